This design comes from an exercise in tuning for small area on the open sky130 flow, not from production work.
At most, simulation tests tie the RTL to the original design; equivalence was not proved.
The runs stand in the order in which they began. Some may have run side by side, so a run need not build on the results above it, and the first need not be the original design.
Not every run is shown, and edits may drop behaviour that the tests do not exercise.
The RTL of runs 2, 3, 5, 6 and 10 was laid out without a check of its function.
The flow treats the clock pin as an ideal source, which a real chip does not have.

<file path="flow/run.sh">
#!/bin/bash
# synth_recipe.tcl (not shown) runs the flow's synth.tcl, then flattens the netlist and writes it again
# the make line also repeats each setting of config.mk as NAME=value (left out here)
make -C /OpenROAD-flow-scripts/flow DESIGN_CONFIG=/design/flow/config.mk WORK_HOME=/design/flow/orfs CLKGATE_MAP_FILE= SYNTH_SCRIPT=/design/flow/synth_recipe.tcl finish
</file>
<file path="flow/config.mk">
export PLATFORM = sky130hd
export DESIGN_NAME = arm
export DESIGN_NICKNAME = arm
export VERILOG_FILES = /design/flow/design.v
export SDC_FILE = /design/flow/constraint.sdc
export NUM_CORES = 8
export LEC_CHECK = 0
export CAP_MARGIN = 20
export CORE_MARGIN = 2
export CORE_UTILIZATION = 40
export SETUP_SLACK_MARGIN = 0.5
export SLEW_MARGIN = 20
</file>
<file path="flow/constraint.sdc">
create_clock -name core_clock -period 20.0 [get_ports {clk}]
set_input_delay 4.0000 -clock core_clock [delete_from_list [all_inputs] [get_ports {clk}]]
set_output_delay 4.0000 -clock core_clock [all_outputs]
set_load 0.01 [all_outputs]
</file>
<file path="flow/design.v">
module ALU
    #(parameter DATA_WIDTH = 32)
    (
        i_Operand1,
        i_Operand2,
        i_ALU_OpCode,
        o_CPSR,
        o_ALU_Result
    );
    input  logic [DATA_WIDTH - 1:0] i_Operand1;
    input  logic [DATA_WIDTH - 1:0] i_Operand2;
    input  logic [2:0] i_ALU_OpCode;
    output logic [3:0] o_CPSR;
    output logic [DATA_WIDTH - 1:0] o_ALU_Result;
    logic Negative;
    logic Zero;
    logic Carry;
    logic Overflow;
    logic throwaway;
    logic [DATA_WIDTH - 1:0] ALU_Result;
    logic SUB_Enable;
    assign SUB_Enable = i_ALU_OpCode[0] & ^i_ALU_OpCode;
    assign o_ALU_Result = ALU_Result;
    assign Negative = ALU_Result[DATA_WIDTH - 1:0];
    assign Zero = &~ALU_Result;
    assign Overflow = &~i_ALU_OpCode[2:1] & (i_Operand1[DATA_WIDTH - 1:0] ^ ALU_Result[DATA_WIDTH - 1:0]) & ( (i_Operand1[DATA_WIDTH - 1:0] & i_Operand2[DATA_WIDTH - 1:0] & &~i_ALU_OpCode) | ((i_Operand1[DATA_WIDTH - 1:0] ^ i_Operand2[DATA_WIDTH - 1:0]) & SUB_Enable) );
    assign o_CPSR = { Negative, Zero, Carry, Overflow };
    logic [DATA_WIDTH + 1:0] Op1_ADD_SUB;
    logic [DATA_WIDTH + 1:0] Op2_ADD_SUB;
    assign Op1_ADD_SUB = { 1'b0, i_Operand1, SUB_Enable };
    assign Op2_ADD_SUB = { 1'b0, SUB_Enable ? ~i_Operand2 : i_Operand2, SUB_Enable };
    always_comb begin
        throwaway <= 1'b0;
        casex (i_ALU_OpCode)
            3'b00x:  
                { Carry, ALU_Result, throwaway } <= Op1_ADD_SUB + Op2_ADD_SUB;
            3'b010:  
                begin
                    Carry <= 1'b0;
                    ALU_Result <= i_Operand1 & i_Operand2;
                end
            3'b011:  
                begin
                    Carry <= 1'b0;
                    ALU_Result <= i_Operand1 | i_Operand2;
                end
            3'b100:  
                begin
                    Carry <= 1'b0;
                    ALU_Result <= i_Operand1 ^ i_Operand2;
                end
            3'b101:  
                begin
                    Carry <= 1'b0;
                    ALU_Result <= ~i_Operand1;
                end
            3'b110:  
                begin
                    Carry <= 1'b0;
                    ALU_Result <= i_Operand1;
                end
            3'b111:  
                begin
                    Carry <= 1'b0;
                    ALU_Result <= i_Operand2;
                end
            default
                begin
                    Carry <= 1'b0;
                    ALU_Result <= 32'bx;
                end
        endcase
    end
endmodule
module ALU_Decoder
    (
        clk,
        reset,
        i_OpCode,
        i_Set_Condition,
        i_CPSR,
        i_IfCondition,
        i_IfDP,
        o_ALU_OpCode,
        o_CPSR
    );
    input  logic clk;
    input  logic reset;
    input  logic [3:0] i_OpCode;
    input  logic i_Set_Condition;
    input logic [3:0] i_CPSR;
    input  logic i_IfCondition;
    input  logic i_IfDP;
    output logic [2:0] o_ALU_OpCode;
    output logic [3:0] o_CPSR;
    always_comb begin
        if (~i_IfDP)
            o_ALU_OpCode <= 3'b000;
        else
            case (i_OpCode)
            4'b0100:
                o_ALU_OpCode <= 3'b000;
            4'b0010:
                o_ALU_OpCode <= 3'b001;
            4'b0000:
                o_ALU_OpCode <= 3'b010;
            4'b1100:
                o_ALU_OpCode <= 3'b011;
            4'b0001:
                o_ALU_OpCode <= 3'b100;
            4'b1111:
                o_ALU_OpCode <= 3'b101;
            4'b1101:
                o_ALU_OpCode <= 3'b111;
            default:
                o_ALU_OpCode <= 3'b0;
            endcase
    end
    always_ff @(posedge clk) begin
        if (reset)
            o_CPSR <= 4'b0;
        else if (i_Set_Condition & i_IfCondition)
            o_CPSR <= i_CPSR;
    end
endmodule
module Check_Condition
    (
        i_Cond,
        i_CPSR,
        o_IfCondition
    );
    input  logic [3:0] i_Cond;
    input  logic [3:0] i_CPSR;
    output logic o_IfCondition;
    logic N, Z, C, V;
    assign { N, Z, C, V } = i_CPSR;
    always_comb begin
        case (i_Cond)
            4'b0000:
                o_IfCondition <= Z;
            4'b0001:
                o_IfCondition <= ~Z;
            4'b0010:
                o_IfCondition <= C;
            4'b0011:
                o_IfCondition <= ~C;
            4'b0100:
                o_IfCondition <= N;
            4'b0101:
                o_IfCondition <= ~N;
            4'b0110:
                o_IfCondition <= V;
            4'b0111:
                o_IfCondition <= ~V;
            4'b1000:
                o_IfCondition <= C & ~Z;
            4'b1001:
                o_IfCondition <= ~C | Z;
            4'b1010:
                o_IfCondition <= N & V;
            4'b1011:
                o_IfCondition <= N ^ V;
            4'b1100:
                o_IfCondition <= ~Z & (N & V);
            4'b1101:
                o_IfCondition <= Z | (N ^ V);
            4'b1110:
                o_IfCondition <= 1'b1;
            default:
                o_IfCondition <= 1'b0;
        endcase
    end
endmodule
module Main_Decoder
    (
        i_Op,
        i_Immediate_Enable,
        i_Set_Condition,
        o_Port3_Write_Enable,
        o_Memory_Write_Enable,
        o_Memory_to_Port3_Write_Enable,
        o_Operand2_Src,
        o_Immediate_Src,
        o_Port1_Read_Address_Src,
        o_Port2_Read_Address_Src,
        o_IfBranch,
        o_IfDP
    );
    input  logic [1:0] i_Op;
    input  logic i_Immediate_Enable;
    input  logic i_Set_Condition;
    output logic o_Port3_Write_Enable;
    output logic o_Memory_Write_Enable;
    output logic o_Memory_to_Port3_Write_Enable;
    output logic o_Operand2_Src;
    output logic [1:0] o_Immediate_Src;
    output logic o_Port1_Read_Address_Src;
    output logic o_Port2_Read_Address_Src;
    output logic o_IfBranch;
    output logic o_IfDP;
    assign o_Port3_Write_Enable = &~i_Op | (~i_Op[1] & i_Op[0] & i_Set_Condition);
    assign o_Memory_Write_Enable = ~i_Op[1] & i_Op[0] & ~i_Set_Condition;  
    assign o_Memory_to_Port3_Write_Enable = ~i_Op[1] & i_Op[0] & i_Set_Condition;  
    assign o_Operand2_Src = |{ i_Op, i_Immediate_Enable, i_Set_Condition };  
    assign o_Immediate_Src = i_Op;
    assign o_Port1_Read_Address_Src = i_Op[1];
    assign o_Port2_Read_Address_Src = i_Op[0];
    assign o_IfBranch = i_Op[1] & ~i_Op[0];
    assign o_IfDP = &~i_Op;
endmodule
module Control_Unit
    #(parameter DATA_WIDTH = 32)
    (
        clk,
        reset,
        i_Cond,
        i_Op,
        i_Funct,
        i_Rd,
        i_CPSR,
        o_PC_Src,
        o_Port3_Write_Enable,
        o_Memory_Write_Enable,
        o_Memory_to_Port3_Write_Enable,
        o_Port1_Read_Address_Src,
        o_Port2_Read_Address_Src,
        o_Immediate_Src,
        o_Operand2_Src,
        o_ALU_OpCode
    );
    input  logic clk;
    input  logic reset;
    input  logic [3:0] i_Cond;
    input  logic [1:0] i_Op;
    input  logic [5:0] i_Funct;
    input  logic [3:0] i_Rd;
    input  logic [3:0] i_CPSR;
    output logic o_PC_Src;
    output logic o_Port3_Write_Enable;
    output logic o_Memory_Write_Enable;
    output logic o_Memory_to_Port3_Write_Enable;
    output logic o_Port1_Read_Address_Src;
    output logic o_Port2_Read_Address_Src;
    output logic [1:0] o_Immediate_Src;
    output logic o_Operand2_Src;
    output logic [2:0] o_ALU_OpCode;
    logic Immediate_Enable;
    logic [3:0] OpCode;
    logic Set_Condition;
    assign Immediate_Enable = i_Funct[5];
    assign OpCode = i_Funct[4:1];
    assign Set_Condition = i_Funct[0];
    logic IfBranch;
    logic Port3_Write_Enable;
    logic Memory_to_Port3_Write_Enable;
    logic IfDP;
    Main_Decoder md(
        .i_Op(i_Op),
        .i_Immediate_Enable(Immediate_Enable),
        .i_Set_Condition(Set_Condition),
        .o_Port3_Write_Enable(Port3_Write_Enable),
        .o_Memory_Write_Enable(o_Memory_Write_Enable),
        .o_Memory_to_Port3_Write_Enable(Memory_to_Port3_Write_Enable),
        .o_Operand2_Src(o_Operand2_Src),
        .o_Immediate_Src(o_Immediate_Src),
        .o_Port1_Read_Address_Src(o_Port1_Read_Address_Src),
        .o_Port2_Read_Address_Src(o_Port2_Read_Address_Src),
        .o_IfBranch(IfBranch),
        .o_IfDP(IfDP)
    );
    logic IfCondition;
    logic [3:0] CPSR;
    Check_Condition check(
        .i_Cond(i_Cond),
        .i_CPSR(CPSR),
        .o_IfCondition(IfCondition)
    );
    ALU_Decoder alu_decoder(
        .clk(clk),
        .reset(reset),
        .i_OpCode(OpCode),
        .i_Set_Condition(Set_Condition),
        .i_CPSR(i_CPSR),
        .i_IfCondition(IfCondition),
        .i_IfDP(IfDP),
        .o_ALU_OpCode(o_ALU_OpCode),
        .o_CPSR(CPSR)
    );
    assign o_PC_Src = IfCondition & (((i_Rd == 15) & Port3_Write_Enable) | IfBranch);
    assign o_Port3_Write_Enable = IfCondition & Port3_Write_Enable;
    assign o_Memory_to_Port3_Write_Enable = IfCondition & Memory_to_Port3_Write_Enable;
endmodule
module Immediate_Select
    (
        i_Immediate_24,
        i_Immediate_Src,
        o_Immediate_32
    );
    input  logic [23:0] i_Immediate_24;
    input  logic [1:0] i_Immediate_Src;
    output logic [31:0] o_Immediate_32;
    always_comb begin
        case (i_Immediate_Src)
            2'b00:
                o_Immediate_32 <= { 24'b0, i_Immediate_24[7:0] };
            2'b01:
                o_Immediate_32 <= { 20'b0, i_Immediate_24[11:0] };
            2'b10:
                o_Immediate_32 <= { 6'b0, i_Immediate_24[23:0], 2'b0 };
            default:
                o_Immediate_32 <= 32'b0;
        endcase
    end
endmodule
module Register_File
    #(parameter DATA_WIDTH = 32)
    (  
        clk,
        reset,
        i_Port1_Read_Address,
        i_Port2_Read_Address,
        i_Port3_Write_Enable,
        i_Port3_Write_Address,
        i_Port3_Write_Data,
        i_PC,
        o_Port1_Read_Data,
        o_Port2_Read_Data,
        o_Register_Bus
    );
    input  logic clk;
    input  logic reset;
    input  logic [3:0] i_Port1_Read_Address;
    input  logic [3:0] i_Port2_Read_Address;
    input  logic i_Port3_Write_Enable;
    input  logic [3:0]i_Port3_Write_Address;
    input  logic [DATA_WIDTH - 1:0] i_Port3_Write_Data;
    input  logic [DATA_WIDTH - 1:0] i_PC;
    output logic [DATA_WIDTH - 1:0] o_Port1_Read_Data;
    output logic [DATA_WIDTH - 1:0] o_Port2_Read_Data;
    output logic [(DATA_WIDTH * 16) - 1:0] o_Register_Bus;
    logic [DATA_WIDTH - 1:0] memory [0:14];
    integer j;
    always_comb begin
        for (j = 0; j < 15; j = j + 1) o_Register_Bus[32*j +: 32] <= memory[j]; 
        o_Register_Bus[32*15 + 31 : 32*15] <= i_PC;
    end
    assign o_Port1_Read_Data = i_Port1_Read_Address == 15 ? i_PC : memory[i_Port1_Read_Address];
    assign o_Port2_Read_Data = i_Port2_Read_Address == 15 ? i_PC : memory[i_Port2_Read_Address];
    integer i;
    always_ff @(posedge clk, posedge reset) begin
        if (reset) begin
            for (i = 0; i < 15; i = i + 1)
                memory[i] <= 32'b0;
        end
        else if (i_Port3_Write_Enable && i_Port3_Write_Address != 4'd15) begin
            memory[i_Port3_Write_Address] <= i_Port3_Write_Data;
        end
    end
endmodule
module DECODE
    #(parameter DATA_WIDTH = 32)
    (
        clk,
        reset,
        i_Instruction,
        i_Port3_Write_Data,
        i_PC,
        i_CPSR,
        o_PC_Src,
        o_Operand1,
        o_Operand2,
        o_ALU_OpCode,
        o_Memory_Write_Enable,
        o_Memory_Write_Data,
        o_Memory_to_Port3_Write_Enable,
        o_Register_Bus
    );
    input  logic clk;
    input  logic reset;
    input  logic [31:0] i_Instruction;
    input  logic [31:0] i_Port3_Write_Data;
    input  logic [31:0] i_PC;
    input  logic [3:0] i_CPSR;
    output logic o_PC_Src;
    output logic [31:0] o_Operand1;
    output logic [31:0] o_Operand2;
    output logic [2:0] o_ALU_OpCode;
    output logic o_Memory_Write_Enable;
    output logic [31:0] o_Memory_Write_Data;
    output logic o_Memory_to_Port3_Write_Enable;
    output logic [(DATA_WIDTH * 16) - 1:0] o_Register_Bus;
    logic [3:0] Cond;
    logic [1:0] Op;
    logic [5:0] Funct;
    logic [3:0] Rn;
    logic [3:0] Rd;
    logic [3:0] Rm;
    logic [23:0] Immediate_24;
    assign Cond = i_Instruction[31:28];
    assign Op = i_Instruction[27:26];
    assign Funct = i_Instruction[25:20];
    assign Rn = i_Instruction[19:16];
    assign Rd = i_Instruction[15:12];
    assign Rm = i_Instruction[3:0];
    assign Immediate_24 = i_Instruction[23:0];
    logic Port3_Write_Enable;
    logic Port1_Read_Address_Src;
    logic Port2_Read_Address_Src;
    logic [1:0] Immediate_Src;
    logic Operand2_Src;
    logic [31:0] Immediate_32;
    logic [3:0] Port1_Read_Address;
    logic [3:0] Port2_Read_Address;
    assign Port1_Read_Address = Port1_Read_Address_Src ? 15 : Rn;
    assign Port2_Read_Address = Port2_Read_Address_Src ? Rd : Rm;
    logic [DATA_WIDTH - 1:0] PC_Plus4;
    assign PC_Plus4 = i_PC + 4;
    logic [DATA_WIDTH - 1:0] Operand2;
    assign o_Operand2 = Operand2_Src ? Immediate_32 : Operand2;
    assign o_Memory_Write_Data = Operand2;
    Control_Unit #(.DATA_WIDTH(DATA_WIDTH)) control_unit (
        .clk(clk),
        .reset(reset),
        .i_Cond(Cond),
        .i_Op(Op),
        .i_Funct(Funct),
        .i_Rd(Rd),
        .i_CPSR(i_CPSR),
        .o_PC_Src(o_PC_Src),
        .o_Port3_Write_Enable(Port3_Write_Enable),
        .o_Memory_Write_Enable(o_Memory_Write_Enable),
        .o_Memory_to_Port3_Write_Enable(o_Memory_to_Port3_Write_Enable),
        .o_Port1_Read_Address_Src(Port1_Read_Address_Src),
        .o_Port2_Read_Address_Src(Port2_Read_Address_Src),
        .o_Immediate_Src(Immediate_Src),
        .o_Operand2_Src(Operand2_Src),
        .o_ALU_OpCode(o_ALU_OpCode)
    );
    Immediate_Select imm_select(
        .i_Immediate_24(Immediate_24),
        .i_Immediate_Src(Immediate_Src),
        .o_Immediate_32(Immediate_32)
    );
    Register_File #(.DATA_WIDTH(DATA_WIDTH)) register_file (
        .clk(clk),
        .reset(reset),
        .i_Port1_Read_Address(Port1_Read_Address),
        .i_Port2_Read_Address(Port2_Read_Address),
        .i_Port3_Write_Enable(Port3_Write_Enable),
        .i_Port3_Write_Address(Rd),
        .i_Port3_Write_Data(i_Port3_Write_Data),
        .i_PC(PC_Plus4),
        .o_Port1_Read_Data(o_Operand1),
        .o_Port2_Read_Data(Operand2),
        .o_Register_Bus(o_Register_Bus)
    );
endmodule
module FETCH
    #(parameter DATA_WIDTH = 32)
    (
        clk,
        reset,
        i_PC_Src,
        i_Branch_Address,
        i_Instruction,
        o_PC,
        o_Fetch_Address,
        o_Instruction
    );
    input  clk;
    input  reset;
    input  i_PC_Src;
    input  [DATA_WIDTH - 1:0] i_Branch_Address;
    input  [DATA_WIDTH - 1:0] i_Instruction;
    output [DATA_WIDTH - 1:0] o_PC;
    output [DATA_WIDTH - 1:0] o_Fetch_Address;
    output [DATA_WIDTH - 1:0] o_Instruction;
    logic [DATA_WIDTH - 1:0] PC_write;
    logic [DATA_WIDTH - 1:0] PC_read;
    logic [DATA_WIDTH - 1:0] PC_Plus4;
    assign PC_Plus4 = PC_read + 4;
    assign PC_write = i_PC_Src ? i_Branch_Address : PC_Plus4;
    assign o_PC = PC_Plus4;
    assign o_Fetch_Address = PC_read;
    assign o_Instruction = i_Instruction;
    PC #(.DATA_WIDTH(DATA_WIDTH)) pc (.clk(clk), .reset(reset), .i_PC_write(PC_write), .o_PC_read(PC_read));
endmodule
module PC
    #(parameter DATA_WIDTH = 32)
    (
        clk,
        reset,
        i_PC_write,
        o_PC_read
    );
    input  logic clk;
    input  logic reset;
    input  logic [DATA_WIDTH - 1:0] i_PC_write;
    output logic [DATA_WIDTH - 1:0] o_PC_read;
    always_ff @(posedge clk, posedge reset) begin
        if (reset)
            o_PC_read <= 32'b0;
        else
            o_PC_read <= i_PC_write;
    end
endmodule
module DATA_MEMORY
    #(parameter DATA_WIDTH = 32, parameter DATA_CAPACITY = 16)
    (
        clk,
        reset,
        i_Memory_Write_Enable,
        i_Memory_Address,
        i_Memory_Write_Data,
        i_Memory_to_Port3_Write_Enable,
        o_Output,
        o_Data_Bus
    );
    input  logic clk;
    input  logic reset;
    input  logic i_Memory_Write_Enable;
    input  logic [DATA_WIDTH - 1:0] i_Memory_Address;
    input  logic [DATA_WIDTH - 1:0] i_Memory_Write_Data;
    input  logic i_Memory_to_Port3_Write_Enable;
    output logic [DATA_WIDTH - 1:0] o_Output;
    output logic [(DATA_WIDTH * DATA_CAPACITY) - 1:0] o_Data_Bus;
    logic [DATA_WIDTH - 1:0] m_Memory_Read_Data;
    assign o_Output = i_Memory_to_Port3_Write_Enable ? m_Memory_Read_Data : i_Memory_Address;
    Memory #(.DATA_WIDTH(DATA_WIDTH), .DATA_CAPACITY(DATA_CAPACITY)) memory (
        .clk(clk),
        .reset(reset),
        .i_Memory_Write_Enable(i_Memory_Write_Enable),
        .i_Memory_Address(i_Memory_Address),
        .i_Memory_Write_Data(i_Memory_Write_Data),
        .o_Memory_Read_Data(m_Memory_Read_Data),
        .o_Data_Bus(o_Data_Bus)
    );
endmodule
module Memory
    #(parameter DATA_WIDTH = 32, parameter DATA_CAPACITY = 16)
    (
        clk,
        reset,
        i_Memory_Write_Enable,
        i_Memory_Address,
        i_Memory_Write_Data,
        o_Memory_Read_Data,
        o_Data_Bus
    );
    input  logic clk;
    input  logic reset;
    input  logic i_Memory_Write_Enable;
    input  logic [DATA_WIDTH - 1:0] i_Memory_Address;
    input  logic [DATA_WIDTH - 1:0] i_Memory_Write_Data;
    output logic [DATA_WIDTH - 1:0] o_Memory_Read_Data;
    output logic [(DATA_WIDTH * DATA_CAPACITY) - 1:0] o_Data_Bus;
    logic [DATA_WIDTH - 1:0] memory [0:DATA_CAPACITY - 1];
    assign o_Memory_Read_Data = memory[i_Memory_Address[3:0]];
    integer o;
    always @(*) begin
        for (o = 0; o < DATA_CAPACITY; o = o + 1) begin
            o_Data_Bus[o*DATA_WIDTH +: DATA_WIDTH] <= memory[o];
        end
    end
    integer i;
    always_ff @(posedge clk, posedge reset) begin
        if (reset)
            for (i = 0; i < DATA_CAPACITY; i++)
                memory[i] <= {DATA_WIDTH{1'b0}};
        else if (i_Memory_Write_Enable)
            memory[i_Memory_Address[3:0]] <= i_Memory_Write_Data;
    end
endmodule
module arm
    #(parameter DATA_WIDTH = 32, parameter DATA_CAPACITY = 16)  
    (
        clk,
        reset,
        i_Instruction,
        o_PC,
        o_Output,
        o_R0,
        o_R1,
        o_R2,
        o_R3,
        o_R4,
        o_R5,
        o_R6,
        o_R7,
        o_R8,
        o_R9,
        o_R10,
        o_R11,
        o_R12,
        o_R13,
        o_R14,
        o_R15,
        o_D0,
        o_D1,
        o_D2,
        o_D3,
        o_D4,
        o_D5,
        o_D6,
        o_D7,
        o_D8,
        o_D9,
        o_D10,
        o_D11,
        o_D12,
        o_D13,
        o_D14,
        o_D15
    );
    input  logic clk;
    input  logic reset;
    input  logic [DATA_WIDTH - 1:0] i_Instruction;
    output logic [DATA_WIDTH - 1:0] o_PC;
    output logic [DATA_WIDTH - 1:0] o_Output;
    output logic [DATA_WIDTH - 1:0] o_R0;
    output logic [DATA_WIDTH - 1:0] o_R1;
    output logic [DATA_WIDTH - 1:0] o_R2;
    output logic [DATA_WIDTH - 1:0] o_R3;
    output logic [DATA_WIDTH - 1:0] o_R4;
    output logic [DATA_WIDTH - 1:0] o_R5;
    output logic [DATA_WIDTH - 1:0] o_R6;
    output logic [DATA_WIDTH - 1:0] o_R7;
    output logic [DATA_WIDTH - 1:0] o_R8;
    output logic [DATA_WIDTH - 1:0] o_R9;
    output logic [DATA_WIDTH - 1:0] o_R10;
    output logic [DATA_WIDTH - 1:0] o_R11;
    output logic [DATA_WIDTH - 1:0] o_R12;
    output logic [DATA_WIDTH - 1:0] o_R13;
    output logic [DATA_WIDTH - 1:0] o_R14;
    output logic [DATA_WIDTH - 1:0] o_R15;
    output logic [DATA_WIDTH - 1:0] o_D0;
    output logic [DATA_WIDTH - 1:0] o_D1;
    output logic [DATA_WIDTH - 1:0] o_D2;
    output logic [DATA_WIDTH - 1:0] o_D3;
    output logic [DATA_WIDTH - 1:0] o_D4;
    output logic [DATA_WIDTH - 1:0] o_D5;
    output logic [DATA_WIDTH - 1:0] o_D6;
    output logic [DATA_WIDTH - 1:0] o_D7;
    output logic [DATA_WIDTH - 1:0] o_D8;
    output logic [DATA_WIDTH - 1:0] o_D9;
    output logic [DATA_WIDTH - 1:0] o_D10;
    output logic [DATA_WIDTH - 1:0] o_D11;
    output logic [DATA_WIDTH - 1:0] o_D12;
    output logic [DATA_WIDTH - 1:0] o_D13;
    output logic [DATA_WIDTH - 1:0] o_D14;
    output logic [DATA_WIDTH - 1:0] o_D15;
    logic [DATA_WIDTH - 1:0] m_PC;
    logic [DATA_WIDTH - 1:0] m_Instruction;
    logic m_PC_Src;
    logic [DATA_WIDTH - 1:0] Operand1;
    logic [DATA_WIDTH - 1:0] Operand2;
    logic [2:0] ALU_OpCode;
    logic [3:0] CPSR;
    logic [DATA_WIDTH - 1:0] ALU_Result;
    logic Memory_Write_Enable;
    logic [DATA_WIDTH - 1:0] Memory_Write_Data;
    logic Memory_to_Port3_Write_Enable;
    logic [DATA_WIDTH - 1:0] Output;
    logic [(DATA_WIDTH*16) - 1:0] m_Register_Bus;
    logic [(DATA_WIDTH * DATA_CAPACITY) - 1:0] m_Data_Bus;
    assign o_R0 = m_Register_Bus[31 : 0];
    assign o_R1 = m_Register_Bus[63 : 32];
    assign o_R2 = m_Register_Bus[95 : 64];
    assign o_R3 = m_Register_Bus[127 : 96];
    assign o_R4 = m_Register_Bus[159 : 128];
    assign o_R5 = m_Register_Bus[191 : 160];
    assign o_R6 = m_Register_Bus[223 : 192];
    assign o_R7 = m_Register_Bus[255 : 224];
    assign o_R8 = m_Register_Bus[287 : 256];
    assign o_R9 = m_Register_Bus[319 : 288];
    assign o_R10 = m_Register_Bus[351 : 320];
    assign o_R11 = m_Register_Bus[383 : 352];
    assign o_R12 = m_Register_Bus[415 : 384];
    assign o_R13 = m_Register_Bus[447 : 416];
    assign o_R14 = m_Register_Bus[479 : 448];
    assign o_R15 = m_Register_Bus[511 : 480];
    assign o_D0 = m_Data_Bus[31:0];
    assign o_D1 = m_Data_Bus[63:32];
    assign o_D2 = m_Data_Bus[95:64];
    assign o_D3 = m_Data_Bus[127:96];
    assign o_D4 = m_Data_Bus[159:128];
    assign o_D5 = m_Data_Bus[191:160];
    assign o_D6 = m_Data_Bus[223:192];
    assign o_D7 = m_Data_Bus[255:224];
    assign o_D8 = m_Data_Bus[287:256];
    assign o_D9 = m_Data_Bus[319:288];
    assign o_D10 = m_Data_Bus[351:320];
    assign o_D11 = m_Data_Bus[383:352];
    assign o_D12 = m_Data_Bus[415:384];
    assign o_D13 = m_Data_Bus[447:416];
    assign o_D14 = m_Data_Bus[479:448];
    assign o_D15 = m_Data_Bus[511:480];
    assign o_Output = Output;
    FETCH #(.DATA_WIDTH(DATA_WIDTH)) fetch (
        .clk(clk),
        .reset(reset),
        .i_PC_Src(m_PC_Src),
        .i_Branch_Address(Output),
        .i_Instruction(i_Instruction),
        .o_PC(m_PC),
        .o_Fetch_Address(o_PC),
        .o_Instruction(m_Instruction)
    );
    DECODE #(.DATA_WIDTH(DATA_WIDTH)) decode(
        .clk(clk),
        .reset(reset),
        .i_Instruction(m_Instruction),
        .i_Port3_Write_Data(o_Output),
        .i_PC(m_PC),
        .i_CPSR(CPSR),
        .o_PC_Src(m_PC_Src),
        .o_Operand1(Operand1),
        .o_Operand2(Operand2),
        .o_ALU_OpCode(ALU_OpCode),
        .o_Memory_Write_Enable(Memory_Write_Enable),
        .o_Memory_Write_Data(Memory_Write_Data),
        .o_Memory_to_Port3_Write_Enable(Memory_to_Port3_Write_Enable),
        .o_Register_Bus(m_Register_Bus)
    );
    ALU #(.DATA_WIDTH(DATA_WIDTH)) alu(
        .i_Operand1(Operand1),
        .i_Operand2(Operand2),
        .i_ALU_OpCode(ALU_OpCode),
        .o_CPSR(CPSR),
        .o_ALU_Result(ALU_Result)
    );
    DATA_MEMORY #(.DATA_WIDTH(DATA_WIDTH)) data_memory(
        .clk(clk),
        .reset(reset),
        .i_Memory_Write_Enable(Memory_Write_Enable),
        .i_Memory_Address(ALU_Result),
        .i_Memory_Write_Data(Memory_Write_Data),
        .i_Memory_to_Port3_Write_Enable(Memory_to_Port3_Write_Enable),
        .o_Output(Output),
        .o_Data_Bus(m_Data_Bus)
    );
endmodule
</file>
==> metrics.md, run 1 <==
| Metric | Value |
|---|---|
| Worst EP arrival | 13.79 ns |
| Flop-to-flop setup slack | between 9 and 10 ns |
| Cells taking the most area after synthesis | dfrtp_1 45%, o21ai_0 9.0%, nand2_1 8.2%, a22oi_1 4.4%, clkbuf_1 2.8% |
| Number of hold-slack violations in the final timing report | 0 |
| Global placer's final weighted congestion | ~1.1 |
| Number of nets in the layout | approximately 7.5k |
| Data required time of the worst path | 16.00 ns |
| Cts-stage hold buffer count | 0 |
| Placed standard-cell area | about 0.070 mm2 |
| Post-CTS setup buffers | 0 |
| Number of enable flip-flop cells after synthesis | 0 |
| Max Slew Vio Count | 0 |
| Cell area after layout | approximately 0.074 mm2 |
| Worst Hold Launch | data_memory.memory.memory[11][18]$_DFFE_PP0P_ |
| Number of max-cap violations | 0 |
| TritonCTS clock tree | done |
| Via count of the first global-routing pass | 59.0k |
| Count of pins on the block boundary | 1122 |
| Commonest register cell after synthesis | dfrtp_1 |
| Netlist cell types | 108 |
| Routed wire length | between 300000 and 400000 um |
| Rows | about 140 |
| # DRC | 0 |
| Clock sinks | approximately 1k |
| Setup violators final | 0 |
| Share of synthesized area occupied by flip-flops and latches | 45.6% |
| Mean cell area of the mapped netlist | 8.72 um2 |
| Routed wire per std cell | 40.5 um |
| Worst r2r path cells | 27 |
| Endpoint of the most critical register-to-register path | decode.control_unit.alu_decoder.o_CPSR[2]$_SDFFE_PP0P_ |
| Starting utilization of the core area | 40.3% |
| Fraction of layout instances using a drive strength above 1 | a little under a tenth |
| CP Class | input port to primary output |
| Number of gates given a new drive strength after cts | 0 |
| Vias per std cell | about 6.9 |
| Max Buffers Root-to-Sink | 3 |
| Critical path capture point type | primary output |
| Total grt overflow | 0 |
| Maximum clock rate | 0.0562 GHz |
| Hold Crit Depth | 2 |
| Hold Crit Class | flop to flop |
| Synth warnings | 9 |
| Core Box Area | 0.140 mm2 |
| Post-synth design cell area | 0.0563 mm2 |
| Number of nets still failing antenna checks after routing | 0 |
| Reg2Reg Launch Point | fetch.pc.o_PC_read[2]$_DFF_PP0_ |
| Number of synthesized register bits | 1028 |
| Height of the die | 379 um |
| Total number of H-tree levels | 3 |
| Router iterations before antenna repair | 15 |
| Nature of the critical path startpoint | input port |
| Clock insertion delay at the later pin of the skew report | 0.78 ns |
| Worst Hold Endpoint | data_memory.memory.memory[11][18]$_DFFE_PP0P_ |
| Count of routing violations after the opening detailed-route iteration | 12.1k |
| Post-DP HPWL | 278000 um |
| Clock-pin transition on the worst setup and hold timing paths | 0.06 ns |
| RSZ-0062 raised after global routing | no |
| Total die area | roughly 0.14 mm2 |
| Number of port buffers | around 1.1k |
| Slew margin rel. | between 10% and 20% |
| Cell type contributing the most total cell area after synthesis | dfrtp_1 |
| Area fraction of the dominant cell type after synthesis | 45.5% |
| Number of fillers in the final layout | between 10k and 15k |
| Initial antenna violation count | 39 |
| Post-route worst hold slack | 0.503 ns |
| Root buf cell | clkbuf_16 |
| Crit share post-route | 89.0% |
| Instance count of the mapped netlist | 6462 |
| Critical-path maximum fanout | 25 |
| Layout-stage area growth over the synthesis result | 31.5% |
| Slew of the pin with the lowest slew margin | 1.28 ns |
| Global-route wire length before repair | 508000 um |
| Minimum clock period | roughly 18 ns |
| Result of the run | complete, no violations |
| GRT Total Usage | 51.1% |
| Maximum number of pins on one net before global-route repair | 173 |
| Clock Skews | 0.0590 ns |
| Die X-Extent | 379 um |
| TritonCTS Buffers | 111 |
| Ys async rst share | between 90% and 100% |
| Total number of vias | 64.7k |
==> registers in the layout (all words and copies together), names as in the netlist <==
name,count
fetch.pc.o_PC_read,32
decode.control_unit.alu_decoder.o_CPSR,4
decode.register_file.memory,480
data_memory.memory.memory,512
==> worst max-delay path by stage <==
stage | from | end | slack, ns | depth (start not counted)
after floorplan | reset | decode.control_unit.alu_decoder.o_CPSR[2]$_SDFFE_PP0P_ | -0.17 | 2
after global placement | i_Instruction[12] | o_Output[31] | 2.59 | 27
after detailed placement | i_Instruction[12] | o_Output[31] | 2.37 | 27
after CTS | i_Instruction[12] | o_Output[31] | 2.36 | 27
after global routing | i_Instruction[1] | o_Output[14] | 2.17 | 26
final | i_Instruction[1] | o_Output[14] | 2.21 | 26
==> Yosys cell counts (all sizes together), types with 21 or more instances <==
cell type	n
nand2b	21
o21ai	1032
nand4	92
and3	63
nor3	80
dfrtp	1024
a21o	25
a222oi	41
mux2	97
and2	23
ha	103
o22ai	57
buf	124
mux2i	89
a211oi	39
a22o	67
nor4	33
o21a	26
o211ai	32
o31ai	33
xor2	38
clkbuf	426
a221oi	55
nor2b	26
nand2	1231
inv	138
nand3	109
xnor2	73
nor2	298
a21oi	249
a31oi	37
a22oi	333
==> stage by stage <==
stage	utilization, %	setup TNS, ns	setup WS (ns)	cells
after floorplan	-	-0.167	-0.167	6462
after global placement	50.1	0	2.59	9128
after detailed placement	50.1	0	2.37	9130
after CTS	53.0	0	2.36	9335
after global routing	53.0	0	2.17	9340
final	53.0	0	2.21	9351
==> cell usage in the layout (no fill, tap or decap), types with 32 or more instances in the layout <==
cell type and instances:
a211oi_1 37, a21oi_1 234, a221oi_1 54, a222oi_1 41, a22o_1 67, a22oi_1 332, a31oi_1 36, and3_1 61
buf_4 219, clkbuf_16 112, clkdlybuf4s50_1 1115, dfrtp_1 1024, ha_1 103, inv_1 137, mux2_2 97, mux2i_1 89
nand2_1 1204, nand3_1 103, nand4_1 92, nor2_1 277, nor3_1 65, o211ai_1 32, o21ai_0 1009, o22ai_1 43
o31ai_1 32, xnor2_1 73, xor2_1 38
==> logic make-up (layout without fill, tap and decap cells) <==
family	Yosys count	count (layout)	synth area share, %
AOI/OAI and AO/OA	2257	2257	25.4
and+or+nand+nor	2087	2087	16.4
DFF	1028	1028	45.6
buffers and inverters	688	1685	4.92
muxes	188	188	3.60
xor gates and xnor gates	111	111	1.73
adders and majority gates	103	103	2.29
other	0	16	0
==> metal layers <==
layer | wire length (um) | part of all wire, % | vias to the layer above | track usage (%)
met5 | 400 | 0.11 | - | 1.92
met4 | 31800 | 8.4 | 36 | 32.8
met3 | 55400 | 15 | 1611 | 21.5
met2 | 152000 | 40 | 6018 | 70.3
met1 | 139000 | 37 | 31800 | 65.2
li1 | - | - | 25200 | -
==> layout make-up <==
cell class | count | area, um2 | area share, %
Antenna cell | 16 | 40.0 | 0.0540
Clock inverter | 55 | 825 | 1.11
Inverter | 138 | 522 | 0.704
Sequential cell | 1028 | 25700 | 34.7
Tap cell | 1876 | 2350 | 3.17
Clock buffer | 150 | 3170 | 4.27
Timing Repair Buffer | 1342 | 12900 | 17.4
Multi-Input combinational cell | 4746 | 28600 | 38.6
==> critical path: stages <==
cell and delay, ns:
clkdlybuf4s50_1 0.95, or3b_1 0.56, o22ai_2 0.70, buf_4 0.50
a22oi_1 0.12, and3_1 0.23, a21o_1 0.42, o21ai_0 0.48
xnor2_1 0.12, ha_1 0.48, nand2_1 0.09, o21ai_0 0.19
xor2_1 0.31, o32ai_4 0.14, buf_4 0.32, nor3_2 0.66
buf_4 0.37, o31ai_1 0.26, nor2_2 0.22, a221oi_1 0.11
and4b_1 0.24, o21ai_0 0.93, o21ai_1 0.24, buf_4 0.28
inv_1 0.21, clkdlybuf4s50_1 0.58
Power of run 1 is not shown: the default activity estimate is doubtful for this run.
==> inputs of run 2 (changes only) <==
==> flow/design.v (replaced) <==
module arm
    #(parameter DATA_WIDTH = 32, parameter DATA_CAPACITY = 16)
    (
    input  logic clk,
    input  logic reset,
    input  logic [31:0] i_Instruction,
    output logic [31:0] o_PC,
    output logic [31:0] o_Output,
    output logic [31:0] o_R0,
    output logic [31:0] o_R1,
    output logic [31:0] o_R2,
    output logic [31:0] o_R3,
    output logic [31:0] o_R4,
    output logic [31:0] o_R5,
    output logic [31:0] o_R6,
    output logic [31:0] o_R7,
    output logic [31:0] o_R8,
    output logic [31:0] o_R9,
    output logic [31:0] o_R10,
    output logic [31:0] o_R11,
    output logic [31:0] o_R12,
    output logic [31:0] o_R13,
    output logic [31:0] o_R14,
    output logic [31:0] o_R15,
    output logic [31:0] o_D0,
    output logic [31:0] o_D1,
    output logic [31:0] o_D2,
    output logic [31:0] o_D3,
    output logic [31:0] o_D4,
    output logic [31:0] o_D5,
    output logic [31:0] o_D6,
    output logic [31:0] o_D7,
    output logic [31:0] o_D8,
    output logic [31:0] o_D9,
    output logic [31:0] o_D10,
    output logic [31:0] o_D11,
    output logic [31:0] o_D12,
    output logic [31:0] o_D13,
    output logic [31:0] o_D14,
    output logic [31:0] o_D15
    );
    logic [31:0] pc;
    logic [31:0] rq [0:14];
    logic [31:0] dq [0:15];
    logic fN, fZ, fC, fV;
    logic [3:0] cond, opcode, rn, rd, rm;
    logic [1:0] op;
    logic       I, S;
    assign cond   = i_Instruction[31:28];
    assign op     = i_Instruction[27:26];
    assign I      = i_Instruction[25];
    assign opcode = i_Instruction[24:21];
    assign S      = i_Instruction[20];
    assign rn     = i_Instruction[19:16];
    assign rd     = i_Instruction[15:12];
    assign rm     = i_Instruction[3:0];
    logic [31:0] pc8;
    assign pc8 = pc + 32'd8;
    logic ok;
    always_comb begin
        case (cond)
            4'h0: ok = fZ;
            4'h1: ok = ~fZ;
            4'h2: ok = fC;
            4'h3: ok = ~fC;
            4'h4: ok = fN;
            4'h5: ok = ~fN;
            4'h6: ok = fV;
            4'h7: ok = ~fV;
            4'h8: ok = fC & ~fZ;
            4'h9: ok = ~fC | fZ;
            4'hA: ok = fN & fV;
            4'hB: ok = fN ^ fV;
            4'hC: ok = ~fZ & fN & fV;
            4'hD: ok = fZ | (fN ^ fV);
            4'hE: ok = 1'b1;
            default: ok = 1'b0;
        endcase
    end
    logic [3:0]  ra, rbi;
    logic [15:0] sa, sb;
    assign ra  = op[1] ? 4'd15 : rn;
    assign rbi = op[0] ? rd : rm;
    always_comb
        for (int k = 0; k < 16; k++) begin
            sa[k] = (ra == k);
            sb[k] = (rbi == k);
        end
    logic [31:0] A, Rb, B, imm;
    genvar g, b;
    generate
        for (b = 0; b < 32; b = b + 1) begin : g_rd
            logic [4:0] ya, yb;
            for (g = 0; g < 5; g = g + 1) begin : g_t
                arm_aoi222 u_a (
                    .A1(sa[3*g]),   .A2(rq[3*g][b]),
                    .B1(sa[3*g+1]), .B2(rq[3*g+1][b]),
                    .C1(sa[3*g+2]), .C2(rq[3*g+2][b]),
                    .Y(ya[g]));
                arm_aoi222 u_b (
                    .A1(sb[3*g]),   .A2(rq[3*g][b]),
                    .B1(sb[3*g+1]), .B2(rq[3*g+1][b]),
                    .C1(sb[3*g+2]), .C2(rq[3*g+2][b]),
                    .Y(yb[g]));
            end
            assign A[b]  = ~(&ya) | (sa[15] & pc8[b]);
            assign Rb[b] = ~(&yb) | (sb[15] & pc8[b]);
        end
    endgenerate
    always_comb begin
        case (op)
            2'b00:   imm = {24'b0, i_Instruction[7:0]};
            2'b01:   imm = {20'b0, i_Instruction[11:0]};
            2'b10:   imm = {6'b0, i_Instruction[23:0], 2'b00};
            default: imm = 32'b0;
        endcase
    end
    assign B = (op == 2'b00 && !I && !S) ? Rb : imm;
    logic dp, f_sub, f_and, f_orr, f_eor, f_not, f_mov, f_add;
    assign dp    = (op == 2'b00);
    assign f_sub = dp & (opcode == 4'b0010);
    assign f_and = dp & (opcode == 4'b0000);
    assign f_orr = dp & (opcode == 4'b1100);
    assign f_eor = dp & (opcode == 4'b0001);
    assign f_not = dp & (opcode == 4'b1111);
    assign f_mov = dp & (opcode == 4'b1101);
    assign f_add = ~(f_sub | f_and | f_orr | f_eor | f_not | f_mov);
    logic [32:0] sum;
    logic [31:0] res;
    assign sum = {1'b0, A} + {1'b0, f_sub ? ~B : B} + {32'b0, f_sub};
    always_comb begin
        res = sum[31:0];
        if (f_and) res = A & B;
        if (f_orr) res = A | B;
        if (f_eor) res = A ^ B;
        if (f_not) res = ~A;
        if (f_mov) res = B;
    end
    logic nN, nZ, nC, nV;
    assign nN = res[0];
    assign nZ = (res == 32'b0);
    assign nC = (f_add | f_sub) & sum[32];
    assign nV = (A[0] ^ res[0]) & ((f_add & A[0] & B[0]) | (f_sub & (A[0] ^ B[0])));
    logic ld, st, ldok, wr_reg, pc_src;
    assign ld     = (op == 2'b01) & S;
    assign st     = (op == 2'b01) & ~S;
    assign ldok   = ld & ok;
    assign wr_reg = ok & (dp | ld);
    assign pc_src = ok & ((op == 2'b10) | ((rd == 4'd15) & (dp | ld)));
    logic [15:0] sm;
    always_comb
        for (int k = 0; k < 16; k++) sm[k] = ldok & (res[3:0] == k);
    generate
        for (b = 0; b < 32; b = b + 1) begin : g_md
            logic [4:0] ym;
            for (g = 0; g < 5; g = g + 1) begin : g_t
                arm_aoi222 u_m (
                    .A1(sm[3*g]),   .A2(dq[3*g][b]),
                    .B1(sm[3*g+1]), .B2(dq[3*g+1][b]),
                    .C1(sm[3*g+2]), .C2(dq[3*g+2][b]),
                    .Y(ym[g]));
            end
            assign o_Output[b] = ~(&ym) | (sm[15] & dq[15][b]) | (~ldok & res[b]);
        end
    endgenerate
    always_ff @(posedge clk) begin
        if (reset) pc <= 32'b0;
        else       pc <= pc_src ? o_Output : pc + 32'd4;
    end
    always_ff @(posedge clk) begin
        if (reset) {fN, fZ, fC, fV} <= 4'b0;
        else if (ok & S) {fN, fZ, fC, fV} <= {nN, nZ, nC, nV};
    end
    logic [31:0] rwd, mwd;
    logic [14:0] rwe;
    logic [15:0] mwe;
    assign rwd = reset ? 32'b0 : o_Output;
    assign mwd = reset ? 32'b0 : Rb;
    always_comb begin
        for (int k = 0; k < 15; k++) rwe[k] = reset | (wr_reg & (rd == k));
        for (int k = 0; k < 16; k++) mwe[k] = reset | (st & (res[3:0] == k));
    end
    logic [14:0] rwen;
    logic [15:0] mwen;
    assign rwen = ~rwe;
    assign mwen = ~mwe;
    generate
        for (g = 0; g < 15; g = g + 1) begin : g_r
            logic [31:0] nx;
            for (b = 0; b < 32; b = b + 1) begin : g_b
                arm_hold u_h (.we(rwe[g]), .wen(rwen[g]), .d(rwd[b]), .q(rq[g][b]), .y(nx[b]));
            end
            always_ff @(posedge clk) rq[g] <= nx;
        end
        for (g = 0; g < 16; g = g + 1) begin : g_m
            logic [31:0] nx;
            for (b = 0; b < 32; b = b + 1) begin : g_b
                arm_hold u_h (.we(mwe[g]), .wen(mwen[g]), .d(mwd[b]), .q(dq[g][b]), .y(nx[b]));
            end
            always_ff @(posedge clk) dq[g] <= nx;
        end
    endgenerate
    assign o_PC = pc;
    assign o_R0 = rq[0];
    assign o_R1 = rq[1];
    assign o_R2 = rq[2];
    assign o_R3 = rq[3];
    assign o_R4 = rq[4];
    assign o_R5 = rq[5];
    assign o_R6 = rq[6];
    assign o_R7 = rq[7];
    assign o_R8 = rq[8];
    assign o_R9 = rq[9];
    assign o_R10 = rq[10];
    assign o_R11 = rq[11];
    assign o_R12 = rq[12];
    assign o_R13 = rq[13];
    assign o_R14 = rq[14];
    assign o_R15 = pc8;
    assign o_D0 = dq[0];
    assign o_D1 = dq[1];
    assign o_D2 = dq[2];
    assign o_D3 = dq[3];
    assign o_D4 = dq[4];
    assign o_D5 = dq[5];
    assign o_D6 = dq[6];
    assign o_D7 = dq[7];
    assign o_D8 = dq[8];
    assign o_D9 = dq[9];
    assign o_D10 = dq[10];
    assign o_D11 = dq[11];
    assign o_D12 = dq[12];
    assign o_D13 = dq[13];
    assign o_D14 = dq[14];
    assign o_D15 = dq[15];
endmodule
module arm_hold (input logic we, input logic wen, input logic d, input logic q, output logic y);
    assign y = (we & d) | (wen & q);
endmodule
module arm_aoi222 (input logic A1, input logic A2, input logic B1, input logic B2, input logic C1, input logic C2, output logic Y);
    assign Y = ~((A1 & A2) | (B1 & B2) | (C1 & C2));
endmodule
--- a/flow/config.mk
+++ b/flow/config.mk
@@ -8,5 +8,5 @@
 export CAP_MARGIN = 20
 export CORE_MARGIN = 2
-export CORE_UTILIZATION = 40
-export SETUP_SLACK_MARGIN = 0.5
+export CORE_UTILIZATION = 60
 export SLEW_MARGIN = 20
+export SYNTH_HIERARCHICAL = 1
==> metrics.md, run 2 <==
| Metric | Value |
|---|---|
| Result of the run | did not finish |
| Stopped at | I/O pin placement (3_2_place_iop) |
| First error line in the log | [ERROR PPL-0024] Number of IO pins (1122) exceeds maximum number of available positions (996). Increase the die perimeter from 1105.66um to 1525.92um. |
| Mean cell area of the mapped netlist | 10.6 um2 |
| Cell type contributing the most total cell area after synthesis | dfxtp_1 |
| Cells taking the most area after synthesis | dfxtp_1 46%, a22o_1 20%, a222oi_1 11%, ha_1 2.7%, nor2_1 1.9% |
| Commonest register cell after synthesis | dfxtp_1 |
| Most frequent cell after synthesis | dfxtp_1 |
| Die X-Extent | 276 um |
| Ys async rst share | 0% |
| Synth cell count leaders | 1028 x dfxtp_1, 998 x a22o_1, 484 x a222oi_1 |
| Post-synth design cell area | 0.0445 mm2 |
| Netlist cell types | 88 |
| Rows | ~100 |
| Share of synthesized area occupied by flip-flops and latches | 46.2% |
| Synth warnings | 11 |
| Area fraction of the dominant cell type after synthesis | 46.2% |
| Number of synthesized register bits | 1028 |
| Height of the die | 276 um |
| Starting utilization of the core area | 60.8% |
| Number of enable flip-flop cells after synthesis | 0 |
| Instance count of the mapped netlist | approximately 4.2k |
[run 2: changes by cell type after synthesis, sizes merged, moves of 54 or more]
| cell | change |
|---|---|
| a21oi | -127 |
| a222oi | +443 |
| a22o | +931 |
| a22oi | -318 |
| buf | -89 |
| clkbuf | -348 |
| dfrtp | -1024 |
| dfxtp | +1024 |
| mux2 | -94 |
| mux2i | -79 |
| nand2 | -1105 |
| nand4 | -54 |
| nor2 | -71 |
| o21ai | -958 |
[run 2: kinds of logic after synthesis]
| kind of cell | Yosys count | share of synthesized area, % |
|---|---|---|
| buffers and inverters | 248 | 2.21 |
| XOR/XNOR | 109 | 2.16 |
| adder cells (fa/ha/maj) | 98 | 2.77 |
| flip-flops | 1028 | 46.2 |
| AO/OA/AOI/OAI | 1965 | 37.9 |
| multiplexers | 13 | 0.318 |
| AND/OR/NAND/NOR | 752 | 8.42 |
[run 2: modules after synthesis, one instance, submodules excluded]
module	area, um2	times used	cells inside	flip-flops and latches
arm	31000	1	2741	1028
arm_aoi222	10.0	480	1	0
arm_hold	8.76	992	1	0
==> inputs of run 3 (changes only) <==
--- a/flow/design.v
+++ b/flow/design.v
@@ -55,6 +55,9 @@
     assign rd     = i_Instruction[15:12];
     assign rm     = i_Instruction[3:0];
-    logic [31:0] pc8;
-    assign pc8 = pc + 32'd8;
+    logic [28:0] q1;
+    logic [31:0] pc4, pc8;
+    assign q1  = pc[31:3] + 29'd1;
+    assign pc8 = {q1, pc[2:0]};
+    assign pc4 = pc[2] ? {q1, 1'b0, pc[1:0]} : {pc[31:3], 1'b1, pc[1:0]};
     logic ok;
     always_comb begin
@@ -78,4 +81,25 @@
         endcase
     end
+    logic dp, ld, st, f_sub, f_and, f_orr, f_eor, f_not, f_mov, arith, use_rb;
+    assign dp     = (op == 2'b00);
+    assign ld     = (op == 2'b01) & S;
+    assign st     = (op == 2'b01) & ~S;
+    assign f_sub  = dp & (opcode == 4'b0010);
+    assign f_and  = dp & (opcode == 4'b0000);
+    assign f_orr  = dp & (opcode == 4'b1100);
+    assign f_eor  = dp & (opcode == 4'b0001);
+    assign f_not  = dp & (opcode == 4'b1111);
+    assign f_mov  = dp & (opcode == 4'b1101);
+    assign arith  = ~(f_and | f_orr | f_eor | f_not | f_mov);    
+    assign use_rb = dp & ~I & ~S;
+    logic [31:0] imm;
+    always_comb begin
+        case (op)
+            2'b00:   imm = use_rb ? 32'b0 : {24'b0, i_Instruction[7:0]};
+            2'b01:   imm = {20'b0, i_Instruction[11:0]};
+            2'b10:   imm = {6'b0, i_Instruction[23:0], 2'b00};
+            default: imm = 32'b0;
+        endcase
+    end
     logic [3:0]  ra, rbi;
     logic [15:0] sa, sb;
@@ -84,8 +108,8 @@
     always_comb
         for (int k = 0; k < 16; k++) begin
-            sa[k] = (ra == k);
+            sa[k] = (ra == k) & ~f_mov;
             sb[k] = (rbi == k);
         end
-    logic [31:0] A, Rb, B, imm;
+    logic [31:0] A, Rb;
     genvar g, b;
     generate
@@ -108,41 +132,41 @@
         end
     endgenerate
-    always_comb begin
-        case (op)
-            2'b00:   imm = {24'b0, i_Instruction[7:0]};
-            2'b01:   imm = {20'b0, i_Instruction[11:0]};
-            2'b10:   imm = {6'b0, i_Instruction[23:0], 2'b00};
-            default: imm = 32'b0;
-        endcase
-    end
-    assign B = (op == 2'b00 && !I && !S) ? Rb : imm;
-    logic dp, f_sub, f_and, f_orr, f_eor, f_not, f_mov, f_add;
-    assign dp    = (op == 2'b00);
-    assign f_sub = dp & (opcode == 4'b0010);
-    assign f_and = dp & (opcode == 4'b0000);
-    assign f_orr = dp & (opcode == 4'b1100);
-    assign f_eor = dp & (opcode == 4'b0001);
-    assign f_not = dp & (opcode == 4'b1111);
-    assign f_mov = dp & (opcode == 4'b1101);
-    assign f_add = ~(f_sub | f_and | f_orr | f_eor | f_not | f_mov);
-    logic [32:0] sum;
-    logic [31:0] res;
-    assign sum = {1'b0, A} + {1'b0, f_sub ? ~B : B} + {32'b0, f_sub};
-    always_comb begin
-        res = sum[31:0];
-        if (f_and) res = A & B;
-        if (f_orr) res = A | B;
-        if (f_eor) res = A ^ B;
-        if (f_not) res = ~A;
-        if (f_mov) res = B;
-    end
-    logic nN, nZ, nC, nV;
+    logic [31:0] bx, res;
+    logic [32:0] c;           
+    logic lg, narith, nlg, nland;
+    assign lg     = f_and | f_orr;
+    assign narith = ~arith;
+    assign nlg    = ~lg;
+    assign nland  = ~f_and;
+    assign c[0]   = f_sub;
+    generate
+        for (b = 0; b < 32; b = b + 1) begin : g_alu
+            logic bsel_n;
+            arm_a21oi u_bs (.A1(use_rb), .A2(Rb[b]), .B1(imm[b] | f_not), .Y(bsel_n));
+            arm_xnor2 u_bx (.A(bsel_n), .B(f_sub), .Y(bx[b]));
+            if (b % 2 == 0) begin : g_even
+                logic p, g, t_n;
+                arm_ha     u_pg (.A(A[b]), .B(bx[b]), .SUM(p), .COUT(g));
+                arm_a21oi  u_c  (.A1(p), .A2(c[b]), .B1(g), .Y(c[b+1]));
+                arm_aoi222 u_t  (.A1(arith), .A2(c[b]), .B1(lg), .B2(g), .C1(f_and), .C2(p), .Y(t_n));
+                arm_xnor2  u_r  (.A(p), .B(t_n), .Y(res[b]));
+            end else begin : g_odd
+                logic p_n, g_n, u, t;
+                arm_xnor2  u_p  (.A(A[b]), .B(bx[b]), .Y(p_n));
+                arm_nand2  u_g  (.A(A[b]), .B(bx[b]), .Y(g_n));
+                arm_o21ai  u_c  (.A1(p_n), .A2(c[b]), .B1(g_n), .Y(c[b+1]));
+                arm_o22a   u_u  (.A1(narith), .A2(c[b]), .B1(nlg), .B2(g_n), .X(u));
+                arm_o21ai  u_t  (.A1(nland), .A2(p_n), .B1(u), .Y(t));
+                arm_xnor2  u_r  (.A(p_n), .B(t), .Y(res[b]));
+            end
+        end
+    endgenerate
+    logic B0, nN, nZ, nC, nV;
+    assign B0 = (use_rb & Rb[0]) | imm[0];
     assign nN = res[0];
-    assign nZ = (res == 32'b0);
-    assign nC = (f_add | f_sub) & sum[32];
-    assign nV = (A[0] ^ res[0]) & ((f_add & A[0] & B[0]) | (f_sub & (A[0] ^ B[0])));
-    logic ld, st, ldok, wr_reg, pc_src;
-    assign ld     = (op == 2'b01) & S;
-    assign st     = (op == 2'b01) & ~S;
+    assign nZ = ~|res;
+    assign nC = arith & c[32];
+    assign nV = (A[0] ^ res[0]) & ((arith & ~f_sub & A[0] & B0) | (f_sub & (A[0] ^ B0)));
+    logic ldok, wr_reg, pc_src;
     assign ldok   = ld & ok;
     assign wr_reg = ok & (dp | ld);
@@ -166,5 +190,5 @@
     always_ff @(posedge clk) begin
         if (reset) pc <= 32'b0;
-        else       pc <= pc_src ? o_Output : pc + 32'd4;
+        else       pc <= pc_src ? o_Output : pc4;
     end
     always_ff @(posedge clk) begin
@@ -172,22 +196,21 @@
         else if (ok & S) {fN, fZ, fC, fV} <= {nN, nZ, nC, nV};
     end
-    logic [31:0] rwd, mwd;
-    logic [14:0] rwe;
-    logic [15:0] mwe;
-    assign rwd = reset ? 32'b0 : o_Output;
-    assign mwd = reset ? 32'b0 : Rb;
+    logic [14:0] rwe, rwen;
+    logic [15:0] mwe, mwen;
     always_comb begin
-        for (int k = 0; k < 15; k++) rwe[k] = reset | (wr_reg & (rd == k));
-        for (int k = 0; k < 16; k++) mwe[k] = reset | (st & (res[3:0] == k));
-    end
-    logic [14:0] rwen;
-    logic [15:0] mwen;
-    assign rwen = ~rwe;
-    assign mwen = ~mwe;
+        for (int k = 0; k < 15; k++) begin
+            rwe[k]  = ~reset & wr_reg & (rd == k);
+            rwen[k] = ~reset & ~(wr_reg & (rd == k));
+        end
+        for (int k = 0; k < 16; k++) begin
+            mwe[k]  = ~reset & st & (res[3:0] == k);
+            mwen[k] = ~reset & ~(st & (res[3:0] == k));
+        end
+    end
     generate
         for (g = 0; g < 15; g = g + 1) begin : g_r
             logic [31:0] nx;
             for (b = 0; b < 32; b = b + 1) begin : g_b
-                arm_hold u_h (.we(rwe[g]), .wen(rwen[g]), .d(rwd[b]), .q(rq[g][b]), .y(nx[b]));
+                arm_hold u_h (.we(rwe[g]), .wen(rwen[g]), .d(o_Output[b]), .q(rq[g][b]), .y(nx[b]));
             end
             always_ff @(posedge clk) rq[g] <= nx;
@@ -196,5 +219,5 @@
             logic [31:0] nx;
             for (b = 0; b < 32; b = b + 1) begin : g_b
-                arm_hold u_h (.we(mwe[g]), .wen(mwen[g]), .d(mwd[b]), .q(dq[g][b]), .y(nx[b]));
+                arm_hold u_h (.we(mwe[g]), .wen(mwen[g]), .d(Rb[b]), .q(dq[g][b]), .y(nx[b]));
             end
             always_ff @(posedge clk) dq[g] <= nx;
@@ -241,2 +264,21 @@
     assign Y = ~((A1 & A2) | (B1 & B2) | (C1 & C2));
 endmodule
+module arm_ha (input logic A, input logic B, output logic SUM, output logic COUT);
+    assign SUM  = A ^ B;
+    assign COUT = A & B;
+endmodule
+module arm_xnor2 (input logic A, input logic B, output logic Y);
+    assign Y = ~(A ^ B);
+endmodule
+module arm_nand2 (input logic A, input logic B, output logic Y);
+    assign Y = ~(A & B);
+endmodule
+module arm_a21oi (input logic A1, input logic A2, input logic B1, output logic Y);
+    assign Y = ~((A1 & A2) | B1);
+endmodule
+module arm_o21ai (input logic A1, input logic A2, input logic B1, output logic Y);
+    assign Y = ~((A1 | A2) & B1);
+endmodule
+module arm_o22a (input logic A1, input logic A2, input logic B1, input logic B2, output logic X);
+    assign X = (A1 | A2) & (B1 | B2);
+endmodule
==> flow/flow/run.sh (new file) <==
#!/bin/bash
# Layout flow: the standard ORFS flow (standard.sh, unchanged synthesis)
# with two layout options changed:
#  - the port buffers use the smallest buffer cell instead of the resizer's
#    default choice (every port still gets its own buffer);
#  - the resizer's power recovery after global routing downsizes gates that
#    have timing slack to spare.
set -euo pipefail
bash standard.sh "BUFFER_PORTS_ARGS=-buffer_cell sky130_fd_sc_hd__buf_1" RECOVER_POWER=100 finish > standard_flow.log 2>&1
==> flow/standard.sh (new file) <==
#!/bin/bash
# synth_recipe.tcl (not shown) runs the flow's synth.tcl, then flattens the netlist and writes it again
# the make line also repeats each setting of config.mk as NAME=value (left out here)
make -C /OpenROAD-flow-scripts/flow DESIGN_CONFIG=/design/flow/config.mk WORK_HOME=/design/flow/orfs CLKGATE_MAP_FILE= SYNTH_SCRIPT=/design/flow/synth_recipe.tcl "${@:-finish}"
--- a/flow/config.mk
+++ b/flow/config.mk
@@ -7,6 +7,7 @@
 export LEC_CHECK = 0
 export CAP_MARGIN = 20
-export CORE_MARGIN = 2
-export CORE_UTILIZATION = 60
+export CORE_AREA = 25 25 365 365
+export CTS_BUF_LIST = sky130_fd_sc_hd__clkbuf_8
+export DIE_AREA = 0 0 390 390
 export SLEW_MARGIN = 20
 export SYNTH_HIERARCHICAL = 1
removed: flow/run.sh
==> metrics.md, run 3 <==
| Metric | Value |
|---|---|
| Result of the run | complete, but fails checks |
| Failing Checks | max-capacitance violations, max-slew violations |
| Critical-path maximum fanout | 32 |
| Total number of H-tree levels | 4 |
| Number of port buffers | 1121 |
| Die X-Extent | slightly below 400 um |
| Crit share post-route | 95.1% |
| Height of the die | 390 um |
| Max Buffers Root-to-Sink | 3 |
| Number of nets in the layout | between 5k and 6k |
| Number of hold-slack violations in the final timing report | 0 |
| Post-route worst hold slack | 0.498 ns |
| Post-DP HPWL | 214000 um |
| Clock Skews | 0.0670 ns |
| Global-route wire length before repair | 386000 um |
| Total grt overflow | 0 |
| Clock-pin transition on the worst setup and hold timing paths | 0.06 ns |
| Largest registers ranked by flip-flop count | dq (512), rq (480), pc (32) |
| Post-synth design cell area | 0.0414 mm2 |
| Commonest register cell after synthesis | dfxtp_1 |
| Cell type contributing the most total cell area after synthesis | dfxtp_1 |
| Data required time of the worst path | 16.00 ns |
| Starting utilization of the core area | 36.2% |
| Global placer's final weighted congestion | 0.995 |
| Share of synthesized area occupied by flip-flops and latches | 49.7% |
| Initial antenna violation count | 11 |
| Area fraction of the dominant cell type after synthesis | 49.7% |
| Cells taking the most area after synthesis | dfxtp_1 50%, a22o_1 21%, a222oi_1 12%, xnor2_1 2.4%, and3_1 1.6% |
| Hold Crit Class | flop to flop |
| Clock sinks | 1028 |
| Total die area | approximately 0.15 mm2 |
| Rows | 124 |
| Via count of the first global-routing pass | 43.6k |
| Number of fillers in the final layout | about 11k |
| Sequential cell area | 0.0206 mm2 |
| Netlist cell types | 64 |
| Minimum clock period | 19.03 ns |
| Most frequent cell after synthesis | dfxtp_1 |
| Most common cell after layout, fill and taps aside | dfxtp_1 |
| Vias per std cell | between 7 and 8 |
| Layout-stage area growth over the synthesis result | 28.4% |
| Sum of negative setup slack | 0 ns |
| Setup violators final | 0 |
| Instance count of the mapped netlist | 3664 |
| Maximum clock rate | around 0.053 GHz |
| Core Box Area | between 0.1 and 0.15 mm2 |
| Area of the multi-input gates | ~0.021 mm2 |
| Clock insertion delay at the later pin of the skew report | around 0.91 ns |
| Largest register by flop count | dq |
| Cts-stage hold buffer count | 0 |
| Ys async rst share | 0% |
| Number of enable flip-flop cells after synthesis | 0 |
| Count of routing violations after the opening detailed-route iteration | 9515 |
| Number of nets still failing antenna checks after routing | 0 |
| Mean cell area of the mapped netlist | 11.3 um2 |
| TritonCTS Buffers | 177 |
| Routed wire per std cell | roughly 43 um |
| Number of max-cap violations | 19 |
| Critical path capture point type | primary output |
| Max Slew Vio Count | 593 |
| Number of synthesized register bits | between 1k and 1.5k |
| Maximum number of pins on one net before global-route repair | 60 |
| RSZ-0062 raised after global routing | no |
| Leading cell types in the layout, fill and taps excluded | 1028 x dfxtp_1, 992 x a22o_1, 873 x buf_1 |
| Synth warnings | 11 |
| Slew of the pin with the lowest slew margin | around 3.6 ns |
| Slew margin rel. | -140% |
| Max FFs per register | 512 |
| CP Class | input port to primary output |
| Router iterations before antenna repair | 13 |
| # DRC | 0 |
| Count of pins on the block boundary | ~1.1k |
| Synth cell count leaders | 1028 x dfxtp_1, 993 x a22o_1, 496 x a222oi_1 |
| Routed wire length | slightly below 300000 um |
| Number of gates given a new drive strength after cts | 0 |
| Root buf cell | clkbuf_8 |
| TritonCTS clock tree | done |
| GRT Total Usage | 34.6% |
| Post-CTS setup buffers | 0 |
| Total number of vias | 47.3k |
| Nature of the critical path startpoint | input port |
| Worst EP arrival | 15.03 ns |
| Fraction of layout instances using a drive strength above 1 | 11.3% |
[run 3: changes by cell type after synthesis, sizes merged, moves of 54 or more]
cell	change
nor2	-103
inv	-88
ha	-80
nand3	-58
o2111ai	+57
a211oi	-54
[run 3: cell type report]
class,count,share of cell area (%)
inverters,46,0.325
multi-input cells,2514,40.1
well taps,1512,3.56
clock inverters,90,1.22
clock buffers,229,5.93
diodes,13,0.0612
repair buffers,1300,10.1
flip-flops and latches,1028,38.7
[run 3: routing by layer]
layer / vias up / track usage, % / part of all wire [%]
met5: - / 0.421 / 0.032
met4: 2 / 22.4 / 7.9
met3: 923 / 13.5 / 13
met2: 4053 / 55.7 / 45
met1: 23400 / 37.2 / 34
li1: 19000 / - / -
[run 3: through the flow]
step                      area [um2]  setup WS [ns]  instances  utilization (%)
after floorplan                41400          0.619       3664                -
after global placement         49500           2.12       6398             43.2
after detailed placement       49600           1.97       6400             43.3
after CTS                      53400           1.93       6719             46.6
after global routing           53200          0.538       6729             46.4
final                          53200          0.970       6732             46.4
[run 3: kinds of logic after synthesis]
logic type | after synthesis | synth area share (%)
XOR/XNOR | 137 | 2.90
adder cells (fa/ha/maj) | 17 | 0.514
flip-flops | 1028 | 49.7
AND/OR/NAND/NOR | 515 | 6.20
AO/OA/AOI/OAI | 1842 | 39.3
buffers and inverters | 122 | 1.29
multiplexers | 3 | 0.0725
[run 3: modules after synthesis (local to each module, per instance)]
module / flip-flops and latches / cells / area [um2] / times used
arm: 1028 / 1968 / 26100 / 1
arm_a21oi: 0 / 1 / 8.76 / 48
arm_aoi222: 0 / 1 / 10.0 / 496
arm_ha: 0 / 1 / 12.5 / 16
arm_hold: 0 / 1 / 8.76 / 992
arm_nand2: 0 / 1 / 3.75 / 16
arm_o21ai: 0 / 1 / 5.00 / 32
arm_o22a: 0 / 1 / 8.76 / 16
arm_xnor2: 0 / 1 / 8.76 / 80
[run 3: worst max-delay path, stage by stage]
cell,delay (ns)
clkbuf_1,0.53
nor2b_1,0.86
a22oi_1,0.39
nor2_1,1.20
a222oi_1,0.23
nand2_1,0.17
nor2_1,0.11
o21ai_2,0.43
a21oi_2,0.11
xnor2_1,0.18
ha_1,0.36
a21oi_1,0.20
o21ai_1,0.13
a21oi_1,0.21
o22a_1,0.17
o21ai_0,0.09
xnor2_1,0.29
or2_0,0.55
nand2b_1,0.40
nor2_4,0.14
clkbuf_1,1.70
a222oi_1,0.64
and3_1,0.31
nand3_1,0.16
a31oi_1,0.12
nand2_1,0.15
clkbuf_1,0.88
buf_1,0.26
[run 3: path summary, 6_finish.rpt]
kind / startpoint / endpoint / slack (ns) / cells after the start
setup reg to reg: pc[2]$_SDFF_PP0_ / rq[6][31]$_DFF_P_ / 9.95 / 42
setup / recovery: i_Instruction[15] / o_Output[19] / 0.97 / 28
hold reg to reg: dq[15][29]$_DFF_P_ / dq[15][29]$_DFF_P_ / 0.50 / 1
hold / removal: dq[15][29]$_DFF_P_ / dq[15][29]$_DFF_P_ / 0.50 / 1
Power of run 3 is not shown: the default activity estimate is doubtful for this run.
==> inputs of run 4 (changes only) <==
--- a/flow/design.v
+++ b/flow/design.v
@@ -132,32 +132,13 @@
         end
     endgenerate
-    logic [31:0] bx, res;
-    logic [32:0] c;           
-    logic lg, narith, nlg, nland;
-    assign lg     = f_and | f_orr;
-    assign narith = ~arith;
-    assign nlg    = ~lg;
-    assign nland  = ~f_and;
-    assign c[0]   = f_sub;
+    logic [32:0] c;
+    logic [31:0] res;
+    assign c[0] = f_sub;
     generate
         for (b = 0; b < 32; b = b + 1) begin : g_alu
-            logic bsel_n;
-            arm_a21oi u_bs (.A1(use_rb), .A2(Rb[b]), .B1(imm[b] | f_not), .Y(bsel_n));
-            arm_xnor2 u_bx (.A(bsel_n), .B(f_sub), .Y(bx[b]));
-            if (b % 2 == 0) begin : g_even
-                logic p, g, t_n;
-                arm_ha     u_pg (.A(A[b]), .B(bx[b]), .SUM(p), .COUT(g));
-                arm_a21oi  u_c  (.A1(p), .A2(c[b]), .B1(g), .Y(c[b+1]));
-                arm_aoi222 u_t  (.A1(arith), .A2(c[b]), .B1(lg), .B2(g), .C1(f_and), .C2(p), .Y(t_n));
-                arm_xnor2  u_r  (.A(p), .B(t_n), .Y(res[b]));
-            end else begin : g_odd
-                logic p_n, g_n, u, t;
-                arm_xnor2  u_p  (.A(A[b]), .B(bx[b]), .Y(p_n));
-                arm_nand2  u_g  (.A(A[b]), .B(bx[b]), .Y(g_n));
-                arm_o21ai  u_c  (.A1(p_n), .A2(c[b]), .B1(g_n), .Y(c[b+1]));
-                arm_o22a   u_u  (.A1(narith), .A2(c[b]), .B1(nlg), .B2(g_n), .X(u));
-                arm_o21ai  u_t  (.A1(nland), .A2(p_n), .B1(u), .Y(t));
-                arm_xnor2  u_r  (.A(p_n), .B(t), .Y(res[b]));
-            end
+            arm_alu_bit u_bit (
+                .a(A[b]), .rb(Rb[b]), .imm(imm[b]), .use_rb(use_rb), .ones(f_not),
+                .sub(f_sub), .arith(arith), .lg(f_and | f_orr), .land(f_and),
+                .cin(c[b]), .res(res[b]), .cout(c[b+1]));
         end
     endgenerate
@@ -264,21 +245,14 @@
     assign Y = ~((A1 & A2) | (B1 & B2) | (C1 & C2));
 endmodule
-module arm_ha (input logic A, input logic B, output logic SUM, output logic COUT);
-    assign SUM  = A ^ B;
-    assign COUT = A & B;
-endmodule
-module arm_xnor2 (input logic A, input logic B, output logic Y);
-    assign Y = ~(A ^ B);
-endmodule
-module arm_nand2 (input logic A, input logic B, output logic Y);
-    assign Y = ~(A & B);
-endmodule
-module arm_a21oi (input logic A1, input logic A2, input logic B1, output logic Y);
-    assign Y = ~((A1 & A2) | B1);
-endmodule
-module arm_o21ai (input logic A1, input logic A2, input logic B1, output logic Y);
-    assign Y = ~((A1 | A2) & B1);
-endmodule
-module arm_o22a (input logic A1, input logic A2, input logic B1, input logic B2, output logic X);
-    assign X = (A1 | A2) & (B1 | B2);
-endmodule
+module arm_alu_bit (
+    input  logic a, rb, imm, use_rb, ones, sub, arith, lg, land, cin,
+    output logic res, cout
+);
+    logic bx, p, g, t;
+    assign bx   = ((use_rb & rb) | imm | ones) ^ sub;
+    assign p    = a ^ bx;
+    assign g    = a & bx;
+    assign cout = g | (p & cin);
+    assign t    = (arith & cin) | (lg & g) | (land & p);
+    assign res  = p ^ t;
+endmodule
==> flow/flow/run.sh (replaced) <==
#!/bin/bash
# Layout flow: the standard ORFS flow (standard.sh, unchanged synthesis),
# with the port buffers built from the smallest buffer cell rather than the
# resizer's default choice. Every port still gets its own buffer.
set -euo pipefail
bash standard.sh "BUFFER_PORTS_ARGS=-buffer_cell sky130_fd_sc_hd__buf_1" finish > standard_flow.log 2>&1
--- a/flow/config.mk
+++ b/flow/config.mk
@@ -8,5 +8,5 @@
 export CAP_MARGIN = 20
 export CORE_AREA = 25 25 365 365
-export CTS_BUF_LIST = sky130_fd_sc_hd__clkbuf_8
+export CTS_BUF_LIST = sky130_fd_sc_hd__clkbuf_4
 export DIE_AREA = 0 0 390 390
 export SLEW_MARGIN = 20
==> metrics.md, run 4 <==
| Metric | Value |
|---|---|
| Result of the run | complete, no violations |
| Number of hold-slack violations in the final timing report | 0 |
| Share of synthesized area occupied by flip-flops and latches | between 40% and 50% |
| GRT Total Usage | 35.3% |
| Vias per std cell | 6.99 |
| Maximum clock rate | approximately 0.053 GHz |
| Crit path launch | i_Instruction[26] |
| WP depth | 46 |
| Number of synthesized register bits | 1028 |
| Maximum number of pins on one net before global-route repair | 38 |
| Core Box Area | 0.115 mm2 |
| Root buf cell | clkbuf_4 |
| Post-synthesis share of cell area spent on xor and xnor gates | 1.89% |
| Mux contribution to synthesized area | 0.801% |
| Number of nets in the layout | about 5.2k |
| Initial antenna violation count | 25 |
| Clock Skews | 0.128 ns |
| Cell with the most instances on the worst path | a21o_1 |
| Minimum clock period | 18.76 ns |
| Area share of fa/ha/maj cells after synthesis | around 1.0% |
| Area fraction of the dominant cell type after synthesis | 49.9% |
| Router iterations before antenna repair | 15 |
| Number of port buffers | 1121 |
| Sum of negative setup slack | 0 ns |
| Critical path capture point type | primary output |
| Main combinational cell family by area after synthesis | compound AO/OA/AOI/OAI gates |
| Commonest register cell after synthesis | dfxtp_1 |
| Most frequent cell after synthesis | dfxtp_1 |
| Clock-pin transition on the worst setup and hold timing paths | 0.06 ns |
| Total grt overflow | 0 |
| Critical Path Sink | o_Output[31] |
| Cells taking the most area after synthesis | dfxtp_1 50%, a22o_1 21%, a222oi_1 12%, and3_1 1.6%, o2111ai_1 1.3% |
| Netlist cell types | 68 |
| Flop-to-flop setup slack | around 10 ns |
| Global placer's final weighted congestion | 1.04 |
| Total number of vias | 47.7k |
| Max FFs per register | just over 500 |
| Instance count of the mapped netlist | 3574 |
| Max Slew Vio Count | 0 |
| Starting utilization of the core area | 36.0% |
| Routed wire per std cell | 43.2 um |
| Largest register by flop count | dq |
| Clock sinks | 1028 |
| Count of routing violations after the opening detailed-route iteration | roughly 9k |
| Setup violators final | 0 |
| Global-route wire length before repair | 391000 um |
| # DRC | 0 |
| Number of nets still failing antenna checks after routing | 0 |
| Synth cell count leaders | 1028 x dfxtp_1, 1003 x a22o_1, 480 x a222oi_1 |
| Cts-stage hold buffer count | 0 |
| Crit share post-route | 93.8% |
| RSZ-0062 raised after global routing | no |
| Post-synthesis compound-gate area fraction | 38.9% |
| Simple-gate share of the synthesized area | roughly 6.3% |
| Ys async rst share | 0% |
| Die X-Extent | between 300 and 400 um |
| Number of gates given a new drive strength after cts | 0 |
| Post-synth design cell area | 0.0412 mm2 |
| Max Buffers Root-to-Sink | 4 |
| Fraction of layout instances using a drive strength above 1 | 14.9% |
| CP top delay family | compound AO/OA/AOI/OAI gates |
| Reg2Reg Launch Point | pc[2]$_SDFF_PP0_ |
| Slew margin rel. | 16.0% |
| Height of the die | 390 um |
| Endpoint of the most critical register-to-register path | fZ$_SDFFE_PP0P_ |
| Post-CTS setup buffers | 0 |
| Slowest stage cell on the critical path | o2111ai_2 |
| Critical-path maximum fanout | 32 |
| Number of enable flip-flop cells after synthesis | 0 |
| Max incr delay on CP | 0.64 ns |
| Clock insertion delay at the later pin of the skew report | 1.30 ns |
| TritonCTS clock tree | done |
| Number of max-cap violations | 0 |
| Slew of the pin with the lowest slew margin | 1.26 ns |
| TritonCTS Buffers | about 300 |
| Largest registers ranked by flip-flop count | dq (512), rq (480), pc (32) |
| Total die area | between 0.15 and 0.2 mm2 |
| Via count of the first global-routing pass | 44.8k |
| CP Class | input port to primary output |
| Data required time of the worst path | 16.00 ns |
| Number of buffer and inverter stages on the critical path | 5 |
| Total number of H-tree levels | 5 |
| Worst EP arrival | around 15 ns |
| Count of pins on the block boundary | roughly 1.1k |
| Hold Crit Class | flop to flop |
| Most common cell after layout, fill and taps aside | buf_1 |
| Cell type contributing the most total cell area after synthesis | dfxtp_1 |
| Nature of the critical path startpoint | input port |
| Post-DP HPWL | 220000 um |
| Leading cell types in the layout, fill and taps excluded | 1120 x buf_1, 1028 x dfxtp_1, 1002 x a22o_1 |
| Rows | 124 |
| Routed wire length | 294000 um |
| Mean cell area of the mapped netlist | approximately 12 um2 |
| Layout-stage area growth over the synthesis result | 28.4% |
| Synth warnings | 11 |
| Worst r2r path cells | 42 |
[run 4: changes by cell type in the layout (fill, tap and decap cells not counted), moves of 44 or more]
cell      delta
clkbuf_4   +407
clkbuf_1   -300
buf_1      +247
clkbuf_8   -229
xnor2_1     -51
inv_1       -46
buf_4       +44
[run 4: cell families (layout without fill, tap and decap cells)]
| logic type | Yosys count | after routing |
|---|---|---|
| compound gates | 1784 | 1784 |
| xor+xnor | 89 | 89 |
| fa+ha+maj | 33 | 33 |
| buf+inv | 105 | 1805 |
| flops | 1028 | 1028 |
| mux | 33 | 33 |
| other cells | 1 | 28 |
| simple gates | 501 | 501 |
[run 4: cell type report]
class                      instances  area, um2
antenna                           22       55.1
clock buffer                     407       3060
clock inverter                    57        332
fill                           11400      61600
inverter                          48        180
multi-input combinational       2446      21300
sequential                      1028      20600
tap                             1512       1890
timing repair buffer            1293       5560
[run 4: how the worst min path moves through the flow]
stage,startpoint,end,slack (ns),cells after the start
after floorplan,fC$_SDFFE_PP0P_,fC$_SDFFE_PP0P_,0.47,2
after global placement,dq[5][22]$_DFF_P_,dq[5][22]$_DFF_P_,0.47,1
after detailed placement,dq[1][26]$_DFF_P_,dq[1][26]$_DFF_P_,0.48,1
after CTS,dq[1][26]$_DFF_P_,dq[1][26]$_DFF_P_,0.49,1
after global routing,dq[0][26]$_DFF_P_,dq[0][26]$_DFF_P_,0.51,1
final,dq[1][26]$_DFF_P_,dq[1][26]$_DFF_P_,0.49,1
[run 4: stage by stage]
step / std cells / worst slack [ns] / hold WS (ns) / area [um2] / util (%)
after detailed placement: 6326 / 1.48 / 0.478 / 49400 / 43.1
after global placement: 6323 / 1.51 / 0.474 / 49300 / 43.1
after floorplan: 3579 / 1.68 / 0.474 / 41200 / -
after CTS: 6790 / 1.43 / 0.494 / 52800 / 46.1
after global routing: 6811 / 0.827 / 0.511 / 52900 / 46.2
final: 6813 / 1.24 / 0.495 / 52900 / 46.2
[run 4: Yosys stat by module, one instance, submodules excluded]
module | copies in the design | cells inside
arm | 1 | 1878
arm_alu_bit | 32 | 7
arm_aoi222 | 480 | 1
arm_hold | 992 | 1
[run 4: layer usage]
metal  wire length [um]  global-route usage [%]  up-vias  part of all wire [%]
met5                182                   0.647        -                 0.062
met4              24400                    25.4        8                   8.3
met3              40300                    15.1     1002                    14
met2             132000                    55.9     4169                    45
met1              97000                    37.0    23500                    33
li1                   -                       -    19000                     -
Power of run 4 is not shown: the default activity estimate is doubtful for this run.
==> inputs of run 5 (changes only) <==
==> flow/design.v: back to that of run 3 <==
==> flow/flow/run.sh (replaced) <==
#!/bin/bash
# Layout flow: the standard ORFS flow (standard.sh, unchanged synthesis)
# with these layout options changed:
#  - the port buffers use the smallest buffer cell instead of the resizer's
#    default choice (every port still gets its own buffer);
#  - clock tree synthesis uses small clock buffers with bounded sink clusters
#    and inserts no dummy load cells.
# make's output goes to standard_flow.log; each ORFS step logs under orfs/logs.
set -euo pipefail
bash standard.sh \
  "BUFFER_PORTS_ARGS=-buffer_cell sky130_fd_sc_hd__buf_1" \
  "CTS_ARGS=-sink_clustering_enable -repair_clock_nets -buf_list sky130_fd_sc_hd__clkbuf_4 -sink_clustering_size 9 -sink_clustering_max_diameter 45 -dont_use_dummy_load" \
  finish > standard_flow.log 2>&1
--- a/flow/config.mk
+++ b/flow/config.mk
@@ -8,5 +8,4 @@
 export CAP_MARGIN = 20
 export CORE_AREA = 25 25 365 365
-export CTS_BUF_LIST = sky130_fd_sc_hd__clkbuf_4
 export DIE_AREA = 0 0 390 390
 export SLEW_MARGIN = 20
==> metrics.md, run 5 <==
| Metric | Value |
|---|---|
| Result of the run | complete, no violations |
| Core Box Area | between 0.1 and 0.15 mm2 |
| Nature of the critical path startpoint | input port |
| RSZ-0062 raised after global routing | no |
| Post-synth design cell area | ~0.041 mm2 |
| Number of nets still failing antenna checks after routing | 0 |
| Post-DP HPWL | 214000 um |
| Number of buffer and inverter stages on the critical path | 2 |
| Count of routing violations after the opening detailed-route iteration | 9971 |
| Root buf cell | clkbuf_4 |
| Netlist cell types | 64 |
| Total die area | 0.152 mm2 |
| Rows | 124 |
| Starting utilization of the core area | between 30% and 40% |
| Synth warnings | 11 |
| Largest register by flop count | dq |
| Number of max-cap violations | 0 |
| Layout-stage area growth over the synthesis result | 22.7% |
| TritonCTS clock tree | done |
| Maximum number of pins on one net before global-route repair | 60 |
| Max Buffers Root-to-Sink | 3 |
| Number of synthesized register bits | between 1k and 1.5k |
| Number of hold-slack violations in the final timing report | 0 |
| Mean cell area of the mapped netlist | 11.3 um2 |
| Initial antenna violation count | 12 |
| Share of synthesized area occupied by flip-flops and latches | 49.7% |
| Number of gates given a new drive strength after cts | 0 |
| Routed wire length | 287000 um |
| Hold Crit Class | flop to flop |
| Die X-Extent | 390 um |
| Most frequent cell after synthesis | dfxtp_1 |
| Commonest register cell after synthesis | dfxtp_1 |
| Cell with the most instances on the worst path | a21oi_2 |
| Global-route wire length before repair | ~380000 um |
| Setup violators final | 0 |
| Maximum clock rate | 0.0545 GHz |
| Critical path capture point type | primary output |
| Minimum clock period | around 18 ns |
| Instance count of the mapped netlist | 3664 |
| Slew margin rel. | between 10% and 20% |
| Critical-path maximum fanout | 17 |
| Clock sinks | 1028 |
| CP Class | input port to primary output |
| TritonCTS Buffers | 152 |
| Leading cell types in the layout, fill and taps excluded | 1120 x buf_1, 1028 x dfxtp_1, 992 x a22o_1 |
| Ys async rst share | 0% |
| Clock-pin transition on the worst setup and hold timing paths | approximately 0.070 ns |
| Number of fillers in the final layout | ~11k |
| Router iterations before antenna repair | 15 |
| Via count of the first global-routing pass | ~43k |
| Vias per std cell | 7.14 |
| Worst EP arrival | between 10 and 15 ns |
| Count of pins on the block boundary | approximately 1.1k |
| Number of nets in the layout | 5094 |
| Total number of vias | 46.9k |
| GRT Total Usage | 34.4% |
| Data required time of the worst path | 16.00 ns |
| Clock Skews | ~0.17 ns |
| Cts-stage hold buffer count | 0 |
| Post-synthesis share of cell area spent on xor and xnor gates | 2.90% |
| Post-synthesis compound-gate area fraction | 39.3% |
| # DRC | 0 |
| Area of the multi-input gates | ~0.021 mm2 |
| Routed wire per std cell | around 44 um |
| Area fraction of the dominant cell type after synthesis | around half |
| Synth cell count leaders | 1028 x dfxtp_1, 993 x a22o_1, 496 x a222oi_1 |
| Sequential cell area | 0.0206 mm2 |
| Pre-CTS setup slack | 1.97 ns |
| Crit share post-route | 91.7% |
| Area share of fa/ha/maj cells after synthesis | 0.514% |
| Cells taking the most area after synthesis | dfxtp_1 50%, a22o_1 21%, a222oi_1 12%, xnor2_1 2.4%, and3_1 1.6% |
| Total number of H-tree levels | 4 |
| Number of port buffers | 1121 |
| Max FFs per register | 512 |
| WP depth | 48 |
| Clock insertion delay at the later pin of the skew report | between 1 and 1.5 ns |
| Sum of negative setup slack | 0 ns |
| Post-CTS setup buffers | 0 |
| Total grt overflow | 0 |
| CP top delay family | compound AO/OA/AOI/OAI gates |
| Worst r2r path cells | 45 |
| Hold Crit Depth | 1 |
| Number of enable flip-flop cells after synthesis | 0 |
| Cell type contributing the most total cell area after synthesis | dfxtp_1 |
| Max incr delay on CP | 0.83 ns |
| Max Slew Vio Count | 0 |
| Slew of the pin with the lowest slew margin | 1.26 ns |
| Slowest stage cell on the critical path | nor2b_1 |
| Height of the die | 390 um |
| Main combinational cell family by area after synthesis | compound AO/OA/AOI/OAI gates |
| Largest registers ranked by flip-flop count | dq (512), rq (480), pc (32) |
| Most common cell after layout, fill and taps aside | buf_1 |
| Mux contribution to synthesized area | 0.0725% |
| Fraction of layout instances using a drive strength above 1 | 10.7% |
| Simple-gate share of the synthesized area | between 6 and 7% |
| Worst-case setup margin in the final layout | 1.65 ns |
| Global placer's final weighted congestion | 0.995 |
## run 5: cell types whose count changed after synthesis, moves of 22 or more
cell,delta
xnor2_1,+51
a22oi_1,-31
a311oi_1,+22
a21oi_2,+47
nand2b_1,-29
a211oi_2,-32
o21ai_0,+25
nand2_1,+35
o21ai_1,+36
mux2i_1,-30
a31oi_1,+29
## run 5: cell type report
cell class | count | share of cell area (%)
Inverter | 46 | 0.340
Clock buffer | 152 | 2.25
Multi-Input combinational cell | 2514 | 42.1
Antenna cell | 19 | 0.0936
Sequential cell | 1028 | 40.5
Timing Repair Buffer | 1301 | 11.0
Tap cell | 1512 | 3.72
## run 5: per-module statistics from Yosys, one instance, submodules excluded
module | flops+latches | copies in the design | area, um2
arm | 1028 | 1 | 26100
arm_ha | 0 | 16 | 12.5
arm_xnor2 | 0 | 80 | 8.76
arm_hold | 0 | 992 | 8.76
arm_o21ai | 0 | 32 | 5.00
arm_aoi222 | 0 | 496 | 10.0
arm_nand2 | 0 | 16 | 3.75
arm_a21oi | 0 | 48 | 8.76
arm_o22a | 0 | 16 | 8.76
## run 5: cell families (layout without fill, tap and decap cells)
logic type	after synthesis	after routing
muxes	3	3
buffers and inverters	122	1499
adders and majority gates	17	17
AOI/OAI and AO/OA	1842	1842
xor gates and xnor gates	137	137
DFF	1028	1028
other	0	19
and+or+nand+nor	515	515
## run 5: path summary, 6_finish.rpt
path	start	endpoint	slack [ns]
max	i_Instruction[15]	o_Output[31]	1.65
min	dq[3][24]$_DFF_P_	dq[3][24]$_DFF_P_	0.50
max reg2reg	rq[9][0]$_DFF_P_	rq[14][31]$_DFF_P_	11.06
min reg2reg	dq[3][24]$_DFF_P_	dq[3][24]$_DFF_P_	0.50
## run 5: layer usage
layer / vias to the layer above / global-route usage (%) / part of all wire [%]
li1: 18800 / - / -
met1: 23200 / 37.3 / 34
met2: 3966 / 55.5 / 45
met3: 924 / 13.2 / 13
met4: 2 / 21.7 / 7.8
met5: - / 0.421 / 0.032
## run 5: worst reg2reg max path: cells and delay by family, from the launching register on
family,cells,cell delay [ns]
AO/OA/AOI/OAI,38,6.53
XOR/XNOR,2,0.36
adder cells (fa/ha/maj),1,0.39
buffers and inverters,1,0.35
flip-flops,1,0.39
AND/OR/NAND/NOR,3,0.83
## run 5: metrics by stage
stage,utilization [%],std cells,cell area [um2],hold slack (ns)
floorplan,-,3664,41400,0.489
global placement,43.2,6398,49500,0.475
detailed placement,43.3,6400,49600,0.479
CTS,44.3,6552,50700,0.501
global route,44.4,6565,50800,0.516
finish,44.4,6572,50800,0.502
Power of run 5 is not shown: the default activity estimate is doubtful for this run.
==> inputs of run 6 (changes only) <==
==> flow/flow/run.sh (replaced) <==
#!/bin/bash
# Layout flow: the standard ORFS flow (standard.sh) with these changes:
#  - synthesis runs my_synth.tcl, which is synth_recipe.tcl with ABC mapping
#    the logic by abc_map.script (area-oriented) instead of the speed script;
#    the flip-flops are mapped exactly as in the standard synthesis;
#  - the port buffers use the smallest buffer cell instead of the resizer's
#    default choice (every port still gets its own buffer);
#  - clock tree synthesis uses small clock buffers with bounded sink clusters
#    and inserts no dummy load cells.
# make's output goes to standard_flow.log; each ORFS step logs under orfs/logs.
set -euo pipefail
export MY_ABC_SCRIPT="$PWD/flow/abc_map.script"
bash standard.sh \
  "SYNTH_SCRIPT=$PWD/flow/my_synth.tcl" \
  "BUFFER_PORTS_ARGS=-buffer_cell sky130_fd_sc_hd__buf_1" \
  "CTS_ARGS=-sink_clustering_enable -repair_clock_nets -buf_list sky130_fd_sc_hd__clkbuf_4 -sink_clustering_size 9 -sink_clustering_max_diameter 45 -dont_use_dummy_load" \
  finish > standard_flow.log 2>&1
==> flow/flow/abc_map.script (new file) <==
&get -n
&st
&dch
&nf -R 1000
&st
&syn2
&if -g -K 6
&synch2
&nf -R 1000
&st
&syn2
&if -g -K 6
&synch2
&nf -R 1000
&put
==> flow/flow/my_synth.tcl (new file) <==
# synth_recipe.tcl (the standard synthesis script) with one change: Yosys's
# abc call uses abc_map.script (ABC mapping with relaxed delay, so that it
# favours area) instead of ORFS's speed script. Everything else, including the
# flip-flop mapping, the flattening and the renaming, is as in synth_recipe.tcl.
proc synth {args} { yosys synth -nofsm -noshare {*}$args }
proc abc {args} {
  set i [lsearch -exact $args -script]
  if {$i >= 0} { lset args [expr {$i + 1}] $::env(MY_ABC_SCRIPT) }
  yosys abc {*}$args
}
source $::env(SCRIPTS_DIR)/synth.tcl
# left out here: clear keep_hierarchy, flatten, clean up, hide names made inside functions, write 1_2_yosys.v
==> metrics.md, run 6 <==
| Metric | Value |
|---|---|
| Total number of H-tree levels | 4 |
| Count of routing violations after the opening detailed-route iteration | approximately 10k |
| Endpoint of the most critical register-to-register path | fZ$_SDFFE_PP0P_ |
| Number of hold-slack violations in the final timing report | 0 |
| Die X-Extent | 390 um |
| Routed wire per std cell | about 44 um |
| Starting utilization of the core area | 35.2% |
| Largest registers ranked by flip-flop count | dq (512), rq (480), pc (32) |
| Worst EP arrival | 14.77 ns |
| Initial antenna violation count | 30 |
| Rows | 124 |
| GRT Total Usage | 34.2% |
| Max FFs per register | between 500 and 600 |
| Maximum clock rate | 0.0533 GHz |
| Layout-stage area growth over the synthesis result | 24.6% |
| Count of pins on the block boundary | around 1.1k |
| Post-DP HPWL | 213000 um |
| Reg2Reg Launch Point | pc[2]$_SDFF_PP0_ |
| Data required time of the worst path | between 15 and 20 ns |
| Setup violators final | 0 |
| Number of synthesized register bits | ~1k |
| Slew of the pin with the lowest slew margin | about 1.2 ns |
| Max Slew Vio Count | 0 |
| Sequential cell area | 0.0206 mm2 |
| CP top delay family | compound AO/OA/AOI/OAI gates |
| Global-route wire length before repair | around 380000 um |
| Netlist cell types | 41 |
| Core Box Area | 0.115 mm2 |
| Critical-path maximum fanout | 32 |
| # DRC | 0 |
| Synth warnings | 11 |
| Total die area | 0.152 mm2 |
| Sum of negative setup slack | 0 ns |
| Max incr delay on CP | 0.65 ns |
| Most common cell after layout, fill and taps aside | buf_1 |
| Cell with the most instances on the worst path | a21oi_1 |
| Share of synthesized area occupied by flip-flops and latches | 51.1% |
| Worst Hold Launch | dq[15][16]$_DFF_P_ |
| Worst-case setup margin in the final layout | 1.23 ns |
| Number of max-cap violations | 0 |
| Number of buffer and inverter stages on the critical path | 4 |
| Cells taking the most area after synthesis | dfxtp_1 51%, a22o_1 22%, a222oi_1 12%, xnor2_1 2.2%, and3_1 1.5% |
| Total number of vias | around 47k |
| Result of the run | complete, no violations |
| Slowest stage cell on the critical path | o2111ai_2 |
| Flop-to-flop setup slack | 10.26 ns |
| Pre-CTS setup slack | 1.51 ns |
| Hold Crit Class | flop to flop |
| Largest register by flop count | dq |
| Number of nets still failing antenna checks after routing | 0 |
| Router iterations before antenna repair | 14 |
| Vias per std cell | around 7.2 |
| Slew margin rel. | 18.0% |
| Minimum clock period | 18.77 ns |
| Area fraction of the dominant cell type after synthesis | 51.1% |
| Instance count of the mapped netlist | 3473 |
| Synth cell count leaders | 1028 x dfxtp_1, 992 x a22o_1, 496 x a222oi_1 |
| TritonCTS Buffers | 154 |
| Most frequent cell after synthesis | dfxtp_1 |
| Root buf cell | clkbuf_4 |
| Total grt overflow | 0 |
| Routed wire length | 286000 um |
| Post-CTS setup buffers | 0 |
| Number of gates given a new drive strength after cts | 0 |
| TritonCTS clock tree | done |
| Maximum number of pins on one net before global-route repair | 56 |
| Fraction of layout instances using a drive strength above 1 | 9.93% |
| Nature of the critical path startpoint | input port |
| Clock sinks | 1028 |
| Number of enable flip-flop cells after synthesis | 0 |
| Leading cell types in the layout, fill and taps excluded | 1120 x buf_1, 1028 x dfxtp_1, 992 x a22o_1 |
| CP Class | input port to primary output |
| Ys async rst share | 0% |
| Number of port buffers | 1121 |
| Post-synth design cell area | 0.0403 mm2 |
| Via count of the first global-routing pass | 42.2k |
| Clock-pin transition on the worst setup and hold timing paths | around 0.050 ns |
| Hold Crit Depth | 1 |
| Mean cell area of the mapped netlist | between 10 and 15 um2 |
| Clock Skews | 0.151 ns |
| Height of the die | around 390 um |
| Crit share post-route | roughly 94% |
| Worst r2r path cells | between 40 and 50 |
| Global placer's final weighted congestion | 0.989 |
| Clock insertion delay at the later pin of the skew report | about 1.2 ns |
| Worst Hold Endpoint | dq[15][16]$_DFF_P_ |
| Number of fillers in the final layout | approximately 11k |
| Max Buffers Root-to-Sink | 3 |
| Area of the multi-input gates | between 0.02 and 0.025 mm2 |
| Number of nets in the layout | approximately 5.0k |
| Critical path capture point type | primary output |
| Cell type contributing the most total cell area after synthesis | dfxtp_1 |
| Commonest register cell after synthesis | dfxtp_1 |
| RSZ-0062 raised after global routing | no |
| Cts-stage hold buffer count | 0 |
[run 6: cell types whose count changed after synthesis, sizes merged, moves of 33 or more]
cell	delta
clkbuf	-44
clkinv	+39
inv	-46
nand2	-60
nand3	-35
o21ai	-33
[run 6: per-module statistics from Yosys (local to each module, per instance), a selection]
module	cell area, um2	flops+latches
arm_ha	12.5	0
arm_aoi222	10.0	0
arm_xnor2	8.76	0
arm_hold	8.76	0
arm_a21oi	5.00	0
arm_o21ai	5.00	0
arm_nand2	3.75	0
[run 6: cell type report]
type                       instances  share of cell area (%)
sequential                      1028                    41.0
multi-input combinational       2403                    41.0
timing repair buffer            1309                    11.5
tap                             1512                    3.77
clock buffer                     154                    2.31
inverter                          39                   0.292
antenna                           26                   0.130
[run 6: metal layers]
layer | vias up | GRT usage (%) | wire length, um
met5 | - | 0 | 26
met4 | 4 | 20.6 | 20100
met3 | 881 | 13.8 | 39500
met2 | 4224 | 54.5 | 129000
met1 | 23200 | 37.8 | 97300
li1 | 18400 | - | -
[run 6: cells by family (layout without fill, tap and decap cells)]
| kind of cell | count (synthesis) | count (layout) | synth area share, % |
|---|---|---|---|
| flops | 1028 | 1028 | 51.1 |
| other cells | 0 | 26 | 0 |
| fa+ha+maj | 17 | 17 | 0.528 |
| buf+inv | 42 | 1502 | 0.420 |
| simple gates | 449 | 449 | 5.61 |
| mux | 6 | 6 | 0.152 |
| compound gates | 1797 | 1797 | 39.3 |
| xor+xnor | 134 | 134 | 2.92 |
[run 6: how the worst max path moves through the flow]
stage                      start  depth (start not counted)  slack [ns]      endpoint
3_5_place_dp   i_Instruction[15]                         50        1.51  o_Output[31]
4_1_cts        i_Instruction[15]                         50        1.47  o_Output[31]
6_report       i_Instruction[15]                         47        1.23  o_Output[31]
5_1_grt        i_Instruction[15]                         47        0.45  o_Output[31]
3_3_place_gp   i_Instruction[15]                         50        1.69  o_Output[31]
2_1_floorplan  i_Instruction[27]                         40        2.68  o_Output[31]
[run 6: through the flow]
step	cell area [um2]	hold slack, ns	instances	util [%]
6_report	50200	0.495	6471	43.8
5_1_grt	50100	0.515	6467	43.8
2_1_floorplan	40300	0.473	3473	-
4_1_cts	50000	0.498	6440	43.6
3_3_place_gp	48700	0.476	6283	42.5
3_5_place_dp	48800	0.479	6286	42.6
Power of run 6 is not shown: the default activity estimate is doubtful for this run.
==> inputs of run 7 (changes only) <==
--- a/flow/design.v
+++ b/flow/design.v
@@ -55,9 +55,14 @@
     assign rd     = i_Instruction[15:12];
     assign rm     = i_Instruction[3:0];
-    logic [28:0] q1;
-    logic [31:0] pc4, pc8;
-    assign q1  = pc[31:3] + 29'd1;
-    assign pc8 = {q1, pc[2:0]};
-    assign pc4 = pc[2] ? {q1, 1'b0, pc[1:0]} : {pc[31:3], 1'b1, pc[1:0]};
+    logic [29:0] ic;          
+    logic [31:0] pc8;
+    assign ic[0] = 1'b1;
+    assign pc8[2:0] = pc[2:0];
+    genvar gi;
+    generate
+        for (gi = 3; gi < 32; gi = gi + 1) begin : g_inc
+            arm_ha u_i (.A(pc[gi]), .B(ic[gi-3]), .SUM(pc8[gi]), .COUT(ic[gi-2]));
+        end
+    endgenerate
     logic ok;
     always_comb begin
@@ -188,8 +193,19 @@
         end
     endgenerate
-    always_ff @(posedge clk) begin
-        if (reset) pc <= 32'b0;
-        else       pc <= pc_src ? o_Output : pc4;
-    end
+    logic s_o, s_8, s_p;
+    logic [31:0] pc_d;
+    assign s_o = ~reset & pc_src;
+    assign s_8 = ~reset & ~pc_src & pc[2];
+    assign s_p = ~reset & ~pc_src & ~pc[2];
+    assign pc_d[1:0] = reset ? 2'b0 : pc_src ? o_Output[1:0] : pc[1:0];
+    assign pc_d[2]   = ~reset & (pc_src ? o_Output[2] : ~pc[2]);
+    generate
+        for (gi = 3; gi < 32; gi = gi + 1) begin : g_npc
+            logic n;
+            arm_aoi222 u_n (.A1(s_o), .A2(o_Output[gi]), .B1(s_8), .B2(pc8[gi]), .C1(s_p), .C2(pc[gi]), .Y(n));
+            assign pc_d[gi] = ~n;
+        end
+    endgenerate
+    always_ff @(posedge clk) pc <= pc_d;
     always_ff @(posedge clk) begin
         if (reset) {fN, fZ, fC, fV} <= 4'b0;
--- a/flow/flow/run.sh
+++ b/flow/flow/run.sh
@@ -14,4 +14,4 @@
   "SYNTH_SCRIPT=$PWD/flow/my_synth.tcl" \
   "BUFFER_PORTS_ARGS=-buffer_cell sky130_fd_sc_hd__buf_1" \
-  "CTS_ARGS=-sink_clustering_enable -repair_clock_nets -buf_list sky130_fd_sc_hd__clkbuf_4 -sink_clustering_size 9 -sink_clustering_max_diameter 45 -dont_use_dummy_load" \
+  "CTS_ARGS=-sink_clustering_enable -repair_clock_nets -buf_list sky130_fd_sc_hd__clkbuf_4 -sink_clustering_size 8 -sink_clustering_max_diameter 40 -dont_use_dummy_load" \
   finish > standard_flow.log 2>&1
--- a/flow/config.mk
+++ b/flow/config.mk
@@ -6,7 +6,7 @@
 export NUM_CORES = 8
 export LEC_CHECK = 0
-export CAP_MARGIN = 20
+export CAP_MARGIN = 5
 export CORE_AREA = 25 25 365 365
 export DIE_AREA = 0 0 390 390
-export SLEW_MARGIN = 20
+export SLEW_MARGIN = 5
 export SYNTH_HIERARCHICAL = 1
==> metrics.md, run 7 <==
| Metric | Value |
|---|---|
| Initial antenna violation count | 17 |
| Maximum number of pins on one net before global-route repair | 37 |
| Synth cell count leaders | 1028 x dfxtp_1, 992 x a22o_1, 525 x a222oi_1 |
| Maximum clock rate | 0.0529 GHz |
| Max Slew Vio Count | 0 |
| Cells taking the most area after synthesis | dfxtp_1 52%, a22o_1 22%, a222oi_1 13%, xnor2_1 1.8%, and3_1 1.6% |
| Cell type contributing the most total cell area after synthesis | dfxtp_1 |
| WP depth | 49 |
| Vias per std cell | 7.13 |
| Largest register by flop count | dq |
| Mean cell area of the mapped netlist | 11.7 um2 |
| Number of synthesized register bits | 1028 |
| GRT Total Usage | 34.1% |
| Slowest stage cell on the critical path | o21ai_0 |
| Nature of the critical path startpoint | input port |
| Die X-Extent | between 300 and 400 um |
| Number of nets still failing antenna checks after routing | 0 |
| Fraction of layout instances using a drive strength above 1 | under 10% |
| Total number of H-tree levels | 4 |
| Post-synth design cell area | approximately 0.040 mm2 |
| Crit path launch | i_Instruction[26] |
| TritonCTS Buffers | between 150 and 200 |
| Area fraction of the dominant cell type after synthesis | roughly half |
| Setup violators final | 0 |
| Cts-stage hold buffer count | 0 |
| Instance count of the mapped netlist | 3410 |
| Netlist cell types | 38 |
| Count of pins on the block boundary | 1122 |
| Data required time of the worst path | between 15 and 20 ns |
| Router iterations before antenna repair | 12 |
| Critical-path maximum fanout | 32 |
| Height of the die | 390 um |
| Number of buffer and inverter stages on the critical path | 5 |
| Worst EP arrival | 14.92 ns |
| Global-route wire length before repair | between 300000 and 400000 um |
| CP Class | input port to primary output |
| Layout-stage area growth over the synthesis result | 24.0% |
| Minimum clock period | 18.92 ns |
| Number of enable flip-flop cells after synthesis | 0 |
| Worst r2r path cells | 41 |
| Global placer's final weighted congestion | 1.03 |
| Number of max-cap violations | 0 |
| Dpl cells | 6207 |
| Largest registers ranked by flip-flop count | dq (512), rq (480), pc (32) |
| Root buf cell | clkbuf_4 |
| Max FFs per register | 512 |
| Share of synthesized area occupied by flip-flops and latches | between 50% and 60% |
| TritonCTS clock tree | done |
| Total number of vias | 45.6k |
| Endpoint of the most critical register-to-register path | pc[31]$_DFF_P_ |
| Clock insertion delay at the later pin of the skew report | roughly 1.1 ns |
| Crit share post-route | 94.6% |
| Slew of the pin with the lowest slew margin | 1.28 ns |
| Ys async rst share | 0% |
| Starting utilization of the core area | 34.8% |
| Hold Crit Class | flop to flop |
| Via count of the first global-routing pass | roughly 42k |
| Core Box Area | between 0.1 and 0.15 mm2 |
| Commonest register cell after synthesis | dfxtp_1 |
| Max incr delay on CP | 0.47 ns |
| CP top delay family | compound AO/OA/AOI/OAI gates |
| Most frequent cell after synthesis | dfxtp_1 |
| Total grt overflow | 0 |
| # DRC | 0 |
| Routed wire per std cell | 44.4 um |
| Most common cell after layout, fill and taps aside | buf_1 |
| Critical Path Sink | o_Output[31] |
| Clock-pin transition on the worst setup and hold timing paths | roughly 0.050 ns |
| Clock Skews | 0.139 ns |
| Rows | 124 |
| Flop-to-flop setup slack | between 8 and 9 ns |
| Max Buffers Root-to-Sink | 3 |
| Slew margin rel. | 14.3% |
| Total die area | 0.152 mm2 |
| Clock sinks | 1028 |
| Result of the run | complete, no violations |
| Number of hold-slack violations in the final timing report | 0 |
| Reg2Reg Launch Point | pc[3]$_DFF_P_ |
| Critical path capture point type | primary output |
| Number of fillers in the final layout | 11.4k |
| Count of routing violations after the opening detailed-route iteration | 9364 |
| Number of port buffers | 1121 |
| Routed wire length | 284000 um |
| Leading cell types in the layout, fill and taps excluded | 1118 x buf_1, 1028 x dfxtp_1, 992 x a22o_1 |
| Post-route worst hold slack | 0.495 ns |
| Post-DP HPWL | 213000 um |
| Synth warnings | 11 |
| RSZ-0062 raised after global routing | no |
| Number of nets in the layout | ~4.9k |
| Cell with the most instances on the worst path | a21oi_1 |
| Sum of negative setup slack | 0 ns |
| Finished Layout Cells | 6394 |
## run 7: cell count changes in the layout (fill, tap and decap cells not counted), sizes merged, moves of 24 or more
cell / before / now
nor2: 151 / 104
ha: 17 / 45
a211oi: 29 / 0
nand2: 55 / 114
xor2: 35 / 3
o2111ai: 63 / 0
a22oi: 28 / 2
nand4: 40 / 64
a222oi: 496 / 525
## run 7: routing by layer
metal | vias up | part of all wire (%) | global-route usage [%]
met5 | - | 0.0042 | 0
met4 | 2 | 7.9 | 22.0
met3 | 867 | 14 | 14.2
met2 | 4090 | 45 | 54.0
met1 | 22600 | 33 | 36.9
li1 | 18100 | - | -
## run 7: layout make-up
type                    count  area (um2)  area share, %
flip-flops and latches   1028       20600           41.6
multi-input cells        2341       20000           40.5
repair buffers           1288        5470           11.1
well taps                1512        1890           3.83
clock buffers             170        1280           2.58
inverters                  38         143          0.289
diodes                     17        42.5         0.0861
## run 7: how the worst min path moves through the flow
stage,slack (ns),startpoint,cells after the start,to
2_1_floorplan,0.50,fZ$_SDFFE_PP0P_,2,fZ$_SDFFE_PP0P_
3_3_place_gp,0.47,dq[3][31]$_DFF_P_,1,dq[3][31]$_DFF_P_
3_5_place_dp,0.47,dq[10][0]$_DFF_P_,1,dq[10][0]$_DFF_P_
4_1_cts,0.49,dq[10][0]$_DFF_P_,1,dq[10][0]$_DFF_P_
5_1_grt,0.52,dq[8][2]$_DFF_P_,1,dq[8][2]$_DFF_P_
6_report,0.50,dq[10][0]$_DFF_P_,1,dq[10][0]$_DFF_P_
## run 7: what timing repair did
action,CTS,global route
buffers inserted,0,0
setup endpoints to repair,0,3
gates resized for setup,0,10
## run 7: worst register-to-register path, delay by kind of cell (launching register included)
kind | cells | cell delay [ns]
adder cells (fa/ha/maj) | 25 | 6.47
AO/OA/AOI/OAI | 9 | 2.27
AND/OR/NAND/NOR | 2 | 1.06
XOR/XNOR | 3 | 0.62
buffers and inverters | 2 | 0.38
flip-flops | 1 | 0.34
## run 7: kinds of logic (layout without fill, tap and decap cells)
kind of cell | after synthesis | count (layout) | share of synthesized area (%)
and+or+nand+nor | 478 | 478 | 5.98
other | 1 | 18 | 0.00941
adders and majority gates | 45 | 45 | 1.41
xor gates and xnor gates | 85 | 85 | 1.87
DFF | 1028 | 1028 | 51.7
muxes | 5 | 5 | 0.126
AOI/OAI and AO/OA | 1727 | 1727 | 38.5
buffers and inverters | 41 | 1496 | 0.415
## run 7: metrics by stage
step / worst slack, ns / util [%] / area [um2]
floorplan: 2.82 / - / 39800
detailed placement: 0.993 / 42.0 / 48000
global route: 0.0620 / 43.1 / 49400
global placement: 1.12 / 42.0 / 48000
CTS: 0.971 / 43.1 / 49300
finish: 1.08 / 43.2 / 49400
## run 7: modules after synthesis, one instance, submodules excluded
module      copies in the design  cells inside  cell area (um2)  flops+latches
arm_a21oi                     48             1             5.00              0
arm_o22a                      16             1             8.76              0
arm_o21ai                     32             1             5.00              0
arm_aoi222                   525             1             10.0              0
arm_nand2                     16             1             3.75              0
arm                            1          1656            24000           1028
arm_xnor2                     80             1             8.76              0
arm_ha                        45             1             12.5              0
arm_hold                     992             1             8.76              0
Power of run 7 is not shown: the default activity estimate is doubtful for this run.
==> inputs of run 8 (changes only) <==
--- a/flow/config.mk
+++ b/flow/config.mk
@@ -6,7 +6,7 @@
 export NUM_CORES = 8
 export LEC_CHECK = 0
-export CAP_MARGIN = 5
+export CAP_MARGIN = 20
 export CORE_AREA = 25 25 365 365
 export DIE_AREA = 0 0 390 390
-export SLEW_MARGIN = 5
+export SLEW_MARGIN = 20
 export SYNTH_HIERARCHICAL = 1
==> metrics.md, run 8 <==
| Metric | Value |
|---|---|
| Result of the run | complete, no violations |
| Slowest stage cell on the critical path | a21oi_1 |
| Netlist cell types | 38 |
| Synth cell count leaders | 1028 x dfxtp_1, 992 x a22o_1, 525 x a222oi_1 |
| Number of max-cap violations | 0 |
| Slew of the pin with the lowest slew margin | 1.22 ns |
| Area fraction of the dominant cell type after synthesis | 51.7% |
| RSZ-0062 raised after global routing | no |
| Maximum number of pins on one net before global-route repair | 37 |
| Fraction of layout instances using a drive strength above 1 | 9.78% |
| Largest registers ranked by flip-flop count | dq (512), rq (480), pc (32) |
| Max Buffers Root-to-Sink | 3 |
| Worst r2r path cells | 41 |
| Routed wire per std cell | 44.3 um |
| Worst Hold Endpoint | dq[10][0]$_DFF_P_ |
| Starting utilization of the core area | 34.8% |
| Share of synthesized area occupied by flip-flops and latches | between 50% and 60% |
| Worst EP arrival | 14.86 ns |
| Minimum clock period | 18.86 ns |
| Critical path capture point type | primary output |
| Routed wire length | ~280000 um |
| Max incr delay on CP | 0.64 ns |
| Cell type contributing the most total cell area after synthesis | dfxtp_1 |
| TritonCTS Buffers | 170 |
| Most common cell after layout, fill and taps aside | buf_1 |
| Endpoint of the most critical register-to-register path | pc[31]$_DFF_P_ |
| Max Slew Vio Count | 0 |
| Number of port buffers | 1121 |
| Reg2Reg Launch Point | pc[3]$_DFF_P_ |
| Layout-stage area growth over the synthesis result | 24.4% |
| Commonest register cell after synthesis | dfxtp_1 |
| Most frequent cell after synthesis | dfxtp_1 |
| Number of synthesized register bits | 1028 |
| Critical-path maximum fanout | 32 |
| Cells taking the most area after synthesis | dfxtp_1 52%, a22o_1 22%, a222oi_1 13%, xnor2_1 1.8%, and3_1 1.6% |
| Clock sinks | 1028 |
| CP Class | input port to primary output |
| Post-CTS setup buffers | 0 |
| Number of buffer and inverter stages on the critical path | 5 |
| Synth warnings | 11 |
| Largest register by flop count | dq |
| Count of routing violations after the opening detailed-route iteration | 9090 |
| Number of fillers in the final layout | about 11k |
| Via count of the first global-routing pass | 42.1k |
| Number of nets in the layout | 4957 |
| Maximum clock rate | around 0.053 GHz |
| Cell with the most instances on the worst path | a21oi_1 |
| Vias per std cell | roughly 7.1 |
| Ys async rst share | 0% |
| Leading cell types in the layout, fill and taps excluded | 1118 x buf_1, 1028 x dfxtp_1, 992 x a22o_1 |
| Root buf cell | clkbuf_4 |
| Count of pins on the block boundary | 1122 |
| Total die area | 0.152 mm2 |
| TritonCTS clock tree | done |
| Instance count of the mapped netlist | 3410 |
| Hold Crit Class | flop to flop |
| Dpl cells | 6212 |
| Number of enable flip-flop cells after synthesis | 0 |
| Total number of H-tree levels | 4 |
| Data required time of the worst path | 16.00 ns |
| Router iterations before antenna repair | 14 |
| WP depth | 49 |
| Core Box Area | approximately 0.11 mm2 |
| CP top delay family | compound AO/OA/AOI/OAI gates |
| Flop-to-flop setup slack | between 9 and 10 ns |
| Sum of negative setup slack | 0 ns |
| Clock Skews | 0.171 ns |
| Cell area after layout | 0.0496 mm2 |
| Worst Hold Launch | dq[10][0]$_DFF_P_ |
| Setup violators final | 0 |
| Crit share post-route | 94.3% |
| Global placer's final weighted congestion | 1.03 |
| Nature of the critical path startpoint | input port |
| Placed standard-cell area | 0.0481 mm2 |
| Die X-Extent | 390 um |
| Mean cell area of the mapped netlist | 11.7 um2 |
| Initial antenna violation count | 16 |
| Post-DP HPWL | 213000 um |
| Number of nets still failing antenna checks after routing | 0 |
| Number of hold-slack violations in the final timing report | 0 |
| Post-synth design cell area | roughly 0.04 mm2 |
| GRT Total Usage | 34.1% |
| # DRC | 0 |
| Total number of vias | 45.7k |
| Slew margin rel. | 18.5% |
| Finished Layout Cells | 6410 |
| Hold Crit Depth | 1 |
| Global-route wire length before repair | 377000 um |
| Total grt overflow | 0 |
| Rows | 124 |
| Max FFs per register | 512 |
| Clock-pin transition on the worst setup and hold timing paths | roughly 0.060 ns |
| Crit path launch | i_Instruction[26] |
| Height of the die | about 390 um |
| Clock insertion delay at the later pin of the skew report | 1.19 ns |
## run 8: cell count changes in the layout (fill, tap and decap cells not counted), sizes merged
cell,delta
buf,+11
diode,+5
## run 8: timing repair
action | in CTS | in global routing
setup endpoints to repair | 0 | 3
hold buffers | 0 | 0
gates resized for setup | 0 | 10
## run 8: Yosys stat by module, one instance, submodules excluded, excerpt
module      flip-flops and latches  area, um2  times used
arm_o21ai                        0       5.00          32
arm_xnor2                        0       8.76          80
arm_hold                         0       8.76         992
arm                           1028      24000           1
arm_nand2                        0       3.75          16
arm_aoi222                       0       10.0         525
arm_o22a                         0       8.76          16
## run 8: metal layers
| layer | vias up | track usage [%] | part of all wire (%) |
|---|---|---|---|
| met2 | 3925 | 54.4 | 45 |
| li1 | 18200 | - | - |
| met5 | - | 0 | 0.0081 |
| met3 | 920 | 14.9 | 14 |
| met4 | 4 | 21.5 | 7.9 |
| met1 | 22600 | 36.6 | 33 |
## run 8: how the worst max path moves through the flow
| stage | endpoint | slack (ns) |
|---|---|---|
| final | o_Output[31] | 1.14 |
| after global placement | o_Output[31] | 1.12 |
| after floorplan | o_Output[31] | 2.82 |
| after global routing | o_Output[31] | 0.17 |
| after detailed placement | o_Output[31] | 0.90 |
| after CTS | o_Output[31] | 0.87 |
## run 8: logic make-up (layout without fill, tap and decap cells)
logic type / Yosys count / count (layout) / synth area share [%]
AND/OR/NAND/NOR: 478 / 478 / 5.98
other: 1 / 23 / 0.00941
adder cells (fa/ha/maj): 45 / 45 / 1.41
XOR/XNOR: 85 / 85 / 1.87
multiplexers: 5 / 5 / 0.126
buffers and inverters: 41 / 1507 / 0.415
flip-flops: 1028 / 1028 / 51.7
AO/OA/AOI/OAI: 1727 / 1727 / 38.5
## run 8: metrics by stage
stage | hold WS (ns) | setup slack, ns | util [%]
6_report | 0.495 | 1.14 | 43.3
5_1_grt | 0.513 | 0.165 | 43.3
4_1_cts | 0.494 | 0.872 | 43.1
3_5_place_dp | 0.478 | 0.896 | 42.0
3_3_place_gp | 0.474 | 1.12 | 42.0
2_1_floorplan | 0.499 | 2.82 | -
## run 8: final cells by class
| class | instances | area, um2 | share of cell area (%) |
|---|---|---|---|
| clock buffer | 170 | 1280 | 2.58 |
| timing repair buffer | 1299 | 5600 | 11.3 |
| tap | 1512 | 1890 | 3.82 |
| inverter | 38 | 143 | 0.288 |
| antenna | 22 | 55.1 | 0.111 |
| multi-input combinational | 2341 | 20000 | 40.4 |
| sequential | 1028 | 20600 | 41.5 |
Power of run 8 is not shown: the default activity estimate is doubtful for this run.
==> inputs of run 9 (changes only) <==
--- a/flow/config.mk
+++ b/flow/config.mk
@@ -7,5 +7,5 @@
 export LEC_CHECK = 0
 export CAP_MARGIN = 20
-export CORE_AREA = 25 25 365 365
+export CORE_AREA = 50 50 340 340
 export DIE_AREA = 0 0 390 390
 export SLEW_MARGIN = 20
==> metrics.md, run 9 <==
| Metric | Value |
|---|---|
| Router iterations before antenna repair | 17 |
| Fraction of layout instances using a drive strength above 1 | 9.06% |
| Count of routing violations after the opening detailed-route iteration | 10.8k |
| # DRC | 0 |
| Worst r2r path cells | 39 |
| Maximum number of pins on one net before global-route repair | 37 |
| RSZ-0062 raised after global routing | no |
| Number of buffer and inverter stages on the critical path | 6 |
| Sum of negative setup slack | 0 ns |
| Number of synthesized register bits | 1028 |
| Max incr delay on CP | a little under 0.6 ns |
| Clock Skews | ~0.14 ns |
| Number of enable flip-flop cells after synthesis | 0 |
| Global placer's final weighted congestion | 1.04 |
| TritonCTS clock tree | done |
| Result of the run | complete, no violations |
| Hold Crit Class | flop to flop |
| Vias per std cell | around 7.9 |
| CP Class | input port to primary output |
| Most common cell after layout, fill and taps aside | buf_1 |
| Netlist cell types | 38 |
| Slew of the pin with the lowest slew margin | 1.22 ns |
| Number of gates given a new drive strength after cts | 0 |
| Minimum clock period | 19.10 ns |
| Share of synthesized area occupied by flip-flops and latches | 51.7% |
| Clock-pin transition on the worst setup and hold timing paths | ~0.060 ns |
| Count of pins on the block boundary | ~1.1k |
| Commonest register cell after synthesis | dfxtp_1 |
| Largest registers ranked by flip-flop count | dq (512), rq (480), pc (32) |
| Die X-Extent | between 300 and 400 um |
| Number of port buffers | 1121 |
| Total number of vias | 46.9k |
| Max Slew Vio Count | 0 |
| Data required time of the worst path | roughly 16 ns |
| Total grt overflow | 0 |
| Area fraction of the dominant cell type after synthesis | slightly above 50% |
| Root buf cell | clkbuf_4 |
| Ys async rst share | 0% |
| Height of the die | 390 um |
| Nature of the critical path startpoint | input port |
| Instance count of the mapped netlist | 3410 |
| Max FFs per register | 512 |
| Post-synth design cell area | 0.0398 mm2 |
| Maximum clock rate | between 0.05 and 0.06 GHz |
| Cells taking the most area after synthesis | dfxtp_1 52%, a22o_1 22%, a222oi_1 13%, xnor2_1 1.8%, and3_1 1.6% |
| Core Box Area | 0.0836 mm2 |
| Synth warnings | 11 |
| Clock insertion delay at the later pin of the skew report | 1.12 ns |
| Global-route wire length before repair | 404000 um |
| Routed wire length | 311000 um |
| Critical-path maximum fanout | 32 |
| Layout-stage area growth over the synthesis result | 22.6% |
| Via count of the first global-routing pass | 42.0k |
| Crit share post-route | roughly 95% |
| CP top delay family | compound AO/OA/AOI/OAI gates |
| Post-DP HPWL | 238000 um |
| Starting utilization of the core area | 47.7% |
| Number of nets in the layout | ~4.9k |
| Number of nets still failing antenna checks after routing | 0 |
| Mean cell area of the mapped netlist | 11.7 um2 |
| Worst EP arrival | 15.10 ns |
| Number of fillers in the final layout | 7515 |
| Max Buffers Root-to-Sink | 3 |
| Clock sinks | 1028 |
| Cts-stage hold buffer count | 0 |
| Largest register by flop count | dq |
| Initial antenna violation count | 19 |
| WP depth | 51 |
| Area of the multi-input gates | 0.0200 mm2 |
| Most frequent cell after synthesis | dfxtp_1 |
| Critical path capture point type | primary output |
| Synth cell count leaders | 1028 x dfxtp_1, 992 x a22o_1, 525 x a222oi_1 |
| Post-CTS setup buffers | 0 |
| Routed wire per std cell | 52.4 um |
| Setup violators final | 0 |
| Sequential cell area | just over 0.02 mm2 |
| Rows | 106 |
| GRT Total Usage | 35.7% |
| Slew margin rel. | 18.5% |
| Number of hold-slack violations in the final timing report | 0 |
| Leading cell types in the layout, fill and taps excluded | 1120 x buf_1, 1028 x dfxtp_1, 992 x a22o_1 |
| Total die area | about 0.15 mm2 |
| Total number of H-tree levels | 4 |
| Number of max-cap violations | 0 |
| TritonCTS Buffers | 160 |
| Cell with the most instances on the worst path | a21oi_1 |
| Cell type contributing the most total cell area after synthesis | dfxtp_1 |
| Slowest stage cell on the critical path | a31oi_2 |
| Hold Crit Depth | 1 |
-- run 9: cell counts after synthesis --
No cell type changed its count.
-- run 9: Yosys stat by module (local to each module, per instance), excerpt --
| module | area, um2 | flops+latches | copies in the design | cells |
|---|---|---|---|---|
| arm_ha | 12.5 | 0 | 45 | 1 |
| arm_aoi222 | 10.0 | 0 | 525 | 1 |
| arm_hold | 8.76 | 0 | 992 | 1 |
| arm_o21ai | 5.00 | 0 | 32 | 1 |
| arm_xnor2 | 8.76 | 0 | 80 | 1 |
| arm | 24000 | 1028 | 1 | 1656 |
| arm_nand2 | 3.75 | 0 | 16 | 1 |
-- run 9: cells by family (layout without fill, tap and decap cells) --
group	count (synthesis)	in the layout	share of synthesized area [%]
other cells	1	16	0.00941
xor+xnor	85	85	1.87
compound gates	1727	1727	38.5
flops	1028	1028	51.7
fa+ha+maj	45	45	1.41
simple gates	478	478	5.98
mux	5	5	0.126
buf+inv	41	1476	0.415
-- run 9: stage by stage --
stage | cell area, um2 | std cells | hold WS (ns) | worst slack (ns) | util (%)
after global routing | 48800 | 5939 | 0.515 | 0.0359 | 58.5
after floorplan | 39800 | 3410 | 0.499 | 2.82 | -
after global placement | 47400 | 5752 | 0.476 | 1.23 | 56.7
after detailed placement | 47400 | 5753 | 0.474 | 1.10 | 56.8
final | 48800 | 5940 | 0.500 | 0.903 | 58.5
after CTS | 48600 | 5913 | 0.500 | 1.05 | 58.2
-- run 9: final timing paths --
| check | startpoint | to | slack [ns] |
|---|---|---|---|
| worst min register to register | dq[3][19]$_DFF_P_ | dq[3][19]$_DFF_P_ | 0.50 |
| worst max-delay path | i_Instruction[23] | o_Output[31] | 0.90 |
| worst min-delay path | dq[3][19]$_DFF_P_ | dq[3][19]$_DFF_P_ | 0.50 |
| worst max register to register | pc[3]$_DFF_P_ | pc[30]$_DFF_P_ | 9.01 |
-- run 9: cell type report --
cell class                      count  area share, %
Inverter                           38          0.292
Clock buffer                      160           2.46
Sequential cell                  1028           42.1
Timing Repair Buffer             1278           11.2
Antenna cell                       15         0.0768
Tap cell                         1080           2.77
Multi-Input combinational cell   2341           41.0
-- run 9: metal layers --
metal  routed length, um  part of all wire, %  global-route usage, %  vias to the layer above
li1                    -                    -                      -                    18100
met5                  95                0.031                      0                        -
met4               30600                  9.8                   26.8                        4
met1               90000                   29                   34.3                    22800
met3               54000                   17                   20.7                     1198
met2              137000                   44                   55.9                     4801
Power of run 9 is not shown: the default activity estimate is doubtful for this run.
==> inputs of run 10 (changes only) <==
--- a/flow/design.v
+++ b/flow/design.v
@@ -108,12 +108,25 @@
     end
     logic [3:0]  ra, rbi;
-    logic [15:0] sa, sb;
+    logic [3:0]  ah_n, al_n, bh_n, bl_n;
+    logic [15:0] sa [0:1];
+    logic [15:0] sb [0:1];
     assign ra  = op[1] ? 4'd15 : rn;
     assign rbi = op[0] ? rd : rm;
     always_comb
-        for (int k = 0; k < 16; k++) begin
-            sa[k] = (ra == k) & ~f_mov;
-            sb[k] = (rbi == k);
+        for (int k = 0; k < 4; k++) begin
+            ah_n[k] = ~((ra[3:2] == k) & ~f_mov);
+            al_n[k] = ~(ra[1:0] == k);
+            bh_n[k] = ~(rbi[3:2] == k);
+            bl_n[k] = ~(rbi[1:0] == k);
         end
+    genvar gh, gk;
+    generate
+        for (gh = 0; gh < 2; gh = gh + 1) begin : g_sh
+            for (gk = 0; gk < 16; gk = gk + 1) begin : g_sk
+                arm_nor2 u_sa (.A(ah_n[gk/4]), .B(al_n[gk%4]), .Y(sa[gh][gk]));
+                arm_nor2 u_sb (.A(bh_n[gk/4]), .B(bl_n[gk%4]), .Y(sb[gh][gk]));
+            end
+        end
+    endgenerate
     logic [31:0] A, Rb;
     genvar g, b;
@@ -123,16 +136,16 @@
             for (g = 0; g < 5; g = g + 1) begin : g_t
                 arm_aoi222 u_a (
-                    .A1(sa[3*g]),   .A2(rq[3*g][b]),
-                    .B1(sa[3*g+1]), .B2(rq[3*g+1][b]),
-                    .C1(sa[3*g+2]), .C2(rq[3*g+2][b]),
+                    .A1(sa[b/16][3*g]),   .A2(rq[3*g][b]),
+                    .B1(sa[b/16][3*g+1]), .B2(rq[3*g+1][b]),
+                    .C1(sa[b/16][3*g+2]), .C2(rq[3*g+2][b]),
                     .Y(ya[g]));
                 arm_aoi222 u_b (
-                    .A1(sb[3*g]),   .A2(rq[3*g][b]),
-                    .B1(sb[3*g+1]), .B2(rq[3*g+1][b]),
-                    .C1(sb[3*g+2]), .C2(rq[3*g+2][b]),
+                    .A1(sb[b/16][3*g]),   .A2(rq[3*g][b]),
+                    .B1(sb[b/16][3*g+1]), .B2(rq[3*g+1][b]),
+                    .C1(sb[b/16][3*g+2]), .C2(rq[3*g+2][b]),
                     .Y(yb[g]));
             end
-            assign A[b]  = ~(&ya) | (sa[15] & pc8[b]);
-            assign Rb[b] = ~(&yb) | (sb[15] & pc8[b]);
+            assign A[b]  = ~(&ya) | (sa[b/16][15] & pc8[b]);
+            assign Rb[b] = ~(&yb) | (sb[b/16][15] & pc8[b]);
         end
     endgenerate
@@ -177,7 +190,18 @@
     assign wr_reg = ok & (dp | ld);
     assign pc_src = ok & ((op == 2'b10) | ((rd == 4'd15) & (dp | ld)));
-    logic [15:0] sm;
+    logic [3:0]  mh_n, ml_n;
+    logic [15:0] sm [0:1];
     always_comb
-        for (int k = 0; k < 16; k++) sm[k] = ldok & (res[3:0] == k);
+        for (int k = 0; k < 4; k++) begin
+            mh_n[k] = ~(ldok & (res[3:2] == k));
+            ml_n[k] = ~(res[1:0] == k);
+        end
+    generate
+        for (gh = 0; gh < 2; gh = gh + 1) begin : g_mh
+            for (gk = 0; gk < 16; gk = gk + 1) begin : g_mk
+                arm_nor2 u_sm (.A(mh_n[gk/4]), .B(ml_n[gk%4]), .Y(sm[gh][gk]));
+            end
+        end
+    endgenerate
     generate
         for (b = 0; b < 32; b = b + 1) begin : g_md
@@ -185,10 +209,10 @@
             for (g = 0; g < 5; g = g + 1) begin : g_t
                 arm_aoi222 u_m (
-                    .A1(sm[3*g]),   .A2(dq[3*g][b]),
-                    .B1(sm[3*g+1]), .B2(dq[3*g+1][b]),
-                    .C1(sm[3*g+2]), .C2(dq[3*g+2][b]),
+                    .A1(sm[b/16][3*g]),   .A2(dq[3*g][b]),
+                    .B1(sm[b/16][3*g+1]), .B2(dq[3*g+1][b]),
+                    .C1(sm[b/16][3*g+2]), .C2(dq[3*g+2][b]),
                     .Y(ym[g]));
             end
-            assign o_Output[b] = ~(&ym) | (sm[15] & dq[15][b]) | (~ldok & res[b]);
+            assign o_Output[b] = ~(&ym) | (sm[b/16][15] & dq[15][b]) | (~ldok & res[b]);
         end
     endgenerate
@@ -212,21 +236,37 @@
         else if (ok & S) {fN, fZ, fC, fV} <= {nN, nZ, nC, nV};
     end
-    logic [14:0] rwe, rwen;
-    logic [15:0] mwe, mwen;
-    always_comb begin
-        for (int k = 0; k < 15; k++) begin
-            rwe[k]  = ~reset & wr_reg & (rd == k);
-            rwen[k] = ~reset & ~(wr_reg & (rd == k));
-        end
-        for (int k = 0; k < 16; k++) begin
-            mwe[k]  = ~reset & st & (res[3:0] == k);
-            mwen[k] = ~reset & ~(st & (res[3:0] == k));
+    logic [3:0] wh, whr_n, wl, wl_n, mh, mhr_n, ml, ml2_n;
+    always_comb
+        for (int k = 0; k < 4; k++) begin
+            wh[k]    = wr_reg & (rd[3:2] == k);
+            whr_n[k] = ~(~reset & wh[k]);
+            wl[k]    = (rd[1:0] == k);
+            wl_n[k]  = ~wl[k];
+            mh[k]    = st & (res[3:2] == k);
+            mhr_n[k] = ~(~reset & mh[k]);
+            ml[k]    = (res[1:0] == k);
+            ml2_n[k] = ~ml[k];
+        end
+    logic [14:0] rwe [0:1];
+    logic [14:0] rwen [0:1];
+    logic [15:0] mwe [0:1];
+    logic [15:0] mwen [0:1];
+    generate
+        for (gh = 0; gh < 2; gh = gh + 1) begin : g_eh
+            for (gk = 0; gk < 16; gk = gk + 1) begin : g_ek
+                if (gk < 15) begin : g_re
+                    arm_nor2  u_we  (.A(whr_n[gk/4]), .B(wl_n[gk%4]), .Y(rwe[gh][gk]));
+                    arm_a21oi u_wen (.A1(wh[gk/4]), .A2(wl[gk%4]), .B1(reset), .Y(rwen[gh][gk]));
+                end
+                arm_nor2  u_me  (.A(mhr_n[gk/4]), .B(ml2_n[gk%4]), .Y(mwe[gh][gk]));
+                arm_a21oi u_men (.A1(mh[gk/4]), .A2(ml[gk%4]), .B1(reset), .Y(mwen[gh][gk]));
+            end
         end
-    end
+    endgenerate
     generate
         for (g = 0; g < 15; g = g + 1) begin : g_r
             logic [31:0] nx;
             for (b = 0; b < 32; b = b + 1) begin : g_b
-                arm_hold u_h (.we(rwe[g]), .wen(rwen[g]), .d(o_Output[b]), .q(rq[g][b]), .y(nx[b]));
+                arm_hold u_h (.we(rwe[b/16][g]), .wen(rwen[b/16][g]), .d(o_Output[b]), .q(rq[g][b]), .y(nx[b]));
             end
             always_ff @(posedge clk) rq[g] <= nx;
@@ -235,5 +275,5 @@
             logic [31:0] nx;
             for (b = 0; b < 32; b = b + 1) begin : g_b
-                arm_hold u_h (.we(mwe[g]), .wen(mwen[g]), .d(Rb[b]), .q(dq[g][b]), .y(nx[b]));
+                arm_hold u_h (.we(mwe[b/16][g]), .wen(mwen[b/16][g]), .d(Rb[b]), .q(dq[g][b]), .y(nx[b]));
             end
             always_ff @(posedge clk) dq[g] <= nx;
@@ -293,4 +333,7 @@
     assign Y = ~((A1 & A2) | B1);
 endmodule
+module arm_nor2 (input logic A, input logic B, output logic Y);
+    assign Y = ~(A | B);
+endmodule
 module arm_o21ai (input logic A1, input logic A2, input logic B1, output logic Y);
     assign Y = ~((A1 | A2) & B1);
--- a/flow/config.mk
+++ b/flow/config.mk
@@ -7,5 +7,5 @@
 export LEC_CHECK = 0
 export CAP_MARGIN = 20
-export CORE_AREA = 50 50 340 340
+export CORE_AREA = 25 25 365 365
 export DIE_AREA = 0 0 390 390
 export SLEW_MARGIN = 20
==> metrics.md, run 10 <==
| Metric | Value |
|---|---|
| Number of nets in the layout | 5195 |
| Largest registers ranked by flip-flop count | dq (512), rq (480), pc (32) |
| Post-route worst hold slack | 0.481 ns |
| CP Class | input port to primary output |
| Critical path capture point type | primary output |
| Setup violators final | 0 |
| Hold Crit Depth | 2 |
| # DRC | 0 |
| Number of fillers in the final layout | 11.4k |
| Share of synthesized area occupied by flip-flops and latches | 51.1% |
| Number of port buffers | 1121 |
| Instance count of the mapped netlist | 3555 |
| Layout-stage area growth over the synthesis result | 23.8% |
| Post-DP HPWL | between 200000 and 250000 um |
| Crit share post-route | 94.3% |
| Routed wire per std cell | 42.6 um |
| Clock Skews | roughly 0.16 ns |
| Cts-stage hold buffer count | 0 |
| Worst r2r path cells | 41 |
| Cells taking the most area after synthesis | dfxtp_1 51%, a22o_1 22%, a222oi_1 13%, a21oi_1 2.3%, nor2_1 1.8% |
| Number of max-cap violations | 0 |
| Commonest register cell after synthesis | dfxtp_1 |
| Slew of the pin with the lowest slew margin | 1.17 ns |
| Finished Layout Cells | approximately 6.6k |
| Via count of the first global-routing pass | roughly 43k |
| Cell type contributing the most total cell area after synthesis | dfxtp_1 |
| Clock insertion delay at the later pin of the skew report | 1.23 ns |
| Result of the run | complete, no violations |
| Routed wire length | around 280000 um |
| Clock-pin transition on the worst setup and hold timing paths | 0.05 ns |
| Total grt overflow | 0 |
| Global placer's final weighted congestion | 0.990 |
| Count of routing violations after the opening detailed-route iteration | 8860 |
| Worst EP arrival | 14.86 ns |
| Global-route wire length before repair | 378000 um |
| Core Box Area | about 0.11 mm2 |
| Router iterations before antenna repair | 13 |
| Max incr delay on CP | about 0.76 ns |
| Max FFs per register | a little over 500 |
| Mean cell area of the mapped netlist | about 11 um2 |
| Number of hold-slack violations in the final timing report | 0 |
| Number of gates given a new drive strength after cts | 0 |
| GRT Total Usage | 33.9% |
| Clock sinks | 1028 |
| Critical-path maximum fanout | 18 |
| TritonCTS Buffers | roughly 170 |
| Count of pins on the block boundary | 1122 |
| Total number of vias | 46.4k |
| Number of enable flip-flop cells after synthesis | 0 |
| Cell with the most instances on the worst path | a21oi_1 |
| Max Slew Vio Count | 0 |
| Netlist cell types | 44 |
| TritonCTS clock tree | done |
| Root buf cell | clkbuf_4 |
| Most common cell after layout, fill and taps aside | buf_1 |
| Total number of H-tree levels | 4 |
| Number of synthesized register bits | ~1.0k |
| Synth cell count leaders | 1028 x dfxtp_1, 992 x a22o_1, 525 x a222oi_1 |
| Rows | 124 |
| Area fraction of the dominant cell type after synthesis | 51.1% |
| Sum of negative setup slack | 0 ns |
| RSZ-0062 raised after global routing | no |
| Fraction of layout instances using a drive strength above 1 | 9.43% |
| Post-synth design cell area | a little over 0.04 mm2 |
| Hold Crit Class | flop to flop |
| Maximum number of pins on one net before global-route repair | 44 |
| Most frequent cell after synthesis | dfxtp_1 |
| Slowest stage cell on the critical path | a22oi_1 |
| Number of nets still failing antenna checks after routing | 0 |
| Maximum clock rate | 0.0530 GHz |
| Vias per std cell | 6.99 |
| Largest register by flop count | dq |
| Starting utilization of the core area | 35.2% |
| Post-CTS setup buffers | 0 |
| Leading cell types in the layout, fill and taps excluded | 1119 x buf_1, 1028 x dfxtp_1, 992 x a22o_1 |
| Max Buffers Root-to-Sink | 3 |
| Data required time of the worst path | around 16 ns |
| Slew margin rel. | roughly 22% |
| Nature of the critical path startpoint | input port |
| Height of the die | 390 um |
| Ys async rst share | 0% |
| Initial antenna violation count | 27 |
| Die X-Extent | 390 um |
| Total die area | 0.152 mm2 |
| Dpl cells | roughly 6.5k |
| Minimum clock period | 18.86 ns |
| Core utilization of the finished layout | 43.5% |
| Synth warnings | 18 |
[run 10: critical path: cells and delay by family]
family                   cells  cell delay (ns)
XOR/XNOR                     2             0.27
AO/OA/AOI/OAI               38             8.09
buffers and inverters        5             1.31
adder cells (fa/ha/maj)      1             0.36
AND/OR/NAND/NOR              4             0.83
[run 10: cells by family after synthesis]
family | count (synthesis) | share of synthesized area, %
AO/OA/AOI/OAI | 1823 | 39.2
flip-flops | 1028 | 51.1
AND/OR/NAND/NOR | 520 | 5.82
XOR/XNOR | 84 | 1.83
buffers and inverters | 50 | 0.494
adder cells (fa/ha/maj) | 45 | 1.40
multiplexers | 4 | 0.0995
other | 1 | 0.00932
[run 10: area by class of cell]
type	instances	area, um2	share of cell area [%]
multi-input combinational	2477	19600	39.3
tap	1512	1890	3.80
clock buffer	167	1250	2.52
inverter	47	176	0.354
sequential	1028	20600	41.3
timing repair buffer	1395	6300	12.6
antenna	19	47.5	0.0954
[run 10: layer usage]
metal	wire (um)	GRT usage, %	vias up
met2	129000	54.2	3792
met3	36600	12.7	782
met5	49	0	-
met4	19400	19.4	8
met1	98600	38.2	23100
li1	-	-	18800
[run 10: final timing paths]
check | startpoint | to | slack (ns)
setup / recovery | i_Instruction[12] | o_Output[31] | 1.14
hold / removal | fZ$_SDFFE_PP0P_ | fZ$_SDFFE_PP0P_ | 0.48
setup reg to reg | pc[3]$_DFF_P_ | pc[31]$_DFF_P_ | 9.93
hold reg to reg | fZ$_SDFFE_PP0P_ | fZ$_SDFFE_PP0P_ | 0.48
[run 10: metrics by stage]
stage / setup slack (ns) / instance area, um2
finish: 1.14 / 49800
detailed placement: 1.44 / 48500
global placement: 1.72 / 48400
CTS: 1.39 / 49800
global route: 0.350 / 49800
floorplan: 3.53 / 40300
[run 10: modules after synthesis (local to each module, per instance), a selection]
module / flops+latches / cell area, um2
arm: 1028 / 23500
arm_ha: 0 / 12.5
arm_aoi222: 0 / 10.0
arm_xnor2: 0 / 8.76
arm_o22a: 0 / 8.76
arm_hold: 0 / 8.76
arm_o21ai: 0 / 5.00
arm_nor2: 0 / 3.75
arm_nand2: 0 / 3.75
Power of run 10 is not shown: the default activity estimate is doubtful for this run.
==> inputs of run 11 (changes only) <==
==> flow/design.v: back to that of run 7 <==
--- a/flow/config.mk
+++ b/flow/config.mk
@@ -6,7 +6,7 @@
 export NUM_CORES = 8
 export LEC_CHECK = 0
-export CAP_MARGIN = 20
-export CORE_AREA = 25 25 365 365
+export CAP_MARGIN = 10
+export CORE_AREA = 50 50 340 340
 export DIE_AREA = 0 0 390 390
-export SLEW_MARGIN = 20
+export SLEW_MARGIN = 10
 export SYNTH_HIERARCHICAL = 1
==> metrics.md, run 11 <==
| Metric | Value |
|---|---|
| Global placer's final weighted congestion | 1.04 |
| Vias per std cell | around 7.9 |
| Largest registers ranked by flip-flop count | dq (512), rq (480), pc (32) |
| Leading cell types in the layout, fill and taps excluded | 1120 x buf_1, 1028 x dfxtp_1, 992 x a22o_1 |
| Nature of the critical path startpoint | input port |
| Number of port buffers | 1121 |
| Die X-Extent | 390 um |
| Result of the run | complete, no violations |
| Maximum number of pins on one net before global-route repair | 37 |
| Post-synth design cell area | approximately 0.04 mm2 |
| Height of the die | 390 um |
| Total grt overflow | 0 |
| Number of enable flip-flop cells after synthesis | 0 |
| Critical path capture point type | primary output |
| Clock sinks | 1028 |
| Synth warnings | 11 |
| TritonCTS clock tree | done |
| Area fraction of the dominant cell type after synthesis | 51.7% |
| Count of pins on the block boundary | between 1k and 1.5k |
| Core Box Area | 0.0836 mm2 |
| Mean cell area of the mapped netlist | 11.7 um2 |
| Most frequent cell after synthesis | dfxtp_1 |
| Data required time of the worst path | 16.00 ns |
| Share of synthesized area occupied by flip-flops and latches | about half |
| Setup violators final | 0 |
| Cell area after layout | 0.0487 mm2 |
| Cell type contributing the most total cell area after synthesis | dfxtp_1 |
| Synth cell count leaders | 1028 x dfxtp_1, 992 x a22o_1, 525 x a222oi_1 |
| Slew margin rel. | 15.0% |
| Critical-path maximum fanout | 32 |
| Max Buffers Root-to-Sink | 3 |
| Slew of the pin with the lowest slew margin | 1.28 ns |
| Slowest stage cell on the critical path | a31oi_2 |
| Post-CTS setup buffers | 0 |
| Placed standard-cell area | ~0.047 mm2 |
| Router iterations before antenna repair | 15 |
| Starting utilization of the core area | 47.7% |
| Most common cell after layout, fill and taps aside | buf_1 |
| Fraction of layout instances using a drive strength above 1 | under 10% |
| TritonCTS Buffers | 162 |
| Max Slew Vio Count | 0 |
| Commonest register cell after synthesis | dfxtp_1 |
| Global-route wire length before repair | approximately 400000 um |
| Initial antenna violation count | 15 |
| Rows | 106 |
| Clock Skews | 0.114 ns |
| Worst EP arrival | 15.26 ns |
| Routed wire per std cell | 52.4 um |
| CP top delay family | compound AO/OA/AOI/OAI gates |
| Via count of the first global-routing pass | 42.0k |
| Number of buffer and inverter stages on the critical path | 6 |
| RSZ-0062 raised after global routing | no |
| Cells taking the most area after synthesis | dfxtp_1 52%, a22o_1 22%, a222oi_1 13%, xnor2_1 1.8%, and3_1 1.6% |
| Cell with the most instances on the worst path | a21oi_1 |
| Total die area | 0.152 mm2 |
| Count of routing violations after the opening detailed-route iteration | 10.7k |
| Ys async rst share | 0% |
| Post-DP HPWL | 238000 um |
| Number of nets still failing antenna checks after routing | 0 |
| GRT Total Usage | 35.8% |
| Layout-stage area growth over the synthesis result | 22.2% |
| # DRC | 0 |
| Instance count of the mapped netlist | 3410 |
| Routed wire length | 311000 um |
| Max FFs per register | between 500 and 600 |
| Hold Crit Class | flop to flop |
| Crit share post-route | 96.3% |
| Netlist cell types | 38 |
| Number of synthesized register bits | 1028 |
| CP Class | input port to primary output |
| Number of hold-slack violations in the final timing report | 0 |
| Sum of negative setup slack | 0 ns |
| Clock insertion delay at the later pin of the skew report | 1.21 ns |
| Max incr delay on CP | 0.58 ns |
| Clock-pin transition on the worst setup and hold timing paths | 0.08 ns |
| Total number of vias | 46.6k |
| Largest register by flop count | dq |
| Total number of H-tree levels | 4 |
| Number of max-cap violations | 0 |
| Number of nets in the layout | 4915 |
| Maximum clock rate | 0.0519 GHz |
| Root buf cell | clkbuf_4 |
| Flop-to-flop setup slack | ~8.8 ns |
| Minimum clock period | just under 20 ns |
| Number of fillers in the final layout | 7655 |
## run 11: logic make-up after synthesis
group | Yosys count | synth area share (%)
compound gates | 1727 | 38.5
xor+xnor | 85 | 1.87
fa+ha+maj | 45 | 1.41
buf+inv | 41 | 0.415
flops | 1028 | 51.7
mux | 5 | 0.126
other cells | 1 | 0.00941
simple gates | 478 | 5.98
## run 11: modules after synthesis (local to each module, per instance)
module | cells inside | copies in the design | flops+latches
arm_o22a | 1 | 16 | 0
arm_ha | 1 | 45 | 0
arm_nand2 | 1 | 16 | 0
arm_hold | 1 | 992 | 0
arm_o21ai | 1 | 32 | 0
arm | 1656 | 1 | 1028
arm_a21oi | 1 | 48 | 0
arm_xnor2 | 1 | 80 | 0
arm_aoi222 | 1 | 525 | 0
## run 11: worst paths after layout
kind                            from                  to  depth (start not counted)
setup / recovery   i_Instruction[23]        o_Output[31]                         51
hold / removal    dq[10][26]$_DFF_P_  dq[10][26]$_DFF_P_                          1
setup reg to reg       pc[3]$_DFF_P_      pc[30]$_DFF_P_                         39
hold reg to reg   dq[10][26]$_DFF_P_  dq[10][26]$_DFF_P_                          1
## run 11: final cells by class
cell class / instances / area (um2) / area share, %
inverters: 38 / 143 / 0.293
diodes: 21 / 52.6 / 0.108
multi-input cells: 2341 / 20000 / 41.2
flip-flops and latches: 1028 / 20600 / 42.3
clock buffers: 162 / 1220 / 2.50
well taps: 1080 / 1350 / 2.78
repair buffers: 1265 / 5290 / 10.9
## run 11: stage by stage
| step | setup WS [ns] | std cells | hold slack (ns) | util (%) |
|---|---|---|---|---|
| detailed placement | 1.10 | 5752 | 0.476 | 56.7 |
| global placement | 1.23 | 5752 | 0.476 | 56.7 |
| finish | 0.736 | 5935 | 0.503 | 58.3 |
| floorplan | 2.82 | 3410 | 0.499 | - |
| CTS | 1.05 | 5914 | 0.501 | 58.2 |
| global route | 0.0631 | 5929 | 0.516 | 58.2 |
## run 11: metal layers
metal	wire [um]	vias to the layer above	track usage, %
met5	117	-	0
met4	30400	4	26.6
met3	52000	1180	20.0
met2	136000	4686	56.0
met1	92100	22700	34.8
li1	-	18100	-
## run 11: timing repair
action                                 4_1_cts  5_1_grt
setup endpoints to repair                    0        1
gates resized for setup                      0        1
endpoints found under the hold margin        0        0
hold buffers                                 0        0
Power of run 11 is not shown: the default activity estimate is doubtful for this run.
==> inputs of run 12 (changes only) <==
--- a/flow/flow/run.sh
+++ b/flow/flow/run.sh
@@ -7,5 +7,7 @@
 #    default choice (every port still gets its own buffer);
 #  - clock tree synthesis uses small clock buffers with bounded sink clusters
-#    and inserts no dummy load cells.
+#    and inserts no dummy load cells;
+#  - the resizer may not use the buffers larger than buf_2 (the platform's
+#    own don't-use cells stay don't-use).
 # make's output goes to standard_flow.log; each ORFS step logs under orfs/logs.
 set -euo pipefail
@@ -15,3 +17,4 @@
   "BUFFER_PORTS_ARGS=-buffer_cell sky130_fd_sc_hd__buf_1" \
   "CTS_ARGS=-sink_clustering_enable -repair_clock_nets -buf_list sky130_fd_sc_hd__clkbuf_4 -sink_clustering_size 8 -sink_clustering_max_diameter 40 -dont_use_dummy_load" \
+  "DONT_USE_CELLS=sky130_fd_sc_hd__probe_p_8 sky130_fd_sc_hd__probec_p_8 sky130_fd_sc_hd__lpflow_bleeder_1 sky130_fd_sc_hd__lpflow_clkbufkapwr_1 sky130_fd_sc_hd__lpflow_clkbufkapwr_16 sky130_fd_sc_hd__lpflow_clkbufkapwr_2 sky130_fd_sc_hd__lpflow_clkbufkapwr_4 sky130_fd_sc_hd__lpflow_clkbufkapwr_8 sky130_fd_sc_hd__lpflow_clkinvkapwr_1 sky130_fd_sc_hd__lpflow_clkinvkapwr_16 sky130_fd_sc_hd__lpflow_clkinvkapwr_2 sky130_fd_sc_hd__lpflow_clkinvkapwr_4 sky130_fd_sc_hd__lpflow_clkinvkapwr_8 sky130_fd_sc_hd__lpflow_decapkapwr_12 sky130_fd_sc_hd__lpflow_decapkapwr_3 sky130_fd_sc_hd__lpflow_decapkapwr_4 sky130_fd_sc_hd__lpflow_decapkapwr_6 sky130_fd_sc_hd__lpflow_decapkapwr_8 sky130_fd_sc_hd__lpflow_inputiso0n_1 sky130_fd_sc_hd__lpflow_inputiso0p_1 sky130_fd_sc_hd__lpflow_inputiso1n_1 sky130_fd_sc_hd__lpflow_inputiso1p_1 sky130_fd_sc_hd__lpflow_inputisolatch_1 sky130_fd_sc_hd__lpflow_isobufsrc_1 sky130_fd_sc_hd__lpflow_isobufsrc_16 sky130_fd_sc_hd__lpflow_isobufsrc_2 sky130_fd_sc_hd__lpflow_isobufsrc_4 sky130_fd_sc_hd__lpflow_isobufsrc_8 sky130_fd_sc_hd__lpflow_isobufsrckapwr_16 sky130_fd_sc_hd__lpflow_lsbuf_lh_hl_isowell_tap_1 sky130_fd_sc_hd__lpflow_lsbuf_lh_hl_isowell_tap_2 sky130_fd_sc_hd__lpflow_lsbuf_lh_hl_isowell_tap_4 sky130_fd_sc_hd__lpflow_lsbuf_lh_isowell_4 sky130_fd_sc_hd__lpflow_lsbuf_lh_isowell_tap_1 sky130_fd_sc_hd__lpflow_lsbuf_lh_isowell_tap_2 sky130_fd_sc_hd__lpflow_lsbuf_lh_isowell_tap_4 sky130_fd_sc_hd__buf_4 sky130_fd_sc_hd__buf_6 sky130_fd_sc_hd__buf_8 sky130_fd_sc_hd__buf_12 sky130_fd_sc_hd__buf_16" \
   finish > standard_flow.log 2>&1
--- a/flow/config.mk
+++ b/flow/config.mk
@@ -6,7 +6,7 @@
 export NUM_CORES = 8
 export LEC_CHECK = 0
-export CAP_MARGIN = 10
-export CORE_AREA = 50 50 340 340
+export CAP_MARGIN = 20
+export CORE_AREA = 25 25 365 365
 export DIE_AREA = 0 0 390 390
-export SLEW_MARGIN = 10
+export SLEW_MARGIN = 20
 export SYNTH_HIERARCHICAL = 1
==> metrics.md, run 12 <==
| Metric | Value |
|---|---|
| Stopped at | synthesis (1_2_yosys) |
| First error line in the log | ERROR: TCL interpreter returned an error: The step that buffers pass-through wires placed cells that are on DONT_USE_CELLS: 3 sky130_fd_sc_hd__buf_4 (a module's cells ... |
| Result of the run | did not finish |
| Synth warnings | 5 |
==> inputs of run 13 (changes only) <==
--- a/flow/design.v
+++ b/flow/design.v
@@ -101,5 +101,5 @@
     always_comb begin
         case (op)
-            2'b00:   imm = use_rb ? 32'b0 : {24'b0, i_Instruction[7:0]};
+            2'b00:   imm = (use_rb | f_not) ? 32'b0 : {24'b0, i_Instruction[7:0]};
             2'b01:   imm = {20'b0, i_Instruction[11:0]};
             2'b10:   imm = {6'b0, i_Instruction[23:0], 2'b00};
@@ -108,12 +108,25 @@
     end
     logic [3:0]  ra, rbi;
-    logic [15:0] sa, sb;
+    logic [3:0]  ah_n, al_n, bh_n, bl_n;
+    logic [15:0] sa [0:1];
+    logic [15:0] sb [0:1];
     assign ra  = op[1] ? 4'd15 : rn;
     assign rbi = op[0] ? rd : rm;
     always_comb
-        for (int k = 0; k < 16; k++) begin
-            sa[k] = (ra == k) & ~f_mov;
-            sb[k] = (rbi == k);
+        for (int k = 0; k < 4; k++) begin
+            ah_n[k] = ~((ra[3:2] == k) & ~f_mov);
+            al_n[k] = ~(ra[1:0] == k);
+            bh_n[k] = ~(rbi[3:2] == k);
+            bl_n[k] = ~(rbi[1:0] == k);
         end
+    genvar gh, gk;
+    generate
+        for (gh = 0; gh < 1; gh = gh + 1) begin : g_sh
+            for (gk = 0; gk < 16; gk = gk + 1) begin : g_sk
+                arm_nor2 u_sa (.A(ah_n[gk/4]), .B(al_n[gk%4]), .Y(sa[gh][gk]));
+                arm_nor2 u_sb (.A(bh_n[gk/4]), .B(bl_n[gk%4]), .Y(sb[gh][gk]));
+            end
+        end
+    endgenerate
     logic [31:0] A, Rb;
     genvar g, b;
@@ -123,21 +136,23 @@
             for (g = 0; g < 5; g = g + 1) begin : g_t
                 arm_aoi222 u_a (
-                    .A1(sa[3*g]),   .A2(rq[3*g][b]),
-                    .B1(sa[3*g+1]), .B2(rq[3*g+1][b]),
-                    .C1(sa[3*g+2]), .C2(rq[3*g+2][b]),
+                    .A1(sa[0][3*g]),   .A2(rq[3*g][b]),
+                    .B1(sa[0][3*g+1]), .B2(rq[3*g+1][b]),
+                    .C1(sa[0][3*g+2]), .C2(rq[3*g+2][b]),
                     .Y(ya[g]));
                 arm_aoi222 u_b (
-                    .A1(sb[3*g]),   .A2(rq[3*g][b]),
-                    .B1(sb[3*g+1]), .B2(rq[3*g+1][b]),
-                    .C1(sb[3*g+2]), .C2(rq[3*g+2][b]),
+                    .A1(sb[0][3*g]),   .A2(rq[3*g][b]),
+                    .B1(sb[0][3*g+1]), .B2(rq[3*g+1][b]),
+                    .C1(sb[0][3*g+2]), .C2(rq[3*g+2][b]),
                     .Y(yb[g]));
             end
-            assign A[b]  = ~(&ya) | (sa[15] & pc8[b]);
-            assign Rb[b] = ~(&yb) | (sb[15] & pc8[b]);
+            assign A[b]  = ~(&ya) | (sa[0][15] & pc8[b]);
+            assign Rb[b] = ~(&yb) | (sb[0][15] & pc8[b]);
         end
     endgenerate
     logic [31:0] bx, res;
     logic [32:0] c;           
-    logic lg, narith, nlg, nland;
+    logic lg, narith, nlg, nland, use_rb_x, b_inv;
+    assign use_rb_x = use_rb & ~f_not;
+    assign b_inv    = f_sub | f_not;
     assign lg     = f_and | f_orr;
     assign narith = ~arith;
@@ -148,6 +163,6 @@
         for (b = 0; b < 32; b = b + 1) begin : g_alu
             logic bsel_n;
-            arm_a21oi u_bs (.A1(use_rb), .A2(Rb[b]), .B1(imm[b] | f_not), .Y(bsel_n));
-            arm_xnor2 u_bx (.A(bsel_n), .B(f_sub), .Y(bx[b]));
+            arm_a21oi u_bs (.A1(use_rb_x), .A2(Rb[b]), .B1(imm[b]), .Y(bsel_n));
+            arm_xnor2 u_bx (.A(bsel_n), .B(b_inv), .Y(bx[b]));
             if (b % 2 == 0) begin : g_even
                 logic p, g, t_n;
@@ -177,7 +192,18 @@
     assign wr_reg = ok & (dp | ld);
     assign pc_src = ok & ((op == 2'b10) | ((rd == 4'd15) & (dp | ld)));
-    logic [15:0] sm;
+    logic [3:0]  mh_n, ml_n;
+    logic [15:0] sm [0:1];
     always_comb
-        for (int k = 0; k < 16; k++) sm[k] = ldok & (res[3:0] == k);
+        for (int k = 0; k < 4; k++) begin
+            mh_n[k] = ~(ldok & (res[3:2] == k));
+            ml_n[k] = ~(res[1:0] == k);
+        end
+    generate
+        for (gh = 0; gh < 1; gh = gh + 1) begin : g_mh
+            for (gk = 0; gk < 16; gk = gk + 1) begin : g_mk
+                arm_nor2 u_sm (.A(mh_n[gk/4]), .B(ml_n[gk%4]), .Y(sm[gh][gk]));
+            end
+        end
+    endgenerate
     generate
         for (b = 0; b < 32; b = b + 1) begin : g_md
@@ -185,10 +211,10 @@
             for (g = 0; g < 5; g = g + 1) begin : g_t
                 arm_aoi222 u_m (
-                    .A1(sm[3*g]),   .A2(dq[3*g][b]),
-                    .B1(sm[3*g+1]), .B2(dq[3*g+1][b]),
-                    .C1(sm[3*g+2]), .C2(dq[3*g+2][b]),
+                    .A1(sm[0][3*g]),   .A2(dq[3*g][b]),
+                    .B1(sm[0][3*g+1]), .B2(dq[3*g+1][b]),
+                    .C1(sm[0][3*g+2]), .C2(dq[3*g+2][b]),
                     .Y(ym[g]));
             end
-            assign o_Output[b] = ~(&ym) | (sm[15] & dq[15][b]) | (~ldok & res[b]);
+            assign o_Output[b] = ~(&ym) | (sm[0][15] & dq[15][b]) | (~ldok & res[b]);
         end
     endgenerate
@@ -212,21 +238,37 @@
         else if (ok & S) {fN, fZ, fC, fV} <= {nN, nZ, nC, nV};
     end
-    logic [14:0] rwe, rwen;
-    logic [15:0] mwe, mwen;
-    always_comb begin
-        for (int k = 0; k < 15; k++) begin
-            rwe[k]  = ~reset & wr_reg & (rd == k);
-            rwen[k] = ~reset & ~(wr_reg & (rd == k));
-        end
-        for (int k = 0; k < 16; k++) begin
-            mwe[k]  = ~reset & st & (res[3:0] == k);
-            mwen[k] = ~reset & ~(st & (res[3:0] == k));
+    logic [3:0] wh, whr_n, wl, wl_n, mh, mhr_n, ml, ml2_n;
+    always_comb
+        for (int k = 0; k < 4; k++) begin
+            wh[k]    = wr_reg & (rd[3:2] == k);
+            whr_n[k] = ~(~reset & wh[k]);
+            wl[k]    = (rd[1:0] == k);
+            wl_n[k]  = ~wl[k];
+            mh[k]    = st & (res[3:2] == k);
+            mhr_n[k] = ~(~reset & mh[k]);
+            ml[k]    = (res[1:0] == k);
+            ml2_n[k] = ~ml[k];
+        end
+    logic [14:0] rwe [0:1];
+    logic [14:0] rwen [0:1];
+    logic [15:0] mwe [0:1];
+    logic [15:0] mwen [0:1];
+    generate
+        for (gh = 0; gh < 1; gh = gh + 1) begin : g_eh
+            for (gk = 0; gk < 16; gk = gk + 1) begin : g_ek
+                if (gk < 15) begin : g_re
+                    arm_nor2  u_we  (.A(whr_n[gk/4]), .B(wl_n[gk%4]), .Y(rwe[gh][gk]));
+                    arm_a21oi u_wen (.A1(wh[gk/4]), .A2(wl[gk%4]), .B1(reset), .Y(rwen[gh][gk]));
+                end
+                arm_nor2  u_me  (.A(mhr_n[gk/4]), .B(ml2_n[gk%4]), .Y(mwe[gh][gk]));
+                arm_a21oi u_men (.A1(mh[gk/4]), .A2(ml[gk%4]), .B1(reset), .Y(mwen[gh][gk]));
+            end
         end
-    end
+    endgenerate
     generate
         for (g = 0; g < 15; g = g + 1) begin : g_r
             logic [31:0] nx;
             for (b = 0; b < 32; b = b + 1) begin : g_b
-                arm_hold u_h (.we(rwe[g]), .wen(rwen[g]), .d(o_Output[b]), .q(rq[g][b]), .y(nx[b]));
+                arm_hold u_h (.we(rwe[0][g]), .wen(rwen[0][g]), .d(o_Output[b]), .q(rq[g][b]), .y(nx[b]));
             end
             always_ff @(posedge clk) rq[g] <= nx;
@@ -235,5 +277,5 @@
             logic [31:0] nx;
             for (b = 0; b < 32; b = b + 1) begin : g_b
-                arm_hold u_h (.we(mwe[g]), .wen(mwen[g]), .d(Rb[b]), .q(dq[g][b]), .y(nx[b]));
+                arm_hold u_h (.we(mwe[0][g]), .wen(mwen[0][g]), .d(Rb[b]), .q(dq[g][b]), .y(nx[b]));
             end
             always_ff @(posedge clk) dq[g] <= nx;
@@ -293,4 +335,7 @@
     assign Y = ~((A1 & A2) | B1);
 endmodule
+module arm_nor2 (input logic A, input logic B, output logic Y);
+    assign Y = ~(A | B);
+endmodule
 module arm_o21ai (input logic A1, input logic A2, input logic B1, output logic Y);
     assign Y = ~((A1 | A2) & B1);
==> flow/flow/run.sh (replaced) <==
#!/bin/bash
# Layout flow: the standard ORFS flow (standard.sh) with these changes:
#  - synthesis runs my_synth.tcl, which is synth_recipe.tcl with ABC mapping
#    the logic by abc_map.script (area-oriented) instead of the speed script;
#    the flip-flops are mapped exactly as in the standard synthesis;
#  - the port buffers use the smallest buffer cell instead of the resizer's
#    default choice (every port still gets its own buffer);
#  - clock tree synthesis uses small clock buffers with bounded sink clusters
#    and inserts no dummy load cells.
# make's output goes to standard_flow.log; each ORFS step logs under orfs/logs.
set -euo pipefail
export MY_ABC_SCRIPT="$PWD/flow/abc_map.script"
bash standard.sh \
  "SYNTH_SCRIPT=$PWD/flow/my_synth.tcl" \
  "BUFFER_PORTS_ARGS=-buffer_cell sky130_fd_sc_hd__buf_1" \
  "CTS_ARGS=-sink_clustering_enable -repair_clock_nets -buf_list sky130_fd_sc_hd__clkbuf_4 -sink_clustering_size 8 -sink_clustering_max_diameter 60 -dont_use_dummy_load" \
  finish > standard_flow.log 2>&1
--- a/flow/config.mk
+++ b/flow/config.mk
@@ -6,7 +6,7 @@
 export NUM_CORES = 8
 export LEC_CHECK = 0
-export CAP_MARGIN = 20
-export CORE_AREA = 25 25 365 365
+export CAP_MARGIN = 10
+export CORE_AREA = 50 50 340 340
 export DIE_AREA = 0 0 390 390
-export SLEW_MARGIN = 20
+export SLEW_MARGIN = 10
 export SYNTH_HIERARCHICAL = 1
==> metrics.md, run 13 <==
| Metric | Value |
|---|---|
| Maximum clock rate | ~0.052 GHz |
| Number of max-cap violations | 0 |
| Core Box Area | 0.0836 mm2 |
| CP Class | input port to primary output |
| # DRC | 0 |
| Slowest stage cell on the critical path | a21oi_1 |
| Count of pins on the block boundary | 1122 |
| Slew margin rel. | 12.0% |
| Slew of the pin with the lowest slew margin | 1.31 ns |
| Worst Hold Endpoint | fZ$_SDFFE_PP0P_ |
| Root buf cell | clkbuf_4 |
| Result of the run | complete, no violations |
| Setup violators final | 0 |
| TritonCTS Buffers | about 150 |
| Minimum clock period | 19.16 ns |
| Number of enable flip-flop cells after synthesis | 0 |
| Mean cell area of the mapped netlist | 11.5 um2 |
| Worst Hold Launch | fZ$_SDFFE_PP0P_ |
| Worst r2r path cells | 39 |
| Global-route wire length before repair | 403000 um |
| Leading cell types in the layout, fill and taps excluded | 1116 x buf_1, 1028 x dfxtp_1, 1001 x a22o_1 |
| Max incr delay on CP | 0.73 ns |
| Area fraction of the dominant cell type after synthesis | 51.7% |
| Router iterations before antenna repair | 21 |
| Routed wire per std cell | 51.9 um |
| Number of gates given a new drive strength after cts | 0 |
| Largest register by flop count | dq |
| Flop-to-flop setup slack | 9.29 ns |
| Fraction of layout instances using a drive strength above 1 | between 8 and 9% |
| Critical path capture point type | primary output |
| Total die area | 0.152 mm2 |
| Reg2Reg Launch Point | pc[3]$_DFF_P_ |
| GRT Total Usage | 35.6% |
| Sum of negative setup slack | 0 ns |
| WP depth | 50 |
| Clock insertion delay at the later pin of the skew report | 1.20 ns |
| Total number of H-tree levels | 4 |
| Clock-pin transition on the worst setup and hold timing paths | 0.10 ns |
| Endpoint of the most critical register-to-register path | pc[30]$_DFF_P_ |
| Netlist cell types | 37 |
| Synth warnings | 18 |
| RSZ-0062 raised after global routing | no |
| Cells taking the most area after synthesis | dfxtp_1 52%, a22o_1 22%, a222oi_1 13%, a21oi_1 1.9%, xnor2_1 1.8% |
| Number of hold-slack violations in the final timing report | 0 |
| Layout-stage area growth over the synthesis result | 21.9% |
| Rows | around 110 |
| Height of the die | 390 um |
| Number of nets in the layout | about 4.9k |
| Most frequent cell after synthesis | dfxtp_1 |
| Routed wire length | 310000 um |
| Cell type contributing the most total cell area after synthesis | dfxtp_1 |
| Number of nets still failing antenna checks after routing | 0 |
| Die X-Extent | between 300 and 400 um |
| Starting utilization of the core area | 47.6% |
| Number of buffer and inverter stages on the critical path | 5 |
| Ys async rst share | 0% |
| Number of fillers in the final layout | 7627 |
| Clock Skews | 0.102 ns |
| Nature of the critical path startpoint | input port |
| Max Buffers Root-to-Sink | 3 |
| Number of synthesized register bits | 1028 |
| Largest registers ranked by flip-flop count | dq (512), rq (480), pc (32) |
| Most common cell after layout, fill and taps aside | buf_1 |
| Hold Crit Class | flop to flop |
| Total grt overflow | 0 |
| Count of routing violations after the opening detailed-route iteration | 11.5k |
| Clock sinks | 1028 |
| Worst EP arrival | 15.16 ns |
| Share of synthesized area occupied by flip-flops and latches | 51.7% |
| TritonCTS clock tree | done |
| Initial antenna violation count | 26 |
| Post-DP HPWL | about 230000 um |
| Crit share post-route | 95.8% |
| Max FFs per register | 512 |
| Maximum number of pins on one net before global-route repair | 36 |
| Instance count of the mapped netlist | 3446 |
| Vias per std cell | slightly below 8 |
| Max Slew Vio Count | 0 |
| Cell with the most instances on the worst path | a21oi_1 |
| Critical-path maximum fanout | 18 |
| Via count of the first global-routing pass | around 42k |
| Post-synth design cell area | 0.0398 mm2 |
| Synth cell count leaders | 1028 x dfxtp_1, 1001 x a22o_1, 525 x a222oi_1 |
| Data required time of the worst path | 16.00 ns |
| Total number of vias | 46.8k |
| Hold Crit Depth | 2 |
| CP top delay family | compound AO/OA/AOI/OAI gates |
| Post-CTS setup buffers | 0 |
| Cts-stage hold buffer count | 0 |
| Number of port buffers | 1121 |
| Global placer's final weighted congestion | between 1 and 1.5 |
| Commonest register cell after synthesis | dfxtp_1 |
-- run 13: area by class of cell --
cell class                      count  area, um2  area share (%)
Timing Repair Buffer             1269       5340            11.0
Antenna cell                       22       55.1           0.114
Multi-Input combinational cell   2375      19900            41.0
Sequential cell                  1028      20600            42.4
Inverter                           45        169           0.348
Clock buffer                      149       1120            2.31
Tap cell                         1080       1350            2.79
-- run 13: worst max-delay path by stage --
| stage | start | endpoint | slack (ns) |
|---|---|---|---|
| after floorplan | i_Instruction[12] | o_Output[31] | 3.58 |
| after global placement | i_Instruction[13] | o_Output[31] | 1.43 |
| after detailed placement | i_Instruction[13] | o_Output[31] | 1.20 |
| after CTS | i_Instruction[13] | o_Output[31] | 1.13 |
| after global routing | i_Instruction[13] | o_Output[31] | 0.03 |
| final | i_Instruction[13] | o_Output[31] | 0.84 |
-- run 13: Yosys stat by module (local to each module, per instance), a selection --
module	cell area, um2	flip-flops and latches	cells
arm_o22a	8.76	0	1
arm_o21ai	5.00	0	1
arm_ha	12.5	0	1
arm_a21oi	5.00	0	1
arm_hold	8.76	0	1
arm_aoi222	10.0	0	1
-- run 13: metrics by stage --
step	setup WS [ns]	instance area, um2	std cells	util (%)	hold WS, ns
2_1_floorplan	3.58	39800	3451	-	0.439
3_3_place_gp	1.43	47300	5797	56.6	0.471
3_5_place_dp	1.20	47300	5797	56.6	0.475
4_1_cts	1.13	48400	5946	58.0	0.489
5_1_grt	0.0309	48500	5965	58.0	0.509
6_report	0.837	48500	5968	58.0	0.493
-- run 13: cell families after synthesis --
logic type	synth area share, %
AND/OR/NAND/NOR	5.45
flip-flops	51.7
adder cells (fa/ha/maj)	1.42
buffers and inverters	0.481
AO/OA/AOI/OAI	39.0
XOR/XNOR	1.83
multiplexers	0.126
other	0.0189
-- run 13: worst register-to-register path, delay by kind of cell, from the launching register on --
kind	cells	cell delay [ns]
buffers and inverters	2	0.34
DFF	1	0.35
AOI/OAI and AO/OA	9	2.83
adders and majority gates	25	5.55
and+or+nand+nor	1	1.02
xor gates and xnor gates	2	0.43
-- run 13: metal layers --
metal  vias up  track usage (%)  wire (um)
met5         -           0.0635          0
met3      1167             20.0      52800
met2      4946             54.6     134000
li1      18100                -          -
met4         0             26.3      29900
met1     22600             35.5      93400
Power of run 13 is not shown: the default activity estimate is doubtful for this run.
==> inputs of run 14 (changes only) <==
--- a/flow/flow/run.sh
+++ b/flow/flow/run.sh
@@ -7,11 +7,16 @@
 #    default choice (every port still gets its own buffer);
 #  - clock tree synthesis uses small clock buffers with bounded sink clusters
-#    and inserts no dummy load cells.
+#    and inserts no dummy load cells;
+#  - after clock tree synthesis, downsize.tcl returns gates and buffers that
+#    earlier repair steps sized up to smaller drive strengths where slew,
+#    capacitance and setup slack allow.
 # make's output goes to standard_flow.log; each ORFS step logs under orfs/logs.
 set -euo pipefail
 export MY_ABC_SCRIPT="$PWD/flow/abc_map.script"
+export DOWNSIZE_SLEW_MARGIN=20
 bash standard.sh \
   "SYNTH_SCRIPT=$PWD/flow/my_synth.tcl" \
   "BUFFER_PORTS_ARGS=-buffer_cell sky130_fd_sc_hd__buf_1" \
   "CTS_ARGS=-sink_clustering_enable -repair_clock_nets -buf_list sky130_fd_sc_hd__clkbuf_4 -sink_clustering_size 8 -sink_clustering_max_diameter 60 -dont_use_dummy_load" \
+  "POST_CTS_TCL=$PWD/flow/downsize.tcl" \
   finish > standard_flow.log 2>&1
==> flow/flow/downsize.tcl (new file) <==
# Area recovery after clock tree synthesis (run as ORFS's POST_CTS_TCL hook).
# Earlier repair steps size gates and buffers up, and a buffer inserted later
# can make an earlier upsizing unnecessary. Each combinational gate or buffer
# above drive strength 1 (flip-flops and clock-tree cells are left alone) is
# tried at the smaller drive strengths of the same cell (same function and
# pins); the smallest one is kept if every load of its output net still sees
# a slew within DOWNSIZE_SLEW_MARGIN percent of the library limit, no
# capacitance or slew limit is newly violated, and the worst setup slack
# drops by no more than 0.1 ns in all.
if {![info exists ::env(DOWNSIZE_SLEW_MARGIN)]} { set ::env(DOWNSIZE_SLEW_MARGIN) 20 }
set db [ord::get_db]
set block [ord::get_db_block]
set slew_limit [expr {1.5 * (1.0 - $::env(DOWNSIZE_SLEW_MARGIN) / 100.0)}]
estimate_parasitics -placement
set wns0 [sta::worst_slack -max]
set wns_floor [expr {$wns0 - 0.1}]
set nslew0 [sta::max_slew_violation_count]
set ncap0 [sta::max_capacitance_violation_count]

proc out_net_slew_ok {inst limit} {
  set cell [sta::find_instance [$inst getName]]
  foreach p [get_pins -of_objects $cell] {
    if {[get_property $p direction] ne "output"} continue
    set net [get_nets -of_objects $p]
    foreach q [get_pins -of_objects $net] {
      foreach e {slew_max_rise slew_max_fall} {
        if {[get_property $q $e] > $limit} { return 0 }
      }
    }
  }
  return 1
}

set tried 0; set kept 0; set saved 0.0
foreach inst [$block getInsts] {
  set master [$inst getMaster]
  if {[$master getType] ne "CORE"} continue
  set name [$master getName]
  if {[string match "*__df*" $name] || [string match "*__clk*" $name]} continue
  if {![regexp {^(.*)_([0-9]+)$} $name -> base size]} continue
  if {$size <= 1} continue
  incr tried
  set area0 [expr {[$master getWidth] * [$master getHeight]}]
  foreach s {1 2 4 6 8} {
    if {$s >= $size} break
    set cand [$db findMaster ${base}_$s]
    if {$cand eq "NULL"} continue
    $inst swapMaster $cand
    if {[out_net_slew_ok $inst $slew_limit]
        && [sta::max_slew_violation_count] <= $nslew0
        && [sta::max_capacitance_violation_count] <= $ncap0
        && [sta::worst_slack -max] >= $wns_floor} {
      incr kept
      set saved [expr {$saved + ($area0 - [$cand getWidth] * [$cand getHeight]) / 1e6}]
      break
    }
    $inst swapMaster $master
  }
}
puts "downsize: tried $tried gates, kept $kept smaller, [format %.1f $saved] um2, worst slack [format %.3f $wns0] -> [format %.3f [sta::worst_slack -max]]"
==> metrics.md, run 14 <==
| Metric | Value |
|---|---|
| Worst r2r path cells | 39 |
| Worst Hold Endpoint | fZ$_SDFFE_PP0P_ |
| Number of nets in the layout | 4947 |
| Most used routing layer in global routing | met2 |
| Most frequent cell after synthesis | dfxtp_1 |
| Cells taking the most area after synthesis | dfxtp_1 52%, a22o_1 22%, a222oi_1 13%, a21oi_1 1.9%, xnor2_1 1.8% |
| Finished Layout Cells | 5972 |
| Hold Crit Class | flop to flop |
| GRT Total Usage | 35.6% |
| Cell type contributing the most total cell area after synthesis | dfxtp_1 |
| Global placer's final weighted congestion | 1.02 |
| Slowest stage cell on the critical path | nor2_2 |
| Clock insertion delay at the later pin of the skew report | between 1 and 1.5 ns |
| Number of enable flip-flop cells after synthesis | 0 |
| Number of max-cap violations | 0 |
| Number of nets still failing antenna checks after routing | 0 |
| Count of pins on the block boundary | 1122 |
| Flop-to-flop setup slack | around 9 ns |
| Endpoint of the most critical register-to-register path | pc[30]$_DFF_P_ |
| Most common cell after layout, fill and taps aside | buf_1 |
| Via count of the first global-routing pass | 42.0k |
| Max incr delay on CP | 0.81 ns |
| Worst EP arrival | 15.46 ns |
| TritonCTS clock tree | done |
| Count of routing violations after the opening detailed-route iteration | 11.7k |
| Minimum clock period | 19.46 ns |
| Core utilization of the finished layout | about 57% |
| Area fraction of the dominant cell type after synthesis | 51.7% |
| Clock-pin transition on the worst setup and hold timing paths | 0.10 ns |
| Nature of the critical path startpoint | input port |
| Crit share post-route | 97.3% |
| Fraction of met2 tracks used by global routing | between 50 and 60% |
| Leading cell types in the layout, fill and taps excluded | 1166 x buf_1, 1028 x dfxtp_1, 1001 x a22o_1 |
| Clock sinks | 1028 |
| RSZ-0062 raised after global routing | no |
| Post-DP HPWL | 235000 um |
| Commonest register cell after synthesis | dfxtp_1 |
| Synth cell count leaders | 1028 x dfxtp_1, 1001 x a22o_1, 525 x a222oi_1 |
| Critical-path maximum fanout | 27 |
| Critical path capture point type | primary output |
| Instance count of the mapped netlist | 3446 |
| Vias per std cell | 7.84 |
| Core Box Area | between 0.08 and 0.09 mm2 |
| Total die area | around 0.15 mm2 |
| Mean cell area of the mapped netlist | 11.5 um2 |
| Max Slew Vio Count | 0 |
| Global routing met3 resource utilization | 20.4% |
| Netlist cell types | 37 |
| Number of port buffers | between 1k and 1.5k |
| Fraction of layout instances using a drive strength above 1 | 6.14% |
| Initial antenna violation count | 27 |
| # DRC | 0 |
| Maximum clock rate | 0.0514 GHz |
| Number of hold-slack violations in the final timing report | 0 |
| CP top delay family | compound AO/OA/AOI/OAI gates |
| Result of the run | complete, no violations |
| Met1 track demand over resource in global routing | 35.3% |
| Largest registers ranked by flip-flop count | dq (512), rq (480), pc (32) |
| Layout-stage area growth over the synthesis result | 19.4% |
| Number of buffer and inverter stages on the critical path | 5 |
| Post-synth design cell area | around 0.04 mm2 |
| Synth warnings | 18 |
| Data required time of the worst path | 16.00 ns |
| Maximum number of pins on one net before global-route repair | 36 |
| Number of synthesized register bits | between 1k and 1.5k |
| Starting utilization of the core area | between 40% and 50% |
| Routed wire per std cell | 51.8 um |
| Slew margin rel. | 10.9% |
| Largest register by flop count | dq |
| Die X-Extent | 390 um |
| Routed wire length | 310000 um |
| Router iterations before antenna repair | 22 |
| CP Class | input port to primary output |
| Share of synthesized area occupied by flip-flops and latches | 51.7% |
| Dpl cells | 5797 |
| Height of the die | approximately 400 um |
| Sum of negative setup slack | 0 ns |
| Reg2Reg Launch Point | pc[3]$_DFF_P_ |
| Max FFs per register | 512 |
| Cell with the most instances on the worst path | a21oi_1 |
| Worst Hold Launch | fZ$_SDFFE_PP0P_ |
| Ys async rst share | 0% |
| Clock Skews | 0.0848 ns |
| Setup violators final | 0 |
| Slew of the pin with the lowest slew margin | 1.34 ns |
| Total grt overflow | 0 |
| Hold Crit Depth | 2 |
| Global-route wire length before repair | 403000 um |
| Rows | 106 |
| Total number of vias | 46.8k |
-- run 14: changes by cell type in the layout (fill, tap and decap cells not counted), moves of 19 or more --
cell	before	now
a21oi_1	124	143
a21oi_4	31	5
buf_1	1116	1166
buf_2	0	96
buf_4	151	1
nor2_1	34	79
nor2_4	57	21
-- run 14: stage by stage --
stage                     hold WS, ns  area [um2]  setup WS, ns
after floorplan                 0.439       39800          3.58
after global placement          0.471       47300          1.43
after detailed placement        0.475       47300          1.20
after global routing            0.509       47500        0.0689
final                           0.495       47500         0.543
-- run 14: final cells by class --
type	instances	area [um2]
diodes	26	65.1
clock buffers	149	1120
fillers	7833	36100
inverters	45	169
multi-input cells	2375	19300
flip-flops and latches	1028	20600
well taps	1080	1350
repair buffers	1269	4900
-- run 14: cells by family after synthesis --
kind of cell | Yosys count | synth area share, %
XOR/XNOR | 83 | 1.83
AO/OA/AOI/OAI | 1778 | 39.0
AND/OR/NAND/NOR | 457 | 5.45
buffers and inverters | 48 | 0.481
multiplexers | 5 | 0.126
adder cells (fa/ha/maj) | 45 | 1.42
flip-flops | 1028 | 51.7
other | 2 | 0.0189
-- run 14: per-module statistics from Yosys, one instance, submodules excluded, excerpt --
module      cells inside  cell area, um2  flip-flops and latches
arm_nor2               1            3.75                       0
arm_a21oi              1            5.00                       0
arm_xnor2              1            8.76                       0
arm_hold               1            8.76                       0
arm                 1582           23500                    1028
arm_aoi222             1            10.0                       0
-- run 14: worst reg2reg max path, delay by kind of cell (launching register included) --
kind,cells,cell delay [ns]
adder cells (fa/ha/maj),27,5.83
XOR/XNOR,3,0.72
flip-flops,1,0.35
AND/OR/NAND/NOR,1,1.04
buffers and inverters,2,0.59
AO/OA/AOI/OAI,6,2.41
-- run 14: how the worst max path moves through the flow --
| stage | startpoint | to | slack [ns] | depth (start not counted) |
|---|---|---|---|---|
| final | i_Instruction[26] | o_Output[31] | 0.54 | 48 |
| after global routing | i_Instruction[12] | o_Output[31] | 0.07 | 51 |
| after detailed placement | i_Instruction[13] | o_Output[31] | 1.20 | 50 |
| after global placement | i_Instruction[13] | o_Output[31] | 1.43 | 50 |
| after floorplan | i_Instruction[12] | o_Output[31] | 3.58 | 45 |
-- run 14: per-layer routing --
metal | share of wire (%) | routed length, um
met3 | 17 | 53700
met5 | 0.0042 | 13
met2 | 43 | 134000
met4 | 9.4 | 29200
met1 | 30 | 92400
Power of run 14 is not shown: the default activity estimate is doubtful for this run.
==> inputs of run 15 (changes only) <==
--- a/flow/flow/run.sh
+++ b/flow/flow/run.sh
@@ -10,9 +10,11 @@
 #  - after clock tree synthesis, downsize.tcl returns gates and buffers that
 #    earlier repair steps sized up to smaller drive strengths where slew,
-#    capacitance and setup slack allow.
+#    capacitance and setup slack allow, and gives strength-0 gates the
+#    same-area strength-1 cell.
 # make's output goes to standard_flow.log; each ORFS step logs under orfs/logs.
 set -euo pipefail
 export MY_ABC_SCRIPT="$PWD/flow/abc_map.script"
 export DOWNSIZE_SLEW_MARGIN=20
+export DOWNSIZE_MIN_SLACK=3.0
 bash standard.sh \
   "SYNTH_SCRIPT=$PWD/flow/my_synth.tcl" \
--- a/flow/flow/downsize.tcl
+++ b/flow/flow/downsize.tcl
@@ -6,7 +6,10 @@
 # pins); the smallest one is kept if every load of its output net still sees
 # a slew within DOWNSIZE_SLEW_MARGIN percent of the library limit, no
-# capacitance or slew limit is newly violated, and the worst setup slack
-# drops by no more than 0.1 ns in all.
+# capacitance or slew limit is newly violated, the gate's own setup slack
+# stays above DOWNSIZE_MIN_SLACK ns (gates on or near the critical paths are
+# not touched) and the worst setup slack does not drop. Gates of drive
+# strength 0 whose strength-1 version has the same area take that version.
 if {![info exists ::env(DOWNSIZE_SLEW_MARGIN)]} { set ::env(DOWNSIZE_SLEW_MARGIN) 20 }
+if {![info exists ::env(DOWNSIZE_MIN_SLACK)]} { set ::env(DOWNSIZE_MIN_SLACK) 3.0 }
 set db [ord::get_db]
 set block [ord::get_db_block]
@@ -14,7 +17,20 @@
 estimate_parasitics -placement
 set wns0 [sta::worst_slack -max]
-set wns_floor [expr {$wns0 - 0.1}]
+set wns_floor $wns0
+set min_slack $::env(DOWNSIZE_MIN_SLACK)
 set nslew0 [sta::max_slew_violation_count]
 set ncap0 [sta::max_capacitance_violation_count]
+
+proc out_slack {inst} {
+  set slack 1e9
+  set cell [sta::find_instance [$inst getName]]
+  foreach p [get_pins -of_objects $cell] {
+    if {[get_property $p direction] eq "output"} {
+      set s [get_property $p slack_max]
+      if {$s ne "" && $s < $slack} { set slack $s }
+    }
+  }
+  return $slack
+}
 
 proc out_net_slew_ok {inst limit} {
@@ -32,4 +48,21 @@
 }
 
+set faster 0
+foreach inst [$block getInsts] {
+  set master [$inst getMaster]
+  if {[$master getType] ne "CORE"} continue
+  set name [$master getName]
+  if {[string match "*__df*" $name] || [string match "*__clk*" $name]} continue
+  if {![regexp {^(.*)_0$} $name -> base]} continue
+  set one [$db findMaster ${base}_1]
+  if {$one eq "NULL"} continue
+  if {[$one getWidth] == [$master getWidth] && [$one getHeight] == [$master getHeight]} {
+    $inst swapMaster $one
+    incr faster
+  }
+}
+set wns0 [sta::worst_slack -max]
+set wns_floor $wns0
+
 set tried 0; set kept 0; set saved 0.0
 foreach inst [$block getInsts] {
@@ -40,4 +73,5 @@
   if {![regexp {^(.*)_([0-9]+)$} $name -> base size]} continue
   if {$size <= 1} continue
+  if {[out_slack $inst] < $min_slack} continue
   incr tried
   set area0 [expr {[$master getWidth] * [$master getHeight]}]
@@ -50,4 +84,5 @@
         && [sta::max_slew_violation_count] <= $nslew0
         && [sta::max_capacitance_violation_count] <= $ncap0
+        && [out_slack $inst] >= $min_slack
         && [sta::worst_slack -max] >= $wns_floor} {
       incr kept
@@ -58,3 +93,3 @@
   }
 }
-puts "downsize: tried $tried gates, kept $kept smaller, [format %.1f $saved] um2, worst slack [format %.3f $wns0] -> [format %.3f [sta::worst_slack -max]]"
+puts "downsize: $faster gates to the same-area strength 1; tried $tried gates, kept $kept smaller, [format %.1f $saved] um2, worst slack [format %.3f $wns0] -> [format %.3f [sta::worst_slack -max]]"
==> metrics.md, run 15 <==
| Metric | Value |
|---|---|
| Max FFs per register | 512 |
| Synth warnings | 18 |
| Most common cell after layout, fill and taps aside | buf_1 |
| Number of port buffers | 1121 |
| Core Box Area | between 0.08 and 0.09 mm2 |
| Clock insertion delay at the later pin of the skew report | 1.18 ns |
| Reg2Reg Launch Point | pc[3]$_DFF_P_ |
| Slew of the pin with the lowest slew margin | 1.32 ns |
| Slew margin rel. | a little under an eighth |
| Minimum clock period | 18.28 ns |
| Mean cell area of the mapped netlist | 11.5 um2 |
| Cells taking the most area after synthesis | dfxtp_1 52%, a22o_1 22%, a222oi_1 13%, a21oi_1 1.9%, xnor2_1 1.8% |
| Synth cell count leaders | 1028 x dfxtp_1, 1001 x a22o_1, 525 x a222oi_1 |
| Share of synthesized area occupied by flip-flops and latches | between 50% and 60% |
| Routed wire length | 310000 um |
| Height of the die | 390 um |
| Routed wire per std cell | between 50 and 60 um |
| Starting utilization of the core area | 47.6% |
| Number of synthesized register bits | just over 1k |
| TritonCTS clock tree | done |
| Critical path capture point type | primary output |
| Number of enable flip-flop cells after synthesis | 0 |
| Fraction of layout instances using a drive strength above 1 | about 6% |
| Cell area after layout | between 0.04 and 0.05 mm2 |
| Count of routing violations after the opening detailed-route iteration | 11.6k |
| Placed standard-cell area | 0.0473 mm2 |
| Worst Hold Endpoint | fZ$_SDFFE_PP0P_ |
| Flop-to-flop setup slack | 8.94 ns |
| Layout-stage area growth over the synthesis result | 19.3% |
| Instance count of the mapped netlist | 3446 |
| Crit share post-route | 91.4% |
| Clock sinks | around 1.0k |
| Hold Crit Class | flop to flop |
| Die X-Extent | 390 um |
| Data required time of the worst path | 16.00 ns |
| GRT Total Usage | between 30% and 40% |
| Max Slew Vio Count | 0 |
| Clock Skews | 0.0890 ns |
| Post-DP HPWL | 235000 um |
| Maximum clock rate | 0.0547 GHz |
| Clock-pin transition on the worst setup and hold timing paths | 0.10 ns |
| Commonest register cell after synthesis | dfxtp_1 |
| Worst EP arrival | around 14 ns |
| Max incr delay on CP | around 0.81 ns |
| Vias per std cell | roughly 8 |
| Setup violators final | 0 |
| Hold Crit Depth | 2 |
| Area fraction of the dominant cell type after synthesis | 51.7% |
| Number of hold-slack violations in the final timing report | 0 |
| Ys async rst share | 0% |
| Number of nets in the layout | 4947 |
| Global-route wire length before repair | between 400000 and 500000 um |
| Maximum number of pins on one net before global-route repair | 36 |
| Endpoint of the most critical register-to-register path | pc[30]$_DFF_P_ |
| Largest registers ranked by flip-flop count | dq (512), rq (480), pc (32) |
| Cell type contributing the most total cell area after synthesis | dfxtp_1 |
| Worst-case setup margin in the final layout | 1.72 ns |
| Largest register by flop count | dq |
| Count of pins on the block boundary | around 1.1k |
| Sum of negative setup slack | 0 ns |
| Most frequent cell after synthesis | dfxtp_1 |
| Initial antenna violation count | 26 |
| Slowest stage cell on the critical path | buf_1 |
| Leading cell types in the layout, fill and taps excluded | 1165 x buf_1, 1028 x dfxtp_1, 1001 x a22o_1 |
| Number of max-cap violations | 0 |
| Total die area | 0.152 mm2 |
| Nature of the critical path startpoint | input port |
| Rows | 106 |
| Worst r2r path cells | 39 |
| CP Class | input port to primary output |
| Critical-path maximum fanout | 18 |
| Total number of vias | around 47k |
| Cell with the most instances on the worst path | a21oi_1 |
| Worst Hold Launch | fZ$_SDFFE_PP0P_ |
| Via count of the first global-routing pass | 41.9k |
| Router iterations before antenna repair | 17 |
| RSZ-0062 raised after global routing | no |
| # DRC | 0 |
| Result of the run | complete, no violations |
| Netlist cell types | 37 |
| Total grt overflow | 0 |
| Number of nets still failing antenna checks after routing | 0 |
| Global placer's final weighted congestion | 1.02 |
| Pre-CTS setup slack | 1.20 ns |
| Post-synth design cell area | 0.0398 mm2 |
run 15: cell counts after synthesis:
No cell type changed its count.
run 15: logic make-up (layout without fill, tap and decap cells):
logic type / count (synthesis) / count (layout) / share of synthesized area, %
adder cells (fa/ha/maj): 45 / 45 / 1.42
AND/OR/NAND/NOR: 457 / 457 / 5.45
multiplexers: 5 / 5 / 0.126
XOR/XNOR: 83 / 83 / 1.83
buffers and inverters: 48 / 1463 / 0.481
AO/OA/AOI/OAI: 1778 / 1778 / 39.0
flip-flops: 1028 / 1028 / 51.7
other: 2 / 28 / 0.0189
run 15: stage by stage:
stage | hold WS, ns | instances | utilization, %
floorplan | 0.439 | 3451 | -
global placement | 0.471 | 5797 | 56.6
detailed placement | 0.475 | 5797 | 56.6
global route | 0.509 | 5966 | 56.8
finish | 0.494 | 5967 | 56.8
run 15: Yosys stat by module (local to each module, per instance):
module | times used | cells
arm | 1 | 1582
arm_nand2 | 16 | 1
arm_nor2 | 79 | 1
arm_o22a | 16 | 1
arm_a21oi | 79 | 1
arm_aoi222 | 525 | 1
arm_hold | 992 | 1
arm_xnor2 | 80 | 1
arm_o21ai | 32 | 1
arm_ha | 45 | 1
run 15: layout make-up:
type                    instances  area [um2]
fillers                      7833       36100
diodes                         21        52.6
well taps                    1080        1350
clock buffers                 149        1120
multi-input cells            2375       19300
flip-flops and latches       1028       20600
inverters                      45         169
repair buffers               1269        4900
run 15: worst max-delay path by stage:
stage                            from      endpoint  slack (ns)  cells after the start
finish              i_Instruction[12]  o_Output[30]        1.72                     48
global route        i_Instruction[12]  o_Output[31]        1.08                     51
detailed placement  i_Instruction[13]  o_Output[31]        1.20                     50
global placement    i_Instruction[13]  o_Output[31]        1.43                     50
floorplan           i_Instruction[12]  o_Output[31]        3.58                     45
run 15: per-layer routing:
metal / vias to the layer above / track usage [%] / wire (um)
met5: - / 0 / 13
met4: 2 / 26.3 / 29900
met3: 1158 / 20.4 / 53600
met2: 4782 / 54.7 / 134000
met1: 22700 / 35.2 / 92300
li1: 18100 / - / -
run 15: worst max-delay path: cells and delay by family:
kind	cells	cell delay, ns
compound gates	36	6.13
xor+xnor	2	0.44
fa+ha+maj	1	0.34
simple gates	4	1.33
buf+inv	5	2.01
Power of run 15 is not shown: the default activity estimate is doubtful for this run.

==> separate check: timing with driven ports <==
Ports are ideal in the flow. The routed layouts listed here were re-timed in OpenROAD. Step 1 sets driving cells, clkbuf_16 on the clock port and buf_2 on the other inputs (assumed; they add their load-dependent delay and slew). Step 2 adds t to the input delays and takes it off the output delays; t is the mean of the earliest and latest rising clock arrival at the registers after step 1. Input paths then give back, and output paths get back, about the clock's delay inside the block. Slacks: ideal / step 1 / step 2; pairs: ideal / step 1.
run | t, ns | setup slack, ns | latest minus earliest clock arrival (ns) | worst register clock-pin slew, ns
run 1 | 0.845 | 2.209 / 2.098 / 2.098 | 0.061 / 0.061 | 0.09 / 0.09
run 3 | 0.961 | 0.970 / 0.906 / 0.906 | 0.067 / 0.067 | 0.08 / 0.08
run 4 | 1.317 | 1.243 / 1.151 / 1.151 | 0.128 / 0.128 | 0.07 / 0.07
run 5 | 1.188 | 1.654 / 1.592 / 1.592 | 0.180 / 0.179 | 0.11 / 0.11
run 6 | 1.153 | 1.226 / 1.078 / 1.078 | 0.151 / 0.152 | 0.12 / 0.12
run 7 | 1.122 | 1.082 / 1.045 / 1.045 | 0.160 / 0.160 | 0.10 / 0.10
run 8 | 1.169 | 1.141 / 1.104 / 1.104 | 0.177 / 0.177 | 0.10 / 0.10
run 9 | 1.153 | 0.903 / 0.843 / 0.843 | 0.169 / 0.169 | 0.10 / 0.10
run 10 | 1.226 | 1.141 / 1.046 / 1.046 | 0.161 / 0.162 | 0.11 / 0.11
run 11 | 1.224 | 0.736 / 0.669 / 0.669 | 0.131 / 0.131 | 0.10 / 0.10
run 13 | 1.231 | 0.837 / 0.710 / 0.710 | 0.102 / 0.102 | 0.11 / 0.11
run 14 | 1.188 | 0.543 / 0.402 / 0.402 | 0.094 / 0.094 | 0.10 / 0.10
run 15 | 1.225 | 1.716 / 1.594 / 1.594 | 0.107 / 0.107 | 0.11 / 0.11
For run 6, which loses most, drivers alone change the setup slack by -0.148 ns; drivers and shift together by -0.148 ns.
